Background: an optimization exercise with open tools, aiming at small area. Do not read the settings as production practice. Only simulation tests tie the RTL to the original design; equivalence was not proved. Runs are listed by start time; runs that overlapped did not see each other's results, and the first one shown may already differ from the original design. The series may have gaps, and a smaller design here may also do less where the tests do not look. Power figures rest on the tool's default switching activity, not on a simulated workload.

==> flow/design.v <==
module adder #(parameter WIDTH = 8) (
  input wire [WIDTH-1:0] a, b,
  output wire [WIDTH-1:0] sum,
  output wire co
);
  wire [WIDTH:0] result;
  assign result = a + b;
  assign co = result[WIDTH];
  assign sum = result[WIDTH-1:0];
endmodule
module subtractor #(parameter WIDTH = 8) (
  input wire [WIDTH-1:0] a, b,
  output wire [WIDTH-1:0] diff
);
  assign diff = a - b;
endmodule
module bitwise_and #(parameter WIDTH = 8) (
  input wire [WIDTH-1:0] a, b,
  output wire [WIDTH-1:0] b_and
);
  assign b_and = a & b;
endmodule
module bitwise_or #(parameter WIDTH = 8) (
  input wire [WIDTH-1:0] a, b,
  output wire [WIDTH-1:0] b_or
);
  assign b_or = a | b;
endmodule
module bitwise_not #(parameter WIDTH = 8) (
  input wire [WIDTH-1:0] a,
  output wire [WIDTH-1:0] a_not
);
  assign a_not = ~a;
endmodule
module comparator #(parameter WIDTH = 8) (
  input wire [WIDTH-1:0] a, b,
  output wire equal
);
  assign equal = (a == b);
endmodule
module left_shift #(parameter WIDTH = 8) (
  input wire [WIDTH-1:0] a,
  input wire [WIDTH-1:0] shift,
  output wire [WIDTH-1:0] left_shift
);
  assign left_shift = (a << shift);
endmodule
module right_shift #(parameter WIDTH = 8)(
  input wire [WIDTH-1:0] a,
  input wire [WIDTH-1:0] shift,
  output wire [WIDTH-1:0] right_shift
);
  assign right_shift = (a >> shift);
endmodule
module alu #(parameter WIDTH = 8, parameter OPCODE_WIDTH = 3) (
    input wire [WIDTH-1:0] a, b,
    input wire [OPCODE_WIDTH-1:0] opcode,
	output wire [WIDTH-1:0] result,
  	output wire equal_out, carry_out
);
    wire [WIDTH-1:0] result_add;
    wire [WIDTH-1:0] result_sub;
    wire [WIDTH-1:0] result_and;
    wire [WIDTH-1:0] result_or;
    wire [WIDTH-1:0] result_not;
    wire [WIDTH-1:0] result_l_shift;
    wire [WIDTH-1:0] result_r_shift;
  	 wire equal, carry;
  	adder #(WIDTH) u_adder (
      a, b, result_add, carry
    );
    subtractor #(WIDTH) u_subtractor (
      a, b, result_sub
    );
 	 bitwise_and #(WIDTH) u_bitwise_and (
      a, b, result_and
     );
  	bitwise_or #(WIDTH) u_bitwise_or (
      a, b, result_or
    );
    bitwise_not #(WIDTH) u_bitwise_not (
      a, result_not
    );
  comparator #(WIDTH) u_comparator (
      .a(a),
      .b(b),
      .equal(equal)
  	);
    left_shift #(WIDTH) u_left_shift (
      .a(a),
      .shift(b),
      .left_shift(result_l_shift)
    );
    right_shift #(WIDTH) u_right_shift (
      .a(a),
      .shift(b),
      .right_shift(result_r_shift)
    );
  assign  equal_out = (opcode == 3'b101) & equal ? 1'b1 : 1'b0;
  assign  carry_out = (opcode == 3'b000) & carry ? 1'b1 : 1'b0;
  assign result = (opcode == 3'b000) ? result_add :
                  (opcode == 3'b001) ? result_sub :
                  (opcode == 3'b010) ? result_and :
                  (opcode == 3'b011) ? result_or  :
                  (opcode == 3'b100) ? result_not :
                  (opcode == 3'b110) ? result_l_shift :
                  (opcode == 3'b111) ? result_r_shift :
                  {WIDTH{1'b0}};
endmodule
module flipflop (
    input wire clk,
    input wire en,
    input wire arst_n,
    input wire in,
    output reg out
);
    always @(posedge clk or negedge arst_n) begin
        if (!arst_n) out <= 1'b0;
        else if (en) out <= in;
    end
endmodule
module shift #(parameter DELAY = 4)(
    input clk,
    input en,
    input arst_n,
    input in,
    output out
); 
    wire [DELAY:0] wires;
    genvar i;
    generate
        for (i = 0; i < DELAY; i = i + 1) begin : FF
            flipflop ff (.clk(clk),
                         .en(en),
                         .arst_n(arst_n),
                         .in(wires[i]),
                         .out(wires[i+1]));
        end
    endgenerate
    assign wires[0]  = in;
    assign out = wires[DELAY];
endmodule
module bus_shift #(parameter DELAY=4, WIDTH=10)(
    input clk,
    input en,
    input arst_n,
    input [WIDTH-1:0] in,
    output [WIDTH-1:0] out
);
    genvar i;
    generate
        for (i = 0; i < WIDTH; i = i + 1) begin : SHIFT
            shift #(DELAY) shift_inst ( .clk(clk),
                                        .en(en),
                                        .arst_n(arst_n),
                                        .in(in[i]),
                                        .out(out[i]));
        end
    endgenerate
endmodule
module gpio_demux (
    input  wire [7:0] gpio_out,   
    input  wire       sel,        
    output reg  [7:0] port_a,    
    output reg  [7:0] port_b      
);
    always @(sel, gpio_out) begin
        case (sel)
            1'b0: begin
                port_a = gpio_out;
                port_b = 8'b0;
            end
            1'b1: begin
                port_a = 8'b0;
                port_b = gpio_out;
            end
        endcase
    end
endmodule
module program_counter #(parameter ADDR_WIDTH = 12)(
    input  wire clk,
	 input  wire clk_valid,
    input  wire arst_n,
    input  wire pc_inc,
    input  wire [ADDR_WIDTH-1:0] pc_next,  
    input  wire pc_load,
	 output wire bootstrapping,
    output reg [ADDR_WIDTH-1:0] pc_out
);
	 assign bootstrapping = (pc_out < 12'h200);  
    always @(posedge clk or negedge arst_n) begin
        if (!arst_n) begin
            pc_out <= 12'h000;
        end else begin
			if(clk_valid) begin
			   if (pc_load)     pc_out <= pc_next;
			   else if (pc_inc) pc_out <= pc_out + {{(ADDR_WIDTH-1){1'b0}}, 1'b1};
			end
		end
    end
endmodule
module sram_64x8 (
    input  wire        clk,
	input  wire        clk_valid,
    input  wire        arst_n,
    input  wire        sram_write_en,     
    input  wire [5:0]  sram_addr,
    input  wire [7:0]  sram_data_out,
    output wire  [7:0]  sram_data_in 
);
    reg [7:0] memory [0:63];
	assign sram_data_in = memory[sram_addr];
	integer i;
    always @(posedge clk or negedge arst_n) begin
        if (!arst_n) begin
            for (i = 0; i < 64; i = i + 1)
                memory[i] <= 8'b0;
        end else begin
            if(clk_valid && sram_write_en) memory[sram_addr] <= sram_data_out;
        end
    end
endmodule
module control_unit (
    input wire clk,
	input wire clk_valid,
    input wire arst_n,
    input wire [15:0] instruction,
    input wire [7:0] sram_read_data,
    input wire [7:0] alu_result,
    input wire equal, carry_out,
    input wire [7:0] in_gpio,
    input wire bootstrapping,
    output reg [2:0] alu_opcode,
    output reg [7:0] alu_a,
    output reg [7:0] alu_b,
    output reg sram_write_en,
    output reg [5:0] sram_addr,
    output reg [7:0] sram_write_data,
    output reg pc_load,
    output reg [11:0] pc_next,
    output reg [7:0] out_gpio,
    output wire pc_inc,
    output reg state,
	output reg out_port
);
    parameter FETCH   = 1'b0;
    parameter EXECUTE = 1'b1;
    assign pc_inc = (state == FETCH);
    reg [3:0] opcode, reg_dst, reg_a, reg_b;
    reg [7:0] registers [0:15];
	reg [7:0] in_gpio_reg;
    integer i;
    always @(posedge clk or negedge arst_n) begin
        if (!arst_n) begin
            state <= FETCH;
            out_gpio <= 8'b0;
            pc_load <= 1'b0;
            sram_write_en <= 1'b0;
            sram_write_data <= 8'b0;
            alu_a <= 8'b0;
            alu_b <= 8'b0;
            alu_opcode <= 3'b0;
            out_port <= 1'b0;
            for (i = 0; i < 16; i = i + 1)
                registers[i] <= 8'h00;
        end else begin
				if(clk_valid) begin
					case (state)
						FETCH: begin
							opcode          <= instruction[15:12];
							reg_dst         <= instruction[11:8];
							reg_a           <= instruction[7:4];
							reg_b           <= instruction[3:0];
							alu_a           <= registers[instruction[7:4]];
							alu_b           <= registers[instruction[3:0]];
							alu_opcode      <= instruction[14:12];
							sram_addr       <= instruction[5:0];
							sram_write_data <= registers[instruction[11:8]];
							in_gpio_reg     <= in_gpio;
							state           <= EXECUTE;
						end
						EXECUTE: begin
							pc_load         <= 1'b0;
							sram_write_en   <= 1'b0;
							case (opcode)
								4'b0000: ;  
								4'b0001: begin  
									registers[reg_dst] <= sram_read_data;
								end
								4'b0010: begin  
									sram_write_en   <= 1'b1;
									sram_write_data <= registers[reg_dst];
								end
								4'b0011: begin  
									pc_next <= {reg_dst, reg_a, reg_b};
									pc_load <= 1'b1;
								end
								4'b0100: begin  
									if (equal) begin
										pc_next <= {reg_dst, reg_a, reg_b};
										pc_load <= 1'b1;
									end
								end
								4'b0101: begin  
									if (carry_out) begin
										pc_next <= {reg_dst, reg_a, reg_b};
										pc_load <= 1'b1;
									end
								end
								4'b0110: begin  
									registers[reg_dst] <= bootstrapping ? {reg_a, reg_b} : in_gpio_reg;
								end
								4'b0111: begin  
									out_gpio <= registers[reg_dst];
									out_port <= reg_b[0];
								end
								default: begin  
									registers[reg_dst] <= alu_result;
								end
							endcase
							state <= FETCH;
						 end
					endcase
				end
        end
    end
endmodule
module uc_8bits (
    input wire        clk,
	input wire        clk_valid,
    input wire        arst_n,
    input wire [7:0]  in,
    input wire [15:0] flash_data,
    output wire [7:0]  out0, out1,
    output wire [11:0] pc_out,
    output wire        bootstrapping,
    output wire        cu_state,
    output wire        equal_flag, carry_flag,
	output wire        out_select
);
    wire        sram_write_en;
    wire [5:0]  sram_addr;
    wire [7:0]  sram_data_out;
	wire [7:0]  sram_data_in;
    wire [7:0]  alu_a, alu_b;
    wire [2:0]  alu_opcode;
    wire        equal, carry_out;
    wire [11:0] pc_next;
	wire [7:0]  out_gpio;
	wire [7:0]  alu_result;
	wire        pc_load;
	wire        pc_inc;
	 gpio_demux DEMUX (
        .gpio_out(out_gpio),   
        .sel(out_select),        
        .port_a(out0),    
        .port_b(out1)    
	 );
    program_counter #(.ADDR_WIDTH(12)) PC (
        .clk(clk),
		.clk_valid(clk_valid),
        .arst_n(arst_n),
        .pc_inc(pc_inc),
        .pc_next(pc_next),
        .pc_load(pc_load),
        .pc_out(pc_out),
        .bootstrapping(bootstrapping)
    );
    alu ALU (
        .a(alu_a),
        .b(alu_b),
        .opcode(alu_opcode),
        .result(alu_result),
        .equal_out(equal),
        .carry_out(carry_out)
    );
    bus_shift #(.DELAY(2), .WIDTH(2)) FLAGS (
        .clk(clk),
        .en(clk_valid),
        .arst_n(arst_n),
        .in({equal, carry_out}),
        .out({equal_flag, carry_flag})
    );
    control_unit CU (
        .clk(clk),
		.clk_valid(clk_valid),
        .arst_n(arst_n),
        .instruction(flash_data),
        .sram_read_data(sram_data_in),
        .alu_result(alu_result),
        .equal(equal_flag),
        .carry_out(carry_flag),
        .in_gpio(in),
        .bootstrapping(bootstrapping),
        .alu_opcode(alu_opcode),
        .alu_a(alu_a),
        .alu_b(alu_b),
        .sram_write_en(sram_write_en),
        .sram_addr(sram_addr),   
        .sram_write_data(sram_data_out),    
        .pc_load(pc_load),
        .pc_next(pc_next),
        .pc_inc(pc_inc),                 
        .out_gpio(out_gpio),
		.out_port(out_select),
        .state(cu_state)
    );
	sram_64x8 SRAM (
		.clk(clk),
		.clk_valid(clk_valid),
		.arst_n(arst_n),
		.sram_write_en(sram_write_en),
		.sram_addr(sram_addr),
		.sram_data_out(sram_data_out),
		.sram_data_in(sram_data_in)
	);
endmodule
==> flow/run.sh <==
#!/bin/bash
# synth_recipe.tcl (not shown) runs the flow's synth.tcl, then flattens the netlist and writes it again
# the make line also repeats each setting of config.mk as NAME=value (left out here)
make -C /OpenROAD-flow-scripts/flow DESIGN_CONFIG=/design/flow/config.mk WORK_HOME=/design/flow/orfs CLKGATE_MAP_FILE= SYNTH_SCRIPT=/design/flow/synth_recipe.tcl finish
==> flow/config.mk <==
export PLATFORM = sky130hd
export DESIGN_NAME = uc_8bits
export DESIGN_NICKNAME = uc_8bits
export VERILOG_FILES = /design/flow/design.v
export SDC_FILE = /design/flow/constraint.sdc
export NUM_CORES = 4
export LEC_CHECK = 0
export CAP_MARGIN = 20
export CORE_MARGIN = 2
export CORE_UTILIZATION = 40
export SLEW_MARGIN = 20
==> flow/constraint.sdc <==
create_clock -name core_clock -period 10.0 [get_ports {clk}]
set_input_delay 2.0000 -clock core_clock [delete_from_list [all_inputs] [get_ports {clk}]]
set_output_delay 2.0000 -clock core_clock [all_outputs]
set_load 0.01 [all_outputs]
==> out/results.ini, run 1 <==
[placed_design]
finalWeightedCongestion = 1.07
numPortBuffers = 59
dp_hpwl_um = 115000
placed_area_um2 = 41000

[synthesis]
async_flop_share = 0.951
synthCells = 3701
ys_seq_area_frac = 0.472
netlist_area_um2 = 39100
ys_seq_elements = 731
synth.avg_cell_area_um2 = 10.6
synth_fp_nets = 3754
ys.flop_type = dfrtp_1
synth_edf_count = 36
synthDistinctLibCells = 91
ys_warn_count = 7

[critical_path]
worstPathMaxFanout = 38
cp_cell_sequence = buf_4 > buf_4 > nor2_4 > buf_4 > nand3_1 > nand4_1 > nor4_1 > nand4_1 > a211oi_4 > o21ai_0
worstSetupEndpointType = flop
crit_path_top_delay_cell = a211oi_4
crit_arrival_ps = 5510
slowest_delay_ps = 990
worst_path_most_repeated_cell = buf_4
cp-start-kind = flop
path_class = reg2reg
worst-endpoint-required_ps = 10500

[clocking]
cts_resized = 0
clk_pin_slew_ps = 60
clk_latency_ps = 700
cts-root-buf = clkbuf_16
hold_buffers = 0
post_cts_buffers = 0
clock_sinks = 731
cts_buffers = 84
cts_tree = built
clock_path_buffers = 3
htree_levels = 3

[global_routing]
antenna_found_initial = 7
overflow = 0
grt_max_degree = 152
track_usage = 0.337
grt_pass1_wl_um = 244000
grt_pass1_vias = 32000

[floorplanning]
die-area_um2 = 100000
core_um2 = 96900
dieWidth_um = 317
start_util = 0.404
io_pins = 60
die_h_um = 317
placementRows = 114

[drt]
wl_um = 171000
dr_total_vias = 33800
drtAntennaViolNets = 0
viasPerCell = 6.78
drc = 0
first_pass_iters = 8
wl_per_cell_um = 34.3
drt_iter0_drc = 4332

[power_and_ir_drop]
combPwrFrac = 0.295
vdd_drop_max_v = 0.000142
p_leak_uw = 0.0191
p_sw_frac = 0.406
cell_internal_pwr_uw = 6260
p_seq_frac = 0.405
powerDensity_nw_per_um2 = 241
p_clk_frac = 0.300
p_total_uw = 10500
switchingPower_uw = 4270

[timing]
worstMarginPinSlew_ps = 1280
relSlewSlack = 0.144
hold_viol = 0
setup_violations = 0
period_needed_ps = 5010
maxSlewViolCount = 0
min_period_over_period = 0.501
hold_slack_ps = 491
rsz0062_at_grt = false
fin_worst_skew_ps = 53.0
fmax_mhz = 200
tns_ps = 0

[final_layout]
layout-drive-gt1-share = 0.246
final_area_um2 = 43800
syn_to_final_growth_pct = 12.0
multi_input_area_um2 = 19300
num-nets-final = 3691
largest_reg_flops = 512
diodes = 0
reg.largest.list = SRAM.memory (512), CU.registers (128)
seq_area_um2 = 18500
num-fill-cells = 9106
top_register = SRAM.memory

[flow_run]
maxCapViolCount = 0

[outcome]
status = timing/DRC/antenna clean

[hold_path]
hp-class = reg2reg

## layer usage
metal | vias to the layer above | track usage | part of all wire
met4 | 8 | 0.218 | 0.076
met1 | 17200 | 0.440 | 0.39
met3 | 581 | 0.0762 | 0.095
met2 | 2157 | 0.503 | 0.44
li1 | 13800 | - | -
met5 | - | 0 | 0.00030
## area by class of cell
cell class | instances | area share
sequential | 731 | 0.422
timing repair buffer | 173 | 0.0336
multi-input combinational | 2601 | 0.440
tap | 1276 | 0.0365
inverter | 47 | 0.00403
clock inverter | 27 | 0.00803
clock buffer | 122 | 0.0552
## power by group through the flow
stage | sequential (uW) | combinational, uW | clock, uW
2_1_floorplan | 3770 | 1960 | 0
3_3_place_gp | 4280 | 2990 | 0
3_5_place_dp | 4260 | 3000 | 0
4_1_cts | 4210 | 3010 | 3180
5_1_grt | 4280 | 3280 | 3300
6_report | 4270 | 3110 | 3160
## worst paths after layout
path	endpoint	slack (ps)	from	depth (start not counted)
worst max-delay path	CU.registers[8][1]	4990	CU.reg_b[0]	10
worst min-delay path	CU.sram_write_data[7]	490	CU.sram_write_data[7]	2
worst max register to register	CU.registers[8][1]	4990	CU.reg_b[0]	10
worst min register to register	CU.sram_write_data[7]	490	CU.sram_write_data[7]	2
max in group asynchronous	SRAM.memory[24][4]	6430	arst_n	3
min in group asynchronous	SRAM.memory[53][2]	1260	arst_n	1
## cells in the final DEF (no fill, tap or decap), types with 33 or more instances in the layout
cell type	Yosys	routed
dfrtp_1	695	687
mux2_2	565	565
nand3_1	311	311
nor2_1	296	283
nand2_1	181	181
a21oi_1	124	122
o21ai_0	117	117
buf_4	16	110
nand4_1	93	93
clkbuf_16	0	85
a32oi_1	83	83
mux2i_1	68	68
a31oi_1	59	59
a22oi_1	58	58
clkdlybuf4s50_1	0	52
nor2b_1	49	46
a41oi_1	46	46
inv_1	44	44
nor3_1	42	40
edfxtp_1	36	36
a221oi_1	33	33
## cell usage after synthesis (16+ instances only)
cell type | instances | area (um^2)
clkbuf_1 | 206 | 773
o21ai_0 | 117 | 586
nor2_1 | 296 | 1110
nand4_1 | 93 | 582
nor3_1 | 42 | 210
a22o_1 | 24 | 210
nand3_1 | 311 | 1560
a211oi_1 | 16 | 120
mux2i_1 | 68 | 681
dfrtp_1 | 695 | 17400
inv_1 | 44 | 165
a32oi_1 | 83 | 727
ha_1 | 24 | 300
buf_1 | 27 | 101
buf_2 | 65 | 325
a22oi_1 | 58 | 435
o22ai_1 | 26 | 163
a21oi_1 | 124 | 621
and2_1 | 28 | 175
nand2_1 | 181 | 679
nand2b_1 | 23 | 144
a41oi_1 | 46 | 403
mux2_2 | 565 | 6360
nor4_1 | 21 | 131
edfxtp_1 | 36 | 1080
nor2b_1 | 49 | 307
o221ai_1 | 16 | 140
a32o_1 | 16 | 160
a221oi_1 | 33 | 289
and3_1 | 27 | 169
o211ai_1 | 18 | 135
a31oi_1 | 59 | 369
buf_4 | 16 | 120
nor2_2 | 17 | 106
## stage by stage
step           worst slack (ps)   util  std cells
3_5_place_dp               4690  0.423       4827
2_1_floorplan              5930      -       3701
3_3_place_gp               4620  0.423       4826
4_1_cts                    5140  0.452       4976
6_report                   4990  0.452       4977
5_1_grt                    4960  0.452       4977
## kinds of logic after synthesis
| logic type | count (synthesis) | synth area share |
|---|---|---|
| and+or+nand+nor | 1177 | 0.152 |
| xor gates and xnor gates | 7 | 0.00157 |
| muxes | 647 | 0.188 |
| DFF | 731 | 0.472 |
| AOI/OAI and AO/OA | 744 | 0.136 |
| buffers and inverters | 369 | 0.0406 |
| adders and majority gates | 26 | 0.00870 |
## critical path: cells and delay by family, from the launching register on
family | cells | cell delay, ps
simple gates | 5 | 1990
buf+inv | 3 | 1240
compound gates | 2 | 1190
flops | 1 | 320
==> run 2, diff against run 1 <==
==> flow/design.v (replaced) <==
module alu (
    input  wire [7:0] a,
    input  wire [7:0] b,
    input  wire [2:0] op,
    output reg  [7:0] result,
    output wire       equal_out,
    output wire       carry_out
);
    wire       sub = (op == 3'd1);
    wire [8:0] sum = {1'b0, a} + {1'b0, sub ? ~b : b} + {8'd0, sub};
    wire       big = |b[7:3];
    wire [7:0] shl = big ? 8'd0 : (a << b[2:0]);
    wire [7:0] shr = big ? 8'd0 : (a >> b[2:0]);
    assign equal_out = (op == 3'd5) & (a == b);
    assign carry_out = (op == 3'd0) & sum[8];
    always @(*) begin
        case (op)
            3'd0, 3'd1: result = sum[7:0];
            3'd2:       result = a & b;
            3'd3:       result = a | b;
            3'd4:       result = ~a;
            3'd6:       result = shl;
            3'd7:       result = shr;
            default:    result = 8'd0;
        endcase
    end
endmodule
module sram_64x8 (
    input  wire       clk,
    input  wire       arst_n,
    input  wire       wr_req,     
    input  wire [5:0] addr,       
    input  wire [7:0] wdata,      
    output wire [7:0] rdata
);
    reg  [5:0] tau;
    reg        swept;
    reg        wr_late;
    reg  [7:0] wbuf;              
    reg  [7:0] ring_e [0:31];     
    reg  [7:0] ring_o [0:31];     
    wire [5:0] pos = addr + tau;           
    wire       now = wr_req & ~pos[0];     
    wire       wr  = now | wr_late;
    wire [4:0] port = pos[5:1];            
    wire [7:0] wd  = swept ? (wr_late ? wbuf : wdata) : 8'd0;
    assign rdata = pos[0] ? ring_o[pos[5:1]] : ring_e[pos[5:1]];
    always @(posedge clk or negedge arst_n) begin
        if (!arst_n) begin
            tau     <= 6'd0;
            swept   <= 1'b0;
            wr_late <= 1'b0;
        end else begin
            tau     <= tau + 6'd1;
            swept   <= 1'b1;
            wr_late <= wr_req & pos[0];
        end
    end
    integer q;
    always @(posedge clk) begin
        wbuf <= wdata;
        ring_e[0] <= ring_o[31];
        for (q = 1; q < 32; q = q + 1)
            ring_e[q] <= ring_o[q-1];
    end
    always @(posedge clk or negedge arst_n) begin
        if (!arst_n) begin
            for (q = 0; q < 32; q = q + 1)
                ring_o[q] <= 8'd0;
        end else begin
            for (q = 0; q < 32; q = q + 1)
                ring_o[q] <= ((wr & (port == q)) | ~swept) ? wd : ring_e[q];
        end
    end
endmodule
module uc_8bits (
    input  wire        clk,
    input  wire        clk_valid,
    input  wire        arst_n,
    input  wire [7:0]  in,
    input  wire [15:0] flash_data,
    output wire [7:0]  out0, out1,
    output wire [11:0] pc_out,
    output wire        bootstrapping,
    output wire        cu_state,
    output wire        equal_flag, carry_flag,
    output wire        out_select
);
    reg        state;
    reg [11:0] pc;
    reg [3:0]  op;           
    reg [3:0]  rd;           
    reg [7:0]  ab;           
    reg [7:0]  a_q;          
    reg [1:0]  fl_src;       
    reg [1:0]  fl;           
    reg [7:0]  out_gpio;
    reg        out_sel;
    reg [7:0]  regs [0:15];
    wire [3:0] f_op = flash_data[15:12];
    wire [3:0] ra   = ab[7:4];
    wire [3:0] rb   = ab[3:0];
    wire [3:0] rp_addr = state ? rb : flash_data[7:4];
    wire [7:0] rp = regs[rp_addr];
    wire [7:0] rq = regs[rd];
    wire [7:0] alu_y;
    wire       alu_eq, alu_c;
    alu ALU (.a(a_q), .b(rp), .op(op[2:0]), .result(alu_y),
             .equal_out(alu_eq), .carry_out(alu_c));
    wire       ex_v = clk_valid & state;
    reg        st_prev;      
    wire [7:0] sram_q;
    sram_64x8 SRAM (.clk(clk), .arst_n(arst_n),
                    .wr_req(ex_v & ((op == 4'd2) | st_prev)),
                    .addr({ra[1:0], rb}), .wdata(rq), .rdata(sram_q));
    wire        taken = (op == 4'd3) | ((op == 4'd4) & fl[1]) | ((op == 4'd5) & fl[0]);
    wire [11:0] pc_d  = taken ? {rd, ab} : pc + 12'd1;
    wire [7:0]  in_val = (pc_d[11:9] == 3'd0) ? flash_data[7:0] : in;
    always @(posedge clk or negedge arst_n) begin
        if (!arst_n) begin
            state <= 1'b0;
            pc    <= 12'd0;
            op    <= 4'd0;
            st_prev <= 1'b0;
        end else if (clk_valid) begin
            state <= ~state;
            if (!state) begin
                pc <= pc_d;
                op <= f_op;
                st_prev <= (op == 4'd2);
            end
        end
    end
    always @(posedge clk) begin
        if (clk_valid & ~state) begin
            rd <= flash_data[11:8];
            ab <= flash_data[7:0];
        end
        if (!state)
            a_q <= (f_op == 4'd6) ? in_val : rp;
    end
    always @(posedge clk or negedge arst_n) begin
        if (!arst_n) begin
            fl_src   <= 2'b00;
            fl       <= 2'b00;
            out_gpio <= 8'd0;
            out_sel  <= 1'b0;
        end else if (clk_valid) begin
            if (state) begin
                fl_src <= {alu_eq, alu_c};
                if (op == 4'd7) begin
                    out_gpio <= rq;
                    out_sel  <= rb[0];
                end
            end else begin
                fl <= fl_src;
            end
        end
    end
    wire       rf_we = ex_v & (op[3] | (op == 4'd1) | (op == 4'd6));
    wire [7:0] rf_wd = op[3] ? alu_y : (op[1] ? a_q : sram_q);
    integer i;
    always @(posedge clk or negedge arst_n) begin
        if (!arst_n) begin
            for (i = 0; i < 16; i = i + 1)
                regs[i] <= 8'd0;
        end else if (rf_we) begin
            regs[rd] <= rf_wd;
        end
    end
    assign pc_out        = pc;
    assign bootstrapping = (pc[11:9] == 3'd0);
    assign cu_state      = state;
    assign equal_flag    = fl[1];
    assign carry_flag    = fl[0];
    assign out_select    = out_sel;
    assign out0          = out_sel ? 8'd0 : out_gpio;
    assign out1          = out_sel ? out_gpio : 8'd0;
endmodule
--- a/flow/config.mk
+++ b/flow/config.mk
@@ -7,2 +7,3 @@
 export LEC_CHECK = 0
+export ABC_AREA = 1
 export CAP_MARGIN = 20
==> run 2 against run 1 <==
Still clean on timing, DRC and antenna. Cell area is 19% lower. Clock skew decreased by 18 ps. Maximum frequency fell by 16%. Synthesized cell count rose by 7.5%. Via count decreased by 21%. Synthesized area fell by 21%. Core utilization grew 1.2 points. Sequential power decreased by 12%. Critical path depth grew 21. Register-to-register slack worse by 30 ps. Critical endpoint is now regs[3][6].
==> out/results.ini, run 2 <==
[clocking]
clock_sinks = 707  ; -3.3%
htree_levels = 3  ; unchanged
post_cts_buffers = 0  ; unchanged
clock_path_buffers = 3  ; unchanged
cts_buffers = 79  ; -6.0%
cts_tree = built
cts-root-buf = clkbuf_16
clk_pin_slew_ps = 60  ; about the same
hold_buffers = 0  ; unchanged
clk_latency_ps = 650  ; -50 ps
cts_resized = 0  ; unchanged

[critical_path]
worstPathMaxFanout = 16  ; -58%
rr_worst_depth = 30  ; +20
cp-start-kind = input port
r2r_slack_ps = 4960  ; -30 ps
path_class = in2reg
crit_arrival_ps = 6570  ; +1060 ps
reg2reg_to = regs[3][6]
worst_path_most_repeated_cell = nand2_1
slowest_delay_ps = 600  ; -390 ps
r2r_start = state
cp-endpoint = regs[3][6]
worstSetupEndpointType = flop
cp-startpoint = flash_data[6]
crit_path_top_delay_cell = clkdlybuf4s50_1
worst-endpoint-required_ps = 10580  ; +80 ps

[drt]
drc = 0  ; unchanged
drt_iter0_drc = 2516  ; -42%
dr_total_vias = 26700  ; -21%
wl_um = 110000  ; -35%
first_pass_iters = 5  ; -3
drtAntennaViolNets = 0  ; unchanged
viasPerCell = 5.20  ; -23%
wl_per_cell_um = 21.5  ; -37%

[global_routing]
antenna_found_initial = 2  ; -5
grt_pass1_vias = 25200  ; -21%
grt_pass1_wl_um = 165000  ; -32%
track_usage = 0.280  ; -0.0566
overflow = 0  ; unchanged
grt_max_degree = 140  ; -7.9%

[floorplanning]
io_pins = 60  ; unchanged
core_um2 = 75900  ; -22%
start_util = 0.405  ; +0.000888
die_h_um = 281  ; -11%
dieWidth_um = 281  ; -11%
die-area_um2 = 79100  ; -21%
placementRows = 101  ; -11%

[synthesis]
synth_most_common_cell = nand2_1
synth_top_area_frac = 0.344  ; -0.100
ys_seq_area_frac = 0.536  ; +0.0635
ys_top_cells_by_count = nand2_1 (1774), dfrtp_1 (423), nor2_1 (342)
yosys-top-cells-area = dfrtp_1 (34%), nand2_1 (22%), dfxtp_1 (17%)
yosysTopAreaCell = dfrtp_1
ys_seq_elements = 707  ; -3.3%
ys.flop_type = dfrtp_1
synth_fp_nets = 4040  ; +7.6%
synthDistinctLibCells = 52  ; -43%
async_flop_share = 0.598  ; -0.352
ys_warn_count = 6  ; -1
synth_edf_count = 20  ; -44%
netlist_area_um2 = 30700  ; -21%
synthCells = 3979  ; +7.5%
synth.avg_cell_area_um2 = 7.72  ; -27%

[hold_path]
hp-class = reg2reg

[timing]
worstMarginPinSlew_ps = 1110  ; -167 ps
setup_violations = 0  ; unchanged
hold_viol = 0  ; unchanged
tns_ps = 0  ; unchanged
period_needed_ps = 5990  ; +982 ps
fin_worst_skew_ps = 34.5  ; -18.5 ps
maxSlewViolCount = 0  ; unchanged
rsz0062_at_grt = false
min_period_over_period = 0.599  ; +0.0982
final.setup.worst_slack_ps = 4010  ; -982 ps
fmax_mhz = 167  ; -16%
relSlewSlack = 0.257  ; +0.114

[placed_design]
dp.cells = 4987  ; +3.3%
finalWeightedCongestion = 1.02  ; -4.4%
dp_hpwl_um = 79800  ; -30%
preCtsSetupSlack_ps = 3440  ; -1250 ps
numPortBuffers = 59  ; unchanged

[final_layout]
final_common_cell = nand2_1
reg.largest.list = SRAM.ring_e (256), SRAM.ring_o (256), regs (128)
final_cell_mix = nand2_1 (1773), dfrtp_1 (423), nor2_1 (340), o21ai_0 (289), dfxtp_1 (264)
syn_to_final_growth_pct = 14.8
num-nets-final = 4099  ; +11%
stdcell_count = 5136  ; +3.2%
layout-drive-gt1-share = 0.0655  ; -0.180
fin_util = 0.464  ; +0.0124

[flow_run]
maxCapViolCount = 0  ; unchanged

[power_and_ir_drop]
powerDensity_nw_per_um2 = 236  ; -2.0%
p_leak_uw = 0.0175  ; -8.8%
vdd_drop_max_v = 0.000147  ; +4.0%
p_total_uw = 8320  ; -21%

[outcome]
status = timing/DRC/antenna clean

[run 2: layout make-up]
type | count | area (um^2)
Timing Repair Buffer | 107 | 1000
Fill cell | 7493 | 40700
Clock buffer | 116 | 2320
Tap cell | 1030 | 1290
Antenna cell | 1 | 2.50
Inverter | 221 | 830
Sequential cell | 707 | 16500
Clock inverter | 32 | 524
Multi-Input combinational cell | 2922 | 12800
[run 2: through the flow]
stage	hold WS [ps]	area, um^2
detailed placement	351	32400
global placement	349	32400
CTS	350	35200
finish	341	35300
floorplan	339	30700
global route	365	35300
[run 2: worst max-delay path: cells and delay by family]
family / cells / cell delay, ps
fa+ha+maj: 1 / 350
buf+inv: 3 / 730
compound gates: 2 / 220
xor+xnor: 1 / 270
simple gates: 24 / 2990
[run 2: routing by layer]
layer	up-vias	GRT usage	part of all wire
met3	190	0.0407	0.066
li1	12700	-	-
met4	0	0.0939	0.037
met5	-	0	0
met2	1054	0.437	0.45
met1	12700	0.398	0.45
[run 2: worst min-delay path by stage]
stage	start	depth (start not counted)	end	slack [ps]
2_1_floorplan	SRAM.ring_o[22][1]	0	SRAM.ring_e[23][1]	340
3_3_place_gp	SRAM.ring_o[19][6]	0	SRAM.ring_e[20][6]	350
3_5_place_dp	SRAM.ring_o[30][2]	0	SRAM.ring_e[31][2]	350
4_1_cts	SRAM.ring_o[29][7]	0	SRAM.ring_e[30][7]	350
5_1_grt	SRAM.ring_o[29][7]	0	SRAM.ring_e[30][7]	360
6_report	SRAM.ring_o[30][0]	0	SRAM.ring_e[31][0]	340
[run 2: cells by family after synthesis]
| logic type | Yosys count | share of synthesized area |
|---|---|---|
| AND/OR/NAND/NOR | 2387 | 0.308 |
| flip-flops | 707 | 0.536 |
| AO/OA/AOI/OAI | 480 | 0.0860 |
| buffers and inverters | 350 | 0.0491 |
| adder cells (fa/ha/maj) | 34 | 0.0143 |
| XOR/XNOR | 19 | 0.00566 |
| other | 1 | 0.000122 |
| multiplexers | 1 | 0.000326 |
[run 2: power breakdown]
| part | switching [uW] | total (uW) | internal [uW] | leakage (uW) |
|---|---|---|---|---|
| sequential | 427 | 3770 | 3350 | 0.00810 |
| combinational | 991 | 1410 | 416 | 0.00797 |
| clock | 1250 | 3140 | 1890 | 0.00139 |
==> run 3, diff against run 2 <==
--- a/flow/config.mk
+++ b/flow/config.mk
@@ -8,5 +8,6 @@
 export ABC_AREA = 1
-export CAP_MARGIN = 20
+export CAP_MARGIN = 10
 export CORE_MARGIN = 2
-export CORE_UTILIZATION = 40
-export SLEW_MARGIN = 20
+export CORE_UTILIZATION = 55
+export CTS_BUF_LIST = sky130_fd_sc_hd__clkbuf_4
+export SLEW_MARGIN = 10
==> run 3 against run 2 <==
Combinational power is essentially flat. Hold slack worse by 38 ps. Clock skew is 58 ps higher. Synthesized cell count is the same. Sequential share of layout area increased by 1.1 points. Synthesized area is the same. Register-to-register slack lost 150 ps. Cell area is 2.4% lower. Final cell count down 1.9%. Via count increased by 6.4%. Clock power shrank 17%. Largest cell class unchanged. Highest routed layer unchanged.
==> out/results.ini, run 3 <==
[timing]
fmax_mhz = 169  ; +1.0%
fin_worst_skew_ps = 92.8  ; +58.3 ps
period_needed_ps = 5930  ; -61.3 ps
worstMarginPinSlew_ps = 1270  ; +156 ps
maxSlewViolCount = 0  ; unchanged
hold_slack_ps = 303  ; -38.1 ps
tns_ps = 0  ; unchanged
setup_violations = 0  ; unchanged
final.setup.worst_slack_ps = 4070  ; +61.3 ps
min_period_over_period = 0.593  ; -0.00613
rsz0062_at_grt = false
relSlewSlack = 0.155  ; -0.102
hold_viol = 0  ; unchanged

[final_layout]
final_area_um2 = 34400  ; -2.4%
final_cell_mix = nand2_1 (1773), dfrtp_1 (423), nor2_1 (340), o21ai_0 (289), clkbuf_4 (282)
reg.largest.list = SRAM.ring_e (256), SRAM.ring_o (256), regs (128)
final_common_cell = nand2_1
layout-drive-gt1-share = 0.100  ; +0.0347
syn_to_final_growth_pct = 12.0
stdcell_count = 5036  ; -1.9%
num-nets-final = 4190  ; +2.2%
num-fill-cells = 4905  ; -35%

[critical_path]
crit_path_top_delay_cell = clkdlybuf4s50_1
worst_path_most_repeated_cell = nand2_1
cp-start-kind = input port
slowest_delay_ps = 640  ; +40 ps
crit_arrival_ps = 6870  ; +300 ps
worst-endpoint-required_ps = 10940  ; +360 ps
worstSetupEndpointType = flop
worstPathMaxFanout = 16  ; unchanged
path_class = in2reg

[global_routing]
track_usage = 0.393  ; +0.112
grt_pass1_vias = 27400  ; +8.7%
overflow = 0  ; unchanged
antenna_found_initial = 2  ; unchanged
grt_pass1_wl_um = 167000  ; +1.4%
grt_max_degree = 157  ; +12%

[floorplanning]
core_um2 = 55200  ; -27%
die_h_um = 240  ; -15%
io_pins = 60  ; unchanged
die-area_um2 = 57800  ; -27%
dieWidth_um = 240  ; -15%
placementRows = 86  ; -15%
start_util = 0.557  ; +0.152

[clocking]
post_cts_buffers = 0  ; unchanged
hold_buffers = 0  ; unchanged
htree_levels = 4  ; +1
cts_buffers = 179  ; +130%
clk_latency_ps = 1040  ; +390 ps
clk_pin_slew_ps = 70  ; about the same
cts_tree = built
clock_path_buffers = 3  ; unchanged
cts_resized = 0  ; unchanged
clock_sinks = 707  ; unchanged
cts-root-buf = clkbuf_4

[drt]
drc = 0  ; unchanged
drt_iter0_drc = 2959  ; +18%
dr_total_vias = 28400  ; +6.4%
drtAntennaViolNets = 0  ; unchanged
wl_per_cell_um = 22.2  ; +3.6%
viasPerCell = 5.64  ; +8.5%
first_pass_iters = 6  ; +1
wl_um = 112000  ; +1.6%

[placed_design]
dp_hpwl_um = 80800  ; +1.3%
placed_area_um2 = 31900  ; -1.4%
finalWeightedCongestion = 0.998  ; -2.2%
numPortBuffers = 59  ; unchanged
dp.cells = 4696  ; -5.8%
preCtsSetupSlack_ps = 3210  ; -228 ps

[synthesis]
synth_fa_ha_area_frac = 0.0143  ; unchanged
ys_seq_area_frac = 0.536  ; unchanged
synthCells = 3979  ; unchanged
yosys.area_share.xor_xnor = 0.00566  ; unchanged
synth.avg_cell_area_um2 = 7.72  ; unchanged
synth_edf_count = 20  ; unchanged
netlist_area_um2 = 30700  ; unchanged
synth_top_family_by_area = simple AND/OR/NAND/NOR gates
async_flop_share = 0.598  ; unchanged
synth-simple-area-share = 0.308  ; unchanged
yosysTopAreaCell = dfrtp_1
synth_compound_area_frac = 0.0860  ; unchanged
ys.flop_type = dfrtp_1
yosys-top-cells-area = dfrtp_1 (34%), nand2_1 (22%), dfxtp_1 (17%)
synth_top_area_frac = 0.344  ; unchanged
synthMuxAreaShare = 0.000326  ; unchanged
ys_top_cells_by_count = nand2_1 (1774), dfrtp_1 (423), nor2_1 (342)
synthDistinctLibCells = 52  ; unchanged
ys_warn_count = 6  ; unchanged
synth_most_common_cell = nand2_1
synth_fp_nets = 4040  ; unchanged
ys_seq_elements = 707  ; unchanged

[power_and_ir_drop]
powerDensity_nw_per_um2 = 227  ; -3.8%
p_leak_uw = 0.0175  ; about the same
vdd_drop_max_v = 0.000143  ; -3.0%

[outcome]
status = timing/DRC/antenna clean

[flow_run]
maxCapViolCount = 0  ; unchanged

[hold_path]
hp-class = reg2reg

-- run 3: changes by cell type in the layout (fill, tap and decap cells not counted), moves of 3 or more --
cell,previous run,this run
inv_2,4,7
clkbuf_1,19,0
clkinv_2,13,3
clkbuf_4,0,282
clkinv_1,7,40
diode_2,1,7
clkinv_16,3,0
bufinv_16,10,2
clkbuf_8,16,0
buf_4,45,37
clkbuf_16,81,0
-- run 3: stage by stage --
stage | util | power, uW
4_1_cts | 0.623 | 7790
3_3_place_gp | 0.578 | 5180
2_1_floorplan | - | 4510
5_1_grt | 0.624 | 8160
6_report | 0.624 | 7810
3_5_place_dp | 0.578 | 5210
-- run 3: cell type report --
| class | count | area, um^2 | area share |
|---|---|---|---|
| inverter | 221 | 830 | 0.0241 |
| timing repair buffer | 98 | 905 | 0.0263 |
| sequential | 707 | 16500 | 0.478 |
| clock inverter | 51 | 322 | 0.00934 |
| clock buffer | 282 | 2120 | 0.0615 |
| antenna | 7 | 17.5 | 0.000509 |
| multi-input combinational | 2922 | 12800 | 0.373 |
| tap | 748 | 936 | 0.0272 |
-- run 3: layer usage --
layer,GRT usage,part of all wire,vias up
met5,0,0,-
met4,0.246,0.067,0
met3,0.0763,0.081,296
met2,0.610,0.45,1512
met1,0.506,0.40,13600
li1,-,-,13000
-- run 3: cells by family after synthesis --
family,count (synthesis)
flops,707
buf+inv,350
mux,1
fa+ha+maj,34
other cells,1
compound gates,480
xor+xnor,19
simple gates,2387
-- run 3: path summary, 6_finish.rpt --
kind,startpoint,endpoint,slack [ps],cells past startpoint
setup / recovery,flash_data[5],regs[10][6],4070,31
hold / removal,SRAM.ring_o[28][5],SRAM.ring_e[29][5],300,0
setup reg to reg,state,regs[10][6],4810,30
hold reg to reg,SRAM.ring_o[28][5],SRAM.ring_e[29][5],300,0
max in group asynchronous,arst_n,SRAM.ring_o[4][0],6880,3
min in group asynchronous,arst_n,SRAM.ring_o[22][4],1000,1
-- run 3: worst max-delay path, delay by kind of cell --
family | cells | cell delay [ps]
and+or+nand+nor | 24 | 3230
buffers and inverters | 3 | 760
adders and majority gates | 1 | 350
xor gates and xnor gates | 1 | 270
AOI/OAI and AO/OA | 2 | 250
-- run 3: report_power, final --
group          switching [uW]  total, uW  internal (uW)
Sequential                429       3770           3340
Combinational            1030       1440            410
Clock                    1250       2600           1350
Total                    2710       7810           5100
==> run 4, diff against run 3 <==
--- a/flow/design.v
+++ b/flow/design.v
@@ -38,3 +38,2 @@
     reg        wr_late;
-    reg  [7:0] wbuf;              
     reg  [7:0] ring_e [0:31];     
@@ -45,3 +44,3 @@
     wire [4:0] port = pos[5:1];            
-    wire [7:0] wd  = swept ? (wr_late ? wbuf : wdata) : 8'd0;
+    wire [7:0] wd  = swept ? wdata : 8'd0;
     assign rdata = pos[0] ? ring_o[pos[5:1]] : ring_e[pos[5:1]];
@@ -60,3 +59,2 @@
     always @(posedge clk) begin
-        wbuf <= wdata;
         ring_e[0] <= ring_o[31];
@@ -102,5 +100,7 @@
     wire [3:0] rb   = ab[3:0];
-    wire [3:0] rp_addr = state ? rb : flash_data[7:4];
+    wire       f_rd_d  = (f_op == 4'd2) | (f_op == 4'd7);
+    wire       ex_st   = (op == 4'd2);
+    wire [3:0] rp_addr = state ? (ex_st ? flash_data[11:8] : rb)
+                               : (f_rd_d ? flash_data[11:8] : flash_data[7:4]);
     wire [7:0] rp = regs[rp_addr];
-    wire [7:0] rq = regs[rd];
     wire [7:0] alu_y;
@@ -111,6 +111,8 @@
     reg        st_prev;      
+    reg  [7:0] st_next;      
     wire [7:0] sram_q;
     sram_64x8 SRAM (.clk(clk), .arst_n(arst_n),
-                    .wr_req(ex_v & ((op == 4'd2) | st_prev)),
-                    .addr({ra[1:0], rb}), .wdata(rq), .rdata(sram_q));
+                    .wr_req(ex_v & (ex_st | st_prev)),
+                    .addr({ra[1:0], rb}), .wdata(ex_st ? a_q : st_next),
+                    .rdata(sram_q));
     wire        taken = (op == 4'd3) | ((op == 4'd4) & fl[1]) | ((op == 4'd5) & fl[0]);
@@ -140,2 +142,4 @@
             a_q <= (f_op == 4'd6) ? in_val : rp;
+        if (state & ex_st)
+            st_next <= rp;
     end
@@ -151,3 +155,3 @@
                 if (op == 4'd7) begin
-                    out_gpio <= rq;
+                    out_gpio <= a_q;
                     out_sel  <= rb[0];
==> run 4 against run 3 <==
Total power is 4.7% higher. Clock skew is 24 ps lower. Non-clock buffer count grew 7. Sequential cell count unchanged. Routed wire length rose by 8.1%. Still clean. Largest cell class unchanged. Highest routed layer is now met5. Maximum frequency rose by 1.6%. Core utilization is 0.40 points higher.
==> out/results.ini, run 4 <==
[power_and_ir_drop]
cell_internal_pwr_uw = 5210  ; +2.2%
p_seq_frac = 0.458  ; -0.025
combPwrFrac = 0.224  ; +0.039
p_leak_uw = 0.0170  ; -2.8%
p_total_uw = 8180  ; +4.7%
vdd_drop_max_v = 0.000191  ; +34%
powerDensity_nw_per_um2 = 241  ; +6.3%
p_clk_frac = 0.318  ; -0.015
p_sw_frac = 0.362  ; +0.0154
switchingPower_uw = 2960  ; +9.4%

[synthesis]
synth_top_area_frac = 0.351  ; +0.00622
yosysTopAreaCell = dfrtp_1
ys_seq_elements = 707  ; unchanged
ys_warn_count = 6  ; unchanged
synth_fp_nets = 3883  ; -3.9%
synthDistinctLibCells = 55  ; +5.8%
synth_edf_count = 28  ; +40%
synth_most_common_cell = nand2_1
netlist_area_um2 = 30200  ; -1.8%
yosys-top-cells-area = dfrtp_1 (35%), nand2_1 (21%), dfxtp_1 (17%)
async_flop_share = 0.598  ; unchanged
ys.flop_type = dfrtp_1
synth.avg_cell_area_um2 = 7.90  ; +2.3%
synthCells = 3822  ; -3.9%
ys_top_cells_by_count = nand2_1 (1673), dfrtp_1 (423), o21ai_0 (335)
ys_seq_area_frac = 0.548  ; +0.0123

[final_layout]
final_area_um2 = 33900  ; -1.5%
final_cell_mix = nand2_1 (1673), dfrtp_1 (423), o21ai_0 (335), nor2_1 (297), clkbuf_4 (281)
layout-drive-gt1-share = 0.111  ; +0.0108
reg.largest.list = SRAM.ring_e (256), SRAM.ring_o (256), regs (128)
syn_to_final_growth_pct = 12.3
num-nets-final = 4053  ; -3.3%
num-fill-cells = 4783  ; -2.5%
final_common_cell = nand2_1

[placed_design]
numPortBuffers = 59  ; unchanged
preCtsSetupSlack_ps = 3210  ; +0.530 ps
finalWeightedCongestion = 1.07  ; +7.2%
placed_area_um2 = 31500  ; -1.4%
dp_hpwl_um = 84100  ; +4.1%

[critical_path]
worstSetupEndpointType = flop
crit_path_top_delay_cell = clkdlybuf4s50_1
path_class = in2reg
worst-endpoint-required_ps = 11010  ; +70 ps
crit_arrival_ps = 6850  ; -20 ps
cp-start-kind = input port
worst_path_most_repeated_cell = nand2_1
slowest_delay_ps = 500  ; -140 ps
worstPathMaxFanout = 16  ; unchanged

[drt]
drc = 0  ; unchanged
drt_iter0_drc = 3203  ; +8.2%
wl_um = 121000  ; +8.1%
first_pass_iters = 6  ; unchanged
dr_total_vias = 28300  ; -0.23%
viasPerCell = 5.84  ; +3.6%
wl_per_cell_um = 24.9  ; +12%
drtAntennaViolNets = 0  ; unchanged

[clocking]
clock_sinks = 707  ; unchanged
post_cts_buffers = 0  ; unchanged
clk_pin_slew_ps = 70  ; about the same
clock_path_buffers = 3  ; unchanged
cts_resized = 0  ; unchanged
cts-root-buf = clkbuf_4
hold_buffers = 0  ; unchanged
clk_latency_ps = 1100  ; +60 ps
cts_buffers = 178  ; -0.56%
htree_levels = 4  ; unchanged
cts_tree = built

[global_routing]
grt_max_degree = 151  ; -3.8%
overflow = 0  ; unchanged
grt_pass1_wl_um = 177000  ; +5.5%
antenna_found_initial = 9  ; +7
track_usage = 0.431  ; +0.0384
grt_pass1_vias = 27700  ; +1.2%

[floorplanning]
die_h_um = 238  ; -0.88%
die-area_um2 = 56800  ; -1.7%
placementRows = 85  ; -1.2%
dieWidth_um = 238  ; -0.88%
start_util = 0.559  ; +0.00200
io_pins = 60  ; unchanged
core_um2 = 54000  ; -2.1%

[timing]
rsz0062_at_grt = false
hold_viol = 0  ; unchanged
period_needed_ps = 5840  ; -93.7 ps
hold_slack_ps = 332  ; +29.8 ps
maxSlewViolCount = 0  ; unchanged
setup_violations = 0  ; unchanged
worstMarginPinSlew_ps = 1330  ; +64.7 ps
relSlewSlack = 0.112  ; -0.0431
final.setup.worst_slack_ps = 4160  ; +93.7 ps
fin_worst_skew_ps = 68.7  ; -24.1 ps
fmax_mhz = 171  ; +1.6%
tns_ps = 0  ; unchanged
min_period_over_period = 0.584  ; -0.00937

[outcome]
status = timing/DRC/antenna clean

[hold_path]
hp-class = reg2reg

[flow_run]
maxCapViolCount = 0  ; unchanged

run 4: cell types whose count changed in the layout (fill, tap and decap cells not counted), moves of 10 or more:
cell,change
a221oi_1,-10
a22o_1,-22
inv_1,+22
nand2_1,-100
nand3_1,-44
nor2_1,-43
nor2_4,+15
nor3_1,+17
o211ai_1,-10
o21ai_0,+46
o21ai_1,-26
run 4: cells by family (layout without fill, tap and decap cells):
| group | Yosys count | after routing | synth area share |
|---|---|---|---|
| adders and majority gates | 34 | 34 | 0.0146 |
| other | 1 | 13 | 0.000124 |
| DFF | 707 | 707 | 0.548 |
| muxes | 5 | 5 | 0.00186 |
| xor gates and xnor gates | 21 | 21 | 0.00759 |
| AOI/OAI and AO/OA | 462 | 462 | 0.0802 |
| and+or+nand+nor | 2226 | 2226 | 0.296 |
| buffers and inverters | 366 | 686 | 0.0510 |
run 4: power groups by stage:
stage,clock (uW),sequential (uW),combinational [uW]
final,2600,3750,1830
after global routing,2750,3790,1990
after global placement,0,3770,1740
after CTS,2590,3730,1780
after floorplan,0,3620,1150
after detailed placement,0,3770,1780
run 4: worst paths after layout:
| path | cells after the start | slack, ps | from | to |
|---|---|---|---|---|
| worst max register to register | 31 | 4300 | op[1] | regs[11][6] |
| worst min register to register | 0 | 330 | SRAM.ring_o[2][7] | SRAM.ring_e[3][7] |
| worst min-delay path | 0 | 330 | SRAM.ring_o[2][7] | SRAM.ring_e[3][7] |
| max in group asynchronous | 3 | 6960 | arst_n | regs[12][0] |
| min in group asynchronous | 1 | 930 | arst_n | SRAM.ring_o[27][3] |
| worst max-delay path | 32 | 4160 | flash_data[13] | regs[11][6] |
run 4: worst max-delay path: cells and delay by family:
kind,cells,cell delay (ps)
and+or+nand+nor,24,3100
AOI/OAI and AO/OA,3,560
xor gates and xnor gates,1,200
buffers and inverters,3,640
adders and majority gates,1,290
run 4: area by class of cell:
type	count	area, um^2	area share
Sequential cell	707	16600	0.488
Multi-Input combinational cell	2749	12200	0.359
Clock buffer	281	2110	0.0622
Timing Repair Buffer	105	953	0.0281
Inverter	251	942	0.0278
Tap cell	696	871	0.0257
Clock inverter	49	282	0.00830
Antenna cell	12	30.0	0.000886
run 4: through the flow:
| step | util | std cells |
|---|---|---|
| after floorplan | - | 3822 |
| after global placement | 0.583 | 4507 |
| after detailed placement | 0.583 | 4507 |
| after CTS | 0.627 | 4837 |
| after global routing | 0.627 | 4840 |
| final | 0.628 | 4850 |
run 4: routing by layer:
| metal | up-vias | GRT usage | wire length [um] |
|---|---|---|---|
| met1 | 13500 | 0.520 | 43400 |
| met5 | - | 0 | 42 |
| li1 | 12500 | - | - |
| met4 | 6 | 0.330 | 10500 |
| met2 | 1888 | 0.672 | 54200 |
| met3 | 502 | 0.100 | 12800 |
==> run 5, diff against run 4 <==
==> flow/flow/run.sh (new file) <==
#!/bin/bash
# The standard layout (standard.sh), with two changes to what it builds:
# clock tree synthesis without dummy loads, and plain buf_1 port buffers.
set -euo pipefail
export CTS_ARGS="-sink_clustering_enable -repair_clock_nets -dont_use_dummy_load -buf_list sky130_fd_sc_hd__clkbuf_4"
export BUFFER_PORTS_ARGS="-buffer_cell sky130_fd_sc_hd__buf_1"
bash standard.sh > standard_flow.log 2>&1
==> flow/standard.sh (new file) <==
#!/bin/bash
# synth_recipe.tcl (not shown) runs the flow's synth.tcl, then flattens the netlist and writes it again
# the make line also repeats each setting of config.mk as NAME=value (left out here)
make -C /OpenROAD-flow-scripts/flow DESIGN_CONFIG=/design/flow/config.mk WORK_HOME=/design/flow/orfs CLKGATE_MAP_FILE= SYNTH_SCRIPT=/design/flow/synth_recipe.tcl "${@:-finish}"
removed: flow/run.sh
==> run 5 against run 4 <==
Routed wire length is 5.5% lower. Count of clock-buffer cells in the layout fell by 101. Total power shrank 10%. Sequential share of layout area increased by 2.0 points. Critical endpoint is now regs[15][6]. Largest cell class unchanged. Highest routed layer unchanged.
==> out/results.ini, run 5 <==
[synthesis]
yosysTopAreaCell = dfrtp_1
synthDistinctLibCells = 55  ; unchanged
synth_fa_ha_area_frac = 0.0146  ; unchanged
async_flop_share = 0.598  ; unchanged
synthMuxAreaShare = 0.00187  ; unchanged
ys.flop_type = dfrtp_1
synthCells = 3822  ; unchanged
synth_top_family_by_area = simple AND/OR/NAND/NOR gates
netlist_area_um2 = 30200  ; unchanged
synth.avg_cell_area_um2 = 7.90  ; unchanged
synth_edf_count = 28  ; unchanged
ys_seq_area_frac = 0.548  ; unchanged
synth_compound_area_frac = 0.0802  ; unchanged
synth_top_area_frac = 0.351  ; unchanged
ys_warn_count = 6  ; unchanged
yosys.area_share.xor_xnor = 0.00758  ; unchanged
synth-simple-area-share = 0.296  ; unchanged
synth_fp_nets = 3883  ; unchanged
synth_most_common_cell = nand2_1
ys_seq_elements = 707  ; unchanged
yosys-top-cells-area = dfrtp_1 (35%), nand2_1 (21%), dfxtp_1 (17%)
ys_top_cells_by_count = nand2_1 (1673), dfrtp_1 (423), o21ai_0 (335)

[drt]
wl_um = 114000  ; -5.5%
wl_per_cell_um = 24.3  ; -2.6%
first_pass_iters = 6  ; unchanged
drt_iter0_drc = 3010  ; -6.0%
dr_total_vias = 27300  ; -3.7%
viasPerCell = 5.80  ; -0.76%
drc = 0  ; unchanged
drtAntennaViolNets = 0  ; unchanged

[timing]
hold_viol = 0  ; unchanged
tns_ps = 0  ; unchanged
relSlewSlack = 0.0890  ; -0.0227
period_needed_ps = 5400  ; -434 ps
final.setup.worst_slack_ps = 4600  ; +434 ps
worstMarginPinSlew_ps = 1360  ; +29.0 ps
fmax_mhz = 185  ; +8.0%
min_period_over_period = 0.540  ; -0.0434
fin_worst_skew_ps = 127  ; +57.9 ps
setup_violations = 0  ; unchanged
maxSlewViolCount = 0  ; unchanged
rsz0062_at_grt = false

[final_layout]
multi_input_area_um2 = 12200  ; about the same
seq_area_um2 = 16600  ; unchanged
layout-drive-gt1-share = 0.0882  ; -0.0229
reg.largest.list = SRAM.ring_e (256), SRAM.ring_o (256), regs (128)
final_cell_mix = nand2_1 (1673), dfrtp_1 (423), o21ai_0 (335), nor2_1 (298), dfxtp_1 (256)
fin_util = 0.603  ; -0.0251
final_area_um2 = 32600  ; -4.0%
syn_to_final_growth_pct = 7.84
num-fill-cells = 5016  ; +4.9%
num-nets-final = 4066  ; +0.32%
final_common_cell = nand2_1

[placed_design]
finalWeightedCongestion = 1.07  ; -0.17%
placed_area_um2 = 31200  ; -0.93%
preCtsSetupSlack_ps = 3690  ; +475 ps
numPortBuffers = 59  ; unchanged
dp_hpwl_um = 80200  ; -4.7%

[floorplanning]
start_util = 0.559  ; unchanged
die_h_um = 238  ; unchanged
dieWidth_um = 238  ; unchanged
die-area_um2 = 56800  ; unchanged
core_um2 = 54000  ; unchanged
placementRows = 85  ; unchanged
io_pins = 60  ; unchanged

[critical_path]
crit_path_top_delay_cell = dfrtp_1
cp-endpoint = regs[15][6]
r2r_start = op[1]
worstPathMaxFanout = 20  ; +4
worstSetupEndpointType = flop
path_class = reg2reg
r2r_slack_ps = 4600  ; +300 ps
worst_path_most_repeated_cell = nand2_1
worst-endpoint-required_ps = 10960  ; -50 ps
crit_arrival_ps = 6370  ; -480 ps
cp-start-kind = flop
reg2reg_to = regs[15][6]
cp-startpoint = op[1]
rr_worst_depth = 33  ; +6.5%
slowest_delay_ps = 860  ; +360 ps

[power_and_ir_drop]
vdd_drop_max_v = 0.000177  ; -7.6%
p_leak_uw = 0.0163  ; -4.1%
p_total_uw = 7340  ; -10%
powerDensity_nw_per_um2 = 225  ; -6.5%

[hold_path]
hp-class = reg2reg

[clocking]
cts-root-buf = clkbuf_4
cts_buffers = 180  ; +1.1%
clock_sinks = 707  ; unchanged
clk_latency_ps = 1090  ; about the same
htree_levels = 4  ; unchanged
clock_path_buffers = 3  ; unchanged
cts_resized = 0  ; unchanged
post_cts_buffers = 0  ; unchanged
hold_buffers = 0  ; unchanged
cts_tree = built
clk_pin_slew_ps = 60  ; about the same

[global_routing]
antenna_found_initial = 5  ; -4
grt_pass1_wl_um = 169000  ; -4.0%
grt_pass1_vias = 27100  ; -2.4%
grt_max_degree = 76  ; -50%
track_usage = 0.412  ; -0.0186
overflow = 0  ; unchanged

[flow_run]
maxCapViolCount = 0  ; unchanged

[outcome]
status = timing/DRC/antenna clean

## run 5: cell count changes in the layout (fill, tap and decap cells not counted), sizes merged
cell           before  now
bufinv              1    0
clkdlybuf4s50      58    0
inv               251  245
clkbuf            281  181
clkinvlp            2    0
clkinv             46    6
diode              12    9
buf                47  115
## run 5: final cells by class
type	instances	share of cell area
antenna	9	0.000692
tap	696	0.0268
clock buffer	180	0.0415
sequential	707	0.508
inverter	251	0.0289
multi-input combinational	2749	0.374
timing repair buffer	116	0.0201
## run 5: per-stage QoR
stage | cells | hold slack, ps
global route | 4703 | 310
finish | 4708 | 309
detailed placement | 4519 | 352
global placement | 4519 | 350
CTS | 4699 | 305
floorplan | 3822 | 347
## run 5: worst max-delay path: cells and delay by family, from the launching register on
kind	cells	cell delay [ps]
DFF	1	860
AOI/OAI and AO/OA	2	340
adders and majority gates	1	400
buffers and inverters	4	280
and+or+nand+nor	26	3480
## run 5: per-layer routing
metal / wire length [um] / vias up / GRT usage
li1: - / 12400 / -
met2: 50600 / 1632 / 0.634
met3: 11500 / 445 / 0.106
met4: 9540 / 2 / 0.313
met5: 13 / - / 0
met1: 42700 / 12900 / 0.500
## run 5: logic make-up after synthesis
kind of cell | after synthesis
AO/OA/AOI/OAI | 462
XOR/XNOR | 21
adder cells (fa/ha/maj) | 34
buffers and inverters | 366
flip-flops | 707
multiplexers | 5
other | 1
AND/OR/NAND/NOR | 2226
## run 5: worst min-delay path by stage
stage / slack, ps / depth (start not counted) / from / end
2_1_floorplan: 350 / 0 / SRAM.ring_o[31][5] / SRAM.ring_e[0][5]
3_3_place_gp: 350 / 0 / SRAM.ring_o[15][1] / SRAM.ring_e[16][1]
3_5_place_dp: 350 / 0 / SRAM.ring_o[24][1] / SRAM.ring_e[25][1]
4_1_cts: 310 / 0 / SRAM.ring_o[7][0] / SRAM.ring_e[8][0]
5_1_grt: 310 / 0 / SRAM.ring_o[5][7] / SRAM.ring_e[6][7]
6_report: 310 / 0 / SRAM.ring_o[7][0] / SRAM.ring_e[8][0]
## run 5: power by group
part	internal, uW	switching, uW
registers	3360	366
clock network	813	1070
logic	479	1250
==> run 6, diff against run 5 <==
--- a/flow/design.v
+++ b/flow/design.v
@@ -30,2 +30,4 @@
     input  wire       arst_n,
+    input  wire [5:0] tau,        
+    input  wire       swept,      
     input  wire       wr_req,     
@@ -35,4 +37,2 @@
 );
-    reg  [5:0] tau;
-    reg        swept;
     reg        wr_late;
@@ -48,8 +48,4 @@
         if (!arst_n) begin
-            tau     <= 6'd0;
-            swept   <= 1'b0;
             wr_late <= 1'b0;
         end else begin
-            tau     <= tau + 6'd1;
-            swept   <= 1'b1;
             wr_late <= wr_req & pos[0];
@@ -96,3 +92,4 @@
     reg        out_sel;
-    reg [7:0]  regs [0:15];
+    reg [5:0]  tau;
+    reg        swept;        
     wire [3:0] f_op = flash_data[15:12];
@@ -104,3 +101,3 @@
                                : (f_rd_d ? flash_data[11:8] : flash_data[7:4]);
-    wire [7:0] rp = regs[rp_addr];
+    wire [7:0] rp;
     wire [7:0] alu_y;
@@ -113,3 +110,3 @@
     wire [7:0] sram_q;
-    sram_64x8 SRAM (.clk(clk), .arst_n(arst_n),
+    sram_64x8 SRAM (.clk(clk), .arst_n(arst_n), .tau(tau), .swept(swept),
                     .wr_req(ex_v & (ex_st | st_prev)),
@@ -163,13 +160,16 @@
     end
+    always @(posedge clk or negedge arst_n) begin
+        if (!arst_n) begin
+            tau   <= 6'd0;
+            swept <= 1'b0;
+        end else begin
+            tau   <= tau + 6'd1;
+            swept <= 1'b1;
+        end
+    end
     wire       rf_we = ex_v & (op[3] | (op == 4'd1) | (op == 4'd6));
     wire [7:0] rf_wd = op[3] ? alu_y : (op[1] ? a_q : sram_q);
-    integer i;
-    always @(posedge clk or negedge arst_n) begin
-        if (!arst_n) begin
-            for (i = 0; i < 16; i = i + 1)
-                regs[i] <= 8'd0;
-        end else if (rf_we) begin
-            regs[rd] <= rf_wd;
-        end
-    end
+    regfile_ring RF (.clk(clk), .arst_n(arst_n), .tau(tau[3:0]), .swept(swept),
+                     .wr_req(rf_we), .waddr(rd), .wdata(rf_wd),
+                     .raddr(rp_addr), .rdata(rp));
     assign pc_out        = pc;
@@ -183 +183,45 @@
 endmodule
+module regfile_ring (
+    input  wire       clk,
+    input  wire       arst_n,
+    input  wire [3:0] tau,
+    input  wire       swept,
+    input  wire       wr_req,
+    input  wire [3:0] waddr,      
+    input  wire [7:0] wdata,      
+    input  wire [3:0] raddr,
+    output wire [7:0] rdata
+);
+    reg        wr_late;
+    reg  [7:0] wbuf;
+    reg  [7:0] ring_e [0:7];
+    reg  [7:0] ring_o [0:7];
+    wire [3:0] wpos = waddr + tau;
+    wire       now  = wr_req & ~wpos[0];
+    wire       wr   = now | wr_late;
+    wire [2:0] port = wpos[3:1];
+    wire [7:0] wd   = swept ? (wr_late ? wbuf : wdata) : 8'd0;
+    wire [3:0] rpos = raddr + tau;
+    wire [7:0] ring_q = rpos[0] ? ring_o[rpos[3:1]] : ring_e[rpos[3:1]];
+    assign rdata = (wr_late & (raddr == waddr)) ? wbuf : (swept ? ring_q : 8'd0);
+    always @(posedge clk or negedge arst_n) begin
+        if (!arst_n) wr_late <= 1'b0;
+        else         wr_late <= wr_req & wpos[0];
+    end
+    integer q;
+    always @(posedge clk) begin
+        wbuf <= wdata;
+        ring_e[0] <= ring_o[7];
+        for (q = 1; q < 8; q = q + 1)
+            ring_e[q] <= ring_o[q-1];
+    end
+    always @(posedge clk or negedge arst_n) begin
+        if (!arst_n) begin
+            for (q = 0; q < 8; q = q + 1)
+                ring_o[q] <= 8'd0;
+        end else begin
+            for (q = 0; q < 8; q = q + 1)
+                ring_o[q] <= ((wr & (port == q)) | ~swept) ? wd : ring_e[q];
+        end
+    end
+endmodule
==> flow/run.sh (new file) <==
#!/bin/bash
# synth_recipe.tcl (not shown) runs the flow's synth.tcl, then flattens the netlist and writes it again
# the make line also repeats each setting of config.mk as NAME=value (left out here)
make -C /OpenROAD-flow-scripts/flow DESIGN_CONFIG=/design/flow/config.mk WORK_HOME=/design/flow/orfs CLKGATE_MAP_FILE= SYNTH_SCRIPT=/design/flow/synth_recipe.tcl finish
removed: flow/flow/run.sh
removed: flow/standard.sh
==> run 6 against run 5 <==
Still clean. Hold slack improved by 20 ps. Global-route usage decreased by 1.8 points. Sequential cell count up 9. Clock skew is 65 ps lower. Synthesized cell count is 12% lower. First-iteration DRC count is 8.8% higher. Largest power group unchanged.
==> out/results.ini, run 6 <==
[synthesis]
ys_seq_area_frac = 0.565  ; +0.0166
ys.flop_type = dfrtp_1
yosysTopAreaCell = dfrtp_1
async_flop_share = 0.503  ; -0.0955
synthCells = 3355  ; -12%
ys_warn_count = 8  ; +2
synth_edf_count = 28  ; unchanged
synth_fp_nets = 3425  ; -12%
synth.avg_cell_area_um2 = 8.66  ; +9.7%
synth_most_common_cell = nand2_1
synth_top_area_frac = 0.310  ; -0.0407
yosys-top-cells-area = dfrtp_1 (31%), dfxtp_1 (23%), nand2_1 (12%)
ys_seq_elements = 716  ; +1.3%
ys_top_cells_by_count = nand2_1 (949), dfrtp_1 (360), o21ai_0 (339)
synthDistinctLibCells = 57  ; +3.6%
netlist_area_um2 = 29100  ; -3.7%

[global_routing]
grt_max_degree = 131  ; +72%
overflow = 0  ; unchanged
grt_pass1_wl_um = 157000  ; -7.3%
grt_pass1_vias = 25300  ; -6.7%
antenna_found_initial = 3  ; -2
track_usage = 0.394  ; -0.0183

[clocking]
cts_tree = built
clock_sinks = 716  ; +1.3%
clk_pin_slew_ps = 80  ; +20 ps
post_cts_buffers = 0  ; unchanged
htree_levels = 4  ; unchanged
clk_latency_ps = 1030  ; -60 ps
clock_path_buffers = 3  ; unchanged
cts_buffers = 184  ; +2.2%
cts-root-buf = clkbuf_4
hold_buffers = 0  ; unchanged
cts_resized = 0  ; unchanged

[timing]
hold_slack_ps = 329  ; +20.3 ps
period_needed_ps = 7350  ; +1950 ps
hold_viol = 0  ; unchanged
min_period_over_period = 0.735  ; +0.195
relSlewSlack = 0.0775  ; -0.0114
rsz0062_at_grt = false
maxSlewViolCount = 0  ; unchanged
fmax_mhz = 136  ; -26%
tns_ps = 0  ; unchanged
worstMarginPinSlew_ps = 1380  ; +22.2 ps
setup_violations = 0  ; unchanged
fin_worst_skew_ps = 61.7  ; -64.9 ps

[final_layout]
final_cell_mix = nand2_1 (949), dfrtp_1 (360), o21ai_0 (339), dfxtp_1 (328), clkbuf_4 (293)
fin_util = 0.629  ; +0.0268
num-fill-cells = 4611  ; -8.1%
num-nets-final = 3597  ; -12%
layout-drive-gt1-share = 0.125  ; +0.0368
final_common_cell = nand2_1
reg.largest.list = SRAM.ring_e (256), SRAM.ring_o (256)
final_area_um2 = 33000  ; +1.4%
syn_to_final_growth_pct = 13.6

[hold_path]
hp-class = reg2reg
min_path_cells = 0  ; unchanged

[critical_path]
cp-start-kind = input port
cp_top_family = simple AND/OR/NAND/NOR gates
crit_path_top_delay_cell = nand2_1
path_class = in2reg
worst_path_most_repeated_cell = nand2_1
critical_path_buf_inv_count = 4  ; unchanged
rr_worst_depth = 41  ; +24%
worstPathMaxFanout = 38  ; +90%
slowest_delay_ps = 530  ; -330 ps
worst-path-stages = 39  ; +18%
worstSetupEndpointType = flop
worst-endpoint-required_ps = 10870  ; -90 ps
crit_arrival_ps = 8220  ; +1850 ps

[floorplanning]
placementRows = 84  ; -1.2%
start_util = 0.554  ; -0.00462
die_h_um = 234  ; -1.9%
io_pins = 60  ; unchanged
dieWidth_um = 234  ; -1.9%
die-area_um2 = 54700  ; -3.7%
core_um2 = 52400  ; -2.9%

[drt]
wl_um = 107000  ; -6.6%
wl_per_cell_um = 24.4  ; +0.52%
viasPerCell = 5.92  ; +2.1%
drtAntennaViolNets = 0  ; unchanged
first_pass_iters = 8  ; +2
drc = 0  ; unchanged
dr_total_vias = 25900  ; -5.1%
drt_iter0_drc = 3274  ; +8.8%

[flow_run]
maxCapViolCount = 0  ; unchanged

[power_and_ir_drop]
powerDensity_nw_per_um2 = 247  ; +9.4%
p_total_uw = 8140  ; +11%
vdd_drop_max_v = 0.000165  ; -7.0%
p_leak_uw = 0.0154  ; -5.4%

[placed_design]
placed_area_um2 = 30400  ; -2.4%
numPortBuffers = 59  ; unchanged
finalWeightedCongestion = 0.978  ; -8.4%
dp_hpwl_um = 71700  ; -11%

[outcome]
status = timing/DRC/antenna clean

## run 6: changes by cell type in the layout (fill, tap and decap cells not counted), moves of 24 or more
| cell | delta |
|---|---|
| buf_1 | -58 |
| nor2_1 | -84 |
| a21oi_1 | +32 |
| clkinv_1 | +39 |
| a22o_1 | +62 |
| clkdlybuf4s50_1 | +58 |
| nand2_1 | -724 |
| nand4_1 | +24 |
| dfrtp_1 | -63 |
| clkbuf_4 | +112 |
| nand3_1 | +137 |
| dfxtp_1 | +72 |
## run 6: per-layer routing
metal / wire (um) / share of wire / global-route usage / vias up
li1: - / - / - / 11500
met1: 43300 / 0.41 / 0.533 / 12400
met2: 46300 / 0.43 / 0.582 / 1634
met3: 12200 / 0.11 / 0.107 / 324
met4: 4980 / 0.047 / 0.202 / 0
met5: 0 / 0 / 0 / -
## run 6: per-stage QoR
| stage | instances | setup WS, ps |
|---|---|---|
| floorplan | 3355 | 3620 |
| global placement | 4028 | 1950 |
| detailed placement | 4028 | 1850 |
| CTS | 4368 | 2880 |
| global route | 4373 | 2060 |
| finish | 4374 | 2650 |
## run 6: final cells by class
type,instances,area [um^2],area share
antenna,5,12.5,0.000379
clock buffer,293,2200,0.0666
clock inverter,47,332,0.0100
inverter,275,1040,0.0315
multi-input combinational,2244,11200,0.339
sequential,716,16400,0.497
tap,688,861,0.0261
timing repair buffer,106,965,0.0292
## run 6: report_power, final
group	internal (uW)	switching, uW	total, uW
sequential	3400	356	3750
clock	1460	1260	2720
combinational	511	1160	1670
total	5370	2780	8140
## run 6: worst paths after layout
kind,startpoint,end,slack [ps]
hold reg to reg,RF.ring_o[0][6],RF.ring_e[1][6],330
setup / recovery,flash_data[12],RF.ring_o[1][6],2650
max in group asynchronous,arst_n,SRAM.ring_o[29][4],7330
min in group asynchronous,arst_n,SRAM.ring_o[22][3],990
hold / removal,RF.ring_o[0][6],RF.ring_e[1][6],330
setup reg to reg,op[1],RF.ring_o[1][6],2950
## run 6: logic make-up after synthesis
| family | Yosys count | share of synthesized area |
|---|---|---|
| buffers and inverters | 395 | 0.0541 |
| XOR/XNOR | 27 | 0.00814 |
| other | 1 | 0.000129 |
| multiplexers | 10 | 0.00375 |
| AO/OA/AOI/OAI | 596 | 0.119 |
| flip-flops | 716 | 0.565 |
| AND/OR/NAND/NOR | 1567 | 0.230 |
| adder cells (fa/ha/maj) | 43 | 0.0195 |
## run 6: worst register-to-register path, delay by kind of cell (launching register included)
kind,cells,cell delay [ps]
buffers and inverters,5,830
AO/OA/AOI/OAI,3,480
adder cells (fa/ha/maj),2,520
flip-flops,1,860
XOR/XNOR,1,190
AND/OR/NAND/NOR,30,4040
==> run 7, diff against run 6 <==
--- a/flow/design.v
+++ b/flow/design.v
@@ -9,11 +9,24 @@
     wire       sub = (op == 3'd1);
-    wire [8:0] sum = {1'b0, a} + {1'b0, sub ? ~b : b} + {8'd0, sub};
+    wire [7:0] bx  = b ^ {8{sub}};
+    wire [8:0] c;
+    wire [7:0] s;
+    assign c[0] = sub;
+    genvar i;
+    generate
+        for (i = 0; i < 8; i = i + 1) begin : FA
+            assign s[i]   = a[i] ^ bx[i] ^ c[i];
+            assign c[i+1] = (a[i] & bx[i]) | (c[i] & (a[i] ^ bx[i]));
+        end
+    endgenerate
     wire       big = |b[7:3];
-    wire [7:0] shl = big ? 8'd0 : (a << b[2:0]);
-    wire [7:0] shr = big ? 8'd0 : (a >> b[2:0]);
+    wire       rt  = op[0];
+    wire [7:0] ar  = {a[0], a[1], a[2], a[3], a[4], a[5], a[6], a[7]};
+    wire [7:0] sh  = (rt ? ar : a) << b[2:0];
+    wire [7:0] shr = {sh[0], sh[1], sh[2], sh[3], sh[4], sh[5], sh[6], sh[7]};
+    wire [7:0] shv = big ? 8'd0 : (rt ? shr : sh);
     assign equal_out = (op == 3'd5) & (a == b);
-    assign carry_out = (op == 3'd0) & sum[8];
+    assign carry_out = (op == 3'd0) & c[8];
     always @(*) begin
         case (op)
-            3'd0, 3'd1: result = sum[7:0];
+            3'd0, 3'd1: result = s;
             3'd2:       result = a & b;
@@ -21,4 +34,3 @@
             3'd4:       result = ~a;
-            3'd6:       result = shl;
-            3'd7:       result = shr;
+            3'd6, 3'd7: result = shv;
             default:    result = 8'd0;
==> flow/flow/run.sh (new file) <==
#!/bin/bash
# The standard layout (standard.sh), with two changes to what it builds:
# clock tree synthesis without dummy loads, and plain buf_1 port buffers.
set -euo pipefail
export CTS_ARGS="-sink_clustering_enable -repair_clock_nets -dont_use_dummy_load -buf_list sky130_fd_sc_hd__clkbuf_8 -sink_clustering_size 16 -sink_clustering_max_diameter 60"
export BUFFER_PORTS_ARGS="-buffer_cell sky130_fd_sc_hd__buf_1"
bash standard.sh > standard_flow.log 2>&1
==> flow/standard.sh (new file) <==
#!/bin/bash
# synth_recipe.tcl (not shown) runs the flow's synth.tcl, then flattens the netlist and writes it again
# the make line also repeats each setting of config.mk as NAME=value (left out here)
make -C /OpenROAD-flow-scripts/flow DESIGN_CONFIG=/design/flow/config.mk WORK_HOME=/design/flow/orfs CLKGATE_MAP_FILE= SYNTH_SCRIPT=/design/flow/synth_recipe.tcl "${@:-finish}"
removed: flow/run.sh
==> run 7 against run 6 <==
Still clean. First-iteration DRC count fell by 24%. Die area fell by 0.12%. Sequential power barely moved. Cell area fell by 6.8%. Sequential cell count did not move. Synthesized cell count fell by 0.18%. Synthesized area fell by 0.12%. Critical path type unchanged.
==> out/results.ini, run 7 <==
[synthesis]
yosysTopAreaCell = dfrtp_1
netlist_area_um2 = 29000  ; -0.12%
synth.avg_cell_area_um2 = 8.67  ; about the same
ys_seq_area_frac = 0.566  ; +0.000682
yosys-top-cells-area = dfrtp_1 (31%), dfxtp_1 (23%), nand2_1 (14%)
async_flop_share = 0.503  ; unchanged
synthCells = 3349  ; -0.18%
synthDistinctLibCells = 59  ; +3.5%
synth_top_area_frac = 0.310  ; +0.000374
ys_seq_elements = 716  ; unchanged
synth_fp_nets = 3416  ; -0.26%
synth_edf_count = 28  ; unchanged
ys_warn_count = 8  ; unchanged
ys.flop_type = dfrtp_1
synth_most_common_cell = nand2_1
ys_top_cells_by_count = nand2_1 (1044), dfrtp_1 (360), o21ai_0 (329)

[floorplanning]
die_h_um = 234  ; about the same
die-area_um2 = 54600  ; -0.12%
core_um2 = 52300  ; -0.20%
placementRows = 84  ; unchanged
start_util = 0.555  ; about the same
dieWidth_um = 234  ; about the same
io_pins = 60  ; unchanged

[placed_design]
dp.cells = 4012  ; -0.40%
finalWeightedCongestion = 1.03  ; +4.9%
numPortBuffers = 59  ; unchanged
dp_hpwl_um = 72400  ; +1.0%

[final_layout]
syn_to_final_growth_pct = 5.93
num-nets-final = 3450  ; -4.1%
final_common_cell = nand2_1
final_cell_mix = nand2_1 (1044), dfrtp_1 (360), dfxtp_1 (328), o21ai_0 (328), nand3_1 (260)
fin_util = 0.587  ; -0.0419
layout-drive-gt1-share = 0.0660  ; -0.0590
stdcell_count = 4070  ; -7.0%
reg.largest.list = SRAM.ring_e (256), SRAM.ring_o (256)
num-fill-cells = 4771  ; +3.5%

[drt]
wl_per_cell_um = 25.3  ; +3.7%
drt_iter0_drc = 2474  ; -24%
drc = 0  ; unchanged
drtAntennaViolNets = 0  ; unchanged
viasPerCell = 5.98  ; +0.94%
first_pass_iters = 6  ; -2
wl_um = 103000  ; -3.6%
dr_total_vias = 24300  ; -6.1%

[clocking]
cts_resized = 0  ; unchanged
clk_latency_ps = 740  ; -290 ps
hold_buffers = 0  ; unchanged
cts_buffers = 56  ; -70%
post_cts_buffers = 0  ; unchanged
cts-root-buf = clkbuf_8
cts_tree = built
clock_path_buffers = 3  ; unchanged
clock_sinks = 716  ; unchanged
htree_levels = 2  ; -2
clk_pin_slew_ps = 80  ; about the same

[critical_path]
worstPathMaxFanout = 10  ; -74%
crit_path_top_delay_cell = fa_1
crit_arrival_ps = 8900  ; +680 ps
worstSetupEndpointType = flop
path_class = in2reg
worst-endpoint-required_ps = 10660  ; -210 ps
worst_path_most_repeated_cell = nand2_1
cp-start-kind = input port
slowest_delay_ps = 440  ; -90 ps

[power_and_ir_drop]
p_seq_frac = 0.561  ; +0.100
p_sw_frac = 0.356  ; +0.0148
p_leak_uw = 0.0142  ; -8.0%
combPwrFrac = 0.226  ; +0.021
p_total_uw = 6720  ; -17%
switchingPower_uw = 2390  ; -14%
p_clk_frac = 0.213  ; -0.121
vdd_drop_max_v = 0.000136  ; -17%
powerDensity_nw_per_um2 = 219  ; -11%
cell_internal_pwr_uw = 4330  ; -19%

[timing]
fmax_mhz = 121  ; -11%
fin_worst_skew_ps = 88.1  ; +26.4 ps
min_period_over_period = 0.823  ; +0.0884
setup_violations = 0  ; unchanged
period_needed_ps = 8230  ; +884 ps
maxSlewViolCount = 0  ; unchanged
hold_viol = 0  ; unchanged
relSlewSlack = 0.182  ; +0.104
rsz0062_at_grt = false
worstMarginPinSlew_ps = 1230  ; -156 ps
tns_ps = 0  ; unchanged

[global_routing]
grt_max_degree = 139  ; +6.1%
grt_pass1_wl_um = 151000  ; -3.8%
grt_pass1_vias = 23300  ; -7.6%
overflow = 0  ; unchanged
track_usage = 0.380  ; -0.0137
antenna_found_initial = 1  ; -2

[flow_run]
maxCapViolCount = 0  ; unchanged

[outcome]
status = timing/DRC/antenna clean

[hold_path]
hp-class = reg2reg

==> run 7: cell count changes in the layout (fill, tap and decap cells not counted), sizes merged, moves of 8 or more <==
cell,change
clkinv,-37
inv,-48
clkbuf,-236
nor2,-38
o21ai,-8
nand2,+105
ha,-9
buf,+62
a22o,-22
clkdlybuf4s50,-58
nand4,-15
nand3,+8
==> run 7: per-layer routing <==
metal  up-vias  wire length, um  GRT usage  part of all wire
met5         -                0          0                 0
met4         0             7560      0.247             0.073
met3       275             8200     0.0582             0.080
met2      1219            46900      0.594              0.45
met1     11800            40400      0.496              0.39
li1      11000                -          -                 -
==> run 7: cells by family (layout without fill, tap and decap cells) <==
| group | Yosys count | after routing | share of synthesized area |
|---|---|---|---|
| flip-flops | 716 | 716 | 0.566 |
| buffers and inverters | 367 | 399 | 0.0512 |
| multiplexers | 3 | 3 | 0.00112 |
| XOR/XNOR | 26 | 26 | 0.00810 |
| AND/OR/NAND/NOR | 1616 | 1616 | 0.238 |
| other | 1 | 2 | 0.000129 |
| AO/OA/AOI/OAI | 580 | 580 | 0.116 |
| adder cells (fa/ha/maj) | 40 | 40 | 0.0198 |
==> run 7: worst max-delay path: cells and delay by family <==
family	cells	cell delay (ps)
xor gates and xnor gates	2	550
adders and majority gates	9	3270
AOI/OAI and AO/OA	2	210
buffers and inverters	7	680
and+or+nand+nor	19	2170
==> run 7: power by group through the flow <==
stage                     clock network (uW)  registers, uW  logic (uW)
after floorplan                            0           3660        1010
after global placement                     0           3820        1470
after detailed placement                   0           3820        1500
after CTS                               1440           3770        1500
after global routing                    1540           3830        1660
final                                   1430           3770        1520
==> run 7: path summary, 6_finish.rpt <==
| check | cells past startpoint | endpoint | slack, ps | from |
|---|---|---|---|---|
| min in group asynchronous | 1 | SRAM.ring_o[13][3] | 1290 | arst_n |
| max in group asynchronous | 3 | SRAM.ring_o[4][1] | 6500 | arst_n |
| hold reg to reg | 0 | RF.ring_e[1][1] | 300 | RF.ring_o[0][1] |
| hold / removal | 0 | RF.ring_e[1][1] | 300 | RF.ring_o[0][1] |
| setup / recovery | 39 | RF.ring_o[0][7] | 1770 | flash_data[14] |
| setup reg to reg | 38 | RF.ring_o[0][7] | 2200 | op[1] |
==> run 7: metrics by stage <==
stage / setup slack, ps / hold slack [ps] / area (um^2)
after global placement: 1230 / 348 / 30000
after CTS: 1830 / 320 / 30700
final: 1770 / 304 / 30700
after detailed placement: 1090 / 353 / 30000
after global routing: 1420 / 317 / 30700
after floorplan: 2070 / 347 / 29000
==> run 7: final cells by class <==
| type | instances | area [um^2] | area share |
|---|---|---|---|
| diodes | 1 | 2.50 | 0.0000814 |
| clock buffers | 56 | 771 | 0.0251 |
| inverters | 232 | 873 | 0.0284 |
| multi-input cells | 2266 | 11200 | 0.364 |
| flip-flops and latches | 716 | 16400 | 0.534 |
| well taps | 688 | 861 | 0.0280 |
| repair buffers | 111 | 628 | 0.0204 |
==> run 8, diff against run 7 <==
==> flow/flow/run.sh (replaced) <==
#!/bin/bash
# The standard layout (standard.sh), with two changes to what it builds:
# clock tree synthesis without dummy loads, and plain buf_1 port buffers.
set -euo pipefail
export CTS_ARGS="-sink_clustering_enable -repair_clock_nets -dont_use_dummy_load -buf_list sky130_fd_sc_hd__clkbuf_4 -sink_clustering_size 9 -sink_clustering_max_diameter 50"
export BUFFER_PORTS_ARGS="-buffer_cell sky130_fd_sc_hd__buf_1"
bash standard.sh > standard_flow.log 2>&1
==> run 8 against run 7 <==
Hold slack got worse by 6.4 ps. Via count is 1.1% higher. Sequential cell count unchanged. Largest cell class unchanged. Largest power group unchanged.
==> out/results.ini, run 8 <==
[outcome]
status = timing/DRC/antenna clean

[timing]
setup_violations = 0  ; unchanged
fmax_mhz = 124  ; +2.3%
fin_worst_skew_ps = 94.1  ; +5.99 ps
hold_viol = 0  ; unchanged
relSlewSlack = 0.164  ; -0.0174
worstMarginPinSlew_ps = 1250  ; +26.1 ps
tns_ps = 0  ; unchanged
maxSlewViolCount = 0  ; unchanged
rsz0062_at_grt = false
period_needed_ps = 8050  ; -182 ps
min_period_over_period = 0.805  ; -0.0182

[synthesis]
synthCells = 3349  ; unchanged
ys_warn_count = 8  ; unchanged
synth_top_area_frac = 0.310  ; unchanged
netlist_area_um2 = 29000  ; unchanged
ys_top_cells_by_count = nand2_1 (1044), dfrtp_1 (360), o21ai_0 (329)
synth.avg_cell_area_um2 = 8.67  ; unchanged
synth_fp_nets = 3416  ; unchanged
async_flop_share = 0.503  ; unchanged
yosysTopAreaCell = dfrtp_1
ys.flop_type = dfrtp_1
yosys-top-cells-area = dfrtp_1 (31%), dfxtp_1 (23%), nand2_1 (14%)
ys_seq_elements = 716  ; unchanged
synth_edf_count = 28  ; unchanged
ys_seq_area_frac = 0.566  ; unchanged
synth_most_common_cell = nand2_1
synthDistinctLibCells = 59  ; unchanged

[drt]
wl_per_cell_um = 25.3  ; about the same
dr_wl_met3_um = 8340  ; +1.7%
drt_iter0_drc = 2529  ; +2.2%
drc = 0  ; unchanged
met1_length_um = 40900  ; +1.4%
dr_total_vias = 24600  ; +1.1%
viasPerCell = 5.98  ; about the same
wl_um = 104000  ; +0.94%
drtAntennaViolNets = 0  ; unchanged
met2_length_um = 47400  ; +1.1%
top_layer = met4
first_pass_iters = 6  ; unchanged

[clocking]
clk_latency_ps = 900  ; +160 ps
cts-root-buf = clkbuf_4
cts_buffers = 95  ; +70%
cts_tree = built
hold_buffers = 0  ; unchanged
clock_sinks = 716  ; unchanged
clock_path_buffers = 3  ; unchanged
htree_levels = 3  ; +1
cts_resized = 0  ; unchanged
clk_pin_slew_ps = 100  ; +20 ps
post_cts_buffers = 0  ; unchanged

[final_layout]
final_cell_mix = nand2_1 (1044), dfrtp_1 (360), dfxtp_1 (328), o21ai_0 (328), nand3_1 (260)
syn_to_final_growth_pct = 5.75
num-nets-final = 3489  ; +1.1%
num-fill-cells = 4805  ; +0.71%
layout-drive-gt1-share = 0.0766  ; +0.0107
final_common_cell = nand2_1
fin_util = 0.586  ; -0.00100
reg.largest.list = SRAM.ring_e (256), SRAM.ring_o (256)

[floorplanning]
start_util = 0.555  ; unchanged
die_h_um = 234  ; unchanged
io_pins = 60  ; unchanged
dieWidth_um = 234  ; unchanged
core_um2 = 52300  ; unchanged
placementRows = 84  ; unchanged
die-area_um2 = 54600  ; unchanged

[placed_design]
dp_hpwl_um = 72400  ; unchanged
numPortBuffers = 59  ; unchanged
finalWeightedCongestion = 1.03  ; unchanged

[flow_run]
maxCapViolCount = 0  ; unchanged

[critical_path]
crit_path_top_delay_cell = fa_1
worst-endpoint-required_ps = 10830  ; +170 ps
path_class = in2reg
worst_path_most_repeated_cell = fa_1
cp-start-kind = input port
crit_arrival_ps = 8880  ; -20 ps
slowest_delay_ps = 440  ; about the same
worstPathMaxFanout = 14  ; +4
worstSetupEndpointType = flop

[power_and_ir_drop]
vdd_drop_max_v = 0.000149  ; +9.9%
p_leak_uw = 0.0142  ; +0.24%
powerDensity_nw_per_um2 = 218  ; -0.33%

[global_routing]
antenna_found_initial = 2  ; +1
grt_pass1_wl_um = 152000  ; +0.84%
grt_max_degree = 139  ; unchanged
grt_pass1_vias = 23600  ; +1.3%
track_usage = 0.384  ; +0.00379
overflow = 0  ; unchanged

[hold_path]
hp-class = reg2reg

## run 8: cell counts after synthesis
No cell type changed its count.
## run 8: cell families (layout without fill, tap and decap cells)
kind of cell	Yosys count	after routing	share of synthesized area
fa+ha+maj	40	40	0.0198
mux	3	3	0.00112
flops	716	716	0.566
simple gates	1616	1616	0.238
buf+inv	367	438	0.0512
compound gates	580	580	0.116
xor+xnor	26	26	0.00810
other cells	1	4	0.000129
## run 8: worst paths after layout
path,depth (start not counted),from,end,slack [ps]
worst max-delay path,40,flash_data[13],RF.ring_o[0][7],1950
worst min register to register,0,RF.ring_o[0][1],RF.ring_e[1][1],300
worst max register to register,39,op[1],RF.ring_o[0][7],2220
max in group asynchronous,3,arst_n,RF.ring_o[5][3],6760
min in group asynchronous,1,arst_n,SRAM.ring_o[8][4],1120
worst min-delay path,0,RF.ring_o[0][1],RF.ring_e[1][1],300
## run 8: critical path, delay by kind of cell
kind | cells | cell delay (ps)
AOI/OAI and AO/OA | 3 | 320
buffers and inverters | 8 | 650
and+or+nand+nor | 19 | 2370
xor gates and xnor gates | 1 | 210
adders and majority gates | 9 | 3300
## run 8: cell type report
cell class	count	area [um^2]	area share
flip-flops and latches	716	16400	0.535
multi-input cells	2266	11200	0.365
diodes	3	7.51	0.000245
inverters	232	873	0.0285
repair buffers	111	628	0.0205
well taps	688	861	0.0280
clock buffers	95	713	0.0232
## run 8: stage by stage
stage	cells	cell area [um^2]	total power [uW]	setup slack (ps)	hold slack, ps
after CTS	4107	30700	6660	2040	311
after global routing	4109	30700	7000	1630	326
after detailed placement	4012	30000	5320	1090	353
final	4111	30700	6690	1950	298
after floorplan	3349	29000	4670	2070	347
after global placement	4012	30000	5290	1230	348
## run 8: metal layers
metal	vias to the layer above	track usage
li1	11100	-
met1	11900	0.498
met2	1294	0.603
met3	287	0.0665
met4	0	0.238
met5	-	0
## run 8: power breakdown
| group | internal, uW | leakage, uW | total, uW | switching, uW |
|---|---|---|---|---|
| Combinational | 440 | 0.00611 | 1520 | 1080 |
| Clock | 435 | 0.000437 | 1390 | 957 |
| Sequential | 3390 | 0.00767 | 3780 | 384 |
==> run 9, diff against run 8 <==
==> flow/flow/run.sh (replaced) <==
#!/bin/bash
# The standard layout (standard.sh), with two changes to what it builds:
# clock tree synthesis without dummy loads and with larger sink clusters
# (clkbuf_8), and plain buf_1 port buffers.
set -euo pipefail
export CTS_ARGS="-sink_clustering_enable -repair_clock_nets -dont_use_dummy_load -buf_list sky130_fd_sc_hd__clkbuf_8 -sink_clustering_size 16 -sink_clustering_max_diameter 60"
export BUFFER_PORTS_ARGS="-buffer_cell sky130_fd_sc_hd__buf_1"
bash standard.sh > standard_flow.log 2>&1
==> run 9 against run 8 <==
Still clean on timing, DRC and antenna. Sequential share of layout area shrank 0.091 points. Clock power grew 3%. Sequential cell count unchanged. Synthesized cell count did not move. Via count is 1.1% lower. Routed wire length fell by 0.93%. Final cell count shrank 1.0%. Maximum frequency down 2.2%. Synthesized area did not move. Critical path depth shrank 1. Count of clock-buffer cells in the layout is 39 lower. First-iteration DRC count is 2.2% lower. Critical path type unchanged.
==> out/results.ini, run 9 <==
[timing]
final.setup.worst_slack_ps = 1770  ; -182 ps
min_period_over_period = 0.823  ; +0.0182
fmax_mhz = 121  ; -2.2%
relSlewSlack = 0.182  ; +0.0174
maxSlewViolCount = 0  ; unchanged
fin_worst_skew_ps = 88.1  ; -5.99 ps
worstMarginPinSlew_ps = 1230  ; -26.1 ps
hold_viol = 0  ; unchanged
period_needed_ps = 8230  ; +182 ps
rsz0062_at_grt = false
setup_violations = 0  ; unchanged
tns_ps = 0  ; unchanged

[clocking]
cts_resized = 0  ; unchanged
cts-root-buf = clkbuf_8
htree_levels = 2  ; -1
cts_tree = built
clk_latency_ps = 740  ; -160 ps
post_cts_buffers = 0  ; unchanged
clock_sinks = 716  ; unchanged
cts_buffers = 56  ; -41%
clk_pin_slew_ps = 80  ; -20 ps
hold_buffers = 0  ; unchanged
clock_path_buffers = 3  ; unchanged

[floorplanning]
die_h_um = 234  ; unchanged
dieWidth_um = 234  ; unchanged
core_um2 = 52300  ; unchanged
io_pins = 60  ; unchanged
die-area_um2 = 54600  ; unchanged
start_util = 0.555  ; unchanged
placementRows = 84  ; unchanged

[drt]
drc = 0  ; unchanged
wl_um = 103000  ; -0.93%
drt_iter0_drc = 2474  ; -2.2%
wl_per_cell_um = 25.3  ; about the same
viasPerCell = 5.98  ; about the same
dr_total_vias = 24300  ; -1.1%
first_pass_iters = 6  ; unchanged
drtAntennaViolNets = 0  ; unchanged

[synthesis]
synth_most_common_cell = nand2_1
ys_warn_count = 8  ; unchanged
synthDistinctLibCells = 59  ; unchanged
async_flop_share = 0.503  ; unchanged
synthMuxAreaShare = 0.00112  ; unchanged
synth-simple-area-share = 0.238  ; unchanged
synth_fp_nets = 3416  ; unchanged
synth_fa_ha_area_frac = 0.0198  ; unchanged
yosysTopAreaCell = dfrtp_1
synth_top_family_by_area = simple AND/OR/NAND/NOR gates
synth.avg_cell_area_um2 = 8.67  ; unchanged
ys.flop_type = dfrtp_1
yosys.area_share.xor_xnor = 0.00810  ; unchanged
ys_seq_elements = 716  ; unchanged
synth_edf_count = 28  ; unchanged
ys_top_cells_by_count = nand2_1 (1044), dfrtp_1 (360), o21ai_0 (329)
synth_compound_area_frac = 0.116  ; unchanged
synthCells = 3349  ; unchanged
yosys-top-cells-area = dfrtp_1 (31%), dfxtp_1 (23%), nand2_1 (14%)
netlist_area_um2 = 29000  ; unchanged
ys_seq_area_frac = 0.566  ; unchanged
synth_top_area_frac = 0.310  ; unchanged

[final_layout]
syn_to_final_growth_pct = 5.93
layout-drive-gt1-share = 0.0660  ; -0.0107
reg.largest.list = SRAM.ring_e (256), SRAM.ring_o (256)
final_common_cell = nand2_1
final_cell_mix = nand2_1 (1044), dfrtp_1 (360), dfxtp_1 (328), o21ai_0 (328), nand3_1 (260)
num-fill-cells = 4771  ; -0.71%
num-nets-final = 3450  ; -1.1%

[power_and_ir_drop]
p_total_uw = 6720  ; +0.50%
powerDensity_nw_per_um2 = 219  ; +0.33%
vdd_drop_max_v = 0.000136  ; -9.0%
p_leak_uw = 0.0142  ; -0.24%

[critical_path]
worst_path_most_repeated_cell = nand2_1
worstPathMaxFanout = 10  ; -4
crit_arrival_ps = 8900  ; +20 ps
slowest_delay_ps = 440  ; about the same
crit_path_top_delay_cell = fa_1
worstSetupEndpointType = flop
cp-start-kind = input port
worst-endpoint-required_ps = 10660  ; -170 ps
path_class = in2reg

[global_routing]
track_usage = 0.380  ; -0.00379
antenna_found_initial = 1  ; -1
overflow = 0  ; unchanged
grt_pass1_wl_um = 151000  ; -0.83%
grt_max_degree = 139  ; unchanged
grt_pass1_vias = 23300  ; -1.3%

[hold_path]
hp-class = reg2reg

[placed_design]
numPortBuffers = 59  ; unchanged
finalWeightedCongestion = 1.03  ; unchanged
preCtsSetupSlack_ps = 1090  ; unchanged
dp_hpwl_um = 72400  ; unchanged

[flow_run]
maxCapViolCount = 0  ; unchanged

[outcome]
status = timing/DRC/antenna clean

[run 9: cells by family (layout without fill, tap and decap cells)]
kind of cell,count (synthesis),after routing
xor+xnor,26,26
other cells,1,2
compound gates,580,580
fa+ha+maj,40,40
simple gates,1616,1616
flops,716,716
mux,3,3
buf+inv,367,399
[run 9: path summary, 6_finish.rpt]
kind / startpoint / to / slack (ps) / depth (start not counted)
min in group asynchronous: arst_n / SRAM.ring_o[13][3] / 1290 / 1
max in group asynchronous: arst_n / SRAM.ring_o[4][1] / 6500 / 3
setup / recovery: flash_data[14] / RF.ring_o[0][7] / 1770 / 39
hold reg to reg: RF.ring_o[0][1] / RF.ring_e[1][1] / 300 / 0
hold / removal: RF.ring_o[0][1] / RF.ring_e[1][1] / 300 / 0
setup reg to reg: op[1] / RF.ring_o[0][7] / 2200 / 38
[run 9: metrics by stage]
step,hold slack [ps],cell area (um^2),utilization,cells
after floorplan,347,29000,-,3349
after global placement,348,30000,0.572,4012
after detailed placement,353,30000,0.572,4012
after CTS,320,30700,0.587,4068
after global routing,317,30700,0.587,4070
final,304,30700,0.587,4070
[run 9: power breakdown]
part | leakage, uW | internal, uW | switching, uW
Clock | 0.000403 | 499 | 930
Combinational | 0.00611 | 440 | 1080
Sequential | 0.00767 | 3390 | 381
[run 9: area by class of cell]
class                           instances  area (um^2)  area share
Timing Repair Buffer                  111          628      0.0204
Clock buffer                           56          771      0.0251
Sequential cell                       716        16400       0.534
Antenna cell                            1         2.50   0.0000814
Multi-Input combinational cell       2266        11200       0.364
Tap cell                              688          861      0.0280
Inverter                              232          873      0.0284
[run 9: worst max-delay path, delay by kind of cell]
kind | cells | cell delay [ps]
AO/OA/AOI/OAI | 2 | 210
adder cells (fa/ha/maj) | 9 | 3270
XOR/XNOR | 2 | 550
AND/OR/NAND/NOR | 19 | 2170
buffers and inverters | 7 | 680
[run 9: routing by layer]
| metal | GRT usage | share of wire | vias to the layer above |
|---|---|---|---|
| met5 | 0 | 0 | - |
| met4 | 0.247 | 0.073 | 0 |
| met3 | 0.0582 | 0.080 | 275 |
| met2 | 0.594 | 0.45 | 1219 |
| met1 | 0.496 | 0.39 | 11800 |
| li1 | - | - | 11000 |
==> run 10, diff against run 9 <==
--- a/flow/config.mk
+++ b/flow/config.mk
@@ -8,6 +8,5 @@
 export ABC_AREA = 1
-export CAP_MARGIN = 10
+export CAP_MARGIN = 0
 export CORE_MARGIN = 2
-export CORE_UTILIZATION = 55
-export CTS_BUF_LIST = sky130_fd_sc_hd__clkbuf_4
-export SLEW_MARGIN = 10
+export CORE_UTILIZATION = 70
+export SLEW_MARGIN = 0
==> run 10 against run 9 <==
Largest power group unchanged. Synthesized area unchanged. Maximum frequency decreased by 3.3%. Critical path type unchanged. Combinational power about the same. Die area decreased by 21%. Via count increased by 3.6%. Core utilization increased by 16 points. Hold slack improved by 18 ps. Register-to-register slack got worse by 310 ps. Clock power decreased by 3%. Total power decreased by 0.72%. Sequential cell count unchanged. Count of clock-buffer cells in the layout decreased by 3. Largest cell class unchanged.
==> out/results.ini, run 10 <==
[outcome]
status = timing/DRC/antenna clean

[critical_path]
path_class = in2reg
worstSetupEndpointType = flop
worst-endpoint-required_ps = 10620  ; -40 ps
r2r_start = op[1]
r2r_slack_ps = 1890  ; -310 ps
cp_top_family = adder cells
cp-endpoint = RF.ring_o[5][7]
worstPathMaxFanout = 14  ; +4
cp-start-kind = input port
worst-path-stages = 36  ; -7.7%
critical_path_buf_inv_count = 6  ; -1
crit_arrival_ps = 9130  ; +230 ps
crit_path_top_delay_cell = nor2_1
slowest_delay_ps = 690  ; +250 ps
rr_worst_depth = 35  ; -7.9%
worst_path_most_repeated_cell = fa_1
reg2reg_to = RF.ring_o[5][7]
cp-startpoint = flash_data[13]

[timing]
setup_violations = 0  ; unchanged
rsz0062_at_grt = false
worstMarginPinSlew_ps = 1310  ; +81.3 ps
maxSlewViolCount = 0  ; unchanged
fmax_mhz = 117  ; -3.3%
min_period_over_period = 0.852  ; +0.0283
tns_ps = 0  ; unchanged
fin_worst_skew_ps = 88.2  ; +0.133 ps
period_needed_ps = 8520  ; +283 ps
relSlewSlack = 0.127  ; -0.0542
hold_viol = 0  ; unchanged

[synthesis]
synthMuxAreaShare = 0.00112  ; unchanged
synth_most_common_cell = nand2_1
synth_fa_ha_area_frac = 0.0198  ; unchanged
synth-simple-area-share = 0.238  ; unchanged
netlist_area_um2 = 29000  ; unchanged
synth_compound_area_frac = 0.116  ; unchanged
synth_edf_count = 28  ; unchanged
ys.flop_type = dfrtp_1
ys_warn_count = 8  ; unchanged
synthCells = 3349  ; unchanged
ys_seq_elements = 716  ; unchanged
ys_seq_area_frac = 0.566  ; unchanged
synth_top_family_by_area = simple AND/OR/NAND/NOR gates
synth_fp_nets = 3416  ; unchanged
async_flop_share = 0.503  ; unchanged
synth.avg_cell_area_um2 = 8.67  ; unchanged
yosysTopAreaCell = dfrtp_1
synth_top_area_frac = 0.310  ; unchanged
yosys.area_share.xor_xnor = 0.00810  ; unchanged
ys_top_cells_by_count = nand2_1 (1044), dfrtp_1 (360), o21ai_0 (329)
synthDistinctLibCells = 59  ; unchanged
yosys-top-cells-area = dfrtp_1 (31%), dfxtp_1 (23%), nand2_1 (14%)

[floorplanning]
start_util = 0.709  ; +0.155
io_pins = 60  ; unchanged
die_h_um = 208  ; -11%
core_um2 = 40900  ; -22%
placementRows = 74  ; -12%
die-area_um2 = 43100  ; -21%
dieWidth_um = 208  ; -11%

[drt]
dr_total_vias = 25200  ; +3.6%
first_pass_iters = 7  ; +1
viasPerCell = 6.46  ; +8.2%
wl_um = 97000  ; -5.8%
wl_per_cell_um = 24.9  ; -1.6%
drtAntennaViolNets = 0  ; unchanged
drc = 0  ; unchanged
drt_iter0_drc = 4085  ; +65%

[placed_design]
finalWeightedCongestion = 1.03  ; about the same
numPortBuffers = 59  ; unchanged
placed_area_um2 = 29700  ; -0.84%
dp.cells = 3843  ; -4.2%
dp_hpwl_um = 66300  ; -8.5%

[final_layout]
seq_area_um2 = 16400  ; unchanged
num-nets-final = 3433  ; -0.49%
final_area_um2 = 30400  ; -0.99%
final_common_cell = nand2_1
reg.largest.list = SRAM.ring_e (256), SRAM.ring_o (256)
layout-drive-gt1-share = 0.0624  ; -0.00353
stdcell_count = 3897  ; -4.3%
multi_input_area_um2 = 11200  ; +0.22%
num-fill-cells = 3014  ; -37%
syn_to_final_growth_pct = 4.88
final_cell_mix = nand2_1 (1044), dfrtp_1 (360), dfxtp_1 (328), o21ai_0 (328), nand3_1 (260)

[clocking]
cts_resized = 0  ; unchanged
hold_buffers = 0  ; unchanged
cts-root-buf = clkbuf_8
clock_sinks = 716  ; unchanged
htree_levels = 2  ; unchanged
cts_tree = built
clk_latency_ps = 740  ; about the same
post_cts_buffers = 0  ; unchanged
clock_path_buffers = 3  ; unchanged
clk_pin_slew_ps = 100  ; +20 ps
cts_buffers = 53  ; -5.4%

[global_routing]
grt_pass1_wl_um = 145000  ; -4.2%
grt_max_degree = 172  ; +24%
overflow = 0  ; unchanged
track_usage = 0.448  ; +0.0673
grt_pass1_vias = 23900  ; +2.2%
antenna_found_initial = 9  ; +8

[power_and_ir_drop]
p_leak_uw = 0.0141  ; -0.61%
p_total_uw = 6670  ; -0.72%
vdd_drop_max_v = 0.000167  ; +23%
powerDensity_nw_per_um2 = 219  ; +0.27%

[hold_path]
hp-start = SRAM.ring_o[7][3]
hp-class = reg2reg

[flow_run]
maxCapViolCount = 0  ; unchanged

[run 10: changes by cell type in the layout (fill, tap and decap cells not counted), sizes merged]
| cell | before | now |
|---|---|---|
| buf | 110 | 96 |
| clkbuf | 57 | 54 |
| clkinv | 16 | 17 |
| inv | 216 | 215 |
[run 10: kinds of logic after synthesis]
group	Yosys count
multiplexers	3
adder cells (fa/ha/maj)	40
AND/OR/NAND/NOR	1616
other	1
XOR/XNOR	26
buffers and inverters	367
AO/OA/AOI/OAI	580
flip-flops	716
[run 10: metal layers]
layer  GRT usage  wire, um
met5           0        59
met2       0.615     39200
met3       0.175     15900
met4       0.177      4490
met1       0.641     37400
[run 10: how the worst min path moves through the flow]
stage	to	slack (ps)	cells past startpoint
final	SRAM.ring_e[8][3]	320	0
after CTS	SRAM.ring_e[11][7]	340	0
after detailed placement	SRAM.ring_e[20][3]	350	0
after global routing	SRAM.ring_e[4][7]	330	0
after floorplan	SRAM.ring_e[1][6]	350	0
after global placement	SRAM.ring_e[7][1]	350	0
[run 10: metrics by stage]
stage / util / setup slack (ps) / hold slack (ps)
after global routing: 0.744 / 1080 / 326
after detailed placement: 0.726 / 917 / 352
after floorplan: - / 2070 / 347
after CTS: 0.744 / 1620 / 336
final: 0.744 / 1480 / 322
after global placement: 0.726 / 1050 / 349
[run 10: layout make-up]
| cell class | count | area share |
|---|---|---|
| tap | 532 | 0.0219 |
| sequential | 716 | 0.539 |
| clock buffer | 53 | 0.0240 |
| timing repair buffer | 97 | 0.0176 |
| antenna | 1 | 0.0000822 |
| inverter | 232 | 0.0287 |
| multi-input combinational | 2266 | 0.369 |
[run 10: power by group]
| part | total, uW | switching (uW) | internal (uW) |
|---|---|---|---|
| clock | 1380 | 909 | 473 |
| sequential | 3770 | 375 | 3390 |
| combinational | 1530 | 1090 | 436 |
==> run 11, diff against run 10 <==
==> flow/flow/run.sh (replaced) <==
#!/bin/bash
# The standard layout (standard.sh) with these changes to how it is made:
# - clock tree synthesis without dummy loads and with larger sink clusters
# - plain buf_1 port buffers
set -euo pipefail
here=$(pwd)
sed "s|^source \$::env(SCRIPTS_DIR)/synth.tcl|proc abc {args} { set i [lsearch \$args -script]; lset args [expr {\$i+1}] $here/flow/abc_area.script; yosys abc {*}\$args }\nsource \$::env(SCRIPTS_DIR)/synth.tcl|" synth_recipe.tcl > flow_synth.tcl
sed "s|SYNTH_SCRIPT=[^ ]*|SYNTH_SCRIPT=$here/flow_synth.tcl|" standard.sh > flow_standard.sh
export CTS_ARGS="-sink_clustering_enable -repair_clock_nets -dont_use_dummy_load -buf_list sky130_fd_sc_hd__clkbuf_8 -sink_clustering_size 16 -sink_clustering_max_diameter 60"
export BUFFER_PORTS_ARGS="-buffer_cell sky130_fd_sc_hd__buf_1"
bash flow_standard.sh > standard_flow.log 2>&1
==> flow/flow/abc_area.script (new file) <==
strash
dch -f
amap
strash
dch -f
amap
topo
==> run 11 against run 10 <==
Still clean. Register-to-register slack worse by 1100 ps. Cell area down 6.1%. Synthesized area down 9.7%. Maximum frequency down 10%. Combinational power down 7%. Count of clock-buffer cells in the layout down 1. Clock power about the same. Sequential cell count unchanged. First-iteration DRC count down 24%. Synthesized cell count down 28%. Hold slack worse by 23 ps. Global-route usage up 1.2 points. Critical path type unchanged. Largest power group unchanged.
==> out/results.ini, run 11 <==
[synthesis]
ys_seq_elements = 716  ; unchanged
synth_edf_count = 28  ; unchanged
synth.avg_cell_area_um2 = 10.8  ; +25%
synthDistinctLibCells = 50  ; -15%
yosys-top-cells-area = dfrtp_1 (34%), dfxtp_1 (25%), o22ai_1 (6.1%)
ys_seq_area_frac = 0.626  ; +0.0608
synthCells = 2426  ; -28%
ys.flop_type = dfrtp_1
async_flop_share = 0.503  ; unchanged
synth_fp_nets = 2493  ; -27%
ys_warn_count = 8  ; unchanged
synth_most_common_cell = dfrtp_1
synth_top_area_frac = 0.344  ; +0.0334
netlist_area_um2 = 26200  ; -9.7%
ys_top_cells_by_count = dfrtp_1 (360), clkinv_1 (336), dfxtp_1 (328)
yosysTopAreaCell = dfrtp_1

[final_layout]
final_area_um2 = 28600  ; -6.1%
multi_input_area_um2 = 8620  ; -23%
num-nets-final = 2704  ; -21%
seq_area_um2 = 16400  ; about the same
reg.largest.list = SRAM.ring_e (256), SRAM.ring_o (256)
layout-drive-gt1-share = 0.0626  ; +0.000193
fin_util = 0.779  ; +0.0348
num-fill-cells = 2371  ; -21%
final_cell_mix = dfrtp_1 (359), clkinv_1 (336), dfxtp_1 (328), o22ai_1 (256), o21ai_0 (234)
stdcell_count = 3104  ; -20%
final_common_cell = dfrtp_1
syn_to_final_growth_pct = 9.03

[timing]
fin_worst_skew_ps = 115  ; +26.4 ps
relSlewSlack = 0.0350  ; -0.0924
period_needed_ps = 9470  ; +949 ps
setup_violations = 0  ; unchanged
rsz0062_at_grt = false
hold_viol = 0  ; unchanged
worstMarginPinSlew_ps = 1450  ; +139 ps
fmax_mhz = 106  ; -10%
tns_ps = 0  ; unchanged
maxSlewViolCount = 0  ; unchanged
min_period_over_period = 0.947  ; +0.0949

[critical_path]
worst-endpoint-required_ps = 10580  ; -40 ps
worst_path_most_repeated_cell = clkinv_1
slowest_delay_ps = 500  ; -190 ps
cp-startpoint = flash_data[12]
r2r_start = op[1]
reg2reg_to = RF.ring_o[0][7]
crit_path_top_delay_cell = o21ai_0
worstSetupEndpointType = flop
cp-start-kind = input port
crit_arrival_ps = 10050  ; +920 ps
rr_worst_depth = 40  ; +14%
r2r_slack_ps = 800  ; -1090 ps
worstPathMaxFanout = 8  ; -6
path_class = in2reg

[flow_run]
maxCapViolCount = 0  ; unchanged

[power_and_ir_drop]
vdd_drop_max_v = 0.000195  ; +16%
p_total_uw = 6430  ; -3.7%
p_leak_uw = 0.0114  ; -19%
powerDensity_nw_per_um2 = 225  ; +2.6%

[clocking]
clk_latency_ps = 730  ; about the same
clk_pin_slew_ps = 100  ; about the same
htree_levels = 2  ; unchanged
clock_path_buffers = 3  ; unchanged
cts-root-buf = clkbuf_8
cts_tree = built
post_cts_buffers = 0  ; unchanged
clock_sinks = 716  ; unchanged
cts_resized = 0  ; unchanged
cts_buffers = 52  ; -1.9%
hold_buffers = 0  ; unchanged

[hold_path]
min_path_cells = 0  ; unchanged
hp-class = reg2reg
hp-start = SRAM.ring_o[1][0]
hold_end = SRAM.ring_e[2][0]

[floorplanning]
core_um2 = 36700  ; -10%
die-area_um2 = 39000  ; -9.5%
io_pins = 60  ; unchanged
start_util = 0.714  ; +0.00491
dieWidth_um = 197  ; -4.9%
die_h_um = 197  ; -4.9%
placementRows = 70  ; -5.4%

[drt]
drtAntennaViolNets = 0  ; unchanged
wl_per_cell_um = 28.6  ; +15%
drc = 0  ; unchanged
viasPerCell = 7.22  ; +12%
first_pass_iters = 10  ; +3
drt_iter0_drc = 3099  ; -24%
dr_total_vias = 22400  ; -11%
wl_um = 88900  ; -8.4%

[placed_design]
numPortBuffers = 59  ; unchanged
finalWeightedCongestion = 1.03  ; +0.34%
dp_hpwl_um = 62900  ; -5.1%
dp.cells = 3051  ; -21%
placed_area_um2 = 27800  ; -6.3%

[global_routing]
grt_max_degree = 176  ; +2.3%
grt_pass1_vias = 21700  ; -9.0%
grt_pass1_wl_um = 133000  ; -8.5%
track_usage = 0.459  ; +0.0115
overflow = 0  ; unchanged
antenna_found_initial = 0  ; -9

[outcome]
status = timing/DRC/antenna clean

-- run 11: logic make-up after synthesis --
logic type      Yosys count  share of synthesized area
flops                   716                      0.626
xor+xnor                  1                   0.000334
fa+ha+maj                40                     0.0220
other cells               1                   0.000143
simple gates            455                     0.0736
compound gates          877                      0.230
buf+inv                 336                     0.0481
-- run 11: through the flow --
stage | setup slack (ps) | hold WS (ps)
final | 533 | 299
after global routing | 47.0 | 317
after CTS | 499 | 324
after detailed placement | -177 | 353
after global placement | 102 | 345
after floorplan | 101 | 340
-- run 11: worst max-delay path: cells and delay by family --
kind / cells / cell delay, ps
buffers and inverters: 11 / 1360
AO/OA/AOI/OAI: 17 / 3570
adder cells (fa/ha/maj): 8 / 2860
AND/OR/NAND/NOR: 2 / 260
-- run 11: final cells by class --
type | count | area share
clock buffer | 52 | 0.0250
timing repair buffer | 157 | 0.0341
inverter | 336 | 0.0441
tap | 468 | 0.0205
antenna | 1 | 0.0000876
sequential | 716 | 0.575
multi-input combinational | 1374 | 0.302
-- run 11: where the power goes --
part | internal (uW) | switching (uW)
Sequential | 3340 | 310
Clock | 465 | 884
Combinational | 479 | 951
Total | 4280 | 2150
-- run 11: worst max path at each step --
stage                      end  cells past startpoint
2_1_floorplan  RF.ring_o[2][7]                     35
3_3_place_gp   RF.ring_o[5][7]                     39
3_5_place_dp   RF.ring_o[0][7]                     38
4_1_cts        RF.ring_o[3][7]                     38
5_1_grt        RF.ring_o[1][7]                     39
6_report       RF.ring_o[0][7]                     38
-- run 11: metal layers --
metal  share of wire  vias up  GRT usage
met4           0.082        0      0.315
li1                -     9438          -
met3            0.13      435      0.131
met1            0.35    10700      0.576
met5               0        -          0
met2            0.44     1859      0.696
==> run 12, diff against run 11 <==
==> flow/flow/abc_area.script (replaced) <==
&get -n
&st
&dch -f
&nf -a -R 1000
&put
topo
==> run 12 against run 11 <==
Cell area is essentially flat. Count of clock-buffer cells in the layout shrank 1. Hold slack gained 29 ps. Non-clock buffer count shrank 3. Synthesized cell count shrank 3.4%. Die area is essentially flat. First-iteration DRC count shrank 11%. Worst setup slack gained 200 ps. Critical path type unchanged. Critical endpoint is now RF.ring_o[7][6]. Highest routed layer unchanged.
==> out/results.ini, run 12 <==
[outcome]
status = timing/DRC/antenna clean

[synthesis]
yosys.area_share.xor_xnor = 0.0147  ; +0.0144
synth_edf_count = 28  ; unchanged
ys_seq_elements = 716  ; unchanged
synthCells = 2344  ; -3.4%
synth_most_common_cell = nand2_1
synth_fa_ha_area_frac = 0.0219  ; about the same
synth_compound_area_frac = 0.178  ; -0.0512
synthDistinctLibCells = 49  ; -2.0%
ys.flop_type = dfrtp_1
ys_top_cells_by_count = nand2_1 (424), dfrtp_1 (360), dfxtp_1 (328)
async_flop_share = 0.503  ; unchanged
netlist_area_um2 = 26200  ; about the same
ys_seq_area_frac = 0.626  ; about the same
synth_fp_nets = 2411  ; -3.3%
yosys-top-cells-area = dfrtp_1 (34%), dfxtp_1 (25%), o21ai_0 (6.2%)
yosysTopAreaCell = dfrtp_1
synth.avg_cell_area_um2 = 11.2  ; +3.6%
synth-simple-area-share = 0.116  ; +0.0423
ys_warn_count = 8  ; unchanged
synthMuxAreaShare = 0.0386  ; +0.0386
synth_top_area_frac = 0.343  ; about the same
synth_top_family_by_area = compound AO/OA/AOI/OAI gates

[critical_path]
worstSetupEndpointType = flop
path_class = in2reg
crit_path_top_delay_cell = fa_1
worst-path-stages = 36  ; -5.3%
crit_arrival_ps = 9880  ; -170 ps
rr_worst_depth = 32  ; -20%
worst-endpoint-required_ps = 10610  ; +30 ps
cp-start-kind = input port
reg2reg_to = RF.ring_o[7][6]
worst_path_most_repeated_cell = fa_1
r2r_start = op[0]
worstPathMaxFanout = 17  ; +9
r2r_slack_ps = 1190  ; +390 ps
slowest_delay_ps = 500  ; about the same
critical_path_buf_inv_count = 6  ; -5
cp_top_family = adder cells

[drt]
first_pass_iters = 9  ; -1
dr_total_vias = 20700  ; -7.8%
drt_iter0_drc = 2773  ; -11%
wl_per_cell_um = 25.7  ; -10%
viasPerCell = 6.85  ; -5.2%
wl_um = 77500  ; -13%
drc = 0  ; unchanged
drtAntennaViolNets = 0  ; unchanged

[clocking]
clock_sinks = 716  ; unchanged
cts-root-buf = clkbuf_8
cts_resized = 0  ; unchanged
cts_buffers = 51  ; -1.9%
clk_latency_ps = 690  ; -40 ps
htree_levels = 2  ; unchanged
post_cts_buffers = 0  ; unchanged
cts_tree = built
clock_path_buffers = 3  ; unchanged
clk_pin_slew_ps = 100  ; about the same
hold_buffers = 0  ; unchanged

[timing]
hold_slack_ps = 328  ; +29.1 ps
min_period_over_period = 0.927  ; -0.0202
rsz0062_at_grt = false
period_needed_ps = 9270  ; -202 ps
relSlewSlack = 0.184  ; +0.149
tns_ps = 0  ; unchanged
maxSlewViolCount = 0  ; unchanged
fmax_mhz = 108  ; +2.2%
setup_violations = 0  ; unchanged
fin_worst_skew_ps = 70.8  ; -43.8 ps
hold_viol = 0  ; unchanged
final.setup.worst_slack_ps = 735  ; +202 ps
worstMarginPinSlew_ps = 1220  ; -227 ps

[power_and_ir_drop]
combPwrFrac = 0.341  ; +0.118
powerDensity_nw_per_um2 = 285  ; +27%
cell_internal_pwr_uw = 4970  ; +16%
p_sw_frac = 0.390  ; +0.0564
p_seq_frac = 0.495  ; -0.072
vdd_drop_max_v = 0.000221  ; +13%
p_clk_frac = 0.164  ; -0.046
switchingPower_uw = 3180  ; +48%
p_total_uw = 8150  ; +27%
p_leak_uw = 0.0120  ; +5.7%

[global_routing]
track_usage = 0.406  ; -0.0531
overflow = 0  ; unchanged
grt_pass1_wl_um = 119000  ; -10%
grt_max_degree = 158  ; -10%
antenna_found_initial = 0  ; unchanged
grt_pass1_vias = 20000  ; -7.7%

[floorplanning]
die_h_um = 198  ; about the same
dieWidth_um = 198  ; about the same
start_util = 0.713  ; -0.00105
placementRows = 70  ; unchanged
core_um2 = 36800  ; +0.24%
io_pins = 60  ; unchanged
die-area_um2 = 39000  ; about the same

[hold_path]
hold_end = SRAM.ring_e[30][6]
hp-start = SRAM.ring_o[29][6]
hp-class = reg2reg
min_path_cells = 0  ; unchanged

[final_layout]
layout-drive-gt1-share = 0.0651  ; +0.00250
reg.largest.list = SRAM.ring_e (256), SRAM.ring_o (256)
syn_to_final_growth_pct = 8.89
final_common_cell = nand2_1
final_cell_mix = nand2_1 (424), dfrtp_1 (359), dfxtp_1 (328), o21ai_0 (317), nor2_1 (111)
num-nets-final = 2618  ; -3.2%

[placed_design]
numPortBuffers = 59  ; unchanged
preCtsSetupSlack_ps = 233  ; +410 ps
finalWeightedCongestion = 1.02  ; -1.4%
dp_hpwl_um = 53800  ; -14%

[flow_run]
maxCapViolCount = 0  ; unchanged

run 12: changes by cell type after synthesis, sizes merged, moves of 22 or more:
cell / before / now
a21boi: 0 / 27
a22oi: 42 / 81
clkinv: 336 / 32
mux2: 0 / 66
mux2i: 0 / 27
nand2: 210 / 424
nand3: 19 / 52
nor2: 142 / 112
o21ai: 239 / 325
o221ai: 32 / 5
o22ai: 256 / 1
xor2: 1 / 23
run 12: power by group through the flow:
stage,logic (uW),registers [uW],clock network [uW]
floorplan,1690,3900,0
global placement,2620,4050,0
detailed placement,2690,4070,0
CTS,2700,4010,1330
global route,3030,4090,1430
finish,2780,4040,1330
run 12: cell type report:
| class | instances | area (um^2) |
|---|---|---|
| Fill cell | 2424 | 8220 |
| Tap cell | 468 | 586 |
| Clock buffer | 51 | 702 |
| Inverter | 32 | 120 |
| Multi-Input combinational cell | 1596 | 9780 |
| Timing Repair Buffer | 154 | 951 |
| Sequential cell | 716 | 16400 |
| Antenna cell | 2 | 5.00 |
run 12: logic make-up (layout without fill, tap and decap cells):
family          after synthesis  count (layout)
mux                          93              93
flops                       716             716
other cells                   1               3
xor+xnor                     44              44
compound gates              707             707
buf+inv                      32             237
simple gates                711             711
fa+ha+maj                    40              40
run 12: metal layers:
layer,global-route usage,vias to the layer above,wire [um]
li1,-,9081,-
met1,0.580,10100,30400
met2,0.579,1333,33400
met3,0.129,212,10200
met4,0.169,0,3430
met5,0,-,0
run 12: per-stage QoR:
stage | area, um^2 | instances | utilization
floorplan | 26300 | 2344 | -
global placement | 27900 | 2966 | 0.757
detailed placement | 27900 | 2966 | 0.757
CTS | 28600 | 3017 | 0.776
global route | 28600 | 3017 | 0.776
finish | 28600 | 3019 | 0.777
run 12: worst max-delay path by stage:
stage / start / endpoint / slack (ps)
6_report: flash_data[12] / RF.ring_o[7][6] / 730
5_1_grt: flash_data[12] / RF.ring_o[0][7] / 130
4_1_cts: flash_data[12] / RF.ring_o[7][7] / 890
3_5_place_dp: flash_data[12] / RF.ring_o[7][6] / 230
3_3_place_gp: flash_data[12] / RF.ring_o[2][7] / 410
2_1_floorplan: flash_data[12] / RF.ring_o[0][7] / 80
run 12: worst register-to-register path: cells and delay by family (launching register included):
kind / cells / cell delay, ps
compound gates: 9 / 1570
xor+xnor: 1 / 290
fa+ha+maj: 8 / 3090
buf+inv: 5 / 900
flops: 1 / 330
mux: 1 / 240
simple gates: 8 / 2370
==> run 13, diff against run 12 <==
--- a/flow/design.v
+++ b/flow/design.v
@@ -57,3 +57,4 @@
     wire [7:0] wd  = swept ? wdata : 8'd0;
-    assign rdata = pos[0] ? ring_o[pos[5:1]] : ring_e[pos[5:1]];
+    wire [7:0] ring_q = pos[0] ? ring_o[pos[5:1]] : ring_e[pos[5:1]];
+    assign rdata = ring_q ^ {8{pos[1] ^ pos[0]}};
     always @(posedge clk or negedge arst_n) begin
@@ -74,6 +75,6 @@
             for (q = 0; q < 32; q = q + 1)
-                ring_o[q] <= 8'd0;
+                ring_o[q] <= (q % 2 == 0) ? 8'hff : 8'h00;
         end else begin
             for (q = 0; q < 32; q = q + 1)
-                ring_o[q] <= ((wr & (port == q)) | ~swept) ? wd : ring_e[q];
+                ring_o[q] <= ~(((wr & (port == q)) | ~swept) ? (wd ^ {8{q[0]}}) : ring_e[q]);
         end
@@ -216,3 +217,4 @@
     wire [3:0] rpos = raddr + tau;
-    wire [7:0] ring_q = rpos[0] ? ring_o[rpos[3:1]] : ring_e[rpos[3:1]];
+    wire [7:0] ring_q = (rpos[0] ? ring_o[rpos[3:1]] : ring_e[rpos[3:1]])
+                        ^ {8{rpos[1] ^ rpos[0]}};
     assign rdata = (wr_late & (raddr == waddr)) ? wbuf : (swept ? ring_q : 8'd0);
@@ -232,8 +234,8 @@
             for (q = 0; q < 8; q = q + 1)
-                ring_o[q] <= 8'd0;
+                ring_o[q] <= (q % 2 == 0) ? 8'hff : 8'h00;
         end else begin
             for (q = 0; q < 8; q = q + 1)
-                ring_o[q] <= ((wr & (port == q)) | ~swept) ? wd : ring_e[q];
-        end
-    end
-endmodule
+                ring_o[q] <= ~(((wr & (port == q)) | ~swept) ? (wd ^ {8{q[0]}}) : ring_e[q]);
+        end
+    end
+endmodule
==> flow/flow/abc_area.script (replaced) <==
strash
dch -f
amap
strash
dch -f
amap
topo
stime -c
upsize -c
dnsize -c
==> run 13 against run 12 <==
Clock skew rose by 39 ps. Combinational power down 41%. Worst setup slack lost 180 ps. Register-to-register slack worse by 460 ps. Synthesized area decreased by 0.64%. The layout now fails its checks (max-slew violations).
==> out/results.ini, run 13 <==
[synthesis]
yosys-top-cells-area = dfxtp_1 (25%), dfrtp_1 (19%), dfstp_2 (16%)
synth.avg_cell_area_um2 = 11.5  ; +2.3%
netlist_area_um2 = 26100  ; -0.64%
ys_seq_elements = 716  ; unchanged
synth_fp_nets = 2343  ; -2.8%
synthDistinctLibCells = 66  ; +35%
async_flop_share = 0.503  ; unchanged
synth_most_common_cell = dfxtp_1
synth_edf_count = 28  ; unchanged
synthCells = 2276  ; -2.9%
ys_warn_count = 8  ; unchanged
ys.flop_type = dfxtp_1
yosysTopAreaCell = dfxtp_1
synth_top_area_frac = 0.252  ; -0.0915
ys_seq_area_frac = 0.638  ; +0.0117
ys_top_cells_by_count = dfxtp_1 (328), nor2_1 (313), o22ai_1 (231)

[drt]
drt_iter0_drc = 4101  ; +48%
wl_um = 91600  ; +18%
wl_per_cell_um = 31.0  ; +21%
first_pass_iters = 13  ; +4
drtAntennaViolNets = 0  ; unchanged
viasPerCell = 7.56  ; +10%
drc = 0  ; unchanged
dr_total_vias = 22300  ; +7.8%

[power_and_ir_drop]
switchingPower_uw = 2350  ; -26%
p_sw_frac = 0.345  ; -0.0450
vdd_drop_max_v = 0.000192  ; -13%
p_seq_frac = 0.559  ; +0.064
cell_internal_pwr_uw = 4460  ; -10%
p_clk_frac = 0.199  ; +0.035
combPwrFrac = 0.242  ; -0.099
p_leak_uw = 0.0110  ; -8.3%
powerDensity_nw_per_um2 = 240  ; -16%

[timing]
period_needed_ps = 9440  ; +178 ps
min_period_over_period = 0.944  ; +0.0178
hold_viol = 0  ; unchanged
setup_violations = 0  ; unchanged
rsz0062_at_grt = false
fmax_mhz = 106  ; -1.9%
final.setup.worst_slack_ps = 557  ; -178 ps
relSlewSlack = -0.141  ; -0.326
maxSlewViolCount = 1  ; +1
fin_worst_skew_ps = 110  ; +39.1 ps
worstMarginPinSlew_ps = 1710  ; +492 ps

[floorplanning]
core_um2 = 36600  ; -0.48%
die_h_um = 197  ; -0.32%
io_pins = 60  ; unchanged
die-area_um2 = 38800  ; -0.63%
start_util = 0.712  ; -0.00120
placementRows = 70  ; unchanged
dieWidth_um = 197  ; -0.32%

[final_layout]
syn_to_final_growth_pct = 8.91  ; about the same
final_common_cell = dfxtp_1
num-nets-final = 2548  ; -2.7%
layout-drive-gt1-share = 0.141  ; +0.0761
num-fill-cells = 2309  ; -4.7%
reg.largest.list = SRAM.ring_e (256), SRAM.ring_o (256)
fin_util = 0.775  ; -0.00117
final_cell_mix = dfxtp_1 (328), nor2_1 (310), o22ai_1 (231), a21oi_1 (220), dfrtp_1 (199)
stdcell_count = 2951  ; -2.3%

[global_routing]
overflow = 0  ; unchanged
grt_max_degree = 169  ; +7.0%
antenna_found_initial = 5  ; +5
grt_pass1_vias = 21900  ; +9.4%
grt_pass1_wl_um = 137000  ; +15%
track_usage = 0.478  ; +0.0717

[clocking]
cts-root-buf = clkbuf_8
post_cts_buffers = 0  ; unchanged
cts_resized = 0  ; unchanged
htree_levels = 2  ; unchanged
clock_path_buffers = 3  ; unchanged
clk_latency_ps = 730  ; +40 ps
cts_tree = built
clk_pin_slew_ps = 100  ; about the same
clock_sinks = 716  ; unchanged
cts_buffers = 52  ; +2.0%
hold_buffers = 0  ; unchanged

[critical_path]
worstSetupEndpointType = flop
worstPathMaxFanout = 10  ; -7
path_class = in2reg
slowest_delay_ps = 680  ; +180 ps
worst_path_most_repeated_cell = fa_1
crit_arrival_ps = 10010  ; +130 ps
worst-endpoint-required_ps = 10560  ; -50 ps
cp-start-kind = input port
crit_path_top_delay_cell = a21oi_1

[placed_design]
dp_hpwl_um = 60900  ; +13%
numPortBuffers = 59  ; unchanged
dp.cells = 2895  ; -2.4%
preCtsSetupSlack_ps = -130  ; -363 ps
finalWeightedCongestion = 1.02  ; +0.56%

[outcome]
failed_checks = max-slew violations
status = failed layout checks

[flow_run]
maxCapViolCount = 0  ; unchanged

[hold_path]
hp-class = reg2reg

## run 13: cell count changes after synthesis, sizes merged, moves of 29 or more
| cell | previous run | this run |
|---|---|---|
| nand2 | 424 | 76 |
| o21ai | 325 | 45 |
| o22ai | 1 | 233 |
| nor2 | 112 | 316 |
| dfrtp | 360 | 200 |
| dfstp | 0 | 160 |
| a21oi | 62 | 221 |
| clkinv | 32 | 110 |
| mux2 | 66 | 0 |
| nand3 | 52 | 23 |
## run 13: path summary, 6_finish.rpt
check,slack (ps),startpoint,cells past startpoint,to
setup / recovery,560,flash_data[12],34,RF.ring_o[3][7]
hold / removal,330,SRAM.ring_o[23][1],0,SRAM.ring_e[24][1]
setup reg to reg,730,op[1],35,RF.ring_o[3][7]
hold reg to reg,330,SRAM.ring_o[23][1],0,SRAM.ring_e[24][1]
max in group asynchronous,6980,arst_n,2,RF.ring_o[3][1]
min in group asynchronous,1460,arst_n,1,SRAM.ring_o[7][3]
## run 13: worst max-delay path, delay by kind of cell
kind / cells / cell delay, ps
buffers and inverters: 9 / 1030
AND/OR/NAND/NOR: 1 / 180
AO/OA/AOI/OAI: 15 / 3500
adder cells (fa/ha/maj): 9 / 3310
## run 13: area by class of cell
type,instances,area (um^2),area share
well taps,468,586,0.0206
inverters,125,477,0.0168
clock buffers,52,716,0.0252
flip-flops and latches,716,16600,0.585
repair buffers,151,928,0.0327
diodes,4,10.0,0.000353
multi-input cells,1435,9050,0.319
## run 13: cell families after synthesis
logic type	share of synthesized area
buf+inv	0.0183
compound gates	0.234
fa+ha+maj	0.0221
simple gates	0.0873
xor+xnor	0.000336
flops	0.638
other cells	0.000144
## run 13: power by group through the flow
stage	sequential, uW	combinational, uW	clock (uW)
final	3810	1650	1360
after global routing	3840	1770	1440
after CTS	3780	1590	1330
after detailed placement	3830	1590	0
after global placement	3830	1550	0
after floorplan	3700	1020	0
## run 13: per-stage QoR
stage          hold WS [ps]  instance area [um^2]  setup TNS [ps]  total power, uW
2_1_floorplan           339                 26100               0             4720
3_3_place_gp            349                 27700               0             5380
3_5_place_dp            353                 27700            -769             5420
4_1_cts                 360                 28400               0             6710
5_1_grt                 359                 28400               0             7050
6_report                334                 28400               0             6810
## run 13: per-layer routing
metal	GRT usage	part of all wire
met5	0	0.00013
met4	0.323	0.083
met3	0.165	0.14
met2	0.723	0.44
met1	0.583	0.33
==> run 14, diff against run 13 <==
==> flow/flow/abc_area.script (replaced) <==
strash
dch -f
amap
strash
dch -f
amap
topo
stime -c
buffer -c
upsize -c
dnsize -c
--- a/flow/config.mk
+++ b/flow/config.mk
@@ -11,2 +11,3 @@
 export CORE_UTILIZATION = 70
+export GPL_TIMING_DRIVEN = 0
 export SLEW_MARGIN = 0
==> run 14 against run 13 <==
Fails layout checks on max-capacitance violations, max-slew violations. Combinational power up 5%. Via count rose by 4.9%. Count of clock-buffer cells in the layout fell by 1. Cell area increased by 0.66%. Register-to-register slack gained 340 ps. Critical path type unchanged. Largest cell class unchanged. Highest routed layer unchanged.
==> out/results.ini, run 14 <==
[critical_path]
cp-start-kind = input port
worstSetupEndpointType = flop
worst-endpoint-required_ps = 10620  ; +60 ps
crit_path_top_delay_cell = a2111oi_1
worstPathMaxFanout = 11  ; +1
worst_path_most_repeated_cell = fa_1
path_class = in2reg
crit_arrival_ps = 10260  ; +250 ps
slowest_delay_ps = 570  ; -110 ps

[final_layout]
fin_util = 0.762  ; -0.0132
multi_input_area_um2 = 9080  ; +0.30%
diodes = 0  ; -4
num-fill-cells = 2570  ; +11%
final_cell_mix = dfxtp_1 (328), nor2_1 (313), o22ai_1 (230), a21oi_1 (217), dfrtp_1 (200)
final_common_cell = dfxtp_1
layout-drive-gt1-share = 0.121  ; -0.0202
syn_to_final_growth_pct = 7.94
seq_area_um2 = 16600  ; about the same
num-nets-final = 2607  ; +2.3%
reg.largest.list = SRAM.ring_e (256), SRAM.ring_o (256)
stdcell_count = 3049  ; +3.3%

[synthesis]
ys.flop_type = dfxtp_1
yosys.area_share.xor_xnor = 0.000331  ; -0.00000518
yosys-top-cells-area = dfxtp_1 (25%), dfrtp_1 (19%), dfstp_2 (16%)
synth_most_common_cell = dfxtp_1
netlist_area_um2 = 26500  ; +1.6%
synth_fp_nets = 2468  ; +5.3%
synth-simple-area-share = 0.0838  ; -0.00347
synth.avg_cell_area_um2 = 11.0  ; -3.7%
synthMuxAreaShare = 0  ; unchanged
async_flop_share = 0.503  ; unchanged
ys_seq_area_frac = 0.628  ; -0.00982
synthCells = 2401  ; +5.5%
yosysTopAreaCell = dfxtp_1
synth_fa_ha_area_frac = 0.0217  ; -0.000340
synthDistinctLibCells = 64  ; -3.0%
synth_top_family_by_area = compound AO/OA/AOI/OAI gates
synth_edf_count = 28  ; unchanged
ys_warn_count = 8  ; unchanged
ys_top_cells_by_count = dfxtp_1 (328), nor2_1 (313), o22ai_1 (231)
synth_compound_area_frac = 0.230  ; -0.00389
ys_seq_elements = 716  ; unchanged
synth_top_area_frac = 0.248  ; -0.00388

[timing]
final.setup.worst_slack_ps = 359  ; -198 ps
relSlewSlack = -0.149  ; -0.00750
worstMarginPinSlew_ps = 1710  ; -4.49 ps
tns_ps = 0  ; unchanged
period_needed_ps = 9640  ; +198 ps
setup_violations = 0  ; unchanged
hold_viol = 0  ; unchanged
min_period_over_period = 0.964  ; +0.0198
fin_worst_skew_ps = 71.4  ; -38.5 ps
fmax_mhz = 104  ; -2.1%
maxSlewViolCount = 11  ; +10

[global_routing]
grt_max_degree = 40  ; -76%
grt_pass1_wl_um = 143000  ; +4.8%
grt_pass1_vias = 22000  ; +0.37%
track_usage = 0.509  ; +0.0308
overflow = 0  ; unchanged
antenna_found_initial = 6  ; +1

[outcome]
failed_checks = max-capacitance violations, max-slew violations
status = failed layout checks

[drt]
first_pass_iters = 12  ; -1
wl_um = 99900  ; +9.1%
drt_iter0_drc = 4377  ; +6.7%
drtAntennaViolNets = 0  ; unchanged
dr_total_vias = 23400  ; +4.9%
viasPerCell = 7.67  ; +1.5%
drc = 0  ; unchanged
wl_per_cell_um = 32.8  ; +5.6%

[clocking]
clock_path_buffers = 3  ; unchanged
cts_tree = built
clk_pin_slew_ps = 110  ; about the same
clk_latency_ps = 720  ; about the same
cts_buffers = 51  ; -1.9%
cts-root-buf = clkbuf_8
clock_sinks = 716  ; unchanged
htree_levels = 2  ; unchanged

[floorplanning]
io_pins = 60  ; unchanged
die_h_um = 198  ; +0.76%
die-area_um2 = 39400  ; +1.5%
placementRows = 71  ; +1.4%
dieWidth_um = 198  ; +0.76%
start_util = 0.706  ; -0.00580
core_um2 = 37500  ; +2.4%

[hold_path]
hp-class = reg2reg

[power_and_ir_drop]
p_seq_frac = 0.549  ; -0.010
powerDensity_nw_per_um2 = 241  ; +0.50%
p_clk_frac = 0.199  ; about the same
switchingPower_uw = 2440  ; +3.8%
p_leak_uw = 0.0113  ; +2.1%
vdd_drop_max_v = 0.000175  ; -8.8%
cell_internal_pwr_uw = 4450  ; -0.22%
p_sw_frac = 0.354  ; +0.00896
combPwrFrac = 0.252  ; +0.010

[placed_design]
finalWeightedCongestion = 1.14  ; +11%
dp_hpwl_um = 70700  ; +16%
dp.cells = 2987  ; +3.2%
numPortBuffers = 59  ; unchanged
preCtsSetupSlack_ps = -1010  ; -875 ps

[flow_run]
maxCapViolCount = 2  ; +2

==> run 14: cell count changes in the layout (fill, tap and decap cells not counted), sizes merged <==
cell	delta
clkbuf	+112
diode	-4
buf	-53
inv	+100
clkinv	-101
clkinvlp	+1
==> run 14: per-layer routing <==
metal / GRT usage / part of all wire / vias to the layer above
met5: 0.0128 / 0.0012 / -
met4: 0.296 / 0.076 / 10
met3: 0.239 / 0.19 / 518
met2: 0.666 / 0.38 / 2450
met1: 0.687 / 0.35 / 11100
li1: - / - / 9291
==> run 14: logic make-up (layout without fill, tap and decap cells) <==
| group | after synthesis | count (layout) |
|---|---|---|
| other | 1 | 1 |
| AND/OR/NAND/NOR | 516 | 516 |
| XOR/XNOR | 1 | 1 |
| flip-flops | 716 | 716 |
| buffers and inverters | 250 | 387 |
| adder cells (fa/ha/maj) | 40 | 40 |
| AO/OA/AOI/OAI | 877 | 877 |
==> run 14: power groups by stage <==
stage               combinational [uW]  sequential (uW)  clock [uW]
floorplan                         1040             3680           0
detailed placement                1590             3810           0
CTS                               1600             3760        1330
global route                      1840             3810        1430
global placement                  1530             3790           0
finish                            1740             3790        1370
==> run 14: final timing paths <==
| path | start | to | slack, ps | depth (start not counted) |
|---|---|---|---|---|
| max in group asynchronous | arst_n | SRAM.ring_o[22][6] | 7270 | 5 |
| max | flash_data[12] | RF.ring_o[0][6] | 360 | 37 |
| min in group asynchronous | arst_n | RF.ring_o[5][3] | 1290 | 1 |
| max reg2reg | op[1] | RF.ring_o[0][6] | 1070 | 36 |
| min | SRAM.ring_o[29][0] | SRAM.ring_e[30][0] | 340 | 0 |
| min reg2reg | SRAM.ring_o[29][0] | SRAM.ring_e[30][0] | 340 | 0 |
==> run 14: layout make-up <==
| class | count | share of cell area |
|---|---|---|
| sequential | 716 | 0.582 |
| tap | 511 | 0.0224 |
| multi-input combinational | 1435 | 0.318 |
| timing repair buffer | 86 | 0.0201 |
| inverter | 125 | 0.0166 |
| buffer | 125 | 0.0171 |
| clock buffer | 51 | 0.0246 |
==> run 14: what timing repair did <==
action                     4_1_cts  5_1_grt
gates resized for setup          8       26
setup endpoints to repair       16       26
pin swaps                        0        5
setup buffers                    0       10
hold buffers                     0        0
==> run 14: worst max-delay path, delay by kind of cell <==
kind / cells / cell delay [ps]
fa+ha+maj: 7 / 2650
compound gates: 16 / 3560
buf+inv: 9 / 1320
simple gates: 5 / 710
==> run 14: stage by stage <==
stage                     hold slack [ps]  total power (uW)  instance area (um^2)
final                                 337              6890                 28600
after global routing                  360              7080                 28600
after CTS                             363              6690                 28400
after detailed placement              355              5390                 27600
after global placement                347              5320                 27300
after floorplan                       339              4720                 26500
==> run 15, diff against run 14 <==
--- a/flow/config.mk
+++ b/flow/config.mk
@@ -8,6 +8,5 @@
 export ABC_AREA = 1
-export CAP_MARGIN = 0
+export CAP_MARGIN = 10
 export CORE_MARGIN = 2
-export CORE_UTILIZATION = 70
-export GPL_TIMING_DRIVEN = 0
-export SLEW_MARGIN = 0
+export CORE_UTILIZATION = 55
+export SLEW_MARGIN = 10
==> run 15 against run 14 <==
Now clean on timing, DRC and antenna. Via count decreased by 8.6%. Routed wire length decreased by 4.3%. Clock skew increased by 17 ps. Combinational power decreased by 5%. Die area increased by 27%. Synthesized cell count unchanged. Critical path depth increased by 2. First-iteration DRC count decreased by 19%. Cell area increased by 0.31%. Largest power group unchanged.
==> out/results.ini, run 15 <==
[outcome]
status = timing/DRC/antenna clean

[clocking]
htree_levels = 2  ; unchanged
cts_buffers = 54  ; +5.9%
clk_latency_ps = 720  ; about the same
clk_pin_slew_ps = 100  ; about the same
clock_path_buffers = 3  ; unchanged
clock_sinks = 716  ; unchanged
cts-root-buf = clkbuf_8
cts_tree = built

[synthesis]
yosys-top-cells-area = dfxtp_1 (25%), dfrtp_1 (19%), dfstp_2 (16%)
synthDistinctLibCells = 64  ; unchanged
async_flop_share = 0.503  ; unchanged
synthCells = 2401  ; unchanged
ys_top_cells_by_count = dfxtp_1 (328), nor2_1 (313), o22ai_1 (231)
ys.flop_type = dfxtp_1
ys_seq_area_frac = 0.628  ; unchanged
synth_most_common_cell = dfxtp_1
yosysTopAreaCell = dfxtp_1
synth_fp_nets = 2468  ; unchanged
ys_seq_elements = 716  ; unchanged
netlist_area_um2 = 26500  ; unchanged
ys_warn_count = 8  ; unchanged
synth_edf_count = 28  ; unchanged
synth.avg_cell_area_um2 = 11.0  ; unchanged
synth_top_area_frac = 0.248  ; unchanged

[flow_run]
maxCapViolCount = 0  ; -2

[drt]
drt_iter0_drc = 3551  ; -19%
drtAntennaViolNets = 0  ; unchanged
dr_total_vias = 21400  ; -8.6%
viasPerCell = 6.89  ; -10%
first_pass_iters = 9  ; -3
wl_um = 95600  ; -4.3%
wl_per_cell_um = 30.8  ; -5.9%
drc = 0  ; unchanged

[floorplanning]
start_util = 0.556  ; -0.151
dieWidth_um = 223  ; +13%
placementRows = 80  ; +13%
io_pins = 60  ; unchanged
core_um2 = 47600  ; +27%
die_h_um = 223  ; +13%
die-area_um2 = 49900  ; +27%

[placed_design]
numPortBuffers = 59  ; unchanged
preCtsSetupSlack_ps = -187  ; +818 ps
finalWeightedCongestion = 0.996  ; -12%
dp_hpwl_um = 65900  ; -6.9%

[final_layout]
fin_util = 0.602  ; -0.161
final_common_cell = dfxtp_1
reg.largest.list = SRAM.ring_e (256), SRAM.ring_o (256)
syn_to_final_growth_pct = 8.28
diodes = 0  ; unchanged
layout-drive-gt1-share = 0.148  ; +0.0271
num-fill-cells = 4030  ; +57%
num-nets-final = 2555  ; -2.0%
final_cell_mix = dfxtp_1 (328), nor2_1 (306), o22ai_1 (231), a21oi_1 (219), dfrtp_1 (199)

[timing]
period_needed_ps = 9350  ; -295 ps
fin_worst_skew_ps = 88.8  ; +17.4 ps
relSlewSlack = 0.105  ; +0.254
worstMarginPinSlew_ps = 1340  ; -365 ps
fmax_mhz = 107  ; +3.2%
hold_viol = 0  ; unchanged
final.setup.worst_slack_ps = 654  ; +295 ps
min_period_over_period = 0.935  ; -0.0295
maxSlewViolCount = 0  ; -11
setup_violations = 0  ; unchanged
hold_slack_ps = 337  ; +0.166 ps

[global_routing]
grt_pass1_vias = 20600  ; -6.4%
overflow = 0  ; unchanged
grt_pass1_wl_um = 140000  ; -2.1%
grt_max_degree = 133  ; +230%
antenna_found_initial = 3  ; -3
track_usage = 0.383  ; -0.126

[critical_path]
worstSetupEndpointType = flop
cp-start-kind = input port
worst-endpoint-required_ps = 10600  ; -20 ps
worstPathMaxFanout = 11  ; unchanged
worst_path_most_repeated_cell = fa_1
crit_path_top_delay_cell = fa_1
slowest_delay_ps = 430  ; -140 ps
path_class = in2reg
crit_arrival_ps = 9940  ; -320 ps

[power_and_ir_drop]
powerDensity_nw_per_um2 = 240  ; -0.70%
p_leak_uw = 0.0114  ; +1.1%
vdd_drop_max_v = 0.000152  ; -13%
p_total_uw = 6870  ; -0.39%

[hold_path]
hp-class = reg2reg

==> run 15: cell types whose count changed in the layout (fill, tap and decap cells not counted), moves of 6 or more <==
cell      before  now
buf_12         9    1
buf_2         10    0
buf_4         15   96
clkbuf_1     109    0
nor2_1       313  306
nor2_2         2   10
o21ai_1       17   11
o221ai_1      16    9
o221ai_4       2    9
o31ai_1        4   13
o31ai_2       10    1
==> run 15: routing by layer <==
metal	routed length, um	global-route usage	vias to the layer above	part of all wire
met4	3330	0.128	6	0.035
met1	39400	0.559	10500	0.41
met5	34	0.00489	-	0.00036
li1	-	-	9175	-
met3	13700	0.139	209	0.14
met2	39100	0.527	1464	0.41
==> run 15: worst max-delay path: cells and delay by family <==
family / cells / cell delay [ps]
adders and majority gates: 8 / 2950
buffers and inverters: 9 / 1060
AOI/OAI and AO/OA: 16 / 3150
and+or+nand+nor: 6 / 780
==> run 15: worst paths after layout <==
check	startpoint	endpoint	slack, ps	cells past startpoint
min	SRAM.ring_o[19][3]	SRAM.ring_e[20][3]	340	0
min in group asynchronous	arst_n	RF.ring_o[1][5]	1330	1
max in group asynchronous	arst_n	swept	7250	2
max	flash_data[12]	RF.ring_o[7][7]	650	39
min reg2reg	SRAM.ring_o[19][3]	SRAM.ring_e[20][3]	340	0
max reg2reg	op[1]	RF.ring_o[7][7]	900	35
==> run 15: what timing repair did <==
item,in CTS,in global routing
hold buffers,0,0
endpoints found under the setup margin,0,14
setup buffers,0,0
resized for setup,0,2
==> run 15: metrics by stage <==
stage | std cells | setup TNS [ps] | cell area (um^2)
global placement | 3047 | 0 | 27900
CTS | 3101 | 0 | 28700
floorplan | 2401 | 0 | 26500
global route | 3101 | -12.9 | 28700
finish | 3101 | 0 | 28700
detailed placement | 3047 | -1380 | 27900
==> run 15: power by group <==
| part | switching, uW | total (uW) | leakage [uW] | internal (uW) |
|---|---|---|---|---|
| combinational | 1090 | 1660 | 0.00377 | 570 |
| sequential | 379 | 3810 | 0.00725 | 3430 |
| clock | 908 | 1390 | 0.000388 | 482 |
| total | 2380 | 6870 | 0.0114 | 4490 |
==> run 15: final cells by class <==
cell class              count  area [um^2]  share of cell area
clock buffers              54          743              0.0259
repair buffers            156          966              0.0337
multi-input cells        1435         9100               0.317
flip-flops and latches    716        16600               0.580
inverters                 125          469              0.0164
well taps                 615          769              0.0268
==> run 15: logic make-up after synthesis <==
| kind of cell | share of synthesized area |
|---|---|
| AOI/OAI and AO/OA | 0.230 |
| xor gates and xnor gates | 0.000331 |
| adders and majority gates | 0.0217 |
| buffers and inverters | 0.0358 |
| DFF | 0.628 |
| other | 0.000142 |
| and+or+nand+nor | 0.0838 |
==> run 16, diff against run 15 <==
==> flow/flow/abc_area.script (replaced) <==
strash
dch -f
amap
strash
dch -f
amap
topo
--- a/flow/config.mk
+++ b/flow/config.mk
@@ -10,3 +10,3 @@
 export CORE_MARGIN = 2
-export CORE_UTILIZATION = 55
+export CORE_UTILIZATION = 60
 export SLEW_MARGIN = 10
==> run 16 against run 15 <==
Total power shrank 0.97%. Core utilization grew 6.4 points. Register-to-register slack lost 200 ps. Hold slack lost 17 ps. Non-clock buffer count grew 1. Die area shrank 10%. Critical path depth shrank 1. Cell area shrank 0.63%. Count of clock-buffer cells in the layout shrank 1. Combinational power is essentially flat. Clock power is essentially flat. Largest cell class unchanged. Largest power group unchanged.
==> out/results.ini, run 16 <==
[timing]
min_period_over_period = 0.930  ; -0.00428
fin_worst_skew_ps = 108  ; +18.7 ps
maxSlewViolCount = 0  ; unchanged
tns_ps = 0  ; unchanged
setup_violations = 0  ; unchanged
period_needed_ps = 9300  ; -42.8 ps
hold_viol = 0  ; unchanged
worstMarginPinSlew_ps = 1280  ; -63.4 ps
fmax_mhz = 107  ; +0.46%
relSlewSlack = 0.147  ; +0.0423
rsz0062_at_grt = false

[synthesis]
ys_seq_area_frac = 0.642  ; +0.0142
synth.avg_cell_area_um2 = 11.4  ; +3.2%
ys_warn_count = 8  ; unchanged
async_flop_share = 0.503  ; unchanged
synth_edf_count = 28  ; unchanged
ys.flop_type = dfxtp_1
synthCells = 2276  ; -5.2%
synth_fp_nets = 2343  ; -5.1%
ys_seq_elements = 716  ; unchanged
yosysTopAreaCell = dfxtp_1
ys_top_cells_by_count = dfxtp_1 (328), nor2_1 (316), o22ai_1 (233)
synth_most_common_cell = dfxtp_1
synthDistinctLibCells = 48  ; -25%
netlist_area_um2 = 25900  ; -2.2%
yosys-top-cells-area = dfxtp_1 (25%), dfrtp_1 (19%), dfstp_2 (16%)
synth_top_area_frac = 0.254  ; +0.00561

[final_layout]
layout-drive-gt1-share = 0.136  ; -0.0121
final_common_cell = dfxtp_1
final_cell_mix = dfxtp_1 (328), nor2_1 (308), o22ai_1 (233), a21oi_1 (220), dfrtp_1 (199)
num-nets-final = 2555  ; unchanged
syn_to_final_growth_pct = 10.0
multi_input_area_um2 = 9010  ; -1.0%
diodes = 0  ; unchanged
reg.largest.list = SRAM.ring_e (256), SRAM.ring_o (256)
num-fill-cells = 3379  ; -16%
seq_area_um2 = 16600  ; unchanged
fin_util = 0.666  ; +0.0640

[critical_path]
path_class = reg2reg
r2r_start = op[1]
worstPathMaxFanout = 14  ; +3
r2r_slack_ps = 700  ; -200 ps
crit_path_top_delay_cell = fa_1
worstSetupEndpointType = flop
worst-endpoint-required_ps = 10600  ; about the same
cp_top_family = adder cells
cp-start-kind = flop
rr_worst_depth = 38  ; +8.6%
worst_path_most_repeated_cell = fa_1
critical_path_buf_inv_count = 10  ; +1
reg2reg_to = RF.ring_o[0][7]
crit_arrival_ps = 9900  ; -40 ps
slowest_delay_ps = 790  ; +360 ps

[hold_path]
min_path_cells = 0  ; unchanged
hold_end = SRAM.ring_e[26][7]
hp-class = reg2reg
hp-start = SRAM.ring_o[25][7]

[power_and_ir_drop]
switchingPower_uw = 2330  ; -2.1%
cell_internal_pwr_uw = 4470  ; -0.36%
p_total_uw = 6800  ; -0.97%
powerDensity_nw_per_um2 = 239  ; -0.34%
combPwrFrac = 0.240  ; -0.002
vdd_drop_max_v = 0.000177  ; +16%
p_clk_frac = 0.201  ; about the same
p_sw_frac = 0.343  ; -0.00405
p_leak_uw = 0.0110  ; -3.5%
p_seq_frac = 0.559  ; +0.004

[clocking]
clock_sinks = 716  ; unchanged
cts_buffers = 53  ; -1.9%
clk_pin_slew_ps = 100  ; about the same
cts_tree = built
htree_levels = 2  ; unchanged
clk_latency_ps = 740  ; +20 ps
cts-root-buf = clkbuf_8
clock_path_buffers = 3  ; unchanged

[floorplanning]
start_util = 0.605  ; +0.0493
die_h_um = 212  ; -5.2%
dieWidth_um = 212  ; -5.2%
placementRows = 76  ; -5.0%
io_pins = 60  ; unchanged
core_um2 = 42800  ; -10%
die-area_um2 = 44800  ; -10%

[drt]
wl_um = 92100  ; -3.7%
first_pass_iters = 10  ; +1
dr_total_vias = 21600  ; +1.0%
viasPerCell = 7.12  ; +3.3%
wl_per_cell_um = 30.4  ; -1.6%
drtAntennaViolNets = 0  ; unchanged
drc = 0  ; unchanged
drt_iter0_drc = 3470  ; -2.3%

[global_routing]
overflow = 0  ; unchanged
antenna_found_initial = 1  ; -2
grt_pass1_wl_um = 135000  ; -3.4%
grt_pass1_vias = 20700  ; +0.39%
track_usage = 0.413  ; +0.0305
grt_max_degree = 143  ; +7.5%

[outcome]
status = timing/DRC/antenna clean

[placed_design]
dp_hpwl_um = 63400  ; -3.8%
numPortBuffers = 59  ; unchanged
finalWeightedCongestion = 1.03  ; +3.2%

[flow_run]
maxCapViolCount = 0  ; unchanged

## run 16: routing by layer
layer  part of all wire  track usage  vias to the layer above  routed length (um)
li1                   -            -                     9187                   -
met1               0.38        0.548                    10500               34500
met2               0.43        0.605                     1550               39800
met3               0.11       0.0975                      353               10200
met4              0.082        0.285                        2                7500
met5            0.00013            0                        -                  12
## run 16: timing repair
| item | in CTS | in global routing |
|---|---|---|
| endpoints found under the setup margin | 0 | 12 |
| buffers inserted | 0 | 0 |
| hold buffers | 0 | 0 |
| resized for setup | 0 | 2 |
## run 16: how the worst max path moves through the flow
stage	to	start	slack (ps)	cells after the start
final	RF.ring_o[0][7]	op[1]	700	38
after detailed placement	RF.ring_o[0][7]	flash_data[12]	50	36
after CTS	RF.ring_o[0][7]	op[1]	530	36
after global placement	RF.ring_o[2][7]	flash_data[12]	50	41
after global routing	RF.ring_o[2][7]	op[1]	20	40
after floorplan	RF.ring_o[2][7]	flash_data[12]	70	35
## run 16: power by group through the flow
stage / combinational, uW / sequential, uW / clock, uW
6_report: 1630 / 3800 / 1360
5_1_grt: 1770 / 3840 / 1470
4_1_cts: 1590 / 3790 / 1370
3_5_place_dp: 1590 / 3830 / 0
3_3_place_gp: 1550 / 3840 / 0
2_1_floorplan: 981 / 3690 / 0
## run 16: final cells by class
class | instances | share of cell area
clock buffers | 53 | 0.0256
inverters | 125 | 0.0166
multi-input cells | 1435 | 0.316
flip-flops and latches | 716 | 0.583
well taps | 546 | 0.0240
repair buffers | 157 | 0.0342
## run 16: metrics by stage
step	cell area [um^2]	hold slack, ps	setup WS [ps]	cells
global placement	27700	349	50.3	2979
floorplan	25900	340	65.7	2276
detailed placement	27700	350	48.1	2979
global route	28500	364	20.9	3032
CTS	28500	343	525	3032
finish	28500	320	697	3032
## run 16: logic make-up (layout without fill, tap and decap cells)
| family | after synthesis | count (layout) | share of synthesized area |
|---|---|---|---|
| buffers and inverters | 125 | 335 | 0.0181 |
| flip-flops | 716 | 716 | 0.642 |
| adder cells (fa/ha/maj) | 40 | 40 | 0.0222 |
| other | 1 | 1 | 0.000145 |
| XOR/XNOR | 1 | 1 | 0.000338 |
| AND/OR/NAND/NOR | 516 | 516 | 0.0846 |
| AO/OA/AOI/OAI | 877 | 877 | 0.233 |
## run 16: worst register-to-register path: cells and delay by family, from the launching register on
kind            cells  cell delay [ps]
simple gates        6             1060
compound gates     13             2040
fa+ha+maj           9             3630
buf+inv            10             1810
flops               1              710
==> run 17, diff against run 16 <==
--- a/flow/config.mk
+++ b/flow/config.mk
@@ -10,3 +10,3 @@
 export CORE_MARGIN = 2
-export CORE_UTILIZATION = 60
+export CORE_UTILIZATION = 65
 export SLEW_MARGIN = 10
==> run 17 against run 16 <==
Sequential share of layout area rose by 0.050 points. Final cell count fell by 0.40%. Highest routed layer unchanged. Routed wire length fell by 0.27%. Global-route usage rose by 3.4 points. Combinational power barely moved. Largest power group unchanged. Count of clock-buffer cells in the layout fell by 1. Via count rose by 1.3%. Sequential cell count did not move. Core utilization rose by 5.4 points. Synthesized cell count did not move. Total power fell by 0.18%.
==> out/results.ini, run 17 <==
[timing]
min_period_over_period = 0.942  ; +0.0115
period_needed_ps = 9420  ; +115 ps
fin_worst_skew_ps = 110  ; +2.78 ps
setup_violations = 0  ; unchanged
hold_slack_ps = 316  ; -3.67 ps
worstMarginPinSlew_ps = 1290  ; +11.1 ps
hold_viol = 0  ; unchanged
relSlewSlack = 0.140  ; -0.00741
maxSlewViolCount = 0  ; unchanged
fmax_mhz = 106  ; -1.2%
rsz0062_at_grt = false

[critical_path]
worstPathMaxFanout = 10  ; -4
cp-startpoint = flash_data[12]
slowest_delay_ps = 450  ; -340 ps
worstSetupEndpointType = flop
cp_top_family = adder cells
worst_path_most_repeated_cell = fa_1
worst-endpoint-required_ps = 10590  ; about the same
cp-start-kind = input port
path_class = in2reg
crit_arrival_ps = 10000  ; +100 ps
r2r_start = op[1]
critical_path_buf_inv_count = 10  ; unchanged
crit_path_top_delay_cell = fa_1

[global_routing]
grtUsageMet1 = 0.570  ; +0.0219
grt_use_met2 = 0.662  ; +0.0567
grt_pass1_wl_um = 136000  ; +0.51%
antenna_found_initial = 2  ; +1
grt_max_degree = 68  ; -52%
grt.busiest_layer = met2
grt_pass1_vias = 21400  ; +3.3%
track_usage = 0.447  ; +0.0336
overflow = 0  ; unchanged
met3_usage = 0.125  ; +0.0275

[synthesis]
synth_most_common_cell = dfxtp_1
synth_compound_area_frac = 0.233  ; unchanged
ys_seq_area_frac = 0.642  ; unchanged
async_flop_share = 0.503  ; unchanged
synth.avg_cell_area_um2 = 11.4  ; unchanged
synth_top_family_by_area = compound AO/OA/AOI/OAI gates
ys_seq_elements = 716  ; unchanged
synth_edf_count = 28  ; unchanged
synth_fa_ha_area_frac = 0.0222  ; unchanged
ys.flop_type = dfxtp_1
yosys-top-cells-area = dfxtp_1 (25%), dfrtp_1 (19%), dfstp_2 (16%)
ys_top_cells_by_count = dfxtp_1 (328), nor2_1 (316), o22ai_1 (233)
synth-simple-area-share = 0.0846  ; unchanged
ys_warn_count = 8  ; unchanged
synthMuxAreaShare = 0  ; unchanged
yosysTopAreaCell = dfxtp_1
synthDistinctLibCells = 48  ; unchanged
yosys.area_share.xor_xnor = 0.000338  ; unchanged
synth_fp_nets = 2343  ; unchanged
netlist_area_um2 = 25900  ; unchanged
synthCells = 2276  ; unchanged
synth_top_area_frac = 0.254  ; unchanged

[drt]
drc = 0  ; unchanged
dr_total_vias = 21900  ; +1.3%
first_pass_iters = 9  ; -1
viasPerCell = 7.24  ; +1.7%
drt_iter0_drc = 3709  ; +6.9%
wl_um = 91800  ; -0.27%
drtAntennaViolNets = 0  ; unchanged
wl_per_cell_um = 30.4  ; +0.12%

[final_layout]
layout-drive-gt1-share = 0.137  ; +0.00128
reg.largest.list = SRAM.ring_e (256), SRAM.ring_o (256)
syn_to_final_growth_pct = 9.94  ; about the same
num-nets-final = 2561  ; +0.23%
fin_util = 0.720  ; +0.0540
final_area_um2 = 28500  ; about the same
final_common_cell = dfxtp_1
final_cell_mix = dfxtp_1 (328), nor2_1 (311), o22ai_1 (233), a21oi_1 (220), dfrtp_1 (198)

[clocking]
clk_pin_slew_ps = 100  ; about the same
cts-root-buf = clkbuf_8
cts_buffers = 52  ; -1.9%
cts_resized = 0  ; unchanged
post_cts_buffers = 0  ; unchanged
htree_levels = 2  ; unchanged
clock_path_buffers = 3  ; unchanged
hold_buffers = 0  ; unchanged
cts_tree = built
clk_latency_ps = 740  ; about the same
clock_sinks = 716  ; unchanged

[power_and_ir_drop]
p_leak_uw = 0.0110  ; +0.18%
powerDensity_nw_per_um2 = 238  ; -0.10%
vdd_drop_max_v = 0.000200  ; +13%

[placed_design]
finalWeightedCongestion = 1.03  ; about the same
placed_area_um2 = 27700  ; about the same
dp_hpwl_um = 62300  ; -1.7%
numPortBuffers = 59  ; unchanged

[floorplanning]
placementRows = 73  ; -3.9%
start_util = 0.655  ; +0.0496
die-area_um2 = 41400  ; -7.6%
dieWidth_um = 204  ; -3.8%
die_h_um = 204  ; -3.8%
core_um2 = 39500  ; -7.6%
io_pins = 60  ; unchanged

[hold_path]
hp-class = reg2reg
hp-start = SRAM.ring_o[29][5]

[outcome]
status = timing/DRC/antenna clean

[flow_run]
maxCapViolCount = 0  ; unchanged

[run 17: cell counts after synthesis]
Identical to the previous run, type by type.
[run 17: metrics by stage]
| stage | cells | setup TNS [ps] | worst slack, ps | total power, uW |
|---|---|---|---|---|
| 3_5_place_dp | 2965 | -3420 | -312 | 5400 |
| 3_3_place_gp | 2965 | -1050 | -164 | 5360 |
| 6_report | 3020 | 0 | 582 | 6790 |
| 2_1_floorplan | 2276 | 0 | 65.7 | 4670 |
| 5_1_grt | 3017 | 0 | 31.3 | 7050 |
| 4_1_cts | 3017 | 0 | 372 | 6710 |
[run 17: worst paths after layout]
kind,cells past startpoint,slack (ps),to
worst min-delay path,0,320,SRAM.ring_e[30][5]
worst max register to register,41,800,RF.ring_o[0][7]
max in group asynchronous,3,6420,SRAM.ring_o[27][5]
min in group asynchronous,1,1440,SRAM.ring_o[11][1]
worst max-delay path,39,580,RF.ring_o[0][7]
worst min register to register,0,320,SRAM.ring_e[30][5]
[run 17: cell families after synthesis]
family                   after synthesis
AO/OA/AOI/OAI                        877
XOR/XNOR                               1
adder cells (fa/ha/maj)               40
buffers and inverters                125
flip-flops                           716
other                                  1
AND/OR/NAND/NOR                      516
[run 17: per-layer routing]
layer	wire, um	share of wire
met2	39300	0.43
met5	15	0.00016
met4	8320	0.091
met1	32800	0.36
met3	11400	0.12
[run 17: cell type report]
class,instances,area [um^2]
flip-flops and latches,716,16600
fillers,2818,11100
multi-input cells,1435,8970
repair buffers,164,1010
clock buffers,52,716
well taps,525,657
inverters,125,473
diodes,3,7.51
[run 17: where the power goes]
part / switching (uW) / internal (uW)
Sequential: 369 / 3430
Combinational: 1060 / 560
Clock: 901 / 465
Total: 2330 / 4460
[run 17: worst reg2reg max path, delay by kind of cell, from the launching register on]
family	cells	cell delay [ps]
buf+inv	11	2180
compound gates	15	2630
flops	1	550
simple gates	7	910
fa+ha+maj	8	2870
==> run 18, diff against run 17 <==
==> flow/flow/abc_area.script (replaced) <==
strash
dch -f
amap
strash
dch -f
amap
strash
dch -f
amap
strash
dch -f
amap
topo
--- a/flow/config.mk
+++ b/flow/config.mk
@@ -10,3 +10,3 @@
 export CORE_MARGIN = 2
-export CORE_UTILIZATION = 65
+export CORE_UTILIZATION = 60
 export SLEW_MARGIN = 10
==> run 18 against run 17 <==
Final cell count grew 1.2%. Non-clock buffer count grew 17. Total power is 0.95% higher. Routed wire length increased by 6.6%. Maximum frequency up 0.84%. Largest cell class unchanged. Highest routed layer is now met4.
==> out/results.ini, run 18 <==
[global_routing]
grt_pass1_vias = 21600  ; +1.1%
antenna_found_initial = 0  ; -2
grt_pass1_wl_um = 142000  ; +4.1%
overflow = 0  ; unchanged
grt_max_degree = 72  ; +5.9%
track_usage = 0.438  ; -0.00909

[drt]
wl_um = 97900  ; +6.6%
top_layer = met4
drt_iter0_drc = 3878  ; +4.6%
dr_wl_met3_um = 13000  ; +14%
dr_total_vias = 22100  ; +0.97%
met2_length_um = 42700  ; +8.6%
drc = 0  ; unchanged
met1_length_um = 34700  ; +5.8%
wl_per_cell_um = 32.0  ; +5.4%
first_pass_iters = 8  ; -1
drtAntennaViolNets = 0  ; unchanged
viasPerCell = 7.23  ; -0.18%

[timing]
worstMarginPinSlew_ps = 1340  ; +50.3 ps
period_needed_ps = 9340  ; -78.4 ps
fin_worst_skew_ps = 84.5  ; -25.8 ps
rsz0062_at_grt = false
maxSlewViolCount = 0  ; unchanged
relSlewSlack = 0.103  ; -0.0369
fmax_mhz = 107  ; +0.84%
setup_violations = 0  ; unchanged
hold_viol = 0  ; unchanged
hold_slack_ps = 344  ; +27.7 ps
min_period_over_period = 0.934  ; -0.00784

[critical_path]
slowest_delay_ps = 430  ; -20 ps
worst_path_most_repeated_cell = clkinv_1
crit_path_top_delay_cell = fa_1
cp-start-kind = input port
cp_top_family = adder cells
path_class = in2reg
worstPathMaxFanout = 8  ; -2
r2r_start = op[1]
rr_worst_depth = 43  ; +4.9%
worstSetupEndpointType = flop
r2r_slack_ps = 880  ; +80 ps
reg2reg_to = RF.ring_o[0][7]
crit_arrival_ps = 9920  ; -80 ps
worst-endpoint-required_ps = 10580  ; about the same
cp-startpoint = flash_data[12]
critical_path_buf_inv_count = 13  ; +3

[hold_path]
min_path_cells = 0  ; unchanged
hp-class = reg2reg
hp-start = SRAM.ring_o[7][5]
hold_end = SRAM.ring_e[8][5]

[clocking]
clock_path_buffers = 3  ; unchanged
cts_tree = built
hold_buffers = 0  ; unchanged
clk_latency_ps = 740  ; about the same
cts_buffers = 52  ; unchanged
htree_levels = 2  ; unchanged
clk_pin_slew_ps = 100  ; about the same
clock_sinks = 716  ; unchanged
cts-root-buf = clkbuf_8

[synthesis]
yosys-top-cells-area = dfxtp_1 (25%), dfrtp_1 (19%), dfstp_2 (16%)
synthDistinctLibCells = 55  ; +15%
netlist_area_um2 = 25900  ; about the same
synth_edf_count = 28  ; unchanged
synth_fp_nets = 2343  ; unchanged
ys_seq_elements = 716  ; unchanged
async_flop_share = 0.503  ; unchanged
yosysTopAreaCell = dfxtp_1
ys.flop_type = dfxtp_1
ys_top_cells_by_count = dfxtp_1 (328), nor2_1 (320), o22ai_1 (236)
ys_seq_area_frac = 0.642  ; about the same
synthCells = 2276  ; unchanged
synth.avg_cell_area_um2 = 11.4  ; about the same
ys_warn_count = 8  ; unchanged
synth_top_area_frac = 0.254  ; about the same
synth_most_common_cell = dfxtp_1

[power_and_ir_drop]
switchingPower_uw = 2360  ; +1.1%
powerDensity_nw_per_um2 = 240  ; +0.65%
p_leak_uw = 0.0111  ; +0.73%
vdd_drop_max_v = 0.000180  ; -10%
p_seq_frac = 0.553  ; -0.007
p_sw_frac = 0.344  ; +0.000662
p_total_uw = 6850  ; +0.95%
p_clk_frac = 0.201  ; about the same
cell_internal_pwr_uw = 4500  ; +0.85%
combPwrFrac = 0.247  ; +0.009

[final_layout]
reg.largest.list = SRAM.ring_e (256), SRAM.ring_o (256)
layout-drive-gt1-share = 0.143  ; +0.00624
final_cell_mix = dfxtp_1 (328), nor2_1 (318), o22ai_1 (236), a21oi_1 (225), dfrtp_1 (198)
diodes = 0  ; -3
syn_to_final_growth_pct = 10.3
final_common_cell = dfxtp_1
num-nets-final = 2578  ; +0.66%

[outcome]
status = timing/DRC/antenna clean

[floorplanning]
start_util = 0.605  ; -0.0498
dieWidth_um = 212  ; +4.0%
placementRows = 76  ; +4.1%
io_pins = 60  ; unchanged
core_um2 = 42800  ; +8.2%
die-area_um2 = 44800  ; +8.1%
die_h_um = 212  ; +4.0%

[placed_design]
numPortBuffers = 59  ; unchanged
finalWeightedCongestion = 1.03  ; about the same
dp_hpwl_um = 65300  ; +4.8%

[flow_run]
maxCapViolCount = 0  ; unchanged

## run 18: cell count changes after synthesis, moves of 5 or more
cell and delta:
or3_1 -9, o32ai_1 +8, a221oi_1 -15, nand4_1 +5, a2111oi_0 -5, a222oi_1 +26, a21oi_1 +5, o21ai_0 -7
nor2b_1 +13, a22o_1 -14, a22oi_1 -24
## run 18: layout make-up
cell class              count  area, um^2
multi-input cells        1435        8910
clock buffers              52         716
inverters                 125         473
well taps                 546         683
repair buffers            181        1140
fillers                  3353       14200
flip-flops and latches    716       16600
## run 18: per-stage QoR
stage | std cells | instance area (um^2) | TNS, ps | util | setup slack [ps]
after floorplan | 2276 | 25900 | 0 | - | 62.3
after global placement | 3002 | 27800 | 0 | 0.650 | 51.7
after detailed placement | 3003 | 27800 | -481 | 0.650 | -79.3
after CTS | 3055 | 28500 | 0 | 0.667 | 597
after global routing | 3055 | 28500 | 0 | 0.667 | 122
final | 3055 | 28500 | 0 | 0.667 | 660
## run 18: cell families after synthesis
family,count (synthesis),synth area share
AO/OA/AOI/OAI,851,0.226
AND/OR/NAND/NOR,542,0.0906
adder cells (fa/ha/maj),40,0.0222
buffers and inverters,125,0.0181
other,1,0.000145
XOR/XNOR,1,0.000339
flip-flops,716,0.642
## run 18: worst max path at each step
stage | to | slack, ps | cells after the start
2_1_floorplan | RF.ring_o[1][6] | 60 | 36
3_3_place_gp | RF.ring_o[4][7] | 50 | 41
3_5_place_dp | RF.ring_o[0][7] | -80 | 41
4_1_cts | RF.ring_o[0][7] | 600 | 41
5_1_grt | RF.ring_o[2][7] | 120 | 41
6_report | RF.ring_o[0][7] | 660 | 41
## run 18: power groups by stage
stage / Sequential (uW) / Combinational [uW] / Clock, uW
6_report: 3790 / 1690 / 1380
5_1_grt: 3820 / 1810 / 1470
4_1_cts: 3770 / 1640 / 1360
3_5_place_dp: 3820 / 1630 / 0
3_3_place_gp: 3820 / 1600 / 0
2_1_floorplan: 3690 / 999 / 0
## run 18: metal layers
layer / track usage / vias up
met4: 0.282 / 0
li1: - / 9238
met5: 0 / -
met2: 0.654 / 1775
met3: 0.132 / 431
met1: 0.557 / 10600
## run 18: timing repair
action | 4_1_cts | 5_1_grt
buffers inserted | 0 | 0
setup endpoints to repair | 0 | 8
resized for setup | 0 | 3
==> run 19, diff against run 18 <==
--- a/flow/design.v
+++ b/flow/design.v
@@ -46,2 +46,4 @@
     input  wire [5:0] addr,       
+    input  wire       fetch,      
+    input  wire [5:0] faddr,      
     input  wire [7:0] wdata,      
@@ -57,4 +59,7 @@
     wire [7:0] wd  = swept ? wdata : 8'd0;
-    wire [7:0] ring_q = pos[0] ? ring_o[pos[5:1]] : ring_e[pos[5:1]];
-    assign rdata = ring_q ^ {8{pos[1] ^ pos[0]}};
+    reg  [7:0] rbuf;
+    wire [5:0] raddr = fetch ? faddr : addr;
+    wire [5:0] rpos  = raddr + tau;
+    wire [7:0] even_q = ring_e[rpos[5:1]] ^ {8{rpos[1]}};
+    assign rdata = rpos[0] ? rbuf : even_q;
     always @(posedge clk or negedge arst_n) begin
@@ -66,2 +71,5 @@
     end
+    always @(posedge clk)
+        if (!rpos[0])
+            rbuf <= (wr_late & (raddr == addr)) ? wd : (swept ? even_q : 8'd0);
     integer q;
@@ -125,3 +133,4 @@
                     .wr_req(ex_v & (ex_st | st_prev)),
-                    .addr({ra[1:0], rb}), .wdata(ex_st ? a_q : st_next),
+                    .addr({ra[1:0], rb}), .fetch(~state), .faddr(flash_data[5:0]),
+                    .wdata(ex_st ? a_q : st_next),
                     .rdata(sram_q));
==> flow/flow/abc_area.script (replaced) <==
strash
dch -f
amap
strash
dch -f
amap
topo
==> run 19 against run 18 <==
Synthesized cell count decreased by 2.8%. Die area decreased by 1.4%. Clock skew increased by 51 ps. Worst setup slack got worse by 130 ps. Final cell count decreased by 2.8%. Register-to-register slack got worse by 300 ps. Synthesized area decreased by 1.5%. Highest routed layer is now met5. Clock power about the same. Sequential cell count increased by 8. Still clean on timing, DRC and antenna.
==> out/results.ini, run 19 <==
[outcome]
status = timing/DRC/antenna clean

[placed_design]
finalWeightedCongestion = 1.02  ; -0.32%
preCtsSetupSlack_ps = -112  ; -32.8 ps
dp_hpwl_um = 56800  ; -13%
numPortBuffers = 59  ; unchanged

[synthesis]
synthDistinctLibCells = 45  ; -18%
ys.flop_type = dfxtp_1
ys_top_cells_by_count = dfxtp_1 (328), nor2_1 (288), o22ai_1 (263)
ys_warn_count = 8  ; unchanged
synth_edf_count = 36  ; +29%
netlist_area_um2 = 25500  ; -1.5%
ys_seq_elements = 724  ; +1.1%
ys_seq_area_frac = 0.661  ; +0.0190
yosysTopAreaCell = dfxtp_1
async_flop_share = 0.497  ; -0.00556
synth_top_area_frac = 0.258  ; +0.00379
synthCells = 2212  ; -2.8%
synth_most_common_cell = dfxtp_1
synth.avg_cell_area_um2 = 11.5  ; +1.4%
yosys-top-cells-area = dfxtp_1 (26%), dfrtp_1 (20%), dfstp_2 (16%)
synth_fp_nets = 2285  ; -2.5%

[drt]
wl_per_cell_um = 27.7  ; -13%
drc = 0  ; unchanged
first_pass_iters = 8  ; unchanged
drt_iter0_drc = 3148  ; -19%
viasPerCell = 6.79  ; -6.1%
dr_total_vias = 20200  ; -8.7%
drtAntennaViolNets = 0  ; unchanged
wl_um = 82400  ; -16%

[global_routing]
grt_pass1_wl_um = 123000  ; -13%
track_usage = 0.376  ; -0.0618
grt_max_degree = 179  ; +150%
overflow = 0  ; unchanged
antenna_found_initial = 1  ; +1
grt_pass1_vias = 19300  ; -10%

[final_layout]
fin_util = 0.671  ; +0.00427
num-nets-final = 2505  ; -2.8%
final_cell_mix = dfxtp_1 (328), nor2_1 (286), o22ai_1 (262), a21oi_1 (214), dfrtp_1 (199)
reg.largest.list = SRAM.ring_e (256), SRAM.ring_o (256)
layout-drive-gt1-share = 0.142  ; -0.00110
final_common_cell = dfxtp_1
syn_to_final_growth_pct = 10.4

[timing]
period_needed_ps = 9470  ; +125 ps
fmax_mhz = 106  ; -1.3%
relSlewSlack = 0.225  ; +0.122
fin_worst_skew_ps = 135  ; +50.7 ps
hold_slack_ps = 294  ; -50.0 ps
rsz0062_at_grt = false
maxSlewViolCount = 0  ; unchanged
min_period_over_period = 0.947  ; +0.0125
setup_violations = 0  ; unchanged
final.setup.worst_slack_ps = 535  ; -125 ps
worstMarginPinSlew_ps = 1160  ; -178 ps
tns_ps = 0  ; unchanged
hold_viol = 0  ; unchanged

[critical_path]
cp_top_family = compound AO/OA/AOI/OAI gates
reg2reg_to = RF.ring_o[4][7]
worstPathMaxFanout = 8  ; unchanged
cp-start-kind = input port
slowest_delay_ps = 470  ; +40 ps
r2r_slack_ps = 580  ; -300 ps
r2r_start = op[1]
worstSetupEndpointType = flop
rr_worst_depth = 43  ; unchanged
crit_arrival_ps = 10080  ; +160 ps
critical_path_buf_inv_count = 11  ; -2
path_class = in2reg
crit_path_top_delay_cell = a2111oi_0
worst-endpoint-required_ps = 10610  ; +30 ps

[clocking]
cts-root-buf = clkbuf_8
clk_pin_slew_ps = 100  ; about the same
hold_buffers = 0  ; unchanged
cts_buffers = 54  ; +3.8%
htree_levels = 2  ; unchanged
cts_tree = built
clock_path_buffers = 3  ; unchanged
clock_sinks = 724  ; +1.1%
clk_latency_ps = 720  ; -20 ps

[power_and_ir_drop]
p_leak_uw = 0.0110  ; -0.95%
p_total_uw = 7060  ; +3.0%
powerDensity_nw_per_um2 = 251  ; +4.4%
vdd_drop_max_v = 0.000151  ; -16%

[flow_run]
maxCapViolCount = 0  ; unchanged

[hold_path]
hold_end = SRAM.ring_e[14][7]
hp-start = SRAM.ring_o[13][7]
min_path_cells = 0  ; unchanged
hp-class = reg2reg

[floorplanning]
placementRows = 75  ; -1.3%
start_util = 0.608  ; +0.00311
core_um2 = 41900  ; -2.0%
io_pins = 60  ; unchanged
die_h_um = 210  ; -0.73%
dieWidth_um = 210  ; -0.73%
die-area_um2 = 44200  ; -1.4%

==> run 19: timing repair <==
item	4_1_cts	5_1_grt
endpoints found under the setup margin	0	26
setup buffers	0	5
resized for setup	0	4
==> run 19: worst max-delay path by stage <==
stage	end	cells past startpoint	start
4_1_cts	RF.ring_o[2][7]	43	op[1]
3_5_place_dp	RF.ring_o[2][7]	39	flash_data[12]
2_1_floorplan	RF.ring_o[1][6]	34	flash_data[12]
3_3_place_gp	RF.ring_o[0][7]	39	flash_data[12]
5_1_grt	RF.ring_o[4][7]	43	op[1]
6_report	RF.ring_o[4][7]	39	flash_data[12]
==> run 19: stage by stage <==
| stage | instances | instance area, um^2 |
|---|---|---|
| after detailed placement | 2910 | 27400 |
| after floorplan | 2212 | 25500 |
| final | 2970 | 28200 |
| after global placement | 2910 | 27400 |
| after global routing | 2970 | 28200 |
| after CTS | 2964 | 28100 |
==> run 19: where the power goes <==
| group | internal [uW] | switching, uW | leakage, uW |
|---|---|---|---|
| combinational | 649 | 1190 | 0.00328 |
| sequential | 3490 | 353 | 0.00733 |
| clock | 482 | 891 | 0.000388 |
| total | 4620 | 2440 | 0.0110 |
==> run 19: area by class of cell <==
class / count / area, um^2
repair buffers: 164 / 1030
multi-input cells: 1347 / 8320
diodes: 1 / 2.50
well taps: 539 / 674
flip-flops and latches: 724 / 16900
fillers: 3219 / 13800
clock buffers: 54 / 743
inverters: 141 / 537
==> run 19: logic make-up (layout without fill, tap and decap cells) <==
family,after synthesis,after routing,synth area share
AO/OA/AOI/OAI,805,805,0.207
adder cells (fa/ha/maj),46,46,0.0258
AND/OR/NAND/NOR,495,495,0.0855
flip-flops,724,724,0.661
buffers and inverters,141,359,0.0208
other,1,2,0.000147
==> run 19: routing by layer <==
metal / vias up / share of wire / global-route usage
met3: 216 / 0.13 / 0.108
met1: 9931 / 0.42 / 0.563
li1: 8714 / - / -
met5: - / 0.00086 / 0.00779
met2: 1311 / 0.42 / 0.531
met4: 4 / 0.034 / 0.119
==> run 20, diff against run 19 <==
--- a/flow/design.v
+++ b/flow/design.v
@@ -46,4 +46,2 @@
     input  wire [5:0] addr,       
-    input  wire       fetch,      
-    input  wire [5:0] faddr,      
     input  wire [7:0] wdata,      
@@ -52,2 +50,3 @@
     reg        wr_late;
+    reg  [7:0] wbuf;              
     reg  [7:0] ring_e [0:31];     
@@ -58,8 +57,5 @@
     wire [4:0] port = pos[5:1];            
-    wire [7:0] wd  = swept ? wdata : 8'd0;
-    reg  [7:0] rbuf;
-    wire [5:0] raddr = fetch ? faddr : addr;
-    wire [5:0] rpos  = raddr + tau;
-    wire [7:0] even_q = ring_e[rpos[5:1]] ^ {8{rpos[1]}};
-    assign rdata = rpos[0] ? rbuf : even_q;
+    wire [7:0] wd  = swept ? (wr_late ? wbuf : wdata) : 8'd0;
+    wire [7:0] ring_q = pos[0] ? ring_o[pos[5:1]] : ring_e[pos[5:1]];
+    assign rdata = ring_q ^ {8{pos[1] ^ pos[0]}};
     always @(posedge clk or negedge arst_n) begin
@@ -71,7 +67,5 @@
     end
-    always @(posedge clk)
-        if (!rpos[0])
-            rbuf <= (wr_late & (raddr == addr)) ? wd : (swept ? even_q : 8'd0);
     integer q;
     always @(posedge clk) begin
+        wbuf <= wdata;
         ring_e[0] <= ring_o[31];
@@ -118,7 +112,6 @@
     wire [3:0] rb   = ab[3:0];
-    wire       f_rd_d  = (f_op == 4'd2) | (f_op == 4'd7);
+    wire       f_rd_d  = (f_op == 4'd7);
     wire       ex_st   = (op == 4'd2);
-    wire [3:0] rp_addr = state ? (ex_st ? flash_data[11:8] : rb)
-                               : (f_rd_d ? flash_data[11:8] : flash_data[7:4]);
-    wire [7:0] rp;
+    wire [3:0] rp_addr = state ? rb : (f_rd_d ? flash_data[11:8] : flash_data[7:4]);
+    wire [7:0] rp, rq;
     wire [7:0] alu_y;
@@ -129,3 +122,2 @@
     reg        st_prev;      
-    reg  [7:0] st_next;      
     wire [7:0] sram_q;
@@ -133,4 +125,3 @@
                     .wr_req(ex_v & (ex_st | st_prev)),
-                    .addr({ra[1:0], rb}), .fetch(~state), .faddr(flash_data[5:0]),
-                    .wdata(ex_st ? a_q : st_next),
+                    .addr({ra[1:0], rb}), .wdata(rq),
                     .rdata(sram_q));
@@ -161,4 +152,2 @@
             a_q <= (f_op == 4'd6) ? in_val : rp;
-        if (state & ex_st)
-            st_next <= rp;
     end
@@ -195,3 +184,3 @@
                      .wr_req(rf_we), .waddr(rd), .wdata(rf_wd),
-                     .raddr(rp_addr), .rdata(rp));
+                     .raddr(rp_addr), .rdata(rp), .raddr2(rd), .rdata2(rq));
     assign pc_out        = pc;
@@ -214,3 +203,5 @@
     input  wire [3:0] raddr,
-    output wire [7:0] rdata
+    output wire [7:0] rdata,
+    input  wire [3:0] raddr2,     
+    output wire [7:0] rdata2      
 );
@@ -229,2 +220,5 @@
     assign rdata = (wr_late & (raddr == waddr)) ? wbuf : (swept ? ring_q : 8'd0);
+    wire [3:0] rpos2 = raddr2 + tau;
+    assign rdata2 = (rpos2[0] ? ring_o[rpos2[3:1]] : ring_e[rpos2[3:1]])
+                    ^ {8{rpos2[1] ^ rpos2[0]}};
     always @(posedge clk or negedge arst_n) begin
==> run 20 against run 19 <==
Die area grew 5.9%. Synthesized area grew 6.1%. Still clean. Routed wire length grew 26%. Synthesized cell count grew 15%. Hold slack gained 12 ps. Cell area grew 5.3%. Worst setup slack lost 33 ps. Core utilization shrank 0.23 points. Sequential share of layout area shrank 4.1 points. Clock power is essentially flat. Critical path depth shrank 3. Global-route usage grew 6.6 points.
==> out/results.ini, run 20 <==
[clocking]
clock_sinks = 716  ; -1.1%
clock_path_buffers = 3  ; unchanged
htree_levels = 2  ; unchanged
clk_latency_ps = 730  ; about the same
cts_buffers = 53  ; -1.9%
cts_tree = built
clk_pin_slew_ps = 100  ; about the same
post_cts_buffers = 0  ; unchanged
cts-root-buf = clkbuf_8

[synthesis]
async_flop_share = 0.503  ; +0.00556
ys_seq_elements = 716  ; -1.1%
yosys-top-cells-area = dfxtp_1 (25%), dfrtp_1 (19%), dfstp_2 (16%)
ys_seq_area_frac = 0.611  ; -0.0496
ys_top_cells_by_count = nor2_1 (373), dfxtp_1 (336), o22ai_1 (277)
synth_top_area_frac = 0.249  ; -0.00879
synth.avg_cell_area_um2 = 10.6  ; -8.1%
yosysTopAreaCell = dfxtp_1
ys_warn_count = 8  ; unchanged
netlist_area_um2 = 27000  ; +6.1%
synthCells = 2553  ; +15%
synth_edf_count = 20  ; -44%
ys.flop_type = dfxtp_1
synth_fp_nets = 2620  ; +15%
synth_most_common_cell = nor2_1
synthDistinctLibCells = 51  ; +13%

[final_layout]
num-nets-final = 2841  ; +13%
fin_util = 0.669  ; -0.00226
reg.largest.list = SRAM.ring_e (256), SRAM.ring_o (256)
syn_to_final_growth_pct = 9.65
num-fill-cells = 3516  ; +9.2%
layout-drive-gt1-share = 0.121  ; -0.0215
final_common_cell = nor2_1
stdcell_count = 3366  ; +13%
final_cell_mix = nor2_1 (371), dfxtp_1 (336), o22ai_1 (276), a21oi_1 (236), clkinv_1 (232)

[drt]
wl_um = 104000  ; +26%
drc = 0  ; unchanged
first_pass_iters = 9  ; +1
dr_total_vias = 24000  ; +19%
wl_per_cell_um = 30.8  ; +11%
drt_iter0_drc = 3671  ; +17%
drtAntennaViolNets = 0  ; unchanged
viasPerCell = 7.12  ; +4.8%

[timing]
rsz0062_at_grt = false
fmax_mhz = 105  ; -0.34%
maxSlewViolCount = 0  ; unchanged
worstMarginPinSlew_ps = 1320  ; +154 ps
period_needed_ps = 9500  ; +32.5 ps
fin_worst_skew_ps = 127  ; -8.63 ps
setup_violations = 0  ; unchanged
hold_viol = 0  ; unchanged
min_period_over_period = 0.950  ; +0.00325
tns_ps = 0  ; unchanged
relSlewSlack = 0.119  ; -0.106

[critical_path]
cp-start-kind = input port
worstPathMaxFanout = 8  ; unchanged
worstSetupEndpointType = flop
critical_path_buf_inv_count = 7  ; -4
crit_arrival_ps = 10070  ; about the same
worst-endpoint-required_ps = 10570  ; -40 ps
crit_path_top_delay_cell = a2111oi_0
path_class = in2reg
cp_top_family = adder cells
slowest_delay_ps = 490  ; +20 ps
worst_path_most_repeated_cell = fa_1

[floorplanning]
core_um2 = 44300  ; +5.7%
dieWidth_um = 216  ; +2.9%
die_h_um = 216  ; +2.9%
placementRows = 77  ; +2.7%
io_pins = 60  ; unchanged
start_util = 0.610  ; +0.00235
die-area_um2 = 46800  ; +5.9%

[power_and_ir_drop]
powerDensity_nw_per_um2 = 253  ; +0.75%
p_leak_uw = 0.0115  ; +4.3%
vdd_drop_max_v = 0.000136  ; -10%

[hold_path]
hp-class = reg2reg

[global_routing]
grt_pass1_vias = 23500  ; +22%
overflow = 0  ; unchanged
track_usage = 0.443  ; +0.0665
grt_max_degree = 79  ; -56%
antenna_found_initial = 5  ; +4
grt_pass1_wl_um = 152000  ; +24%

[placed_design]
dp.cells = 3311  ; +14%
numPortBuffers = 59  ; unchanged
finalWeightedCongestion = 0.987  ; -3.7%
dp_hpwl_um = 69500  ; +22%

[outcome]
status = timing/DRC/antenna clean

[flow_run]
maxCapViolCount = 0  ; unchanged

==> run 20: changes by cell type after synthesis, sizes merged, moves of 16 or more <==
cell	change
nand4	+22
or3	-23
nand3	+19
o21ai	+16
nor2	+85
clkinv	+91
edfxtp	-16
a22o	+16
a222oi	+32
a21oi	+19
==> run 20: metrics by stage <==
step	worst slack (ps)	power, uW	hold WS (ps)	area (um^2)
finish	502	7490	306	29700
global route	41.3	7770	330	29600
CTS	530	7390	334	29600
detailed placement	-134	6060	352	28900
global placement	148	6020	349	28900
floorplan	4.92	5160	346	27000
==> run 20: logic make-up after synthesis <==
logic type | share of synthesized area
fa+ha+maj | 0.0213
buf+inv | 0.0322
simple gates | 0.0989
flops | 0.611
other cells | 0.000139
compound gates | 0.236
==> run 20: worst register-to-register path: cells and delay by family, from the launching register on <==
kind	cells	cell delay (ps)
adders and majority gates	8	3030
AOI/OAI and AO/OA	12	2690
buffers and inverters	7	1360
and+or+nand+nor	6	890
DFF	1	550
==> run 20: path summary, 6_finish.rpt <==
check | cells past startpoint | slack (ps) | start | to
worst max-delay path | 36 | 500 | flash_data[12] | RF.ring_o[0][7]
worst min register to register | 0 | 310 | SRAM.ring_o[5][5] | SRAM.ring_e[6][5]
min in group asynchronous | 1 | 1270 | arst_n | SRAM.ring_o[25][0]
max in group asynchronous | 3 | 6420 | arst_n | pc[3]
worst max register to register | 33 | 1410 | state | RF.ring_o[0][7]
worst min-delay path | 0 | 310 | SRAM.ring_o[5][5] | SRAM.ring_e[6][5]
==> run 20: cell type report <==
| type | instances | area, um^2 | area share |
|---|---|---|---|
| Clock buffer | 53 | 729 | 0.0246 |
| Inverter | 232 | 871 | 0.0294 |
| Sequential cell | 716 | 16500 | 0.558 |
| Tap cell | 592 | 741 | 0.0250 |
| Timing Repair Buffer | 166 | 1030 | 0.0347 |
| Antenna cell | 2 | 5.00 | 0.000169 |
| Multi-Input combinational cell | 1605 | 9740 | 0.328 |
==> run 20: metal layers <==
layer,GRT usage,vias up,share of wire
met3,0.113,562,0.12
met1,0.542,11400,0.34
met4,0.325,4,0.091
li1,-,10100,-
met2,0.682,1932,0.45
met5,0,-,0.00024
==> run 20: timing repair <==
| action | CTS | global route |
|---|---|---|
| endpoints found under the setup margin | 0 | 8 |
| hold buffers | 0 | 0 |
| gates resized for setup | 0 | 1 |
==> run 20: power by group <==
| part | internal (uW) | switching [uW] |
|---|---|---|
| logic | 652 | 1270 |
| clock network | 474 | 905 |
| registers | 3660 | 527 |
==> run 21, diff against run 20 <==
--- a/flow/config.mk
+++ b/flow/config.mk
@@ -10,3 +10,3 @@
 export CORE_MARGIN = 2
-export CORE_UTILIZATION = 60
+export CORE_UTILIZATION = 55
 export SLEW_MARGIN = 10
==> run 21 against run 20 <==
Maximum frequency is 1.4% higher. Non-clock buffer count is 6 lower. Synthesized area stayed put. Global-route usage is 3.1 points lower. Still clean. Hold slack better by 16 ps. Highest routed layer is now met4. First-iteration DRC count is 8.8% lower. Sequential power hardly changed. Critical path type unchanged. Routed wire length is 0.52% higher. Combinational power hardly changed. Largest power group unchanged.
==> out/results.ini, run 21 <==
[synthesis]
ys_seq_area_frac = 0.611  ; unchanged
synth-simple-area-share = 0.0989  ; unchanged
ys.flop_type = dfxtp_1
synth_top_area_frac = 0.249  ; unchanged
synth_most_common_cell = nor2_1
synth.avg_cell_area_um2 = 10.6  ; unchanged
synthMuxAreaShare = 0  ; unchanged
synthDistinctLibCells = 51  ; unchanged
synth_compound_area_frac = 0.236  ; unchanged
yosysTopAreaCell = dfxtp_1
ys_seq_elements = 716  ; unchanged
synthCells = 2553  ; unchanged
ys_warn_count = 8  ; unchanged
synth_fa_ha_area_frac = 0.0213  ; unchanged
ys_top_cells_by_count = nor2_1 (373), dfxtp_1 (336), o22ai_1 (277)
yosys-top-cells-area = dfxtp_1 (25%), dfrtp_1 (19%), dfstp_2 (16%)
synth_edf_count = 20  ; unchanged
yosys.area_share.xor_xnor = 0  ; unchanged
async_flop_share = 0.503  ; unchanged
netlist_area_um2 = 27000  ; unchanged
synth_top_family_by_area = compound AO/OA/AOI/OAI gates
synth_fp_nets = 2620  ; unchanged

[drt]
wl_per_cell_um = 30.4  ; -1.4%
drc = 0  ; unchanged
viasPerCell = 6.82  ; -4.2%
wl_um = 104000  ; +0.52%
drtAntennaViolNets = 0  ; unchanged
drt_iter0_drc = 3349  ; -8.8%
first_pass_iters = 7  ; -2
dr_total_vias = 23400  ; -2.3%

[timing]
fin_worst_skew_ps = 89.4  ; -37.2 ps
min_period_over_period = 0.937  ; -0.0128
fmax_mhz = 107  ; +1.4%
relSlewSlack = 0.150  ; +0.0312
setup_violations = 0  ; unchanged
rsz0062_at_grt = false
hold_viol = 0  ; unchanged
maxSlewViolCount = 0  ; unchanged
period_needed_ps = 9370  ; -128 ps
worstMarginPinSlew_ps = 1270  ; -42.0 ps
tns_ps = 0  ; unchanged

[clocking]
clock_sinks = 716  ; unchanged
cts_tree = built
cts_resized = 0  ; unchanged
hold_buffers = 0  ; unchanged
cts_buffers = 54  ; +1.9%
clk_latency_ps = 740  ; about the same
cts-root-buf = clkbuf_8
clk_pin_slew_ps = 100  ; about the same
htree_levels = 2  ; unchanged
post_cts_buffers = 0  ; unchanged
clock_path_buffers = 3  ; unchanged

[placed_design]
numPortBuffers = 59  ; unchanged
finalWeightedCongestion = 0.972  ; -1.5%
dp_hpwl_um = 71000  ; +2.3%

[critical_path]
slowest_delay_ps = 480  ; about the same
path_class = in2reg
crit_arrival_ps = 9930  ; -140 ps
worstPathMaxFanout = 11  ; +3
worstSetupEndpointType = flop
worst_path_most_repeated_cell = fa_1
cp-start-kind = input port
crit_path_top_delay_cell = a2111oi_0
worst-endpoint-required_ps = 10560  ; about the same

[floorplanning]
placementRows = 81  ; +5.2%
io_pins = 60  ; unchanged
die-area_um2 = 51000  ; +8.9%
start_util = 0.555  ; -0.0555
die_h_um = 226  ; +4.4%
core_um2 = 48700  ; +10%
dieWidth_um = 226  ; +4.4%

[global_routing]
grt_pass1_vias = 23100  ; -1.7%
grt_pass1_wl_um = 153000  ; +0.48%
grt_max_degree = 156  ; +97%
track_usage = 0.411  ; -0.0313
overflow = 0  ; unchanged
antenna_found_initial = 2  ; -3

[power_and_ir_drop]
p_total_uw = 7490  ; about the same
p_seq_frac = 0.559  ; about the same
p_sw_frac = 0.361  ; about the same
powerDensity_nw_per_um2 = 252  ; -0.21%
p_leak_uw = 0.0115  ; -0.14%
p_clk_frac = 0.186  ; +0.002
switchingPower_uw = 2700  ; about the same
vdd_drop_max_v = 0.000154  ; +14%
cell_internal_pwr_uw = 4790  ; about the same
combPwrFrac = 0.255  ; -0.002

[final_layout]
layout-drive-gt1-share = 0.119  ; -0.00159
syn_to_final_growth_pct = 9.95
final_common_cell = nor2_1
num-nets-final = 2836  ; -0.18%
reg.largest.list = SRAM.ring_e (256), SRAM.ring_o (256)
final_cell_mix = nor2_1 (371), dfxtp_1 (336), o22ai_1 (277), a21oi_1 (236), clkinv_1 (232)
num-fill-cells = 4113  ; +17%

[hold_path]
hp-class = reg2reg

[outcome]
status = timing/DRC/antenna clean

[flow_run]
maxCapViolCount = 0  ; unchanged

## run 21: cell counts after synthesis
Identical to the previous run, type by type.
## run 21: power by group through the flow
stage,registers (uW),clock network [uW],logic [uW]
floorplan,4000,0,1170
global placement,4210,0,1840
detailed placement,4220,0,1860
CTS,4170,1400,1870
global route,4250,1500,2070
finish,4190,1390,1910
## run 21: logic make-up (layout without fill, tap and decap cells)
family          Yosys count  after routing
buf+inv                 232            446
compound gates          947            947
fa+ha+maj                40             40
simple gates            617            617
flops                   716            716
other cells               1              3
## run 21: final cells by class
type | count | area [um^2] | area share
antenna | 2 | 5.00 | 0.000168
sequential | 716 | 16500 | 0.556
timing repair buffer | 160 | 996 | 0.0335
clock buffer | 54 | 743 | 0.0250
tap | 664 | 831 | 0.0279
inverter | 232 | 871 | 0.0293
multi-input combinational | 1605 | 9750 | 0.328
## run 21: path summary, 6_finish.rpt
kind                                   startpoint                 end  slack, ps  cells past startpoint
min in group asynchronous                  arst_n  SRAM.ring_o[21][0]       1500                      2
max in group asynchronous                  arst_n     RF.ring_o[5][0]       6920                      3
worst max-delay path               flash_data[15]     RF.ring_o[0][7]        630                     40
worst min register to register  SRAM.ring_e[6][5]   SRAM.ring_o[6][5]        320                      1
worst min-delay path            SRAM.ring_e[6][5]   SRAM.ring_o[6][5]        320                      1
worst max register to register              state     RF.ring_o[0][7]       1430                     36
## run 21: metal layers
layer,GRT usage,part of all wire
met4,0.311,0.089
met5,0,0
met2,0.639,0.45
met3,0.0826,0.10
met1,0.509,0.36
## run 21: stage by stage
stage,cell area [um^2],util,std cells,hold slack (ps),setup WS [ps]
6_report,29700,0.610,3433,322,630
5_1_grt,29700,0.610,3432,354,37.2
4_1_cts,29700,0.610,3431,340,745
3_5_place_dp,29000,0.595,3377,351,91.1
3_3_place_gp,29000,0.595,3377,349,232
2_1_floorplan,27000,-,2553,346,4.92
## run 21: worst max-delay path: cells and delay by family
| family | cells | cell delay (ps) |
|---|---|---|
| fa+ha+maj | 8 | 2950 |
| compound gates | 13 | 2680 |
| simple gates | 9 | 990 |
| buf+inv | 10 | 1300 |
==> run 22, diff against run 21 <==
--- a/flow/design.v
+++ b/flow/design.v
@@ -46,2 +46,4 @@
     input  wire [5:0] addr,       
+    input  wire       fetch,      
+    input  wire [5:0] faddr,      
     input  wire [7:0] wdata,      
@@ -58,4 +60,7 @@
     wire [7:0] wd  = swept ? (wr_late ? wbuf : wdata) : 8'd0;
-    wire [7:0] ring_q = pos[0] ? ring_o[pos[5:1]] : ring_e[pos[5:1]];
-    assign rdata = ring_q ^ {8{pos[1] ^ pos[0]}};
+    reg  [7:0] rbuf;
+    wire [5:0] raddr = fetch ? faddr : addr;
+    wire [5:0] rpos  = raddr + tau;
+    wire [7:0] even_q = ring_e[rpos[5:1]] ^ {8{rpos[1]}};
+    assign rdata = rpos[0] ? rbuf : even_q;
     always @(posedge clk or negedge arst_n) begin
@@ -67,2 +72,5 @@
     end
+    always @(posedge clk)
+        if (!rpos[0])
+            rbuf <= (wr_late & (raddr == addr)) ? wd : (swept ? even_q : 8'd0);
     integer q;
@@ -125,3 +133,4 @@
                     .wr_req(ex_v & (ex_st | st_prev)),
-                    .addr({ra[1:0], rb}), .wdata(rq),
+                    .addr({ra[1:0], rb}), .fetch(~state), .faddr(flash_data[5:0]),
+                    .wdata(rq),
                     .rdata(sram_q));
--- a/flow/config.mk
+++ b/flow/config.mk
@@ -10,3 +10,3 @@
 export CORE_MARGIN = 2
-export CORE_UTILIZATION = 55
+export CORE_UTILIZATION = 60
 export SLEW_MARGIN = 10
==> run 22 against run 21 <==
Still clean on timing, DRC and antenna. Synthesized cell count shrank 3.8%. Combinational power grew 13%. Sequential power is essentially flat. Die area shrank 10%. Sequential share of layout area grew 1.9 points. Critical path depth is the same. Register-to-register slack lost 170 ps. First-iteration DRC count shrank 25%. Sequential cell count grew 8. Final cell count shrank 5.2%. Critical path type unchanged.
==> out/results.ini, run 22 <==
[final_layout]
reg.largest.list = SRAM.ring_e (256), SRAM.ring_o (256)
multi_input_area_um2 = 9070  ; -6.9%
final_cell_mix = nor2_1 (359), dfxtp_1 (336), o22ai_1 (278), a21oi_1 (226), clkinv_1 (219)
fin_util = 0.673  ; +0.0627
final_common_cell = nor2_1
num-fill-cells = 3424  ; -17%
layout-drive-gt1-share = 0.125  ; +0.00550
syn_to_final_growth_pct = 10.1
seq_area_um2 = 16800  ; +1.5%
num-nets-final = 2744  ; -3.2%

[power_and_ir_drop]
p_sw_frac = 0.358  ; -0.00333
switchingPower_uw = 2780  ; +2.7%
combPwrFrac = 0.278  ; +0.023
cell_internal_pwr_uw = 4990  ; +4.1%
p_leak_uw = 0.0114  ; -0.45%
vdd_drop_max_v = 0.000151  ; -2.1%
p_seq_frac = 0.543  ; -0.016
powerDensity_nw_per_um2 = 266  ; +5.6%
p_clk_frac = 0.179  ; -0.007

[timing]
maxSlewViolCount = 0  ; unchanged
min_period_over_period = 0.950  ; +0.0133
rsz0062_at_grt = false
period_needed_ps = 9500  ; +133 ps
setup_violations = 0  ; unchanged
hold_viol = 0  ; unchanged
hold_slack_ps = 287  ; -35.5 ps
fmax_mhz = 105  ; -1.4%
relSlewSlack = 0.195  ; +0.0448
fin_worst_skew_ps = 122  ; +32.3 ps
worstMarginPinSlew_ps = 1210  ; -67.2 ps
tns_ps = 0  ; unchanged

[synthesis]
yosysTopAreaCell = dfxtp_1
ys_top_cells_by_count = nor2_1 (360), dfxtp_1 (336), o22ai_1 (278)
yosys-top-cells-area = dfxtp_1 (25%), dfrtp_1 (19%), dfstp_2 (16%)
ys_warn_count = 8  ; unchanged
synth_fp_nets = 2528  ; -3.5%
async_flop_share = 0.497  ; -0.00556
netlist_area_um2 = 26500  ; -2.1%
synth.avg_cell_area_um2 = 10.8  ; +1.8%
ys_seq_area_frac = 0.633  ; +0.0220
synth_top_area_frac = 0.254  ; +0.00525
synthCells = 2455  ; -3.8%
ys.flop_type = dfxtp_1
synth_most_common_cell = nor2_1
synth_edf_count = 28  ; +40%
ys_seq_elements = 724  ; +1.1%
synthDistinctLibCells = 52  ; +2.0%

[clocking]
cts_tree = built
clock_path_buffers = 3  ; unchanged
clk_pin_slew_ps = 100  ; about the same
htree_levels = 2  ; unchanged
clk_latency_ps = 730  ; about the same
clock_sinks = 724  ; +1.1%
cts-root-buf = clkbuf_8
cts_buffers = 55  ; +1.9%

[drt]
met1_length_um = 33200  ; -12%
top_layer = met4
drt_iter0_drc = 2504  ; -25%
dr_wl_met3_um = 7450  ; -28%
drc = 0  ; unchanged
first_pass_iters = 9  ; +2
viasPerCell = 6.60  ; -3.2%
dr_total_vias = 21500  ; -8.3%
drtAntennaViolNets = 0  ; unchanged
met2_length_um = 38900  ; -17%
wl_per_cell_um = 26.1  ; -14%
wl_um = 85100  ; -18%

[floorplanning]
core_um2 = 43400  ; -11%
die-area_um2 = 45800  ; -10%
dieWidth_um = 214  ; -5.2%
die_h_um = 214  ; -5.2%
placementRows = 76  ; -6.2%
start_util = 0.611  ; +0.0560
io_pins = 60  ; unchanged

[hold_path]
hp-class = reg2reg
min_path_cells = 0  ; -1
hp-start = SRAM.ring_o[31][4]

[critical_path]
cp-startpoint = flash_data[13]
reg2reg_to = RF.ring_o[5][7]
slowest_delay_ps = 480  ; about the same
worst-endpoint-required_ps = 10520  ; -40 ps
crit_arrival_ps = 10020  ; +90 ps
path_class = in2reg
cp-endpoint = RF.ring_o[5][7]
rr_worst_depth = 32  ; -11%
worstPathMaxFanout = 8  ; -3
worstSetupEndpointType = flop
r2r_start = state
cp-start-kind = input port
crit_path_top_delay_cell = a2111oi_0
r2r_slack_ps = 1260  ; -170 ps

[global_routing]
grt_pass1_vias = 21000  ; -9.2%
antenna_found_initial = 1  ; -1
grt_max_degree = 164  ; +5.1%
track_usage = 0.369  ; -0.0420
overflow = 0  ; unchanged
grt_pass1_wl_um = 129000  ; -16%

[placed_design]
numPortBuffers = 59  ; unchanged
dp_hpwl_um = 59200  ; -17%
finalWeightedCongestion = 0.993  ; +2.2%

[outcome]
status = timing/DRC/antenna clean

[flow_run]
maxCapViolCount = 0  ; unchanged

[run 22: cell types whose count changed after synthesis, sizes merged, moves of 14 or more]
cell | previous run | this run
a222oi | 74 | 54
a22oi | 71 | 34
nand2 | 78 | 93
nand4 | 39 | 13
o21ai | 73 | 87
or3 | 10 | 36
[run 22: layout make-up]
cell class / instances / area share
sequential: 724 / 0.575
tap: 585 / 0.0251
multi-input combinational: 1512 / 0.311
timing repair buffer: 159 / 0.0343
clock buffer: 55 / 0.0260
inverter: 219 / 0.0282
antenna: 1 / 0.0000858
[run 22: cell families (layout without fill, tap and decap cells)]
family,count (synthesis),in the layout,synth area share
xor+xnor,1,1,0.000331
simple gates,607,607,0.0982
buf+inv,219,433,0.0310
other cells,1,2,0.000142
compound gates,857,857,0.212
flops,724,724,0.633
fa+ha+maj,46,46,0.0249
[run 22: worst min path at each step]
stage                    endpoint  slack, ps
2_1_floorplan   SRAM.ring_e[0][0]        320
3_3_place_gp    SRAM.ring_e[8][3]        320
3_5_place_dp   SRAM.ring_e[26][1]        330
4_1_cts        SRAM.ring_e[28][3]        290
5_1_grt         SRAM.ring_e[0][4]        300
6_report        SRAM.ring_e[0][4]        290
[run 22: critical path: cells and delay by family]
kind | cells | cell delay (ps)
buffers and inverters | 11 | 1290
adders and majority gates | 8 | 2880
AOI/OAI and AO/OA | 15 | 2840
and+or+nand+nor | 6 | 990
[run 22: per-layer routing]
layer | up-vias | GRT usage
met4 | 0 | 0.203
met1 | 10500 | 0.488
met2 | 1217 | 0.587
li1 | 9484 | -
met3 | 278 | 0.0631
met5 | - | 0
[run 22: power by group through the flow]
stage                     Sequential, uW  Combinational (uW)  Clock, uW
after floorplan                     4070                1300          0
after global placement              4230                2070          0
after detailed placement            4250                2090          0
after CTS                           4200                2110       1400
after global routing                4280                2330       1500
final                               4210                2160       1390
[run 22: per-stage QoR]
stage          cells  area [um^2]  total power [uW]  setup slack, ps
6_report        3255        29200              7760              498
4_1_cts         3254        29100              7700              567
2_1_floorplan   2455        26500              5370             72.9
5_1_grt         3255        29200              8120             3.15
3_3_place_gp    3199        28400              6300              181
3_5_place_dp    3199        28400              6350            -41.5
[run 22: repair_timing]
action	CTS	global route
hold buffers	0	0
setup buffers	0	0
endpoints found under the hold margin	0	0
resized for setup	0	4
setup endpoints to repair	0	5

port drivers added, routing unchanged:
The results above use ideal ports. As a check the final layouts listed here were re-extracted and re-timed, cells and wires unchanged. Step 1 (the two cells are an assumption about what drives the block):
set clk [get_ports {clk}]
set_driving_cell -lib_cell sky130_fd_sc_hd__clkbuf_16 $clk
set_driving_cell -lib_cell sky130_fd_sc_hd__buf_2 [delete_from_list [all_inputs] $clk]
Step 2 also shifts input and output timing later by t, the mid clock arrival at the registers, as if the neighbouring blocks saw the same clock. Slacks: ideal / step 1 / step 2; pairs: ideal / step 1.
run | t, ns | setup WS [ns] | hold WS [ns] | clock arrival spread, ns
run 1 | 0.738 | 4.989 / 4.989 / 4.574 | 0.491 / 0.491 / 0.491 | 0.053 / 0.054
run 2 | 0.702 | 4.008 / 4.049 / 3.347 | 0.341 / 0.341 / 0.341 | 0.035 / 0.035
run 3 | 1.058 | 4.069 / 4.109 / 3.050 | 0.303 / 0.303 / 0.303 | 0.093 / 0.093
run 4 | 1.131 | 4.163 / 4.200 / 3.069 | 0.332 / 0.332 / 0.332 | 0.081 / 0.081
run 5 | 1.089 | 4.597 / 4.597 / 3.634 | 0.309 / 0.309 / 0.309 | 0.126 / 0.126
run 6 | 1.060 | 2.649 / 2.688 / 1.628 | 0.329 / 0.329 / 0.329 | 0.066 / 0.066
run 7 | 0.753 | 1.765 / 1.802 / 1.049 | 0.304 / 0.304 / 0.304 | 0.088 / 0.088
run 8 | 0.903 | 1.947 / 1.972 / 1.069 | 0.298 / 0.298 / 0.298 | 0.096 / 0.095
run 9 | 0.753 | 1.765 / 1.802 / 1.049 | 0.304 / 0.304 / 0.304 | 0.088 / 0.088
run 10 | 0.754 | 1.482 / 1.514 / 0.760 | 0.322 / 0.322 / 0.322 | 0.090 / 0.090
run 11 | 0.725 | 0.533 / 0.566 / -0.159 | 0.299 / 0.299 / 0.299 | 0.115 / 0.115
run 12 | 0.717 | 0.735 / 0.772 / 0.055 | 0.328 / 0.328 / 0.328 | 0.071 / 0.071
run 13 | 0.731 | 0.557 / 0.588 / -0.143 | 0.334 / 0.334 / 0.334 | 0.110 / 0.111
run 14 | 0.723 | 0.359 / 0.380 / -0.343 | 0.337 / 0.337 / 0.337 | 0.104 / 0.104
run 15 | 0.736 | 0.654 / 0.688 / -0.048 | 0.337 / 0.337 / 0.337 | 0.089 / 0.089
run 16 | 0.739 | 0.697 / 0.697 / -0.001 | 0.320 / 0.320 / 0.320 | 0.107 / 0.107
run 17 | 0.732 | 0.582 / 0.614 / -0.118 | 0.316 / 0.316 / 0.316 | 0.118 / 0.117
run 18 | 0.752 | 0.660 / 0.693 / -0.060 | 0.344 / 0.344 / 0.344 | 0.085 / 0.085
run 19 | 0.703 | 0.535 / 0.567 / -0.136 | 0.294 / 0.294 / 0.294 | 0.135 / 0.136
run 20 | 0.726 | 0.502 / 0.538 / -0.187 | 0.306 / 0.306 / 0.306 | 0.126 / 0.127
run 21 | 0.749 | 0.630 / 0.653 / -0.096 | 0.322 / 0.322 / 0.322 | 0.091 / 0.090
run 22 | 0.729 | 0.498 / 0.533 / -0.196 | 0.287 / 0.287 / 0.287 | 0.121 / 0.122
The setup slack of run 4, which loses most, moves by +0.037 ns with the drivers and by -1.094 ns with both steps.
